Background: an optimization exercise with open tools, aiming at small area and a short achievable clock period. Do not read the settings as production practice.
Where RTL was checked, it was by simulation tests only, not by an equivalence proof against the original.
Runs are listed by start time; runs that overlapped did not see each other's results, and the first one shown may already differ from the original design.
The series may have gaps, and a smaller design here may also do less where the tests do not look.
Function not checked in runs 3 to 5, 21 and 22: the RTL went through the layout flow alone.
The clock cells of runs 8 to 25 come from the design's own scripts or RTL, not from TritonCTS.
The clock port is modelled as an ideal driver, which makes a skipped or thinned clock tree look cheaper than it is; a real chip needs a root buffer or a tree.
Power is estimated from default activity; no workload was simulated.

===== design.v =====
	module median_filter
	#(
		 parameter WINDOW_SIZE = 3,  
		 parameter IMAGE_WIDTH = 8,  
		 parameter IMAGE_HEIGHT = 8,  
		 parameter PIXEL_WIDTH = 8   
	)
	(
		 input  clk,          
		 input  rst_n,        
		 input  data_valid,   
		 input  [PIXEL_WIDTH-1:0] data_in,  
		 output reg data_valid_out, 
		 output reg [PIXEL_WIDTH-1:0] data_out  
	);
	localparam WINDOW_AREA = WINDOW_SIZE * WINDOW_SIZE;  
	reg [PIXEL_WIDTH-1:0] line_buffers [0:WINDOW_SIZE-1][0:IMAGE_WIDTH-1];
	reg [3:0] col_count;
	reg [3:0] row_count;
	reg [PIXEL_WIDTH-1:0] window_buffer [0:WINDOW_AREA-1];
	reg stage1_valid;
	wire window_valid;
	reg [PIXEL_WIDTH-1:0] stage1_values [0:WINDOW_AREA-1];
	reg [PIXEL_WIDTH-1:0] sorted [0:WINDOW_AREA-1];
	reg [PIXEL_WIDTH-1:0] temp;
	reg [PIXEL_WIDTH-1:0] sort_result;
	reg sort_valid;
	reg [PIXEL_WIDTH-1:0] median_value;
	reg median_valid;
	integer i, j, k;
	always @(posedge clk or negedge rst_n) begin
		if (!rst_n) begin
			for (i = 0; i < WINDOW_SIZE; i = i + 1)
				for (j = 0; j < IMAGE_WIDTH; j = j + 1)
					 line_buffers[i][j] <= 8'b0;
			col_count <= 4'b0;
			row_count <= 4'b0;
		end
		else if (data_valid) begin
			if (col_count == IMAGE_WIDTH) begin
				for (i = WINDOW_SIZE - 1; i > 0; i = i - 1) begin
					 for (j = 0; j < IMAGE_WIDTH; j = j + 1) begin
						  line_buffers[i][j] <= line_buffers[i - 1][j];
					 end
				end
				for (j = 0; j < IMAGE_WIDTH; j = j + 1) begin
					 line_buffers[0][j] <= 8'b0;
				end
				line_buffers[0][0] <= data_in;
				col_count <= 1; 
				if (row_count == IMAGE_HEIGHT - 1)
					 row_count <= 4'b0;
				else
					 row_count <= row_count + 1;
			end
			else begin
				line_buffers[0][col_count] <= data_in;
				col_count <= col_count + 1;
			end
		end
	end
	assign window_valid = (row_count >= WINDOW_SIZE-1) && 
								 (col_count >= WINDOW_SIZE-1) && 
								 (col_count < IMAGE_WIDTH) &&
								 (row_count < IMAGE_HEIGHT);
	always @(posedge clk or negedge rst_n) begin
		if (!rst_n) begin
			for (i = 0; i < WINDOW_AREA; i = i + 1)
				window_buffer[i] <= 8'b0;
				stage1_valid <= 1'b0;
		end
		else if (data_valid && window_valid) begin
			k = 0;
			for (i = 0; i < WINDOW_SIZE; i = i + 1) begin
				for (j = 0; j < WINDOW_SIZE; j = j + 1) begin
					if (col_count >= j && col_count < IMAGE_WIDTH) begin
					  window_buffer[k] <= line_buffers[i][col_count - j];
					end
					k = k + 1; 
				end
			end
		  stage1_valid <= window_valid;
		end
		else begin
		  stage1_valid <= 1'b0;
		end
	end
	always @(posedge clk or negedge rst_n) begin
		if (!rst_n) begin
			for (i = 0; i < WINDOW_AREA; i = i + 1)
				stage1_values[i] <= 8'b0;
		end
		else if (stage1_valid) begin
			for (i = 0; i < WINDOW_AREA; i = i + 1)
				stage1_values[i] <= window_buffer[i];
		end
	end
	always @(*) begin
		for (i = 0; i < WINDOW_AREA; i = i + 1) begin
			 sorted[i] = stage1_values[i]; 
		end
		for (i = 0; i < WINDOW_AREA - 1; i = i + 1) begin
			for (j = 0; j < WINDOW_AREA - 1 - i; j = j + 1) begin
				if (sorted[j] > sorted[j + 1]) begin
					temp = sorted[j];   
					sorted[j] = sorted[j + 1];
					sorted[j + 1] = temp;
				end
			end
		end
		sort_result = sorted[WINDOW_AREA >> 1];
		sort_valid = stage1_valid;
	end
	always @(posedge clk or negedge rst_n) begin
		if (!rst_n) begin
		  median_value <= 8'b0;
		  median_valid <= 1'b0;
		end
		else begin
		  median_value <= sort_result;
		  median_valid <= sort_valid;
		end
	end
	always @(posedge clk or negedge rst_n) begin
		if (!rst_n) begin
			data_out <= 8'b0;
			data_valid_out <= 1'b0;
		end
		else begin
			data_valid_out <= median_valid;
			data_out <= median_value;
		end
	end
	endmodule
module zero_edge_handler
#(
    parameter WINDOW_SIZE = 3,      
    parameter IMAGE_WIDTH = 8,      
    parameter IMAGE_HEIGHT = 8,     
    parameter PIXEL_WIDTH = 8       
)
(
    input wire clk,                 
    input wire rst_n,               
    input wire filtered_valid,      
    input wire [PIXEL_WIDTH-1:0] filtered_data,  
    output reg data_valid_out,      
    output reg [PIXEL_WIDTH-1:0] data_out,       
    output reg frame_complete       
);
    localparam MARGIN = (WINDOW_SIZE - 1) / 2;
    localparam FILTERED_WIDTH = IMAGE_WIDTH - 2*MARGIN;
    localparam FILTERED_HEIGHT = IMAGE_HEIGHT - 2*MARGIN;
    reg [3:0] out_row, out_col;
    reg [7:0] filtered_count;
    reg [PIXEL_WIDTH-1:0] filtered_buffer [0:FILTERED_WIDTH*FILTERED_HEIGHT];
    localparam COLLECTING = 2'b00;
    localparam OUTPUTTING = 2'b01;
    localparam COMPLETED = 2'b10;
    reg [1:0] state;
    always @(posedge clk or negedge rst_n) begin
        if (!rst_n) begin
            filtered_count <= 0;
            out_row <= 0;
            out_col <= 0;
            data_valid_out <= 0;
            data_out <= 0;
            frame_complete <= 0;
            state <= COLLECTING;
        end
        else begin
            case (state)
                COLLECTING: begin
                    if (filtered_valid) begin
                        filtered_buffer[filtered_count] <= filtered_data;
                        filtered_count <= filtered_count + 1;
                        if (filtered_count == FILTERED_WIDTH*FILTERED_HEIGHT) begin
                            filtered_count <= 0;
                            state <= OUTPUTTING;
                        end
                    end
                end
                OUTPUTTING: begin
                    data_valid_out <= 1;
                    if (out_row < MARGIN || out_row >= IMAGE_HEIGHT-MARGIN || 
                        out_col < MARGIN || out_col >= IMAGE_WIDTH-MARGIN) begin
                        data_out <= {PIXEL_WIDTH{1'b0}};  
                    end
                    else begin
                        data_out <= filtered_buffer[(out_row-MARGIN)*FILTERED_WIDTH + (out_col-(MARGIN-1))];
                    end
                    if (out_col == IMAGE_WIDTH-1) begin
                        out_col <= 0;
                        if (out_row == IMAGE_HEIGHT-1) begin
                            out_row <= 0;
                            state <= COMPLETED;
                        end
                        else begin
                            out_row <= out_row + 1;
                        end
                    end
                    else begin
                        out_col <= out_col + 1;
                    end
                end
                COMPLETED: begin
                    data_valid_out <= 0;
                    frame_complete <= 1;
                    state <= COLLECTING;
                end
            endcase
        end
    end
endmodule
module median_filter_system
#(
    parameter WINDOW_SIZE = 3,
    parameter IMAGE_WIDTH = 8,
    parameter IMAGE_HEIGHT = 8,
    parameter PIXEL_WIDTH = 8
)
(
    input wire clk,
    input wire rst_n,
    input wire data_valid,
    input wire [PIXEL_WIDTH-1:0] data_in,
    output wire data_valid_out,
    output wire [PIXEL_WIDTH-1:0] data_out,
    output wire frame_complete
);
    wire filtered_valid;
    wire [PIXEL_WIDTH-1:0] filtered_data;
    median_filter #(
        .WINDOW_SIZE(WINDOW_SIZE),
        .IMAGE_WIDTH(IMAGE_WIDTH),
        .IMAGE_HEIGHT(IMAGE_HEIGHT),
        .PIXEL_WIDTH(PIXEL_WIDTH)
    ) median_filter_inst (
        .clk(clk),
        .rst_n(rst_n),
        .data_valid(data_valid),
        .data_in(data_in),
        .data_valid_out(filtered_valid),
        .data_out(filtered_data)
    );
    zero_edge_handler #(
        .WINDOW_SIZE(WINDOW_SIZE),
        .IMAGE_WIDTH(IMAGE_WIDTH),
        .IMAGE_HEIGHT(IMAGE_HEIGHT),
        .PIXEL_WIDTH(PIXEL_WIDTH)
    ) edge_handler_inst (
        .clk(clk),
        .rst_n(rst_n),
        .filtered_valid(filtered_valid),
        .filtered_data(filtered_data),
        .data_valid_out(data_valid_out),
        .data_out(data_out),
        .frame_complete(frame_complete)
    );
endmodule

===== config.mk =====
export PLATFORM = sky130hd
export DESIGN_NAME = median_filter_system
export DESIGN_NICKNAME = median_filter_system
export VERILOG_FILES = /design/flow/design.v
export SDC_FILE = /design/flow/constraint.sdc
export NUM_CORES = 4
export LEC_CHECK = 0
export CAP_MARGIN = 20
export CORE_MARGIN = 2
export CORE_UTILIZATION = 40
export SLEW_MARGIN = 20

===== run.sh =====
#!/bin/bash
# synth_recipe.tcl (not shown) runs the flow's synth.tcl, then flattens the netlist and writes it again
# the make line also repeats each setting of config.mk as NAME=value (left out here)
make -C /OpenROAD-flow-scripts/flow DESIGN_CONFIG=/design/flow/config.mk WORK_HOME=/design/flow/orfs CLKGATE_MAP_FILE= SYNTH_SCRIPT=/design/flow/synth_recipe.tcl finish

===== constraint.sdc =====
create_clock -name core_clock -period 24.0 [get_ports {clk}]
set_input_delay 4.8000 -clock core_clock [delete_from_list [all_inputs] [get_ports {clk}]]
set_output_delay 4.8000 -clock core_clock [all_outputs]
set_load 0.01 [all_outputs]

==> flow_metrics.py, run 1 <==
metrics = {
    "yosys": {
        "syn-num-nets": 5129,
        "yosys_warnings": 7,
        "yosys.area.top_type_share_pct": 21.2,
        "ys_seq_area_share_pct": 40.5,
        "synth_edf_count": 296,
        "synth_cells": 4881,
        "synth_cell_type_count": 112,
        "synthFlopType": "dfrtp_1",
        "synthArstFlopShare_pct": 56.9,
        "synth_area_leader_cell": "dfrtp_1",
        "ys_ff_latch": 687,
        "synth.area.top_cells": "dfrtp_1, edfxtp_1, ha_1",
        "synthesis.area_sq_mm": 0.0461,
        "syn_avg_cell_area_sq_um": 9.45,
    },
    "detailed_routing": {
        "dr.first_iter.drc_count": 7116,
        "wl_met3_mm": 23.8,
        "via_per_inst": 6.86,
        "detailroute.wirelength.met2_mm": 80.7,
        "routed.top_layer": "met5",
        "wl_met1_mm": 76.4,
        "drc": 0,
        "routed_wirelength_mm": 196,
        "drt_first_pass_iters": 15,
        "postRouteAntennaNets": 0,
        "wl_per_cell_um": 31.1,
        "via_count": 43200,
    },
    "setup_path": {
        "cp_max_fo": 29,
        "cp_common_cell": "ha_1",
        "crit_path_top_delay_cell": "a2111oi_2",
        "critical_path_buf_inv_count": 18,
        "worst_setup_path_start_kind": "flop",
        "worstPathArrival_ns": 23.20,
        "end_kind": "flop",
        "crit_required_ns": 24.60,
        "max_stage_delay_ns": 0.52,
        "crit_type": "reg2reg",
        "crit_family": "compound AO/OA/AOI/OAI gates",
    },
    "sta": {
        "finalClockSkew_ns": 0.0329,
        "hold_viol_final": 0,
        "period_share_pct": 94.2,
        "setup_violations": 0,
        "slew_viol_final": 0,
        "relSlewSlack_pct": 3.41,
        "tns_ns": 0,
        "period_needed_ns": 22.61,
        "tightest_slew_ns": 1.45,
        "timing.fmax_mhz": 44.2,
        "hold_ws_ns": 0.334,
    },
    "global_route": {
        "grt_max_degree": 168,
        "grt_pass1_vias": 41000,
        "grt_first_pass_wirelength_mm": 286,
        "gr-total-overflow": 0,
        "grt.total_usage_pct": 32.6,
        "antenna_found_initial": 14,
    },
    "floorplanning": {
        "fp.dieW_um": 344,
        "boundaryPins": 21,
        "die-area_sq_mm": 0.118,
        "design.core.area_sq_mm": 0.114,
        "die_h_um": 344,
        "floorplan.rows": 124,
        "start_util_pct": 40.3,
    },
    "hold_path": {
        "hold_path.class": "reg2reg",
    },
    "outcome": {
        "outcome": "timing/DRC/antenna clean",
    },
    "clock_network": {
        "cts_tree": "built",
        "cts_inserted_buffers": 77,
        "clockBufferDepth": 3,
        "hold_buffers": 0,
        "clock_latency_ns": 0.69,
        "clock-sinks": 687,
        "root_buffer": "clkbuf_16",
        "h-tree-depth": 3,
        "clk_transition_reported_paths_ns": 0.08,
    },
    "cells_and_area": {
        "finalNonFillerCells": 6290,
        "fin_util_pct": 44.8,
        "fin_nets": 4958,
        "area_growth_pct": 11.0,
        "drive_gt1_share_pct": 13.2,
    },
    "place": {
        "gp_congestion": 1.00,
        "post-place-cells": 6110,
        "portBuffers": 20,
        "dp_hpwl_mm": 123,
    },
    "run": {
        "drv_cap": 0,
    },
}
## routing by layer
metal,GRT usage (%),vias to the layer above
li1,-,18400
met1,41.5,20800
met2,47.1,2930
met3,12.8,1074
met4,17.9,20
met5,0.801,-
## metrics by stage
stage               setup slack (ns)  cell area [sq um]
CTS                           0.0658              50600
floorplan                      0.408              46100
global placement             -0.0338              47800
detailed placement            -0.278              47800
global route                  -0.188              51200
finish                          1.39              51200
## synth_stat cells, types with 5 or more instances
master and instances:
a22oi_1 296, o21ai_1 25, inv_1 236, a21oi_1 234, mux2i_1 146, a222oi_1 50, nor3_1 60, edfxtp_1 296
a2111oi_0 13, o22ai_1 30, or4_1 5, or3_1 7, a211oi_2 6, ha_1 235, a22o_1 249, o31ai_1 8
a31oi_1 20, a21o_1 59, a21oi_2 10, a32o_1 8, buf_1 68, a211oi_1 57, nor2b_1 33, a211o_1 7
xnor2_1 20, clkbuf_1 374, nor2_1 237, nand2_1 431, a221oi_1 203, nand2b_1 28, o21ai_0 332, xor2_1 13
and4_1 11, or2_2 8, mux2_2 160, dfrtp_1 391, and3_1 37, and2_1 65, nand3_1 108, o211ai_1 11
nand4_1 136, o21a_1 24
## final timing paths
path	start	end	slack, ns	cells past startpoint
max	median_filter_inst.stage1_values[1][1]	median_filter_inst.median_value[3]	1.39	119
min	median_filter_inst.median_value[5]	median_filter_inst.data_out[5]	0.33	0
max reg2reg	median_filter_inst.stage1_values[1][1]	median_filter_inst.median_value[3]	1.39	119
min reg2reg	median_filter_inst.median_value[5]	median_filter_inst.data_out[5]	0.33	0
max in group asynchronous	rst_n	median_filter_inst.line_buffers[6][5]	17.90	3
min in group asynchronous	rst_n	edge_handler_inst.data_out[6]	4.00	1
## area by class of cell
type | count | area [sq um]
clock buffer | 107 | 2090
timing repair buffer | 197 | 1600
sequential | 687 | 18700
timing repair inverter | 1 | 7.51
antenna | 3 | 7.51
inverter | 239 | 901
multi-input combinational | 3507 | 25400
clock inverter | 37 | 581
fill | 10800 | 63100
tap | 1512 | 1890
## kinds of logic after synthesis
family	after synthesis	share of synthesized area [%]
multiplexers	312	7.24
flip-flops	687	40.5
AO/OA/AOI/OAI	1715	26.9
adder cells (fa/ha/maj)	243	6.60
XOR/XNOR	33	0.627
buffers and inverters	691	5.72
AND/OR/NAND/NOR	1200	12.4
## flip-flops by register name, indices dropped and copies added (netlist names)
register and flops:
edge_handler_inst.filtered_buffer 296, median_filter_inst.line_buffers 192, median_filter_inst.stage1_values 72, median_filter_inst.window_buffer 72
edge_handler_inst.data_out 8, edge_handler_inst.filtered_count 8, median_filter_inst.data_out 8, median_filter_inst.median_value 8
edge_handler_inst.out_col 4, edge_handler_inst.out_row 4, median_filter_inst.col_count 4, median_filter_inst.row_count 4
edge_handler_inst.state 2, edge_handler_inst.data_valid_out 1, edge_handler_inst.frame_complete 1, median_filter_inst.data_valid_out 1
median_filter_inst.median_valid 1, median_filter_inst.stage1_valid 1
## cells in the final DEF (no fill, tap or decap), drive strengths merged, types with 33 or more instances in the layout
cell    Yosys  routed
a22oi     296     296
a22o      249     249
clkbuf    374     107
nor3       61      61
a21o       59      59
a211oi     63      63
dfrtp     391     391
nand3     108     108
and2       67      67
ha        235     235
nand4     136     136
and3       38      38
o21ai     359     359
nor2      237     237
buf        78     178
a222oi     50      50
edfxtp    296     296
a21oi     244     244
nor2b      33      33
a221oi    205     207
inv       237     239
mux2i     147     147
mux2      165     165
nand2     435     435
## what timing repair did
item,in CTS,in global routing
resized for setup,4,108
setup buffers,3,22
endpoints found under the setup margin,7,8
cloned,1,4
pin swaps,2,10
Power of run 1 is not shown: default switching activity piles up to over one toggle a cycle in this logic, so the estimate is an artifact.
==> run 2, diff against run 1 <==
==> design.v (replaced) <==
module median_filter
(
    input  wire       clk,
    input  wire       rst_n,
    input  wire       data_valid,
    input  wire [7:0] data_in,
    output wire       win,
    output reg  [7:0] win_median
);
    reg       v_r;
    reg [7:0] d_r;
    reg [5:0] pos;
    reg [7:0] lb [1:18];
    integer i, j;
    always @(posedge clk or negedge rst_n) begin
        if (!rst_n) begin
            v_r <= 1'b0;
            pos <= 6'd0;
        end else begin
            v_r <= data_valid;
            if (v_r)
                pos <= pos + 6'd1;
        end
    end
    always @(posedge clk) begin
        d_r <= data_in;
        if (v_r) begin
            lb[1] <= d_r;
            for (i = 2; i <= 18; i = i + 1)
                lb[i] <= lb[i-1];
        end
    end
    assign win = v_r & (pos[2] | pos[1]) & (pos[5] | pos[4]);
    wire [7:0] x [0:7];
    assign x[0] = lb[1];
    assign x[1] = lb[2];
    assign x[2] = lb[8];
    assign x[3] = lb[9];
    assign x[4] = lb[10];
    assign x[5] = lb[16];
    assign x[6] = lb[17];
    assign x[7] = lb[18];
    reg [7:0] bf [0:7];    
    reg [7:0] sel;
    reg [3:0] cnt;
    always @(*) begin
        for (i = 0; i < 8; i = i + 1)
            bf[i] = 8'd0;
        for (i = 0; i < 8; i = i + 1)
            for (j = i + 1; j < 8; j = j + 1) begin
                bf[i][j] = x[j] < x[i];
                bf[j][i] = !(x[j] < x[i]);
            end
        win_median = 8'd0;
        for (i = 0; i < 8; i = i + 1) begin
            cnt = 4'd0;
            for (j = 0; j < 8; j = j + 1)
                cnt = cnt + {3'd0, bf[i][j]};
            sel[i] = (cnt == 4'd3);
            win_median = win_median | ({8{sel[i]}} & x[i]);
        end
    end
endmodule
module zero_edge_handler
(
    input  wire       clk,
    input  wire       rst_n,
    input  wire       win,
    input  wire [7:0] win_median,
    output reg        data_valid_out,
    output reg  [7:0] data_out,
    output reg        frame_complete
);
    reg       play;
    reg [5:0] low;
    reg [7:0] buf_q [0:35];
    integer i;
    wire at_end  = play & (&low) & data_valid_out;
    wire collect = ~play | at_end;
    wire last    = ~play & (low == 6'd36);
    wire push    = win & collect & ~last;
    wire inner   = (low[5:3] != 3'd0) & (low[5:3] != 3'd7) &
                   (low[2:0] != 3'd0) & (low[2:0] != 3'd7);
    wire shift   = push | (play & inner);
    always @(posedge clk or negedge rst_n) begin
        if (!rst_n) begin
            play           <= 1'b0;
            low            <= 6'd0;
            data_valid_out <= 1'b0;
            frame_complete <= 1'b0;
        end else begin
            if (!play) begin
                if (win) begin
                    if (last) begin
                        play <= 1'b1;
                        low  <= 6'd62;
                    end else
                        low <= low + 6'd1;
                end
            end else if (at_end) begin
                play <= 1'b0;
                low  <= {5'd0, win};
            end else
                low <= low + 6'd1;
            data_valid_out <= play & (data_valid_out | (low[5:1] != 5'b11111));
            frame_complete <= frame_complete | (data_valid_out & ~play);
        end
    end
    always @(posedge clk) begin
        if (shift) begin
            buf_q[0] <= win_median;
            for (i = 1; i < 36; i = i + 1)
                buf_q[i] <= buf_q[i-1];
        end
        data_out <= inner ? buf_q[35] : 8'd0;
    end
endmodule
module median_filter_system
#(
    parameter WINDOW_SIZE = 3,
    parameter IMAGE_WIDTH = 8,
    parameter IMAGE_HEIGHT = 8,
    parameter PIXEL_WIDTH = 8
)
(
    input wire clk,
    input wire rst_n,
    input wire data_valid,
    input wire [PIXEL_WIDTH-1:0] data_in,
    output wire data_valid_out,
    output wire [PIXEL_WIDTH-1:0] data_out,
    output wire frame_complete
);
    wire       win;
    wire [7:0] win_median;
    median_filter median_filter_inst (
        .clk(clk),
        .rst_n(rst_n),
        .data_valid(data_valid),
        .data_in(data_in),
        .win(win),
        .win_median(win_median)
    );
    zero_edge_handler edge_handler_inst (
        .clk(clk),
        .rst_n(rst_n),
        .win(win),
        .win_median(win_median),
        .data_valid_out(data_valid_out),
        .data_out(data_out),
        .frame_complete(frame_complete)
    );
endmodule
==> run 2 against run 1 <==
Against the previous run: final area is 55% lower; largest cell class is now sequential cells; register-to-register slack better by 17 ns; flip-flop and latch count is 223 lower; still clean; cell count is 68% lower; first-iteration DRC count is 84% lower; die area is 55% lower; non-clock buffer count is 170 lower; via count is 75% lower; routed wire length is 79% lower; hold slack better by 0.057 ns; setup slack better by 16 ns.
==> flow_metrics.py, run 2 <==
metrics = {
    "yosys": {
        "synth_cell_type_count": 47,
        "yosys.area.top_type_share_pct": 63.7,
        "syn_avg_cell_area_sq_um": 16.3,
        "syn-num-nets": 1518,
        "synthFlopType": "edfxtp_1",
        "ys_seq_area_share_pct": 67.2,
        "yosysMostFrequentCell": "edfxtp_1",
        "synth_top_family_by_area": "adder cells",
        "synthesis.area_sq_mm": 0.0204,
        "synth_xor_xnor_area_share_pct": 0.215,
        "synth_edf_count": 432,
        "yosys_warnings": 5,
        "synth_commonest_cells": "edfxtp_1, ha_1, inv_1, nor2_1, a21oi_1",
        "ys_ff_latch": 464,
        "synth-compound-area-share_pct": 9.83,
        "yosys.area_share.simple_pct": 4.32,
        "synthArstFlopShare_pct": 3.45,
        "synth_area_leader_cell": "edfxtp_1",
        "synthAdderAreaFrac_pct": 16.6,
        "synth.area.mux_share_pct": 0.0553,
        "synth_cells": 1251,
        "synth.area.top_cells": "edfxtp_1, ha_1, fa_1",
    },
    "setup_path": {
        "max_stage_delay_ns": 0.55,
        "worst_setup_path_start_kind": "flop",
        "crit_path_top_delay_cell": "clkdlybuf4s50_1",
        "cp_max_fo": 4,
        "crit_family": "buffers and inverters",
        "critical_path_buf_inv_count": 1,
        "worstPathArrival_ns": 1.50,
        "end_kind": "output port",
        "crit_required_ns": 19.20,
        "crit_chain": "clkdlybuf4s50_1",
        "crit_type": "reg2out",
    },
    "floorplanning": {
        "die_h_um": 230,
        "fp.dieW_um": 230,
        "boundaryPins": 21,
        "design.core.area_sq_mm": 0.0502,
        "floorplan.rows": 82,
        "start_util_pct": 40.6,
        "die-area_sq_mm": 0.0528,
    },
    "sta": {
        "hold_ws_ns": 0.390,
        "period_share_pct": 26.2,
        "rsz0062_at_grt": "no",
        "fin_ws_ns": 17.70,
        "relSlewSlack_pct": 18.9,
        "tightest_slew_ns": 1.20,
        "timing.fmax_mhz": 159,
        "tns_ns": 0,
        "hold_viol_final": 0,
        "setup_violations": 0,
        "slew_viol_final": 0,
        "finalClockSkew_ns": 0.0310,
        "period_needed_ns": 6.30,
    },
    "clock_network": {
        "cts_inserted_buffers": 47,
        "cts_repair_resize_count": 0,
        "postCtsSetupBuffers": 0,
        "clk_transition_reported_paths_ns": 0.06,
        "clock_latency_ns": 0.59,
        "hold_buffers": 0,
        "cts_tree": "built",
        "h-tree-depth": 2,
        "clockBufferDepth": 3,
        "root_buffer": "clkbuf_16",
        "clock-sinks": 464,
    },
    "global_route": {
        "grt_first_pass_wirelength_mm": 64.1,
        "grt_pass1_vias": 10900,
        "grt_max_degree": 94,
        "grt.total_usage_pct": 15.9,
        "antenna_found_initial": 0,
        "gr-total-overflow": 0,
    },
    "cells_and_area": {
        "postLayoutCellArea_sq_mm": 0.0230,
        "regMostFlops": "edge_handler_inst.buf_q",
        "finalNonFillerCells": 2028,
        "fin_nets": 1584,
        "layout_commonest_cell": "edfxtp_1",
        "fin_util_pct": 45.9,
        "antenna_cells": 0,
        "largest_reg_flops": 288,
        "drive_gt1_share_pct": 7.60,
        "final_cell_mix": "edfxtp_1, ha_1, inv_1",
        "area_growth_pct": 13.0,
        "reg_top3": "edge_handler_inst.buf_q: 288 flops, median_filter_inst.lb: 144 flops",
    },
    "power": {
        "pwr_density_cell_mw_per_mm2": 104,
        "leakage_nw": 8.75,
        "total_power_mw": 2.40,
        "vdd_drop_max_uv": 59.6,
    },
    "detailed_routing": {
        "via_count": 10900,
        "drc": 0,
        "dr.first_iter.drc_count": 1159,
        "wl_per_cell_um": 20.3,
        "drt_first_pass_iters": 6,
        "postRouteAntennaNets": 0,
        "routed_wirelength_mm": 41.2,
        "via_per_inst": 5.39,
    },
    "place": {
        "placed_area_sq_mm": 0.0214,
        "dp_hpwl_mm": 26.0,
        "place_ws_ns": 18.16,
        "portBuffers": 20,
        "gp_congestion": 0.879,
        "post-place-cells": 1940,
    },
    "hold_path": {
        "hold_path.class": "reg2reg",
    },
    "run": {
        "drv_cap": 0,
    },
    "outcome": {
        "outcome": "timing/DRC/antenna clean",
    },
}
## run 2: cell types whose count changed after synthesis, moves of 136 or more
cell,previous run,this run
dfrtp_1,391,16
nand2_1,431,24
mux2i_1,146,0
inv_1,236,78
a21oi_1,234,46
edfxtp_1,296,432
o21ai_0,332,33
clkbuf_1,374,1
a221oi_1,203,10
a22o_1,249,14
a22oi_1,296,28
nor2_1,237,59
mux2_2,160,1
## run 2: worst paths after layout
kind | from | end | slack (ns) | cells after the start
max in group asynchronous | rst_n | median_filter_inst.v_r | 18.84 | 1
min | edge_handler_inst.buf_q[6][3] | edge_handler_inst.buf_q[7][3] | 0.39 | 0
min reg2reg | edge_handler_inst.buf_q[6][3] | edge_handler_inst.buf_q[7][3] | 0.39 | 0
min in group asynchronous | rst_n | edge_handler_inst.frame_complete | 4.65 | 1
max reg2reg | median_filter_inst.lb[17][5] | edge_handler_inst.buf_q[0][5] | 18.30 | 15
max | edge_handler_inst.data_valid_out | data_valid_out | 17.70 | 1
## run 2: layout make-up
class,instances,area (sq um)
Clock buffer,65,1310
Multi-Input combinational cell,699,6350
Tap cell,672,841
Timing Repair Buffer,27,256
Inverter,78,293
Fill cell,4255,27200
Clock inverter,23,274
Sequential cell,464,13700
## run 2: cells by family after synthesis
family | Yosys count
DFF | 464
AOI/OAI and AO/OA | 271
adders and majority gates | 256
and+or+nand+nor | 166
buffers and inverters | 88
xor gates and xnor gates | 5
muxes | 1
## run 2: metal layers
layer  vias up  global-route usage [%]  share of wire, %
met5         -                       0                 0
met4         0                    7.24               3.9
met3       120                    3.00               6.0
met2       368                    23.9                43
met1      5362                    22.5                47
li1       5079                       -                 -
## run 2: power breakdown
part	internal [mW]	total (mW)	switching (mW)
combinational	0.181	0.470	0.289
sequential	1.13	1.20	0.0704
clock	0.428	0.729	0.302
total	1.74	2.40	0.661
==> run 3, diff against run 2 <==
--- a/design.v
+++ b/design.v
@@ -33,2 +33,45 @@
     assign win = v_r & (pos[2] | pos[1]) & (pos[5] | pos[4]);
+    function lt8(input [7:0] a, input [7:0] b);
+        reg l;
+        integer t;
+        begin
+            l = 1'b0;
+            for (t = 0; t < 8; t = t + 1)
+                l = (~a[t] & b[t]) | ((~a[t] | b[t]) & l);
+            lt8 = l;
+        end
+    endfunction
+    wire k1_2   = lt8(lb[2],  lb[1]);
+    wire k8_9   = lt8(lb[9],  lb[8]);
+    wire k16_17 = lt8(lb[17], lb[16]);
+    wire k8_10  = lt8(lb[10], lb[8]);
+    wire k16_18 = lt8(lb[18], lb[16]);
+    wire k2_8   = lt8(lb[8],  lb[2]);
+    wire k10_16 = lt8(lb[16], lb[10]);
+    wire k1_8   = lt8(lb[8],  lb[1]);
+    wire k9_16  = lt8(lb[16], lb[9]);
+    wire k1_9   = lt8(lb[9],  lb[1]);
+    wire k8_16  = lt8(lb[16], lb[8]);
+    wire k1_10  = lt8(lb[10], lb[1]);
+    wire k8_17  = lt8(lb[17], lb[8]);
+    wire k8_18  = lt8(lb[18], lb[8]);
+    wire k2_16  = lt8(lb[16], lb[2]);
+    wire k1_16  = lt8(lb[16], lb[1]);
+    wire k1_17  = lt8(lb[17], lb[1]);
+    wire k1_18  = lt8(lb[18], lb[1]);
+    reg k9_10, k17_18, k2_9, k10_17, k2_10, k9_17, k10_18, k9_18, k2_17, k2_18;
+    always @(posedge clk) begin
+        if (v_r) begin
+            k9_10  <= k8_9;
+            k17_18 <= k16_17;
+            k2_9   <= k1_8;
+            k10_17 <= k9_16;
+            k2_10  <= k1_9;
+            k9_17  <= k8_16;
+            k10_18 <= k9_17;
+            k9_18  <= k8_17;
+            k2_17  <= k1_16;
+            k2_18  <= k1_17;
+        end
+    end
     wire [7:0] x [0:7];
@@ -42,19 +85,39 @@
     assign x[7] = lb[18];
+    wire [7:0] g [0:7];
+    assign g[0] = {k1_18,  k1_17,  k1_16,  k1_10,  k1_9,  k1_8,  k1_2,  1'b0};
+    assign g[1] = {k2_18,  k2_17,  k2_16,  k2_10,  k2_9,  k2_8,  2'b0};
+    assign g[2] = {k8_18,  k8_17,  k8_16,  k8_10,  k8_9,  3'b0};
+    assign g[3] = {k9_18,  k9_17,  k9_16,  k9_10,  4'b0};
+    assign g[4] = {k10_18, k10_17, k10_16, 5'b0};
+    assign g[5] = {k16_18, k16_17, 6'b0};
+    assign g[6] = {k17_18, 7'b0};
+    assign g[7] = 8'b0;
     reg [7:0] bf [0:7];    
+    reg [6:0] b;
     reg [7:0] sel;
-    reg [3:0] cnt;
+    reg s1, c1, s2, c2, s3, c3;
     always @(*) begin
         for (i = 0; i < 8; i = i + 1)
-            bf[i] = 8'd0;
-        for (i = 0; i < 8; i = i + 1)
-            for (j = i + 1; j < 8; j = j + 1) begin
-                bf[i][j] = x[j] < x[i];
-                bf[j][i] = !(x[j] < x[i]);
-            end
+            for (j = 0; j < 8; j = j + 1)
+                if (j > i)
+                    bf[i][j] = g[i][j];
+                else if (j < i)
+                    bf[i][j] = !g[j][i];
+                else
+                    bf[i][j] = 1'b0;
         win_median = 8'd0;
         for (i = 0; i < 8; i = i + 1) begin
-            cnt = 4'd0;
+            b = 7'd0;
             for (j = 0; j < 8; j = j + 1)
-                cnt = cnt + {3'd0, bf[i][j]};
-            sel[i] = (cnt == 4'd3);
+                if (j < i)
+                    b[j] = bf[i][j];
+                else if (j > i)
+                    b[j-1] = bf[i][j];
+            s1 = b[0] ^ b[1] ^ b[2];
+            c1 = (b[0] & b[1]) | (b[0] & b[2]) | (b[1] & b[2]);
+            s2 = b[3] ^ b[4] ^ b[5];
+            c2 = (b[3] & b[4]) | (b[3] & b[5]) | (b[4] & b[5]);
+            s3 = s1 ^ s2 ^ b[6];
+            c3 = (s1 & s2) | (s1 & b[6]) | (s2 & b[6]);
+            sel[i] = s3 & (c1 ^ c2 ^ c3) & ~(c1 & c2 & c3);
             win_median = win_median | ({8{sel[i]}} & x[i]);
--- a/config.mk
+++ b/config.mk
@@ -9,3 +9,4 @@
 export CORE_MARGIN = 2
-export CORE_UTILIZATION = 40
+export CORE_UTILIZATION = 70
+export CTS_BUF_LIST = sky130_fd_sc_hd__clkbuf_4 sky130_fd_sc_hd__clkbuf_8
 export SLEW_MARGIN = 20
==> run 3 against run 2 <==
Against the previous run: via count decreased by 20%; still clean; largest cell class unchanged; critical path type unchanged; core utilization grew 33 points; total power fell by 11%; first-iteration DRC count decreased by 16%; largest power group unchanged; clock power shrank 13%.
==> flow_metrics.py, run 3 <==
metrics = {
    "outcome": {
        "outcome": "timing/DRC/antenna clean",
    },
    "sta": {
        "period_share_pct": 26.3,
        "period_needed_ns": 6.32,
        "hold_ws_ns": 0.394,
        "rsz0062_at_grt": "no",
        "tns_ns": 0,
        "finalClockSkew_ns": 0.0283,
        "timing.fmax_mhz": 158,
        "slew_viol_final": 0,
        "hold_viol_final": 0,
        "tightest_slew_ns": 1.04,
        "relSlewSlack_pct": 30.4,
        "setup_violations": 0,
    },
    "cells_and_area": {
        "fin_nets": 1131,
        "final_cell_mix": "edfxtp_1, inv_1, clkbuf_8",
        "postLayoutCellArea_sq_mm": 0.0197,
        "largest_reg_flops": 288,
        "drive_gt1_share_pct": 11.7,
        "antenna_cells": 0,
        "reg_top3": "edge_handler_inst.buf_q: 288 flops, median_filter_inst.lb: 144 flops",
        "fin_util_pct": 78.8,
        "area_growth_pct": 11.6,
        "regMostFlops": "edge_handler_inst.buf_q",
        "layout_commonest_cell": "edfxtp_1",
    },
    "place": {
        "portBuffers": 20,
        "placed_area_sq_mm": 0.0182,
        "dp_hpwl_mm": 17.2,
        "gp_congestion": 0.921,
    },
    "yosys": {
        "yosysMostFrequentCell": "edfxtp_1",
        "synth_cells": 1007,
        "syn_avg_cell_area_sq_um": 17.5,
        "synth_edf_count": 442,
        "ys_ff_latch": 474,
        "synthesis.area_sq_mm": 0.0176,
        "synth_cell_type_count": 58,
        "synth.area.top_cells": "edfxtp_1, fa_1, dfrtp_1",
        "yosys.area.top_type_share_pct": 75.3,
        "synthArstFlopShare_pct": 3.38,
        "synth_commonest_cells": "edfxtp_1, inv_1, nor2_1, nand2_1, maj3_1",
        "synthFlopType": "edfxtp_1",
        "ys_seq_area_share_pct": 79.4,
        "synth_area_leader_cell": "edfxtp_1",
        "syn-num-nets": 1054,
        "yosys_warnings": 5,
    },
    "detailed_routing": {
        "via_per_inst": 5.96,
        "drc": 0,
        "dr.first_iter.drc_count": 972,
        "wl_per_cell_um": 19.9,
        "via_count": 8773,
        "postRouteAntennaNets": 0,
        "drt_first_pass_iters": 6,
        "routed_wirelength_mm": 29.2,
    },
    "setup_path": {
        "worstPathArrival_ns": 1.52,
        "end_kind": "output port",
        "crit_type": "reg2out",
        "worst_setup_path_start_kind": "flop",
        "critical_path_buf_inv_count": 1,
        "cp_max_fo": 4,
        "max_stage_delay_ns": 0.55,
        "crit_path_top_delay_cell": "clkdlybuf4s50_1",
        "crit_family": "buffers and inverters",
        "crit_chain": "clkdlybuf4s50_1",
        "crit_required_ns": 19.20,
    },
    "floorplanning": {
        "die-area_sq_mm": 0.0265,
        "boundaryPins": 21,
        "die_h_um": 163,
        "design.core.area_sq_mm": 0.0250,
        "fp.dieW_um": 163,
        "floorplan.rows": 58,
        "start_util_pct": 70.6,
    },
    "global_route": {
        "grt_first_pass_wirelength_mm": 46.2,
        "grt_pass1_vias": 8816,
        "grt.total_usage_pct": 23.1,
        "grt_max_degree": 212,
        "gr-total-overflow": 0,
        "antenna_found_initial": 0,
    },
    "clock_network": {
        "clock_latency_ns": 0.59,
        "clockBufferDepth": 3,
        "cts_repair_resize_count": 0,
        "clk_transition_reported_paths_ns": 0.06,
        "postCtsSetupBuffers": 0,
        "clock-sinks": 474,
        "cts_inserted_buffers": 71,
        "hold_buffers": 0,
        "root_buffer": "clkbuf_8",
        "h-tree-depth": 3,
        "cts_tree": "built",
    },
    "power": {
        "vdd_drop_max_uv": 73.8,
        "leakage_nw": 6.92,
        "pwr_density_cell_mw_per_mm2": 108,
        "total_power_mw": 2.13,
    },
    "hold_path": {
        "hold_path.class": "reg2reg",
    },
    "run": {
        "drv_cap": 0,
    },
}
==> run 3: cell types whose count changed after synthesis, sizes merged, moves of 12 or more <==
cell     before  now
o22ai         0   17
nand2        24   36
nor3          2   16
ha          232   12
maj3          0   42
a211oi       51    7
a21o         44    5
o2111ai      28    0
a21oi        46   19
o21ai        35   22
nor2         59   39
nor2b         0   28
clkbuf        1   15
==> run 3: cell type report <==
| cell class | count | area, sq um |
|---|---|---|
| fillers | 1315 | 5290 |
| inverters | 83 | 312 |
| clock buffers | 106 | 1290 |
| flip-flops and latches | 474 | 14000 |
| clock inverters | 25 | 130 |
| multi-input cells | 431 | 3270 |
| well taps | 330 | 413 |
| repair buffers | 23 | 255 |
==> run 3: logic make-up (layout without fill, tap and decap cells) <==
kind of cell               Yosys count  after routing  share of synthesized area [%]
muxes                                3              3                          0.177
xor gates and xnor gates             6              6                          0.298
AOI/OAI and AO/OA                  164            164                           6.74
DFF                                474            474                           79.4
and+or+nand+nor                    180            180                           5.15
buffers and inverters              102            237                           2.19
adders and majority gates           78             78                           6.03
==> run 3: where the power goes <==
part | internal [mW] | total, mW | leakage, nW | switching, mW
clock | 0.347 | 0.636 | 0.754 | 0.289
sequential | 1.15 | 1.22 | 4.52 | 0.0714
combinational | 0.0925 | 0.274 | 1.64 | 0.181
total | 1.59 | 2.13 | 6.92 | 0.542
==> run 3: worst paths after layout <==
check	end	cells past startpoint	slack, ns	startpoint
max in group asynchronous	median_filter_inst.v_r	1	18.85	rst_n
hold / removal	median_filter_inst.lb[1][1]	0	0.39	median_filter_inst.d_r[1]
hold reg to reg	median_filter_inst.lb[1][1]	0	0.39	median_filter_inst.d_r[1]
min in group asynchronous	edge_handler_inst.frame_complete	1	4.64	rst_n
setup / recovery	data_valid_out	1	17.68	edge_handler_inst.data_valid_out
setup reg to reg	edge_handler_inst.buf_q[0][4]	14	19.07	median_filter_inst.lb[16][0]
==> run 3: per-layer routing <==
layer  GRT usage (%)  part of all wire [%]  vias up
met5               0                     0        -
met4            10.3                   3.7        0
met3            4.63                   6.3       99
met2            35.6                    47      328
met1            33.1                    43     4317
li1                -                     -     4029
==> run 3: metrics by stage <==
stage / cells / worst slack (ns)
global placement: 1340 / 18.23
finish: 1472 / 17.68
floorplan: 1007 / 12.39
CTS: 1471 / 17.64
detailed placement: 1340 / 18.21
global route: 1472 / 17.62
==> run 4, diff against run 3 <==
==> flow/run.sh (new file) <==
#!/bin/bash
# Standard ORFS layout with two changes to how it is made:
#  - port buffers are buf_4 instead of the default delay buffer, so the
#    output ports are driven quickly;
#  - timing repair is asked to over-fix setup by SETUP_SLACK_MARGIN.
# Constraints (clock period, I/O delays, loads) are the design's.
set -euo pipefail
cd "$(dirname "$0")/.."
export BUFFER_PORTS_ARGS="-buffer_cell sky130_fd_sc_hd__buf_4"
export SETUP_SLACK_MARGIN="${OWN_SETUP_MARGIN:-18.2}"
bash standard.sh > standard_flow.log 2>&1
==> standard.sh (new file) <==
#!/bin/bash
# synth_recipe.tcl (not shown) runs the flow's synth.tcl, then flattens the netlist and writes it again
# the make line also repeats each setting of config.mk as NAME=value (left out here)
make -C /OpenROAD-flow-scripts/flow DESIGN_CONFIG=/design/flow/config.mk WORK_HOME=/design/flow/orfs CLKGATE_MAP_FILE= SYNTH_SCRIPT=/design/flow/synth_recipe.tcl "${@:-finish}"
removed: run.sh
==> run 4 against run 3 <==
Against the previous run: hold slack improved by 0.0048 ns; global-route usage rose by 0.99 points; first-iteration DRC count rose by 17%; critical endpoint is now frame_complete; largest cell class unchanged; largest power group unchanged.
==> flow_metrics.py, run 4 <==
metrics = {
    "yosys": {
        "synth_area_leader_cell": "edfxtp_1",
        "synthFlopType": "edfxtp_1",
        "syn-num-nets": 1054,
        "synthesis.area_sq_mm": 0.0176,
        "ys_ff_latch": 474,
        "yosys.area.top_type_share_pct": 75.3,
        "synth.area.top_cells": "edfxtp_1, fa_1, dfrtp_1",
        "yosysMostFrequentCell": "edfxtp_1",
        "synth_edf_count": 442,
        "synth_commonest_cells": "edfxtp_1, inv_1, nor2_1, nand2_1, maj3_1",
        "synthArstFlopShare_pct": 3.38,
        "synth_cell_type_count": 58,
        "synth_cells": 1007,
        "yosys_warnings": 5,
        "syn_avg_cell_area_sq_um": 17.5,
        "ys_seq_area_share_pct": 79.4,
    },
    "clock_network": {
        "root_buffer": "clkbuf_8",
        "cts_inserted_buffers": 72,
        "h-tree-depth": 3,
        "clock_latency_ns": 0.61,
        "clock-sinks": 474,
        "clk_transition_reported_paths_ns": 0.06,
        "clockBufferDepth": 3,
        "cts_tree": "built",
    },
    "detailed_routing": {
        "via_count": 8869,
        "drc": 0,
        "postRouteAntennaNets": 0,
        "dr.first_iter.drc_count": 1134,
        "via_per_inst": 6.03,
        "wl_per_cell_um": 20.9,
        "drt_first_pass_iters": 5,
        "routed_wirelength_mm": 30.8,
    },
    "sta": {
        "setup_violations": 0,
        "finalClockSkew_ns": 0.0327,
        "period_needed_ns": 5.91,
        "relSlewSlack_pct": 28.4,
        "tns_ns": 0,
        "timing.fmax_mhz": 169,
        "hold_viol_final": 0,
        "fin_ws_ns": 18.09,
        "slew_viol_final": 0,
        "rsz0062_at_grt": "yes",
        "tightest_slew_ns": 1.07,
        "period_share_pct": 24.6,
    },
    "setup_path": {
        "worstPathArrival_ns": 1.11,
        "crit_family": "flip-flops",
        "r2r_end": "edge_handler_inst.buf_q[0][4]",
        "crit_type": "reg2out",
        "reg2reg_slack_ns": 19.18,
        "crit_cells": 1,
        "reg2reg_depth": 14,
        "cp_max_fo": 2,
        "max_stage_delay_ns": 0.39,
        "crit_chain": "buf_6",
        "crit_required_ns": 19.20,
        "end_kind": "output port",
        "critical_path_buf_inv_count": 1,
        "worst_setup_path_start_kind": "flop",
        "crit_path_top_delay_cell": "dfrtp_1",
        "r2r_start": "median_filter_inst.lb[16][0]",
    },
    "power": {
        "vdd_drop_max_uv": 78.2,
        "pwr_density_cell_mw_per_mm2": 109,
        "total_power_mw": 2.15,
        "leakage_nw": 6.97,
    },
    "place": {
        "portBuffers": 20,
        "placed_area_sq_mm": 0.0182,
        "place_ws_ns": 18.67,
        "gp_congestion": 0.923,
        "dp_hpwl_mm": 18.3,
        "post-place-cells": 1343,
    },
    "global_route": {
        "grt_pass1_vias": 8851,
        "gr-total-overflow": 0,
        "grt_max_degree": 97,
        "met1_usage_pct": 34.1,
        "grt_first_pass_wirelength_mm": 47.5,
        "groute.layer.met3.usage_pct": 4.71,
        "grt.total_usage_pct": 24.1,
        "antenna_found_initial": 1,
        "busiest_layer": "met2",
        "use_met2_pct": 37.8,
    },
    "outcome": {
        "outcome": "timing/DRC/antenna clean",
    },
    "floorplanning": {
        "start_util_pct": 70.6,
        "die_h_um": 163,
        "boundaryPins": 21,
        "fp.dieW_um": 163,
        "design.core.area_sq_mm": 0.0250,
        "floorplan.rows": 58,
        "die-area_sq_mm": 0.0265,
    },
    "cells_and_area": {
        "layout_commonest_cell": "edfxtp_1",
        "final_cell_mix": "edfxtp_1, inv_1, clkbuf_8",
        "largest_reg_flops": 288,
        "reg_top3": "edge_handler_inst.buf_q: 288 flops, median_filter_inst.lb: 144 flops",
        "n_fill_cell": 1328,
        "drive_gt1_share_pct": 14.5,
        "regMostFlops": "edge_handler_inst.buf_q",
        "fin_nets": 1136,
        "postLayoutCellArea_sq_mm": 0.0197,
        "finalNonFillerCells": 1470,
        "area_growth_pct": 11.6,
        "antenna_cells": 0,
    },
    "hold_path": {
        "hold_depth": 0,
        "hold_start": "edge_handler_inst.buf_q[23][6]",
        "hold_end": "edge_handler_inst.buf_q[24][6]",
        "hold_path.class": "reg2reg",
    },
    "run": {
        "drv_cap": 0,
    },
}
## run 4: cell counts after synthesis
No cell type changed its count.
## run 4: layer usage
layer / wire length, um / vias up
met5: 0 / -
met4: 1060 / 0
met3: 1660 / 90
met2: 15100 / 356
met1: 13000 / 4398
li1: - / 4025
## run 4: layout make-up
cell class | count | area [sq um] | share of cell area (%)
Inverter | 83 | 312 | 1.58
Clock buffer | 100 | 1230 | 6.27
Timing Repair Buffer | 27 | 248 | 1.26
Tap cell | 330 | 413 | 2.10
Sequential cell | 474 | 14000 | 71.2
Multi-Input combinational cell | 431 | 3260 | 16.6
Clock inverter | 25 | 198 | 1.01
## run 4: worst max path at each step
stage	start	to	slack, ns
6_report	edge_handler_inst.frame_complete	frame_complete	18.09
5_1_grt	edge_handler_inst.frame_complete	frame_complete	18.05
4_1_cts	edge_handler_inst.data_valid_out	data_valid_out	18.06
3_5_place_dp	edge_handler_inst.data_valid_out	data_valid_out	18.67
3_3_place_gp	edge_handler_inst.data_valid_out	data_valid_out	18.68
2_1_floorplan	edge_handler_inst.data_valid_out	data_valid_out	18.80
## run 4: worst register-to-register path, cell delays in order (launching register included)
cell and delay, ns:
edfxtp_1 0.53, nand2b_1 0.21, maj3_2 0.31, maj3_2 0.31, maj3_2 0.31, maj3_2 0.35
o41ai_1 0.40, fa_1 0.52, fa_1 0.45, nor3_1 0.19, a21oi_1 0.07, nor2_1 0.57
a22o_1 0.25, a221oi_1 0.05, nand3_1 0.14
## run 4: metrics by stage
stage                     hold slack, ns  utilization, %
after detailed placement           0.394            72.8
after global placement             0.387            72.8
final                              0.399            78.8
after floorplan                    0.386               -
after CTS                          0.400            78.7
after global routing               0.411            78.8
## run 4: cells by family after synthesis
logic type	count (synthesis)	share of synthesized area, %
flops	474	79.4
simple gates	180	5.15
compound gates	164	6.74
buf+inv	102	2.19
fa+ha+maj	78	6.03
xor+xnor	6	0.298
mux	3	0.177
## run 4: repair_timing
| action | in CTS | in global routing |
|---|---|---|
| setup endpoints to repair | 10 | 10 |
| gates cloned | 0 | 0 |
| buffers inserted | 1 | 1 |
| gates resized for setup | 17 | 0 |
| hold buffers | 0 | 0 |
## run 4: report_power, final
group,leakage [nW],switching (mW),total [mW],internal [mW]
sequential,4.53,0.0716,1.22,1.15
combinational,1.69,0.186,0.275,0.0887
clock,0.754,0.304,0.654,0.350
total,6.97,0.562,2.15,1.59
==> run 5, diff against run 4 <==
--- a/config.mk
+++ b/config.mk
@@ -10,3 +10,5 @@
 export CORE_UTILIZATION = 70
-export CTS_BUF_LIST = sky130_fd_sc_hd__clkbuf_4 sky130_fd_sc_hd__clkbuf_8
+export CTS_BUF_LIST = sky130_fd_sc_hd__clkbuf_8 sky130_fd_sc_hd__clkbuf_16
+export CTS_CLUSTER_DIAMETER = 80
+export CTS_CLUSTER_SIZE = 30
 export SLEW_MARGIN = 20
==> run 5 against run 4 <==
Against the previous run: critical endpoint unchanged; largest power group unchanged; hold slack improved by 0.0071 ns; largest cell class unchanged; setup slack improved by 0.051 ns; clock-buffer cell count fell by 78; die area did not move; sequential share of layout area rose by 3.1 points; combinational power barely moved; synthesized cell count did not move.
==> flow_metrics.py, run 5 <==
metrics = {
    "run": {
        "drv_cap": 0,
    },
    "setup_path": {
        "crit_type": "reg2out",
        "crit_required_ns": 19.20,
        "reg2reg_depth": 14,
        "max_stage_delay_ns": 0.41,
        "end_kind": "output port",
        "crit_family": "flip-flops",
        "worstPathArrival_ns": 1.06,
        "crit_chain": "buf_6",
        "cp_max_fo": 2,
        "r2r_start": "median_filter_inst.lb[16][0]",
        "reg2reg_slack_ns": 19.20,
        "r2r_end": "edge_handler_inst.buf_q[0][4]",
        "worst_setup_path_start_kind": "flop",
        "crit_path_top_delay_cell": "dfrtp_1",
        "critical_path_buf_inv_count": 1,
    },
    "place": {
        "placed_area_sq_mm": 0.0182,
        "place_ws_ns": 18.67,
        "gp_congestion": 0.923,
        "portBuffers": 20,
        "dp_hpwl_mm": 18.3,
        "post-place-cells": 1343,
    },
    "power": {
        "vdd_drop_max_uv": 81.8,
        "combPwrFrac_pct": 14.4,
        "netSwitchingFraction_pct": 25.9,
        "p_int_mw": 1.40,
        "p_switching_mw": 0.490,
        "pwr_density_cell_mw_per_mm2": 100,
        "total_power_mw": 1.89,
        "clock_power_share_pct": 21.2,
        "seq_power_share_pct": 64.4,
        "leakage_nw": 6.56,
    },
    "detailed_routing": {
        "drc": 0,
        "via_count": 8481,
        "routed_wirelength_mm": 29.9,
        "via_per_inst": 6.14,
        "wl_per_cell_um": 21.6,
        "dr.first_iter.drc_count": 995,
        "postRouteAntennaNets": 0,
        "drt_first_pass_iters": 5,
    },
    "yosys": {
        "yosys.area.top_type_share_pct": 75.3,
        "ys_seq_area_share_pct": 79.4,
        "synth_area_leader_cell": "edfxtp_1",
        "synth_cells": 1007,
        "synth_commonest_cells": "edfxtp_1, inv_1, nor2_1, nand2_1, maj3_1",
        "synthFlopType": "edfxtp_1",
        "synthesis.area_sq_mm": 0.0176,
        "ys_ff_latch": 474,
        "synthArstFlopShare_pct": 3.38,
        "syn-num-nets": 1054,
        "syn_avg_cell_area_sq_um": 17.5,
        "synth_cell_type_count": 58,
        "synth_edf_count": 442,
        "yosysMostFrequentCell": "edfxtp_1",
        "yosys_warnings": 5,
        "synth.area.top_cells": "edfxtp_1, fa_1, dfrtp_1",
    },
    "global_route": {
        "grt_first_pass_wirelength_mm": 46.2,
        "grt_pass1_vias": 8279,
        "grt.total_usage_pct": 23.1,
        "gr-total-overflow": 0,
        "antenna_found_initial": 0,
        "grt_max_degree": 97,
    },
    "sta": {
        "period_needed_ns": 5.86,
        "fin_ws_ns": 18.14,
        "hold_viol_final": 0,
        "period_share_pct": 24.4,
        "hold_ws_ns": 0.406,
        "finalClockSkew_ns": 0.0161,
        "setup_violations": 0,
        "tns_ns": 0,
        "tightest_slew_ns": 1.07,
        "rsz0062_at_grt": "yes",
        "timing.fmax_mhz": 171,
        "slew_viol_final": 0,
        "relSlewSlack_pct": 28.7,
    },
    "floorplanning": {
        "die_h_um": 163,
        "floorplan.rows": 58,
        "design.core.area_sq_mm": 0.0250,
        "die-area_sq_mm": 0.0265,
        "boundaryPins": 21,
        "fp.dieW_um": 163,
        "start_util_pct": 70.6,
    },
    "clock_network": {
        "root_buffer": "clkbuf_16",
        "h-tree-depth": 1,
        "clk_transition_reported_paths_ns": 0.11,
        "clock_latency_ns": 0.53,
        "cts_tree": "built",
        "cts_inserted_buffers": 20,
        "clockBufferDepth": 3,
        "clock-sinks": 474,
    },
    "cells_and_area": {
        "largest_reg_flops": 288,
        "regMostFlops": "edge_handler_inst.buf_q",
        "postLayoutCellArea_sq_mm": 0.0189,
        "drive_gt1_share_pct": 7.04,
        "area_growth_pct": 7.02,
        "fin_nets": 1084,
        "layout_commonest_cell": "edfxtp_1",
        "antenna_cells": 0,
        "fin_util_pct": 75.6,
        "finalNonFillerCells": 1381,
        "final_cell_mix": "edfxtp_1, inv_1, nor2_1",
        "reg_top3": "edge_handler_inst.buf_q: 288 flops, median_filter_inst.lb: 144 flops",
    },
    "hold_path": {
        "hold_depth": 0,
        "hold_end": "median_filter_inst.lb[6][2]",
        "hold_path.class": "reg2reg",
        "hold_start": "median_filter_inst.lb[5][2]",
    },
    "outcome": {
        "outcome": "timing/DRC/antenna clean",
    },
}
-- run 5: cell counts after synthesis --
Identical to the previous run, type by type.
-- run 5: worst max path at each step --
stage	slack [ns]	cells past startpoint	from	to
2_1_floorplan	18.80	0	edge_handler_inst.data_valid_out	data_valid_out
3_3_place_gp	18.68	1	edge_handler_inst.data_valid_out	data_valid_out
3_5_place_dp	18.67	1	edge_handler_inst.data_valid_out	data_valid_out
4_1_cts	18.12	1	edge_handler_inst.data_valid_out	data_valid_out
5_1_grt	18.10	1	edge_handler_inst.frame_complete	frame_complete
6_report	18.14	1	edge_handler_inst.frame_complete	frame_complete
-- run 5: layout make-up --
cell class,count,area (sq um)
fill,1436,6100
clock buffer,22,539
clock inverter,14,82.6
sequential,474,14000
inverter,83,312
timing repair buffer,27,248
multi-input combinational,431,3260
tap,330,413
-- run 5: logic make-up after synthesis --
family / after synthesis / share of synthesized area [%]
buf+inv: 102 / 2.19
mux: 3 / 0.177
flops: 474 / 79.4
simple gates: 180 / 5.15
fa+ha+maj: 78 / 6.03
xor+xnor: 6 / 0.298
compound gates: 164 / 6.74
-- run 5: timing repair --
action | in CTS | in global routing
buffers inserted | 1 | 1
setup endpoints to repair | 7 | 10
endpoints found under the hold margin | 0 | 0
pin swaps | 0 | 0
cloned | 0 | 0
hold buffers | 0 | 0
gates resized for setup | 12 | 5
-- run 5: routing by layer --
| metal | global-route usage [%] | share of wire, % | up-vias |
|---|---|---|---|
| met5 | 0 | 0 | - |
| met4 | 7.52 | 3.0 | 0 |
| met3 | 2.37 | 4.9 | 63 |
| met2 | 37.9 | 49 | 287 |
| met1 | 33.7 | 43 | 4249 |
| li1 | - | - | 3882 |
-- run 5: power by group through the flow --
stage          registers (mW)  clock network [mW]  logic [mW]
6_report                 1.22               0.401       0.273
3_5_place_dp             1.23                   0       0.270
5_1_grt                  1.24               0.437       0.305
4_1_cts                  1.22               0.412       0.271
2_1_floorplan            1.21                   0       0.198
3_3_place_gp             1.22                   0       0.260
==> run 6, diff against run 5 <==
--- a/design.v
+++ b/design.v
@@ -9,4 +9,2 @@
 );
-    reg       v_r;
-    reg [7:0] d_r;
     reg [5:0] pos;
@@ -15,15 +13,10 @@
     always @(posedge clk or negedge rst_n) begin
-        if (!rst_n) begin
-            v_r <= 1'b0;
+        if (!rst_n)
             pos <= 6'd0;
-        end else begin
-            v_r <= data_valid;
-            if (v_r)
-                pos <= pos + 6'd1;
-        end
+        else if (data_valid)
+            pos <= pos + 6'd1;
     end
     always @(posedge clk) begin
-        d_r <= data_in;
-        if (v_r) begin
-            lb[1] <= d_r;
+        if (data_valid) begin
+            lb[1] <= data_in;
             for (i = 2; i <= 18; i = i + 1)
@@ -32,3 +25,3 @@
     end
-    assign win = v_r & (pos[2] | pos[1]) & (pos[5] | pos[4]);
+    assign win = data_valid & (pos[2] | pos[1]) & (pos[5] | pos[4]);
     function lt8(input [7:0] a, input [7:0] b);
@@ -63,3 +56,3 @@
     always @(posedge clk) begin
-        if (v_r) begin
+        if (data_valid) begin
             k9_10  <= k8_9;
@@ -137,2 +130,4 @@
     reg       play;
+    reg       on;
+    reg       tail;
     reg [5:0] low;
@@ -140,3 +135,5 @@
     integer i;
-    wire at_end  = play & (&low) & data_valid_out;
+    wire lead    = (&low[5:2]) & (low[1] | low[0]);
+    wire showing = play & (on | ~lead);
+    wire at_end  = play & on & (low == 6'd62);
     wire collect = ~play | at_end;
@@ -150,2 +147,4 @@
             play           <= 1'b0;
+            on             <= 1'b0;
+            tail           <= 1'b0;
             low            <= 6'd0;
@@ -158,3 +157,3 @@
                         play <= 1'b1;
-                        low  <= 6'd62;
+                        low  <= 6'd61;
                     end else
@@ -167,4 +166,6 @@
                 low <= low + 6'd1;
-            data_valid_out <= play & (data_valid_out | (low[5:1] != 5'b11111));
-            frame_complete <= frame_complete | (data_valid_out & ~play);
+            on             <= showing & ~at_end;
+            tail           <= at_end;
+            data_valid_out <= showing | tail;
+            frame_complete <= frame_complete | (data_valid_out & ~play & ~tail);
         end
--- a/config.mk
+++ b/config.mk
@@ -9,3 +9,3 @@
 export CORE_MARGIN = 2
-export CORE_UTILIZATION = 70
+export CORE_UTILIZATION = 85
 export CTS_BUF_LIST = sky130_fd_sc_hd__clkbuf_8 sky130_fd_sc_hd__clkbuf_16
==> run 6 against run 5 <==
Against the previous run: the flow now stops in 3_5_place_dp; synthesized cell count is 1.6% lower; area after synthesis is 0.53% lower.
==> flow_metrics.py, run 6 <==
metrics = {
    "yosys": {
        "synth_commonest_cells": "edfxtp_1, inv_1, maj3_1, nor2_1, a21oi_1",
        "synthesis.area_sq_mm": 0.0175,
        "synth_area_leader_cell": "edfxtp_1",
        "synth_cell_type_count": 56,
        "synthArstFlopShare_pct": 3.64,
        "syn_avg_cell_area_sq_um": 17.7,
        "ys_ff_latch": 467,
        "syn-num-nets": 1039,
        "ys_seq_area_share_pct": 79.1,
        "synth-compound-area-share_pct": 7.53,
        "synthAdderAreaFrac_pct": 6.70,
        "synth.area.mux_share_pct": 0.121,
        "yosysMostFrequentCell": "edfxtp_1",
        "synth_xor_xnor_area_share_pct": 0.250,
        "yosys.area_share.simple_pct": 4.10,
        "synth_edf_count": 442,
        "synth_top_family_by_area": "compound AO/OA/AOI/OAI gates",
        "yosys.area.top_type_share_pct": 75.7,
        "synthFlopType": "edfxtp_1",
        "synth_cells": 991,
        "synth.area.top_cells": "edfxtp_1, fa_1, maj3_1",
        "yosys_warnings": 5,
    },
    "floorplanning": {
        "fp.dieW_um": 148,
        "floorplan.rows": 52,
        "boundaryPins": 21,
        "die_h_um": 148,
        "start_util_pct": 86.6,
    },
    "outcome": {
        "stop_error": "[ERROR DPL-0033] detailed placement checks failed during check placement.",
        "outcome": "aborted with a tool error",
        "haltStage": "3_5_place_dp",
    },
    "place": {
        "gp_congestion": 1.01,
        "portBuffers": 20,
        "dp_hpwl_mm": 22.9,
    },
}
==> run 6: cell count changes after synthesis, moves of 5 or more <==
cell and change:
nand2b_1 -13, dfxtp_1 -8, maj3_1 +11, nor3_1 -5
a31oi_1 +6, nor2b_1 -9, inv_1 -6, a211oi_1 -7
a21oi_1 +12, nand2_1 -13, clkbuf_1 +5
==> run 6: cells by family after synthesis <==
| kind of cell | after synthesis |
|---|---|
| xor+xnor | 5 |
| mux | 2 |
| flops | 467 |
| buf+inv | 103 |
| simple gates | 140 |
| compound gates | 185 |
| fa+ha+maj | 89 |
==> run 6: worst max path at each step <==
stage,startpoint,end,slack [ns],cells past startpoint
floorplan,data_valid,edge_handler_inst.buf_q[0][0],16.38,3
global placement,data_valid,edge_handler_inst.buf_q[25][6],16.49,4
==> run 6: metrics by stage <==
step,cells,hold slack (ns),area (sq um),setup WS (ns)
3_3_place_gp,1259,0.400,18000,16.49
2_1_floorplan,991,0.400,17600,16.38
==> run 7, diff against run 6 <==
==> flow/run.sh (replaced) <==
#!/bin/bash
# Layout flow: the standard ORFS flow (standard.sh) with these changes
# to how the layout is made (constraints are the design's):
#  1. After the standard synthesis, its combinational logic is re-mapped by
#     yosys/ABC with an area-oriented script (flow/remap.*). Flip-flops are
#     kept exactly as the standard synthesis made them.
#  2. Port buffers are buf_4 instead of the default delay buffer.
#  3. Timing repair over-fixes setup by SETUP_SLACK_MARGIN.
# Each tool's output goes to a log file in the work folder.
set -euo pipefail
cd "$(dirname "$0")/.."
W=$PWD
F=$W/flow
RES=$W/orfs/results/${FLOW_PLATFORM:-sky130hd}/median_filter_system/base
export BUFFER_PORTS_ARGS="-buffer_cell sky130_fd_sc_hd__buf_4"
export SETUP_SLACK_MARGIN="${OWN_SETUP_MARGIN:-18.3}"

# 1. standard synthesis netlist
bash standard.sh "$RES/1_2_yosys.v" > flow_synth.log 2>&1
cp "$RES/1_2_yosys.v" "$W/standard_synth.v"

# 2. re-map combinational logic
LIB=$(ls "$FLOW_HOME"/platforms/sky130hd/lib/sky130_fd_sc_hd__tt_025C_1v80.lib)
python3 "$F/gen_models.py" "$LIB" "$W/remap_models.v" > gen_models.log 2>&1
python3 "$F/gen_models.py" "$LIB" "$W/remap_stubs.v" -stubs >> gen_models.log 2>&1
LIB="$LIB" TOP="${FLOW_TOP:-median_filter_system}" \
  REMAP_IN="$W/standard_synth.v" REMAP_OUT="$W/remapped.v" \
  REMAP_MODELS="$W/remap_models.v" REMAP_STUBS="$W/remap_stubs.v" \
  REMAP_ABC="$F/remap.abc" \
  DONT_USE="sky130_fd_sc_hd__probe_p_8 sky130_fd_sc_hd__probec_p_8 sky130_fd_sc_hd__lpflow_* sky130_fd_sc_hd__fa_* sky130_fd_sc_hd__ha_* sky130_fd_sc_hd__fah*" \
  yosys -c "$F/remap.tcl" > remap_yosys.log 2>&1
cp "$W/remapped.v" "$RES/1_2_yosys.v"
touch "$RES/1_2_yosys.v"

# 3. the rest of the standard flow
bash standard.sh > flow_layout.log 2>&1
==> flow/gen_models.py (new file) <==
#!/usr/bin/env python3
"""Write Verilog models of the liberty's combinational cells (name list on argv[2:] or all)."""
import re, sys
lib = open(sys.argv[1]).read()
stub_all = len(sys.argv) > 3 and sys.argv[3] == "-stubs"
want = set()
out = open(sys.argv[2], 'w')
# split into cells by brace matching
pos = 0
for m in re.finditer(r'\n\s*cell\s*\(\s*"?([\w]+)"?\s*\)\s*\{', lib):
    name = m.group(1)
    if want and name not in want:
        continue
    i = m.end(); depth = 1
    while depth:
        c = lib[i]
        if c == '{': depth += 1
        elif c == '}': depth -= 1
        i += 1
    body = lib[m.end():i]
    seq = bool(re.search(r'\n\s*(ff|latch|statetable|ff_bank)\s*\(', body))
    pins = []
    for pm in re.finditer(r'\n\s*pin\s*\(\s*"?(\w+)"?\s*\)\s*\{', body):
        j = pm.end(); d = 1
        while d:
            c = body[j]
            if c == '{': d += 1
            elif c == '}': d -= 1
            j += 1
        pb = body[pm.end():j]
        dm = re.search(r'direction\s*:\s*"?(\w+)"?', pb)
        fm = re.search(r'\n\s*function\s*:\s*"([^"]*)"', pb)
        pins.append((pm.group(1), dm.group(1) if dm else None, fm.group(1) if fm else None))
    seen = set(); up = []
    for p in pins:
        if p[0] not in seen:
            seen.add(p[0]); up.append(p)
    pins = up
    outs = [p for p in pins if p[1] == 'output']
    ins = [p for p in pins if p[1] == 'input']
    ports = [p[0] for p in ins] + [p[0] for p in outs]
    if stub_all or seq or not outs or any(p[2] is None for p in outs):
        out.write("(* blackbox *)\n")
        out.write(f"module {name} ({', '.join(ports)});\n")
        for p in ins:
            out.write(f"  input {p[0]};\n")
        for p in outs:
            out.write(f"  output {p[0]};\n")
        out.write("endmodule\n")
        continue
    out.write(f"module {name} ({', '.join(ports)});\n")
    for p in ins:
        out.write(f"  input {p[0]};\n")
    for p in outs:
        f = p[2].replace('!', '~').replace('+', '|')
        out.write(f"  output {p[0]};\n  assign {p[0]} = {f};\n")
    out.write("endmodule\n")
==> flow/remap.abc (new file) <==
strash
&get -n
&fraig -x
&put
scorr
dc2
strash
&get -n
&dch -f
&nf -R 1000
&put
topo
==> flow/remap.tcl (new file) <==
# Re-map the combinational logic of the standard synthesis netlist with an
# area-oriented ABC script. Flip-flop instances (names, cell types and
# connections to their own nets) are left as the standard synthesis made them.
# env: REMAP_IN REMAP_OUT REMAP_MODELS REMAP_STUBS REMAP_ABC LIB TOP DONT_USE
yosys read_verilog $::env(REMAP_MODELS)
yosys read_verilog $::env(REMAP_IN)
yosys hierarchy -check -top $::env(TOP)
yosys flatten
yosys delete "A:blackbox"
yosys hierarchy -top $::env(TOP)
yosys delete "A:blackbox"
yosys read_verilog $::env(REMAP_STUBS)
yosys hierarchy -check -top $::env(TOP)
yosys opt -purge
yosys techmap
yosys opt -fast -purge
set du {}
foreach c $::env(DONT_USE) { lappend du -dont_use $c }
yosys abc -script $::env(REMAP_ABC) -liberty $::env(LIB) {*}$du
yosys opt_clean -purge
yosys hilomap -singleton -hicell sky130_fd_sc_hd__conb_1 HI -locell sky130_fd_sc_hd__conb_1 LO
yosys insbuf -buf sky130_fd_sc_hd__buf_4 A X
yosys splitnets
yosys opt_clean -purge
yosys check -assert
yosys tee -o $::env(REMAP_OUT).stat stat -liberty $::env(LIB)
yosys select $::env(TOP)
yosys write_verilog -noattr -nohex -nodec -selected $::env(REMAP_OUT)
--- a/config.mk
+++ b/config.mk
@@ -9,6 +9,6 @@
 export CORE_MARGIN = 2
-export CORE_UTILIZATION = 85
+export CORE_UTILIZATION = 70
 export CTS_BUF_LIST = sky130_fd_sc_hd__clkbuf_8 sky130_fd_sc_hd__clkbuf_16
-export CTS_CLUSTER_DIAMETER = 80
-export CTS_CLUSTER_SIZE = 30
+export CTS_CLUSTER_DIAMETER = 70
+export CTS_CLUSTER_SIZE = 25
 export SLEW_MARGIN = 20
==> run 7 against run 6 <==
Against the previous run: now clean on timing, DRC and antenna; area after synthesis shrank 4.2%; synthesized cell count down 4.9%.
==> flow_metrics.py, run 7 <==
metrics = {
    "clock_network": {
        "hold_buffers": 0,
        "cts_tree": "built",
        "cts_inserted_buffers": 23,
        "clk_transition_reported_paths_ns": 0.11,
        "clock-sinks": 467,
        "clockBufferDepth": 3,
        "clock_latency_ns": 0.57,
        "root_buffer": "clkbuf_16",
        "h-tree-depth": 1,
    },
    "global_route": {
        "grt_max_degree": 94,
        "antenna_found_initial": 0,
        "grt_pass1_vias": 8735,
        "grt_first_pass_wirelength_mm": 50.4,
        "grt.total_usage_pct": 26.1,
        "gr-total-overflow": 0,
    },
    "setup_path": {
        "max_stage_delay_ns": 0.42,
        "reg2reg_slack_ns": 19.01,
        "crit_path_top_delay_cell": "dfrtp_1",
        "crit_family": "flip-flops",
        "crit_required_ns": 19.20,
        "reg2reg_depth": 17,
        "crit_chain": "buf_6",
        "critical_path_buf_inv_count": 1,
        "worstPathArrival_ns": 1.11,
        "r2r_start": "median_filter_inst.lb[16][1]",
        "crit_type": "reg2out",
        "end_kind": "output port",
        "cp_max_fo": 2,
        "r2r_end": "edge_handler_inst.buf_q[0][4]",
        "crit_cells": 1,
        "worst_setup_path_start_kind": "flop",
    },
    "yosys": {
        "synthesis.area_sq_mm": 0.0168,
        "synth_cells": 942,
        "syn-num-nets": 953,
        "syn_avg_cell_area_sq_um": 17.8,
        "yosys_warnings": 5,
    },
    "floorplanning": {
        "boundaryPins": 21,
        "die_h_um": 159,
        "die-area_sq_mm": 0.0253,
        "start_util_pct": 71.3,
        "floorplan.rows": 56,
        "design.core.area_sq_mm": 0.0235,
        "fp.dieW_um": 159,
    },
    "detailed_routing": {
        "postRouteAntennaNets": 0,
        "via_count": 8941,
        "wl_per_cell_um": 24.2,
        "via_per_inst": 6.67,
        "drt_first_pass_iters": 7,
        "dr.first_iter.drc_count": 1408,
        "routed_wirelength_mm": 32.5,
        "drc": 0,
    },
    "sta": {
        "slew_viol_final": 0,
        "timing.fmax_mhz": 169,
        "finalClockSkew_ns": 0.0349,
        "fin_ws_ns": 18.09,
        "rsz0062_at_grt": "yes",
        "period_share_pct": 24.6,
        "relSlewSlack_pct": 23.9,
        "hold_viol_final": 0,
        "tns_ns": 0,
        "hold_ws_ns": 0.392,
        "tightest_slew_ns": 1.14,
        "setup_violations": 0,
        "period_needed_ns": 5.91,
    },
    "cells_and_area": {
        "antenna_cells": 0,
        "regMostFlops": "edge_handler_inst.buf_q",
        "drive_gt1_share_pct": 7.84,
        "final_cell_mix": "edfxtp_1, clkinv_1, nand2_1",
        "finalNonFillerCells": 1340,
        "regArea_sq_mm": 0.0139,
        "multiInputGateArea_sq_mm": 0.00278,
        "n_fill_cell": 1269,
        "area_growth_pct": 10.1,
        "reg_top3": "edge_handler_inst.buf_q: 288 flops, median_filter_inst.lb: 144 flops, edge_handler_inst.data_out: 8 flops",
        "layout_commonest_cell": "edfxtp_1",
        "fin_util_pct": 78.6,
        "largest_reg_flops": 288,
        "fin_nets": 1018,
    },
    "place": {
        "portBuffers": 20,
        "post-place-cells": 1287,
        "place_ws_ns": 16.27,
        "gp_congestion": 0.896,
        "dp_hpwl_mm": 16.9,
    },
    "power": {
        "leakage_nw": 6.45,
        "vdd_drop_max_uv": 61.3,
        "pwr_density_cell_mw_per_mm2": 83.7,
    },
    "hold_path": {
        "hold_path.class": "reg2reg",
        "hold_start": "edge_handler_inst.buf_q[3][7]",
        "hold_end": "edge_handler_inst.buf_q[4][7]",
        "hold_depth": 0,
    },
    "outcome": {
        "outcome": "timing/DRC/antenna clean",
    },
    "run": {
        "drv_cap": 0,
    },
}
## run 7: through the flow
| stage | area [sq um] | total power, mW |
|---|---|---|
| after floorplan | 16800 | 1.06 |
| after global placement | 17400 | 1.11 |
| after detailed placement | 17400 | 1.11 |
| after CTS | 18500 | 1.54 |
| after global routing | 18500 | 1.60 |
| final | 18500 | 1.55 |
## run 7: cell type report
| type | instances | area share [%] |
|---|---|---|
| Inverter | 58 | 1.18 |
| Sequential cell | 467 | 75.0 |
| Timing Repair Buffer | 38 | 2.83 |
| Clock buffer | 23 | 3.11 |
| Multi-Input combinational cell | 419 | 15.1 |
| Tap cell | 319 | 2.16 |
| Clock inverter | 16 | 0.690 |
## run 7: repair_timing
item,CTS,global route
buffers inserted,4,1
gates resized for setup,21,4
endpoints found under the setup margin,396,102
pin swaps,1,1
cloned,8,0
## run 7: power breakdown
group / total (mW) / switching, mW / internal (mW) / leakage [nW]
logic: 0.176 / 0.105 / 0.0704 / 1.24
clock network: 0.438 / 0.247 / 0.191 / 0.383
registers: 0.935 / 0.0253 / 0.910 / 4.83
total: 1.55 / 0.378 / 1.17 / 6.45
## run 7: worst max path at each step
stage                                     startpoint                              to
floorplan                                 data_valid   edge_handler_inst.buf_q[0][0]
global placement                          data_valid  edge_handler_inst.buf_q[25][7]
detailed placement                        data_valid  edge_handler_inst.buf_q[31][7]
CTS                 edge_handler_inst.data_valid_out                  data_valid_out
global route        edge_handler_inst.frame_complete                  frame_complete
finish              edge_handler_inst.frame_complete                  frame_complete
## run 7: routing by layer
layer / vias up / share of wire, % / GRT usage [%]
met1: 4417 / 39 / 37.0
met5: - / 0 / 0
met4: 0 / 4.1 / 8.72
met2: 512 / 49 / 43.2
li1: 3889 / - / -
met3: 123 / 7.3 / 3.45
==> run 8, diff against run 7 <==
--- a/design.v
+++ b/design.v
@@ -9,2 +9,4 @@
 );
+    reg       v_r;
+    reg [7:0] d_r;
     reg [5:0] pos;
@@ -13,10 +15,15 @@
     always @(posedge clk or negedge rst_n) begin
-        if (!rst_n)
+        if (!rst_n) begin
+            v_r <= 1'b0;
             pos <= 6'd0;
-        else if (data_valid)
-            pos <= pos + 6'd1;
+        end else begin
+            v_r <= data_valid;
+            if (v_r)
+                pos <= pos + 6'd1;
+        end
     end
     always @(posedge clk) begin
-        if (data_valid) begin
-            lb[1] <= data_in;
+        d_r <= data_in;
+        if (v_r) begin
+            lb[1] <= d_r;
             for (i = 2; i <= 18; i = i + 1)
@@ -25,3 +32,3 @@
     end
-    assign win = data_valid & (pos[2] | pos[1]) & (pos[5] | pos[4]);
+    assign win = v_r & (pos[2] | pos[1]) & (pos[5] | pos[4]);
     function lt8(input [7:0] a, input [7:0] b);
@@ -56,3 +63,3 @@
     always @(posedge clk) begin
-        if (data_valid) begin
+        if (v_r) begin
             k9_10  <= k8_9;
@@ -131,3 +138,2 @@
     reg       on;
-    reg       tail;
     reg [5:0] low;
@@ -135,5 +141,5 @@
     integer i;
-    wire lead    = (&low[5:2]) & (low[1] | low[0]);
+    wire lead    = &low[5:1];
     wire showing = play & (on | ~lead);
-    wire at_end  = play & on & (low == 6'd62);
+    wire at_end  = play & on & (&low);
     wire collect = ~play | at_end;
@@ -148,3 +154,2 @@
             on             <= 1'b0;
-            tail           <= 1'b0;
             low            <= 6'd0;
@@ -157,3 +162,3 @@
                         play <= 1'b1;
-                        low  <= 6'd61;
+                        low  <= 6'd62;
                     end else
@@ -167,5 +172,4 @@
             on             <= showing & ~at_end;
-            tail           <= at_end;
-            data_valid_out <= showing | tail;
-            frame_complete <= frame_complete | (data_valid_out & ~play & ~tail);
+            data_valid_out <= showing;
+            frame_complete <= frame_complete | (data_valid_out & ~play);
         end
--- a/flow/run.sh
+++ b/flow/run.sh
@@ -8,2 +8,5 @@
 #  3. Timing repair over-fixes setup by SETUP_SLACK_MARGIN.
+#  4. The clock tree is a balanced two-level tree (flow/mytree.tcl) in
+#     place of TritonCTS's three-level one: 4 group buffers on the clock
+#     port, 8 leaf buffers on each, 1/32 of the flip-flops on each leaf.
 # Each tool's output goes to a log file in the work folder.
@@ -15,3 +18,4 @@
 export BUFFER_PORTS_ARGS="-buffer_cell sky130_fd_sc_hd__buf_4"
-export SETUP_SLACK_MARGIN="${OWN_SETUP_MARGIN:-18.3}"
+export SETUP_SLACK_MARGIN="${OWN_SETUP_MARGIN:-18.0}"
+export PRE_CTS_TCL="$F/mytree.tcl"
 
==> flow/mytree.tcl (new file) <==
# Two-level clock tree: the clock port drives 4 group buffers (one per
# quadrant of the flip-flops), each drives 4 leaf buffers, each leaf drives
# the flip-flops of its sixteenth. Groups come from recursive median
# bisection of the flip-flop positions, alternating x and y.
proc mytree_split {items axis} {
  set s [lsort -real -index $axis $items]
  set h [expr {[llength $s] / 2}]
  return [list [lrange $s 0 [expr {$h - 1}]] [lrange $s $h end]]
}
proc mytree_centroid {items} {
  set sx 0.0; set sy 0.0
  foreach it $items { set sx [expr {$sx + [lindex $it 1]}]; set sy [expr {$sy + [lindex $it 2]}] }
  set n [llength $items]
  return [list [expr {int($sx / $n)}] [expr {int($sy / $n)}]]
}
proc mytree_build {clk_port_net leaf_master group_master {leaf_depth 2}} {
  set block [ord::get_db_block]
  set db [ord::get_db]
  set net [$block findNet $clk_port_net]
  set sinks {}
  foreach it [$net getITerms] {
    set inst [$it getInst]
    set loc [$inst getLocation]
    lappend sinks [list $it [lindex $loc 0] [lindex $loc 1]]
  }
  # two bisections -> 4 groups; two more -> 4 leaves per group
  set groups {}
  foreach a [mytree_split $sinks 1] { foreach b [mytree_split $a 2] { lappend groups $b } }
  set lm [$db findMaster $leaf_master]
  set gm [$db findMaster $group_master]
  set gi 0; set li 0
  foreach g $groups {
    set leaves [list $g]
    for {set d 0} {$d < $leaf_depth} {incr d} {
      set nl {}
      foreach l $leaves { foreach h [mytree_split $l [expr {1 + ($d % 2)}]] { lappend nl $h } }
      set leaves $nl
    }
    set gbuf [odb::dbInst_create $block $gm "clkbuf_grp_$gi"]
    set gnet [odb::dbNet_create $block "clknet_grp_$gi"]
    $gnet setSigType CLOCK
    [$gbuf findITerm A] connect $net
    [$gbuf findITerm X] connect $gnet
    set lcs {}
    foreach l $leaves {
      set lbuf [odb::dbInst_create $block $lm "clkbuf_leaf_$li"]
      set lnet [odb::dbNet_create $block "clknet_leaf_$li"]
      $lnet setSigType CLOCK
      foreach it $l {
        set iterm [lindex $it 0]
        $iterm disconnect
        $iterm connect $lnet
      }
      [$lbuf findITerm A] connect $gnet
      [$lbuf findITerm X] connect $lnet
      set c [mytree_centroid $l]
      $lbuf setLocation [lindex $c 0] [lindex $c 1]
      $lbuf setPlacementStatus PLACED
      lappend lcs [list x [lindex $c 0] [lindex $c 1]]
      incr li
    }
    set c [mytree_centroid $lcs]
    $gbuf setLocation [lindex $c 0] [lindex $c 1]
    $gbuf setPlacementStatus PLACED
    incr gi
  }
  $net setSigType CLOCK
  global_connect
  puts "mytree: [llength $sinks] sinks, $gi group buffers, $li leaf buffers"
}

# Used as PRE_CTS_TCL: cts.tcl then calls clock_tree_synthesis, which builds
# this tree instead of TritonCTS's; the rest of cts.tcl (placement
# legalization, timing repair) runs as usual.
rename clock_tree_synthesis tritoncts_clock_tree_synthesis
proc clock_tree_synthesis { args } {
  mytree_build clk sky130_fd_sc_hd__clkbuf_8 sky130_fd_sc_hd__clkbuf_16 3
  set_propagated_clock [all_clocks]
}
--- a/config.mk
+++ b/config.mk
@@ -10,5 +10,2 @@
 export CORE_UTILIZATION = 70
-export CTS_BUF_LIST = sky130_fd_sc_hd__clkbuf_8 sky130_fd_sc_hd__clkbuf_16
-export CTS_CLUSTER_DIAMETER = 70
-export CTS_CLUSTER_SIZE = 25
 export SLEW_MARGIN = 20
==> run 8 against run 7 <==
Against the previous run: still clean on timing, DRC and antenna; sequential power up 34%; maximum frequency up 3.7%; sequential share of layout area up 2.1 points; clock power down 16%; setup slack better by 0.21 ns; clock skew down 0.0029 ns; register-to-register slack worse by 0.14 ns; flip-flop and latch count up 8; synthesized cell count up 1.6%; first-iteration DRC count down 16%; total power up 23%; hold slack better by 0.011 ns.
==> flow_metrics.py, run 8 <==
metrics = {
    "place": {
        "dp_hpwl_mm": 19.2,
        "place_ws_ns": 18.67,
        "gp_congestion": 0.849,
        "placed_area_sq_mm": 0.0176,
        "portBuffers": 20,
        "post-place-cells": 1307,
    },
    "setup_path": {
        "crit_chain": "buf_4",
        "crit_type": "reg2out",
        "cp_max_fo": 2,
        "worst_setup_path_start_kind": "flop",
        "crit_path_top_delay_cell": "dfrtp_1",
        "worstPathArrival_ns": 0.90,
        "critical_path_buf_inv_count": 1,
        "crit_cells": 1,
        "reg2reg_depth": 16,
        "end_kind": "output port",
        "max_stage_delay_ns": 0.42,
        "crit_family": "flip-flops",
        "crit_required_ns": 19.20,
    },
    "cells_and_area": {
        "finalNonFillerCells": 1344,
        "regArea_sq_mm": 0.0140,
        "largest_reg_flops": 288,
        "antenna_cells": 0,
        "reg_top3": "edge_handler_inst.buf_q: 288 flops, median_filter_inst.lb: 144 flops",
        "final_cell_mix": "edfxtp_1, clkinv_1, o22ai_1",
        "postLayoutCellArea_sq_mm": 0.0182,
        "fin_util_pct": 75.7,
        "multiInputGateArea_sq_mm": 0.00277,
        "drive_gt1_share_pct": 6.57,
        "area_growth_pct": 7.12,
        "regMostFlops": "edge_handler_inst.buf_q",
        "layout_commonest_cell": "edfxtp_1",
        "fin_nets": 1033,
        "n_fill_cell": 1287,
    },
    "floorplanning": {
        "design.core.area_sq_mm": 0.0240,
        "die-area_sq_mm": 0.0255,
        "boundaryPins": 21,
        "fp.dieW_um": 160,
        "floorplan.rows": 57,
        "start_util_pct": 70.7,
        "die_h_um": 160,
    },
    "sta": {
        "period_share_pct": 23.7,
        "rsz0062_at_grt": "no",
        "finalClockSkew_ns": 0.0320,
        "period_needed_ns": 5.70,
        "fin_ws_ns": 18.30,
        "tightest_slew_ns": 1.06,
        "tns_ns": 0,
        "relSlewSlack_pct": 29.1,
        "timing.fmax_mhz": 175,
        "hold_ws_ns": 0.403,
        "hold_viol_final": 0,
        "setup_violations": 0,
        "slew_viol_final": 0,
    },
    "global_route": {
        "grt_pass1_vias": 8679,
        "antenna_found_initial": 0,
        "grt_max_degree": 244,
        "gr-total-overflow": 0,
        "grt_first_pass_wirelength_mm": 49.5,
        "grt.total_usage_pct": 24.9,
    },
    "hold_path": {
        "hold_path.class": "reg2reg",
        "hold_depth": 0,
    },
    "clock_network": {
        "clk_transition_reported_paths_ns": 0.10,
        "hold_buffers": 0,
        "cts_repair_resize_count": 0,
        "clock_latency_ns": 0.35,
        "postCtsSetupBuffers": 0,
    },
    "detailed_routing": {
        "dr.first_iter.drc_count": 1181,
        "routed_wirelength_mm": 32.0,
        "drt_first_pass_iters": 8,
        "postRouteAntennaNets": 0,
        "via_count": 8799,
        "via_per_inst": 6.55,
        "wl_per_cell_um": 23.8,
        "drc": 0,
    },
    "power": {
        "total_power_mw": 1.91,
        "leakage_nw": 5.92,
        "pwr_density_cell_mw_per_mm2": 105,
        "vdd_drop_max_uv": 90.1,
    },
    "yosys": {
        "yosys_warnings": 5,
        "syn-num-nets": 968,
        "synthesis.area_sq_mm": 0.0170,
        "syn_avg_cell_area_sq_um": 17.7,
        "synth_cells": 957,
    },
    "run": {
        "drv_cap": 0,
    },
    "outcome": {
        "outcome": "timing/DRC/antenna clean",
    },
}
[run 8: worst paths after layout]
| path | end | start | slack (ns) |
|---|---|---|---|
| setup / recovery | frame_complete | edge_handler_inst.frame_complete | 18.30 |
| hold reg to reg | median_filter_inst.lb[13][2] | median_filter_inst.lb[12][2] | 0.40 |
| max in group asynchronous | median_filter_inst.v_r | rst_n | 19.46 |
| min in group asynchronous | edge_handler_inst.low[0] | rst_n | 4.32 |
| setup reg to reg | edge_handler_inst.buf_q[0][4] | median_filter_inst.lb[8][1] | 18.87 |
| hold / removal | median_filter_inst.lb[13][2] | median_filter_inst.lb[12][2] | 0.40 |
[run 8: area by class of cell]
class / instances / area share (%)
Buffer: 36 / 2.97
Timing Repair Buffer: 27 / 1.31
Inverter: 57 / 1.18
Tap cell: 324 / 2.23
Multi-Input combinational cell: 425 / 15.2
Sequential cell: 475 / 77.1
[run 8: routing by layer]
layer	vias to the layer above	routed length [um]	GRT usage (%)	share of wire, %
li1	3888	-	-	-
met1	4368	12900	35.3	40
met2	466	16000	42.6	50
met3	77	2220	2.62	6.9
met4	0	938	6.63	2.9
met5	-	0	0	0
[run 8: worst reg2reg max path: stages (launching register included)]
cell and delay, ns:
edfxtp_1 0.55, clkinv_1 0.33, maj3_1 0.44, maj3_1 0.38, a21oi_1 0.16, nor2_1 0.07
a221oi_1 0.24, a221oi_1 0.10, o22ai_1 0.48, xor2_1 0.15, xnor2_1 0.20, a21boi_0 0.38
o21ai_0 0.18, a21oi_1 0.82, a222oi_1 0.26, nand3_1 0.17, a21o_1 0.13
[run 8: report_power, final]
part | total (mW) | switching [mW] | internal (mW)
clock network | 0.367 | 0.216 | 0.151
registers | 1.25 | 0.0863 | 1.16
logic | 0.297 | 0.203 | 0.0940
==> run 9, diff against run 8 <==
--- a/config.mk
+++ b/config.mk
@@ -7,5 +7,5 @@
 export LEC_CHECK = 0
-export CAP_MARGIN = 20
+export CAP_MARGIN = 5
 export CORE_MARGIN = 2
 export CORE_UTILIZATION = 70
-export SLEW_MARGIN = 20
+export SLEW_MARGIN = 5
==> run 9 against run 8 <==
Against the previous run: critical path type unchanged; critical endpoint is now data_valid_out; combinational power decreased by 2%; still clean on timing, DRC and antenna; area after synthesis unchanged; die area stayed put; critical path depth did not move.
==> flow_metrics.py, run 9 <==
metrics = {
    "detailed_routing": {
        "via_per_inst": 6.55,
        "wl_per_cell_um": 23.6,
        "postRouteAntennaNets": 0,
        "routed_wirelength_mm": 31.6,
        "drt_first_pass_iters": 6,
        "via_count": 8800,
        "dr.first_iter.drc_count": 1187,
        "drc": 0,
    },
    "cells_and_area": {
        "antenna_cells": 0,
        "reg_top3": "edge_handler_inst.buf_q: 288 flops, median_filter_inst.lb: 144 flops",
        "final_cell_mix": "edfxtp_1, clkinv_1, o22ai_1",
        "layout_commonest_cell": "edfxtp_1",
        "largest_reg_flops": 288,
        "fin_nets": 1032,
        "drive_gt1_share_pct": 6.48,
        "area_growth_pct": 6.93,
        "fin_util_pct": 75.6,
        "finalNonFillerCells": 1343,
        "regMostFlops": "edge_handler_inst.buf_q",
    },
    "sta": {
        "timing.fmax_mhz": 176,
        "tns_ns": 0,
        "setup_violations": 0,
        "period_share_pct": 23.7,
        "finalClockSkew_ns": 0.0305,
        "period_needed_ns": 5.70,
        "tightest_slew_ns": 1.22,
        "fin_ws_ns": 18.30,
        "rsz0062_at_grt": "no",
        "slew_viol_final": 0,
        "relSlewSlack_pct": 18.6,
        "hold_viol_final": 0,
    },
    "clock_network": {
        "postCtsSetupBuffers": 0,
        "clk_transition_reported_paths_ns": 0.10,
        "clock_latency_ns": 0.34,
        "cts_repair_resize_count": 0,
        "hold_buffers": 0,
    },
    "global_route": {
        "busiest_layer": "met2",
        "use_met2_pct": 42.6,
        "met1_usage_pct": 35.3,
        "groute.layer.met3.usage_pct": 2.62,
        "grt_pass1_vias": 8679,
        "grt_first_pass_wirelength_mm": 49.5,
        "grt.total_usage_pct": 24.9,
        "gr-total-overflow": 0,
        "grt_max_degree": 244,
        "antenna_found_initial": 0,
    },
    "setup_path": {
        "max_stage_delay_ns": 0.42,
        "worstPathArrival_ns": 0.90,
        "crit_path_top_delay_cell": "dfrtp_1",
        "reg2reg_slack_ns": 18.91,
        "critical_path_buf_inv_count": 1,
        "crit_chain": "buf_4",
        "crit_required_ns": 19.20,
        "crit_family": "flip-flops",
        "worst_setup_path_start_kind": "flop",
        "end_kind": "output port",
        "crit_type": "reg2out",
        "cp_max_fo": 2,
    },
    "floorplanning": {
        "floorplan.rows": 57,
        "fp.dieW_um": 160,
        "design.core.area_sq_mm": 0.0240,
        "die-area_sq_mm": 0.0255,
        "start_util_pct": 70.7,
        "die_h_um": 160,
        "boundaryPins": 21,
    },
    "hold_path": {
        "hold_path.class": "reg2reg",
    },
    "power": {
        "p_switching_mw": 0.500,
        "pwr_density_cell_mw_per_mm2": 105,
        "netSwitchingFraction_pct": 26.2,
        "p_int_mw": 1.41,
        "leakage_nw": 5.91,
        "seq_power_share_pct": 65.6,
        "vdd_drop_max_uv": 108,
        "total_power_mw": 1.91,
        "clock_power_share_pct": 19.1,
        "combPwrFrac_pct": 15.3,
    },
    "yosys": {
        "synth_cells": 957,
        "syn_avg_cell_area_sq_um": 17.7,
        "synthesis.area_sq_mm": 0.0170,
        "yosys_warnings": 5,
        "syn-num-nets": 968,
    },
    "place": {
        "dp_hpwl_mm": 19.2,
        "gp_congestion": 0.849,
        "post-place-cells": 1307,
        "portBuffers": 20,
        "place_ws_ns": 18.67,
    },
    "outcome": {
        "outcome": "timing/DRC/antenna clean",
    },
    "run": {
        "drv_cap": 0,
    },
}
[run 9: final timing paths]
kind,startpoint,to,depth (start not counted)
min in group asynchronous,rst_n,edge_handler_inst.low[1],1
hold / removal,median_filter_inst.lb[12][2],median_filter_inst.lb[13][2],0
setup reg to reg,median_filter_inst.lb[8][1],edge_handler_inst.buf_q[0][5],16
setup / recovery,edge_handler_inst.data_valid_out,data_valid_out,1
max in group asynchronous,rst_n,median_filter_inst.v_r,1
hold reg to reg,median_filter_inst.lb[12][2],median_filter_inst.lb[13][2],0
[run 9: layout make-up]
cell class	instances	area [sq um]
Inverter	57	214
Fill cell	1290	5870
Buffer	36	541
Tap cell	324	405
Sequential cell	475	14000
Timing Repair Buffer	26	208
Multi-Input combinational cell	425	2770
[run 9: stage by stage]
step	hold WS, ns	area [sq um]
floorplan	0.386	17000
global placement	0.386	17600
detailed placement	0.392	17600
CTS	0.411	18200
global route	0.419	18200
finish	0.405	18200
[run 9: power by group through the flow]
stage                     registers [mW]  logic [mW]  clock network (mW)
after detailed placement            1.26       0.287                   0
after global routing                1.27       0.314               0.401
after CTS                           1.25       0.288               0.373
after floorplan                     1.24       0.189                   0
final                               1.25       0.292               0.364
after global placement              1.24       0.268                   0
[run 9: per-layer routing]
layer  up-vias  wire length [um]  part of all wire, %
met1      4375             12800                   41
met3        83              2090                  6.6
met2       461             15800                   50
li1       3881                 -                    -
met4         0               954                  3.0
met5         -                 0                    0
==> run 10, diff against run 9 <==
--- a/config.mk
+++ b/config.mk
@@ -9,3 +9,3 @@
 export CORE_MARGIN = 2
-export CORE_UTILIZATION = 70
+export CORE_UTILIZATION = 80
 export SLEW_MARGIN = 5
==> run 10 against run 9 <==
Against the previous run: critical path type is now reg2reg; cell count shrank 3.6%; final area fell by 0.39%; first-iteration DRC count is 96% higher; maximum frequency is 5.3% lower; synthesized cell count did not move; combinational power rose by 11%; routed wire length increased by 19%; die area decreased by 12%; flip-flop and latch count unchanged; clock power up 4%.
==> flow_metrics.py, run 10 <==
metrics = {
    "cells_and_area": {
        "multiInputGateArea_sq_mm": 0.00277,
        "postLayoutCellArea_sq_mm": 0.0181,
        "layout_commonest_cell": "edfxtp_1",
        "regArea_sq_mm": 0.0140,
        "antenna_cells": 0,
        "regMostFlops": "edge_handler_inst.buf_q",
        "area_growth_pct": 6.52,
        "drive_gt1_share_pct": 6.47,
        "largest_reg_flops": 288,
        "reg_top3": "edge_handler_inst.buf_q: 288 flops, median_filter_inst.lb: 144 flops",
        "n_fill_cell": 773,
        "fin_nets": 1033,
        "final_cell_mix": "edfxtp_1, clkinv_1, o22ai_1",
    },
    "detailed_routing": {
        "dr.first_iter.drc_count": 2325,
        "postRouteAntennaNets": 0,
        "drt_first_pass_iters": 14,
        "wl_per_cell_um": 29.1,
        "via_count": 9635,
        "via_per_inst": 7.44,
        "drc": 0,
        "routed_wirelength_mm": 37.7,
    },
    "floorplanning": {
        "design.core.area_sq_mm": 0.0210,
        "fp.dieW_um": 150,
        "start_util_pct": 81.1,
        "die_h_um": 150,
        "floorplan.rows": 53,
        "die-area_sq_mm": 0.0224,
        "boundaryPins": 21,
    },
    "power": {
        "vdd_drop_max_uv": 87.4,
        "pwr_density_cell_mw_per_mm2": 108,
        "leakage_nw": 5.91,
    },
    "setup_path": {
        "cp_max_fo": 9,
        "worstPathArrival_ns": 6.11,
        "end_kind": "flop",
        "reg2reg_depth": 17,
        "crit_start": "median_filter_inst.lb[8][1]",
        "r2r_end": "edge_handler_inst.buf_q[0][4]",
        "crit_required_ns": 24.09,
        "reg2reg_slack_ns": 17.98,
        "cp-endpoint": "edge_handler_inst.buf_q[0][4]",
        "worst_setup_path_start_kind": "flop",
        "r2r_start": "median_filter_inst.lb[8][1]",
        "crit_type": "reg2reg",
    },
    "sta": {
        "relSlewSlack_pct": 16.5,
        "timing.fmax_mhz": 166,
        "finalClockSkew_ns": 0.0298,
        "tightest_slew_ns": 1.25,
        "rsz0062_at_grt": "no",
        "setup_violations": 0,
        "period_needed_ns": 6.02,
        "hold_viol_final": 0,
        "tns_ns": 0,
        "period_share_pct": 25.1,
        "slew_viol_final": 0,
    },
    "place": {
        "placed_area_sq_mm": 0.0175,
        "gp_congestion": 0.855,
        "dp_hpwl_mm": 22.1,
        "portBuffers": 20,
    },
    "global_route": {
        "grt.total_usage_pct": 34.6,
        "grt_max_degree": 103,
        "grt_first_pass_wirelength_mm": 57.1,
        "antenna_found_initial": 0,
        "gr-total-overflow": 0,
        "grt_pass1_vias": 9480,
    },
    "yosys": {
        "syn-num-nets": 968,
        "syn_avg_cell_area_sq_um": 17.7,
        "synth_cells": 957,
        "yosys_warnings": 5,
        "synthesis.area_sq_mm": 0.0170,
    },
    "clock_network": {
        "clk_transition_reported_paths_ns": 0.10,
        "hold_buffers": 0,
        "clock_latency_ns": 0.35,
    },
    "hold_path": {
        "hold_path.class": "reg2reg",
    },
    "run": {
        "drv_cap": 0,
    },
    "outcome": {
        "outcome": "timing/DRC/antenna clean",
    },
}
[run 10: cell count changes in the layout (fill, tap and decap cells not counted), sizes merged]
| cell | before | now |
|---|---|---|
| buf | 26 | 27 |
[run 10: worst min path at each step]
stage | from | end | slack (ns) | depth (start not counted)
2_1_floorplan | median_filter_inst.d_r[0] | median_filter_inst.lb[1][0] | 0.39 | 0
3_3_place_gp | median_filter_inst.d_r[3] | median_filter_inst.lb[1][3] | 0.39 | 0
3_5_place_dp | median_filter_inst.d_r[5] | median_filter_inst.lb[1][5] | 0.39 | 0
4_1_cts | median_filter_inst.d_r[5] | median_filter_inst.lb[1][5] | 0.41 | 0
5_1_grt | median_filter_inst.lb[13][0] | median_filter_inst.lb[14][0] | 0.42 | 0
6_report | median_filter_inst.d_r[5] | median_filter_inst.lb[1][5] | 0.41 | 0
[run 10: through the flow]
stage,hold WS (ns),utilization [%],power (mW),setup WS (ns),std cells
after floorplan,0.386,-,1.43,18.62,957
after global placement,0.391,83.7,1.50,18.71,1259
after detailed placement,0.389,83.7,1.56,18.50,1259
after CTS,0.410,86.3,1.94,18.09,1295
after global routing,0.415,86.3,2.02,18.03,1295
final,0.411,86.3,1.96,17.98,1295
[run 10: final cells by class]
class                      instances  area share (%)
buffer                            36            2.99
inverter                          57            1.18
multi-input combinational        425            15.3
tap                              275            1.90
sequential                       475            77.5
timing repair buffer              27            1.12
[run 10: metal layers]
| layer | part of all wire (%) | GRT usage [%] |
|---|---|---|
| met1 | 32 | 46.1 |
| met2 | 47 | 55.1 |
| met3 | 14 | 9.51 |
| met4 | 6.7 | 15.3 |
| met5 | 0 | 0 |
[run 10: worst max-delay path, stage by stage (launching register included)]
cell and delay (ns):
edfxtp_1 0.59, clkinv_1 0.44, a211oi_1 0.33, o2bb2ai_1 0.16
maj3_1 0.43, o21ai_0 0.14, o21ai_0 0.24, a21oi_1 0.17
a221oi_1 0.07, o22ai_1 0.58, xor2_1 0.23, xnor2_2 0.41
a21oi_1 0.19, o311ai_0 0.16, o21ai_1 0.45, a222oi_1 0.77
nand3_1 0.17, a21o_1 0.24
[run 10: power by group]
group	switching [mW]	internal, mW
logic	0.233	0.0907
registers	0.0947	1.17
clock network	0.226	0.151
[run 10: repair_timing]
action                                  CTS  global route
endpoints found under the setup margin    0             5
setup buffers                             0             0
gates resized for setup                   0             2
==> run 11, diff against run 10 <==
--- a/design.v
+++ b/design.v
@@ -138,2 +138,3 @@
     reg       on;
+    reg       done;
     reg [5:0] low;
@@ -154,2 +155,3 @@
             on             <= 1'b0;
+            done           <= 1'b0;
             low            <= 6'd0;
@@ -173,3 +175,4 @@
             data_valid_out <= showing;
-            frame_complete <= frame_complete | (data_valid_out & ~play);
+            done           <= done | at_end;
+            frame_complete <= done;
         end
--- a/config.mk
+++ b/config.mk
@@ -9,3 +9,3 @@
 export CORE_MARGIN = 2
-export CORE_UTILIZATION = 80
+export CORE_UTILIZATION = 70
 export SLEW_MARGIN = 5
==> run 11 against run 10 <==
Against the previous run: still clean on timing, DRC and antenna; maximum frequency up 6.3%; total power decreased by 2.4%; final area grew 0.29%; flip-flop and latch count grew 1; synthesized cell count shrank 2.0%; register-to-register slack better by 0.55 ns; hold slack got worse by 0.034 ns; setup slack better by 0.36 ns; global-route usage is 9.6 points lower; die area up 14%; routed wire length fell by 15%; critical path type is now reg2out; largest cell class unchanged; largest power group unchanged.
==> flow_metrics.py, run 11 <==
metrics = {
    "outcome": {
        "outcome": "timing/DRC/antenna clean",
    },
    "power": {
        "leakage_nw": 5.87,
        "pwr_density_cell_mw_per_mm2": 106,
        "vdd_drop_max_uv": 64.4,
    },
    "global_route": {
        "gr-total-overflow": 0,
        "grt_max_degree": 99,
        "grt_pass1_vias": 8546,
        "antenna_found_initial": 0,
        "grt_first_pass_wirelength_mm": 49.4,
        "grt.total_usage_pct": 25.0,
    },
    "sta": {
        "hold_viol_final": 0,
        "setup_violations": 0,
        "period_share_pct": 23.6,
        "tightest_slew_ns": 1.15,
        "finalClockSkew_ns": 0.0486,
        "tns_ns": 0,
        "period_needed_ns": 5.66,
        "timing.fmax_mhz": 177,
        "relSlewSlack_pct": 23.4,
        "fin_ws_ns": 18.34,
        "rsz0062_at_grt": "no",
        "slew_viol_final": 0,
    },
    "setup_path": {
        "cp_max_fo": 1,
        "worst_setup_path_start_kind": "flop",
        "crit_cells": 1,
        "crit_family": "flip-flops",
        "crit_path_top_delay_cell": "dfrtp_1",
        "end_kind": "output port",
        "reg2reg_depth": 8,
        "r2r_end": "edge_handler_inst.buf_q[19][5]",
        "crit_chain": "buf_4",
        "critical_path_buf_inv_count": 1,
        "crit_type": "reg2out",
        "reg2reg_slack_ns": 18.53,
        "crit_required_ns": 19.20,
        "r2r_start": "edge_handler_inst.low[3]",
        "worstPathArrival_ns": 0.86,
        "max_stage_delay_ns": 0.39,
    },
    "clock_network": {
        "cts_repair_resize_count": 0,
        "hold_buffers": 0,
        "clock_latency_ns": 0.35,
        "clk_transition_reported_paths_ns": 0.08,
        "postCtsSetupBuffers": 0,
    },
    "place": {
        "place_ws_ns": 18.53,
        "placed_area_sq_mm": 0.0176,
        "dp_hpwl_mm": 20.0,
        "post-place-cells": 1287,
        "gp_congestion": 0.942,
        "portBuffers": 20,
    },
    "yosys": {
        "syn_avg_cell_area_sq_um": 18.1,
        "yosys_warnings": 5,
        "syn-num-nets": 949,
        "synth_cells": 938,
        "synthesis.area_sq_mm": 0.0170,
    },
    "hold_path": {
        "hold_path.class": "reg2reg",
        "hold_end": "edge_handler_inst.frame_complete",
        "hold_depth": 0,
        "hold_start": "edge_handler_inst.done",
    },
    "cells_and_area": {
        "antenna_cells": 0,
        "reg_top3": "edge_handler_inst.buf_q: 288 flops, median_filter_inst.lb: 144 flops",
        "regMostFlops": "edge_handler_inst.buf_q",
        "postLayoutCellArea_sq_mm": 0.0181,
        "largest_reg_flops": 288,
        "final_cell_mix": "edfxtp_1, clkinv_1, o22ai_1",
        "finalNonFillerCells": 1323,
        "area_growth_pct": 6.99,
        "fin_util_pct": 76.8,
        "layout_commonest_cell": "edfxtp_1",
        "fin_nets": 1017,
        "drive_gt1_share_pct": 6.87,
    },
    "detailed_routing": {
        "dr.first_iter.drc_count": 1576,
        "routed_wirelength_mm": 32.0,
        "via_per_inst": 6.65,
        "postRouteAntennaNets": 0,
        "via_count": 8803,
        "drc": 0,
        "drt_first_pass_iters": 6,
        "wl_per_cell_um": 24.2,
    },
    "floorplanning": {
        "start_util_pct": 71.8,
        "fp.dieW_um": 160,
        "boundaryPins": 21,
        "design.core.area_sq_mm": 0.0236,
        "floorplan.rows": 56,
        "die-area_sq_mm": 0.0255,
        "die_h_um": 160,
    },
    "run": {
        "drv_cap": 0,
    },
}
[run 11: cell count changes in the layout (fill, tap and decap cells not counted), moves of 4 or more]
cell / change
nand2_1: -17
o2bb2ai_1: -5
a221oi_1: +9
o221ai_1: +11
o21ai_0: -18
clkinv_1: +5
a21o_1: -8
nor2_1: +4
a22oi_1: +9
nor3_1: +10
[run 11: worst max-delay path by stage]
stage                                                end                              from  slack (ns)
final                                     data_valid_out  edge_handler_inst.data_valid_out       18.34
after global routing      edge_handler_inst.buf_q[18][5]          edge_handler_inst.low[3]       18.07
after CTS                                 data_valid_out  edge_handler_inst.data_valid_out       18.35
after detailed placement  edge_handler_inst.buf_q[22][6]          edge_handler_inst.low[3]       18.53
after global placement                    frame_complete  edge_handler_inst.frame_complete       18.72
after floorplan                           data_valid_out  edge_handler_inst.data_valid_out       18.82
[run 11: cell type report]
cell class                      count  area [sq um]
Buffer                             36           541
Fill cell                        1259          5470
Tap cell                          319           399
Inverter                           62           233
Multi-Input combinational cell    400          2700
Timing Repair Buffer               30           225
Sequential cell                   476         14000
[run 11: through the flow]
step                power, mW  hold WS (ns)
CTS                      1.92         0.373
floorplan                1.43         0.347
global route             1.99         0.384
global placement         1.51         0.356
finish                   1.91         0.377
detailed placement       1.55         0.357
[run 11: power breakdown]
group / internal [mW] / total, mW / switching, mW / leakage [nW]
sequential: 1.17 / 1.26 / 0.0898 / 4.56
combinational: 0.0919 / 0.292 / 0.201 / 1.03
clock: 0.151 / 0.365 / 0.214 / 0.279
[run 11: metal layers]
metal	track usage [%]	vias to the layer above	wire (um)	part of all wire [%]
met5	0	-	0	0
met3	2.96	76	2510	7.8
met1	37.0	4367	13100	41
met4	5.17	0	832	2.6
met2	41.8	504	15600	49
li1	-	3856	-	-
==> run 12, diff against run 11 <==
--- a/flow/run.sh
+++ b/flow/run.sh
@@ -6,3 +6,3 @@
 #     kept exactly as the standard synthesis made them.
-#  2. Port buffers are buf_4 instead of the default delay buffer.
+#  2. Port buffers are buf_2 instead of the default delay buffer.
 #  3. Timing repair over-fixes setup by SETUP_SLACK_MARGIN.
@@ -17,3 +17,3 @@
 RES=$W/orfs/results/${FLOW_PLATFORM:-sky130hd}/median_filter_system/base
-export BUFFER_PORTS_ARGS="-buffer_cell sky130_fd_sc_hd__buf_4"
+export BUFFER_PORTS_ARGS="-buffer_cell sky130_fd_sc_hd__buf_2"
 export SETUP_SLACK_MARGIN="${OWN_SETUP_MARGIN:-18.0}"
==> run 12 against run 11 <==
Against the previous run: still clean on timing, DRC and antenna; maximum frequency down 0.17%; setup slack worse by 0.0097 ns; via count fell by 1.3%; synthesized cell count unchanged; hold slack improved by 0.017 ns; cell count up 0.15%; die area stayed put; total power fell by 0.51%; first-iteration DRC count shrank 14%; clock power about the same; final area fell by 0.22%; clock skew fell by 0.011 ns; critical endpoint unchanged.
==> flow_metrics.py, run 12 <==
metrics = {
    "setup_path": {
        "r2r_start": "median_filter_inst.lb[8][1]",
        "crit_required_ns": 19.20,
        "worst_setup_path_start_kind": "flop",
        "crit_chain": "buf_2",
        "end_kind": "output port",
        "reg2reg_slack_ns": 18.91,
        "crit_type": "reg2out",
        "crit_family": "flip-flops",
        "r2r_end": "edge_handler_inst.buf_q[0][7]",
        "critical_path_buf_inv_count": 1,
        "reg2reg_depth": 18,
        "crit_path_top_delay_cell": "dfrtp_1",
        "worstPathArrival_ns": 0.87,
        "max_stage_delay_ns": 0.40,
        "cp_max_fo": 1,
    },
    "sta": {
        "period_share_pct": 23.6,
        "relSlewSlack_pct": 26.9,
        "setup_violations": 0,
        "hold_viol_final": 0,
        "rsz0062_at_grt": "no",
        "finalClockSkew_ns": 0.0372,
        "hold_ws_ns": 0.394,
        "tns_ns": 0,
        "period_needed_ns": 5.67,
        "timing.fmax_mhz": 176,
        "tightest_slew_ns": 1.10,
        "slew_viol_final": 0,
    },
    "hold_path": {
        "hold_end": "median_filter_inst.lb[1][4]",
        "hold_depth": 0,
        "hold_start": "median_filter_inst.d_r[4]",
        "hold_path.class": "reg2reg",
    },
    "clock_network": {
        "hold_buffers": 0,
        "cts_repair_resize_count": 0,
        "clock_latency_ns": 0.34,
        "clk_transition_reported_paths_ns": 0.10,
        "postCtsSetupBuffers": 0,
    },
    "outcome": {
        "outcome": "timing/DRC/antenna clean",
    },
    "detailed_routing": {
        "routed_wirelength_mm": 31.6,
        "dr.first_iter.drc_count": 1352,
        "via_per_inst": 6.56,
        "drc": 0,
        "postRouteAntennaNets": 0,
        "via_count": 8689,
        "wl_per_cell_um": 23.8,
        "drt_first_pass_iters": 6,
    },
    "floorplanning": {
        "design.core.area_sq_mm": 0.0236,
        "boundaryPins": 21,
        "start_util_pct": 71.8,
        "die_h_um": 160,
        "floorplan.rows": 56,
        "fp.dieW_um": 160,
        "die-area_sq_mm": 0.0255,
    },
    "cells_and_area": {
        "area_growth_pct": 6.75,
        "fin_nets": 1019,
        "n_fill_cell": 1269,
        "layout_commonest_cell": "edfxtp_1",
        "reg_top3": "edge_handler_inst.buf_q: 288 flops, median_filter_inst.lb: 144 flops",
        "final_cell_mix": "edfxtp_1, clkinv_1, o22ai_1",
        "regMostFlops": "edge_handler_inst.buf_q",
        "antenna_cells": 0,
        "largest_reg_flops": 288,
        "drive_gt1_share_pct": 6.96,
        "postLayoutCellArea_sq_mm": 0.0181,
    },
    "run": {
        "drv_cap": 0,
    },
    "yosys": {
        "syn-num-nets": 949,
        "yosys_warnings": 5,
        "synthesis.area_sq_mm": 0.0170,
        "synth_cells": 938,
        "syn_avg_cell_area_sq_um": 18.1,
    },
    "global_route": {
        "grt_pass1_vias": 8555,
        "gr-total-overflow": 0,
        "antenna_found_initial": 0,
        "grt_first_pass_wirelength_mm": 48.5,
        "grt.total_usage_pct": 24.6,
        "grt_max_degree": 95,
    },
    "place": {
        "dp_hpwl_mm": 19.3,
        "placed_area_sq_mm": 0.0176,
        "portBuffers": 20,
        "gp_congestion": 0.903,
    },
    "power": {
        "leakage_nw": 5.87,
        "vdd_drop_max_uv": 83.4,
        "pwr_density_cell_mw_per_mm2": 105,
    },
}
-- run 12: through the flow --
stage | worst slack (ns) | power, mW | util [%] | std cells
2_1_floorplan | 18.82 | 1.43 | - | 938
3_3_place_gp | 18.74 | 1.51 | 74.4 | 1289
3_5_place_dp | 18.71 | 1.54 | 74.4 | 1289
4_1_cts | 18.33 | 1.91 | 76.7 | 1325
5_1_grt | 18.31 | 1.98 | 76.7 | 1325
6_report | 18.33 | 1.90 | 76.7 | 1325
-- run 12: area by class of cell --
cell class	count	area [sq um]	share of cell area, %
sequential	476	14000	77.6
multi-input combinational	400	2700	14.9
buffer	36	541	2.99
tap	319	399	2.20
inverter	62	233	1.29
timing repair buffer	32	190	1.05
-- run 12: how the worst max path moves through the flow --
| stage | from | end | slack [ns] | cells after the start |
|---|---|---|---|---|
| after global placement | edge_handler_inst.frame_complete | frame_complete | 18.74 | 1 |
| final | edge_handler_inst.data_valid_out | data_valid_out | 18.33 | 1 |
| after detailed placement | edge_handler_inst.data_valid_out | data_valid_out | 18.71 | 1 |
| after floorplan | edge_handler_inst.data_valid_out | data_valid_out | 18.82 | 0 |
| after global routing | edge_handler_inst.data_valid_out | data_valid_out | 18.31 | 1 |
| after CTS | edge_handler_inst.data_valid_out | data_valid_out | 18.33 | 1 |
-- run 12: routing by layer --
layer | share of wire [%] | track usage, % | routed length, um
met1 | 40 | 34.4 | 12500
met2 | 51 | 42.6 | 16000
met3 | 7.0 | 2.62 | 2220
met4 | 2.7 | 6.24 | 850
met5 | 0 | 0 | 0
-- run 12: power by group --
part	total [mW]	internal [mW]	switching, mW	leakage [nW]
sequential	1.25	1.17	0.0865	4.56
clock	0.367	0.151	0.217	0.279
combinational	0.284	0.0890	0.195	1.03
==> run 13, diff against run 12 <==
--- a/flow/run.sh
+++ b/flow/run.sh
@@ -6,3 +6,3 @@
 #     kept exactly as the standard synthesis made them.
-#  2. Port buffers are buf_2 instead of the default delay buffer.
+#  2. Port buffers are buf_1 instead of the default delay buffer.
 #  3. Timing repair over-fixes setup by SETUP_SLACK_MARGIN.
@@ -17,4 +17,4 @@
 RES=$W/orfs/results/${FLOW_PLATFORM:-sky130hd}/median_filter_system/base
-export BUFFER_PORTS_ARGS="-buffer_cell sky130_fd_sc_hd__buf_2"
-export SETUP_SLACK_MARGIN="${OWN_SETUP_MARGIN:-18.0}"
+export BUFFER_PORTS_ARGS="-buffer_cell sky130_fd_sc_hd__buf_1"
+export SETUP_SLACK_MARGIN="${OWN_SETUP_MARGIN:-18.6}"
 export PRE_CTS_TCL="$F/mytree.tcl"
==> run 13 against run 12 <==
Against the previous run: still clean on timing, DRC and antenna; hold slack improved by 0.0025 ns; routed wire length increased by 3.4%; die area did not move; sequential share of layout area fell by 0.20 points; sequential power barely moved; total power increased by 1.2%; largest power group unchanged.
==> flow_metrics.py, run 13 <==
metrics = {
    "power": {
        "pwr_density_cell_mw_per_mm2": 106,
        "p_int_mw": 1.41,
        "vdd_drop_max_uv": 77.2,
        "clock_power_share_pct": 19.3,
        "netSwitchingFraction_pct": 26.7,
        "total_power_mw": 1.93,
        "leakage_nw": 5.86,
        "seq_power_share_pct": 65.4,
        "p_switching_mw": 0.515,
        "combPwrFrac_pct": 15.3,
    },
    "detailed_routing": {
        "drt_first_pass_iters": 9,
        "via_count": 8897,
        "routed_wirelength_mm": 32.7,
        "drc": 0,
        "via_per_inst": 6.71,
        "wl_per_cell_um": 24.7,
        "postRouteAntennaNets": 0,
        "dr.first_iter.drc_count": 1609,
    },
    "sta": {
        "period_needed_ns": 5.64,
        "hold_ws_ns": 0.397,
        "tightest_slew_ns": 1.14,
        "rsz0062_at_grt": "yes",
        "finalClockSkew_ns": 0.0301,
        "hold_viol_final": 0,
        "slew_viol_final": 0,
        "period_share_pct": 23.5,
        "setup_violations": 0,
        "relSlewSlack_pct": 23.1,
        "tns_ns": 0,
        "timing.fmax_mhz": 177,
    },
    "place": {
        "placed_area_sq_mm": 0.0175,
        "dp_hpwl_mm": 19.2,
        "gp_congestion": 0.899,
        "post-place-cells": 1287,
        "portBuffers": 20,
    },
    "floorplanning": {
        "design.core.area_sq_mm": 0.0236,
        "die_h_um": 160,
        "die-area_sq_mm": 0.0255,
        "boundaryPins": 21,
        "start_util_pct": 71.8,
        "floorplan.rows": 56,
        "fp.dieW_um": 160,
    },
    "yosys": {
        "syn-num-nets": 949,
        "syn_avg_cell_area_sq_um": 18.1,
        "synthesis.area_sq_mm": 0.0170,
        "synth_cells": 938,
        "yosys_warnings": 5,
    },
    "cells_and_area": {
        "largest_reg_flops": 288,
        "drive_gt1_share_pct": 6.95,
        "regMostFlops": "edge_handler_inst.buf_q",
        "finalNonFillerCells": 1326,
        "final_cell_mix": "edfxtp_1, clkinv_1, o22ai_1",
        "layout_commonest_cell": "edfxtp_1",
        "reg_top3": "edge_handler_inst.buf_q: 288 flops, median_filter_inst.lb: 144 flops",
        "antenna_cells": 0,
        "postLayoutCellArea_sq_mm": 0.0182,
        "area_growth_pct": 7.09,
        "fin_nets": 1020,
    },
    "setup_path": {
        "end_kind": "output port",
        "critical_path_buf_inv_count": 1,
        "crit_family": "flip-flops",
        "crit_chain": "clkbuf_2",
        "max_stage_delay_ns": 0.39,
        "crit_path_top_delay_cell": "dfrtp_1",
        "cp_max_fo": 1,
        "crit_required_ns": 19.20,
        "crit_type": "reg2out",
        "worst_setup_path_start_kind": "flop",
        "worstPathArrival_ns": 0.84,
    },
    "global_route": {
        "grt_first_pass_wirelength_mm": 50.0,
        "grt.total_usage_pct": 25.2,
        "antenna_found_initial": 1,
        "grt_pass1_vias": 8621,
        "gr-total-overflow": 0,
        "grt_max_degree": 105,
    },
    "clock_network": {
        "clock_latency_ns": 0.34,
        "clk_transition_reported_paths_ns": 0.10,
    },
    "hold_path": {
        "hold_path.class": "reg2reg",
    },
    "outcome": {
        "outcome": "timing/DRC/antenna clean",
    },
    "run": {
        "drv_cap": 0,
    },
}
==> run 13: changes by cell type in the layout (fill, tap and decap cells not counted), moves of 3 or more <==
cell      before  now
dfxtp_2        0    6
buf_6          0    8
buf_1          0    9
buf_2         20    2
clkbuf_2       0    3
dfxtp_1       16   10
==> run 13: worst paths after layout <==
| kind | start | endpoint | slack, ns | depth (start not counted) |
|---|---|---|---|---|
| max in group asynchronous | rst_n | median_filter_inst.v_r | 19.22 | 1 |
| worst min register to register | median_filter_inst.d_r[7] | median_filter_inst.lb[1][7] | 0.40 | 0 |
| worst min-delay path | median_filter_inst.d_r[7] | median_filter_inst.lb[1][7] | 0.40 | 0 |
| worst max-delay path | edge_handler_inst.frame_complete | frame_complete | 18.36 | 1 |
| min in group asynchronous | rst_n | edge_handler_inst.low[4] | 4.42 | 1 |
| worst max register to register | median_filter_inst.lb[8][1] | edge_handler_inst.buf_q[0][1] | 18.92 | 17 |
==> run 13: metrics by stage <==
| stage | utilization (%) | worst slack, ns |
|---|---|---|
| finish | 76.9 | 18.36 |
| floorplan | - | 18.82 |
| global placement | 74.2 | 18.46 |
| global route | 76.9 | 18.34 |
| CTS | 76.7 | 18.35 |
| detailed placement | 74.2 | 18.29 |
==> run 13: power by group through the flow <==
stage          Clock, mW  Combinational, mW  Sequential, mW
2_1_floorplan          0              0.189            1.24
3_3_place_gp           0              0.260            1.25
6_report           0.372              0.296            1.26
3_5_place_dp           0              0.279            1.27
5_1_grt            0.409              0.318            1.28
4_1_cts            0.377              0.286            1.26
==> run 13: cell type report <==
type	count	area, sq um
plain buffers	36	541
fillers	1234	5450
inverters	62	233
multi-input cells	400	2700
flip-flops and latches	476	14100
well taps	319	399
repair buffers	33	231
==> run 13: per-layer routing <==
metal / up-vias / part of all wire, % / GRT usage, %
li1: 3871 / - / -
met1: 4367 / 39 / 36.4
met2: 563 / 49 / 42.2
met3: 96 / 8.4 / 3.04
met4: 0 / 2.9 / 6.65
met5: - / 0 / 0
==> run 13: what timing repair did <==
action | in CTS | in global routing
gates cloned | 0 | 0
setup endpoints to repair | 114 | 140
setup buffers | 0 | 3
hold buffers | 0 | 0
resized for setup | 17 | 10
==> run 14, diff against run 13 <==
--- a/flow/run.sh
+++ b/flow/run.sh
@@ -18,3 +18,3 @@
 export BUFFER_PORTS_ARGS="-buffer_cell sky130_fd_sc_hd__buf_1"
-export SETUP_SLACK_MARGIN="${OWN_SETUP_MARGIN:-18.6}"
+export SETUP_SLACK_MARGIN="${OWN_SETUP_MARGIN:-18.0}"
 export PRE_CTS_TCL="$F/mytree.tcl"
==> run 14 against run 13 <==
Against the previous run: still clean on timing, DRC and antenna; critical path depth is the same; register-to-register slack lost 0.42 ns; hold slack lost 0.0045 ns; cell count shrank 0.23%; final area shrank 0.51%; largest cell class unchanged; highest routed layer unchanged.
==> flow_metrics.py, run 14 <==
metrics = {
    "outcome": {
        "outcome": "timing/DRC/antenna clean",
    },
    "yosys": {
        "synthesis.area_sq_mm": 0.0170,
        "yosys_warnings": 5,
        "syn-num-nets": 949,
        "synth_cells": 938,
        "syn_avg_cell_area_sq_um": 18.1,
    },
    "sta": {
        "relSlewSlack_pct": 20.7,
        "hold_viol_final": 0,
        "setup_violations": 0,
        "finalClockSkew_ns": 0.0301,
        "tns_ns": 0,
        "period_share_pct": 23.5,
        "rsz0062_at_grt": "no",
        "slew_viol_final": 0,
        "period_needed_ns": 5.64,
        "tightest_slew_ns": 1.18,
        "timing.fmax_mhz": 177,
        "hold_ws_ns": 0.392,
        "fin_ws_ns": 18.36,
    },
    "cells_and_area": {
        "fin_util_pct": 76.5,
        "n_fill_cell": 1251,
        "reg_top3": "edge_handler_inst.buf_q: 288 flops, median_filter_inst.lb: 144 flops",
        "drive_gt1_share_pct": 4.88,
        "largest_reg_flops": 288,
        "regArea_sq_mm": 0.0140,
        "final_cell_mix": "edfxtp_1, clkinv_1, o22ai_1",
        "multiInputGateArea_sq_mm": 0.00270,
        "area_growth_pct": 6.54,
        "layout_commonest_cell": "edfxtp_1",
        "fin_nets": 1017,
        "regMostFlops": "edge_handler_inst.buf_q",
        "antenna_cells": 0,
    },
    "place": {
        "place_ws_ns": 18.29,
        "dp_hpwl_mm": 19.2,
        "gp_congestion": 0.899,
        "portBuffers": 20,
    },
    "setup_path": {
        "crit_required_ns": 19.20,
        "crit_start": "edge_handler_inst.frame_complete",
        "crit_cells": 1,
        "reg2reg_depth": 6,
        "crit_family": "flip-flops",
        "r2r_end": "edge_handler_inst.buf_q[10][7]",
        "critical_path_buf_inv_count": 1,
        "cp-endpoint": "frame_complete",
        "crit_type": "reg2out",
        "crit_chain": "buf_1",
        "end_kind": "output port",
        "cp_max_fo": 1,
        "worstPathArrival_ns": 0.84,
        "crit_path_top_delay_cell": "dfrtp_1",
        "worst_setup_path_start_kind": "flop",
        "reg2reg_slack_ns": 18.50,
        "r2r_start": "edge_handler_inst.low[1]",
        "max_stage_delay_ns": 0.39,
    },
    "detailed_routing": {
        "postRouteAntennaNets": 0,
        "dr.first_iter.drc_count": 1638,
        "via_per_inst": 6.66,
        "via_count": 8808,
        "drc": 0,
        "wl_per_cell_um": 24.2,
        "drt_first_pass_iters": 7,
        "routed_wirelength_mm": 32.0,
    },
    "floorplanning": {
        "die-area_sq_mm": 0.0255,
        "die_h_um": 160,
        "floorplan.rows": 56,
        "design.core.area_sq_mm": 0.0236,
        "boundaryPins": 21,
        "fp.dieW_um": 160,
        "start_util_pct": 71.8,
    },
    "power": {
        "seq_power_share_pct": 65.8,
        "clock_power_share_pct": 19.3,
        "netSwitchingFraction_pct": 26.5,
        "leakage_nw": 5.79,
        "p_int_mw": 1.40,
        "p_switching_mw": 0.506,
        "total_power_mw": 1.91,
        "vdd_drop_max_uv": 70.5,
        "combPwrFrac_pct": 14.9,
        "pwr_density_cell_mw_per_mm2": 106,
    },
    "hold_path": {
        "hold_path.class": "reg2reg",
    },
    "clock_network": {
        "clock_latency_ns": 0.35,
        "postCtsSetupBuffers": 0,
        "cts_repair_resize_count": 0,
        "hold_buffers": 0,
        "clk_transition_reported_paths_ns": 0.11,
    },
    "global_route": {
        "grt_pass1_vias": 8596,
        "grt_max_degree": 105,
        "gr-total-overflow": 0,
        "antenna_found_initial": 0,
        "grt.total_usage_pct": 25.2,
        "grt_first_pass_wirelength_mm": 49.9,
    },
    "run": {
        "drv_cap": 0,
    },
}
-- run 14: final cells by class --
type / instances / share of cell area [%]
buffer: 36 / 2.99
inverter: 62 / 1.29
multi-input combinational: 400 / 14.9
sequential: 476 / 77.7
tap: 319 / 2.21
timing repair buffer: 30 / 0.831
-- run 14: worst min path at each step --
stage                                         start                               end  cells past startpoint
final                     median_filter_inst.d_r[7]       median_filter_inst.lb[1][7]                      0
after global routing      median_filter_inst.d_r[7]       median_filter_inst.lb[1][7]                      0
after CTS                 median_filter_inst.d_r[7]       median_filter_inst.lb[1][7]                      0
after detailed placement     edge_handler_inst.done  edge_handler_inst.frame_complete                      0
after global placement       edge_handler_inst.done  edge_handler_inst.frame_complete                      0
after floorplan              edge_handler_inst.done  edge_handler_inst.frame_complete                      0
-- run 14: layer usage --
metal  share of wire [%]  global-route usage, %
met1                  40                   36.5
met3                 7.8                   3.04
met2                  49                   41.9
met4                 3.5                   6.61
met5                   0                      0
-- run 14: power by group through the flow --
stage | clock network [mW] | registers, mW | logic (mW)
2_1_floorplan | 0 | 1.24 | 0.189
3_5_place_dp | 0 | 1.27 | 0.279
3_3_place_gp | 0 | 1.25 | 0.260
4_1_cts | 0.377 | 1.26 | 0.280
5_1_grt | 0.406 | 1.28 | 0.308
6_report | 0.369 | 1.26 | 0.285
-- run 14: metrics by stage --
stage	cell area (sq um)	std cells
2_1_floorplan	17000	938
3_3_place_gp	17500	1287
3_5_place_dp	17500	1287
4_1_cts	18100	1323
5_1_grt	18100	1323
6_report	18100	1323
==> run 15, diff against run 14 <==
--- a/flow/run.sh
+++ b/flow/run.sh
@@ -9,4 +9,4 @@
 #  4. The clock tree is a balanced two-level tree (flow/mytree.tcl) in
-#     place of TritonCTS's three-level one: 4 group buffers on the clock
-#     port, 8 leaf buffers on each, 1/32 of the flip-flops on each leaf.
+#     place of TritonCTS's three-level one: 4 group buffers (buf_12) on the clock
+#     port, 8 leaf buffers (buf_6) on each, 1/32 of the flip-flops on each leaf.
 # Each tool's output goes to a log file in the work folder.
--- a/flow/mytree.tcl
+++ b/flow/mytree.tcl
@@ -1,9 +1,16 @@
 # Two-level clock tree: the clock port drives 4 group buffers (one per
-# quadrant of the flip-flops), each drives 4 leaf buffers, each leaf drives
-# the flip-flops of its sixteenth. Groups come from recursive median
-# bisection of the flip-flop positions, alternating x and y.
-proc mytree_split {items axis} {
+# quadrant of the flip-flops), each drives 8 leaf buffers, each leaf drives
+# the flip-flops of its 1/32. Groups come from recursive median bisection
+# of the flip-flop positions, alternating x and y. Every flip-flop is
+# behind exactly one group and one leaf buffer, so the tree is balanced.
+proc mytree_split {items axis {k 2}} {
   set s [lsort -real -index $axis $items]
-  set h [expr {[llength $s] / 2}]
-  return [list [lrange $s 0 [expr {$h - 1}]] [lrange $s $h end]]
+  set n [llength $s]
+  set out {}
+  for {set i 0} {$i < $k} {incr i} {
+    set a [expr {($n * $i) / $k}]
+    set b [expr {($n * ($i + 1)) / $k - 1}]
+    lappend out [lrange $s $a $b]
+  }
+  return $out
 }
@@ -15,3 +22,3 @@
 }
-proc mytree_build {clk_port_net leaf_master group_master {leaf_depth 2}} {
+proc mytree_build {clk_port_net leaf_master group_master {leaf_depth {2 2}}} {
   set block [ord::get_db_block]
@@ -33,6 +40,8 @@
     set leaves [list $g]
-    for {set d 0} {$d < $leaf_depth} {incr d} {
+    set d 0
+    foreach k $leaf_depth {
       set nl {}
-      foreach l $leaves { foreach h [mytree_split $l [expr {1 + ($d % 2)}]] { lappend nl $h } }
+      foreach l $leaves { foreach h [mytree_split $l [expr {1 + ($d % 2)}] $k] { lappend nl $h } }
       set leaves $nl
+      incr d
     }
@@ -76,3 +85,3 @@
 proc clock_tree_synthesis { args } {
-  mytree_build clk sky130_fd_sc_hd__clkbuf_8 sky130_fd_sc_hd__clkbuf_16 3
+  mytree_build clk sky130_fd_sc_hd__buf_6 sky130_fd_sc_hd__buf_12 {2 2 2}
   set_propagated_clock [all_clocks]
==> run 15 against run 14 <==
Against the previous run: routed wire length decreased by 0.80%; flip-flop and latch count is the same; core utilization is 0.42 points lower; sequential share of layout area grew 0.43 points; combinational power barely moved; synthesized cell count unchanged; setup slack improved by 0.027 ns; clock power shrank 5%; area after synthesis stayed put; clock skew grew 0.0069 ns; via count increased by 0.17%; sequential power about the same.
==> flow_metrics.py, run 15 <==
metrics = {
    "yosys": {
        "synth_cells": 938,
        "syn-num-nets": 949,
        "synthesis.area_sq_mm": 0.0170,
        "syn_avg_cell_area_sq_um": 18.1,
        "yosys_warnings": 5,
    },
    "floorplanning": {
        "start_util_pct": 71.8,
        "die-area_sq_mm": 0.0255,
        "die_h_um": 160,
        "floorplan.rows": 56,
        "fp.dieW_um": 160,
        "boundaryPins": 21,
        "design.core.area_sq_mm": 0.0236,
    },
    "power": {
        "leakage_nw": 5.75,
        "pwr_density_cell_mw_per_mm2": 105,
        "vdd_drop_max_uv": 59.9,
    },
    "setup_path": {
        "crit_start": "edge_handler_inst.frame_complete",
        "r2r_end": "edge_handler_inst.buf_q[25][5]",
        "crit_family": "flip-flops",
        "worst_setup_path_start_kind": "flop",
        "r2r_start": "edge_handler_inst.low[1]",
        "max_stage_delay_ns": 0.40,
        "end_kind": "output port",
        "reg2reg_slack_ns": 18.48,
        "crit_path_top_delay_cell": "dfrtp_1",
        "critical_path_buf_inv_count": 1,
        "cp_max_fo": 1,
        "crit_chain": "buf_1",
        "crit_required_ns": 19.20,
        "reg2reg_depth": 6,
        "crit_cells": 1,
        "worstPathArrival_ns": 0.82,
        "crit_type": "reg2out",
        "cp-endpoint": "frame_complete",
    },
    "place": {
        "post-place-cells": 1287,
        "portBuffers": 20,
        "gp_congestion": 0.899,
        "dp_hpwl_mm": 19.2,
    },
    "sta": {
        "period_needed_ns": 5.62,
        "tns_ns": 0,
        "rsz0062_at_grt": "no",
        "timing.fmax_mhz": 178,
        "hold_viol_final": 0,
        "setup_violations": 0,
        "tightest_slew_ns": 1.23,
        "finalClockSkew_ns": 0.0371,
        "hold_ws_ns": 0.393,
        "period_share_pct": 23.4,
        "relSlewSlack_pct": 18.3,
        "slew_viol_final": 0,
    },
    "cells_and_area": {
        "reg_top3": "edge_handler_inst.buf_q: 288 flops, median_filter_inst.lb: 144 flops",
        "layout_commonest_cell": "edfxtp_1",
        "drive_gt1_share_pct": 4.88,
        "area_growth_pct": 5.95,
        "regMostFlops": "edge_handler_inst.buf_q",
        "final_cell_mix": "edfxtp_1, clkinv_1, o22ai_1",
        "fin_nets": 1017,
        "finalNonFillerCells": 1323,
        "n_fill_cell": 1286,
        "largest_reg_flops": 288,
        "antenna_cells": 0,
    },
    "outcome": {
        "outcome": "timing/DRC/antenna clean",
    },
    "global_route": {
        "grt_pass1_vias": 8600,
        "grt_first_pass_wirelength_mm": 49.7,
        "antenna_found_initial": 0,
        "grt.total_usage_pct": 25.0,
        "grt_max_degree": 105,
        "gr-total-overflow": 0,
    },
    "detailed_routing": {
        "via_per_inst": 6.67,
        "drt_first_pass_iters": 8,
        "routed_wirelength_mm": 31.8,
        "drc": 0,
        "wl_per_cell_um": 24.0,
        "dr.first_iter.drc_count": 1637,
        "postRouteAntennaNets": 0,
        "via_count": 8823,
    },
    "clock_network": {
        "hold_buffers": 0,
        "cts_repair_resize_count": 0,
        "postCtsSetupBuffers": 0,
        "clk_transition_reported_paths_ns": 0.11,
        "clock_latency_ns": 0.30,
    },
    "hold_path": {
        "hold_path.class": "reg2reg",
        "hold_depth": 0,
    },
    "run": {
        "drv_cap": 0,
    },
}
## run 15: cell types whose count changed in the layout (fill, tap and decap cells not counted), sizes merged
cell / previous run / this run
clkbuf: 36 / 0
buf: 30 / 66
## run 15: worst min path at each step
stage                                        to                      start
2_1_floorplan  edge_handler_inst.frame_complete     edge_handler_inst.done
3_3_place_gp   edge_handler_inst.frame_complete     edge_handler_inst.done
3_5_place_dp   edge_handler_inst.frame_complete     edge_handler_inst.done
4_1_cts             median_filter_inst.lb[1][7]  median_filter_inst.d_r[7]
5_1_grt             median_filter_inst.lb[1][7]  median_filter_inst.d_r[7]
6_report            median_filter_inst.lb[1][7]  median_filter_inst.d_r[7]
## run 15: cell type report
| type | instances | area, sq um | area share (%) |
|---|---|---|---|
| inverter | 62 | 233 | 1.30 |
| buffer | 36 | 440 | 2.45 |
| multi-input combinational | 400 | 2700 | 15.0 |
| tap | 319 | 399 | 2.22 |
| timing repair buffer | 30 | 150 | 0.836 |
| sequential | 476 | 14000 | 78.2 |
## run 15: report_power, final
part	internal (mW)	total (mW)	switching (mW)
registers	1.17	1.26	0.0887
clock network	0.131	0.352	0.221
logic	0.0861	0.287	0.201
## run 15: stage by stage
| step | util (%) | power (mW) | setup WS (ns) | area [sq um] |
|---|---|---|---|---|
| 2_1_floorplan | - | 1.43 | 18.82 | 17000 |
| 3_3_place_gp | 74.2 | 1.51 | 18.46 | 17500 |
| 4_1_cts | 76.1 | 1.90 | 18.39 | 18000 |
| 3_5_place_dp | 74.2 | 1.55 | 18.29 | 17500 |
| 5_1_grt | 76.1 | 1.97 | 18.08 | 18000 |
| 6_report | 76.1 | 1.90 | 18.38 | 18000 |
## run 15: metal layers
metal	part of all wire, %	vias to the layer above	GRT usage, %
met5	0	-	0
met2	49	532	41.8
met4	2.8	0	5.83
met3	8.3	93	3.38
met1	40	4326	36.2
li1	-	3872	-
==> run 16, diff against run 15 <==
--- a/config.mk
+++ b/config.mk
@@ -9,3 +9,3 @@
 export CORE_MARGIN = 2
-export CORE_UTILIZATION = 70
+export CORE_UTILIZATION = 75
 export SLEW_MARGIN = 5
==> run 16 against run 15 <==
Against the previous run: routed wire length is 3.5% higher; maximum frequency is 0.23% lower; clock skew is 0.0026 ns higher; first-iteration DRC count is 22% lower; via count is 1.8% higher; core utilization is 3.8 points higher; register-to-register slack better by 0.15 ns; area after synthesis stayed put; synthesized cell count stayed put; sequential share of layout area is 0.15 points higher; sequential power hardly changed; die area is 6.5% lower; largest power group unchanged.
==> flow_metrics.py, run 16 <==
metrics = {
    "setup_path": {
        "r2r_end": "edge_handler_inst.buf_q[0][2]",
        "end_kind": "output port",
        "reg2reg_slack_ns": 18.63,
        "max_stage_delay_ns": 0.36,
        "cp_max_fo": 1,
        "worstPathArrival_ns": 0.83,
        "worst_setup_path_start_kind": "flop",
        "crit_type": "reg2out",
        "r2r_start": "median_filter_inst.lb[8][1]",
        "crit_family": "flip-flops",
        "critical_path_buf_inv_count": 1,
        "reg2reg_depth": 18,
        "crit_chain": "buf_1",
        "crit_path_top_delay_cell": "dfrtp_1",
        "crit_required_ns": 19.20,
    },
    "hold_path": {
        "hold_end": "median_filter_inst.lb[1][7]",
        "hold_path.class": "reg2reg",
        "hold_start": "median_filter_inst.d_r[7]",
        "hold_depth": 0,
    },
    "sta": {
        "setup_violations": 0,
        "finalClockSkew_ns": 0.0397,
        "timing.fmax_mhz": 178,
        "rsz0062_at_grt": "no",
        "slew_viol_final": 0,
        "hold_viol_final": 0,
        "hold_ws_ns": 0.409,
        "period_needed_ns": 5.63,
        "period_share_pct": 23.5,
        "relSlewSlack_pct": 11.7,
        "tns_ns": 0,
        "tightest_slew_ns": 1.31,
    },
    "clock_network": {
        "clk_transition_reported_paths_ns": 0.10,
        "cts_repair_resize_count": 0,
        "clock_latency_ns": 0.31,
        "postCtsSetupBuffers": 0,
        "hold_buffers": 0,
    },
    "power": {
        "combPwrFrac_pct": 15.6,
        "pwr_density_cell_mw_per_mm2": 106,
        "vdd_drop_max_uv": 61.1,
        "leakage_nw": 5.75,
        "p_int_mw": 1.39,
        "p_switching_mw": 0.525,
        "clock_power_share_pct": 18.4,
        "seq_power_share_pct": 65.9,
        "netSwitchingFraction_pct": 27.5,
    },
    "floorplanning": {
        "design.core.area_sq_mm": 0.0224,
        "fp.dieW_um": 154,
        "boundaryPins": 21,
        "start_util_pct": 75.6,
        "floorplan.rows": 55,
        "die_h_um": 154,
        "die-area_sq_mm": 0.0238,
    },
    "global_route": {
        "grt_pass1_vias": 8664,
        "grt_max_degree": 87,
        "grt_first_pass_wirelength_mm": 50.4,
        "antenna_found_initial": 0,
        "gr-total-overflow": 0,
        "grt.total_usage_pct": 27.8,
    },
    "yosys": {
        "synthesis.area_sq_mm": 0.0170,
        "syn_avg_cell_area_sq_um": 18.1,
        "syn-num-nets": 949,
        "synth_cells": 938,
        "yosys_warnings": 5,
    },
    "cells_and_area": {
        "fin_nets": 1018,
        "postLayoutCellArea_sq_mm": 0.0179,
        "final_cell_mix": "edfxtp_1, clkinv_1, o22ai_1",
        "largest_reg_flops": 288,
        "regMostFlops": "edge_handler_inst.buf_q",
        "regArea_sq_mm": 0.0140,
        "reg_top3": "edge_handler_inst.buf_q: 288 flops, median_filter_inst.lb: 144 flops",
        "finalNonFillerCells": 1290,
        "antenna_cells": 0,
        "area_growth_pct": 5.75,
        "drive_gt1_share_pct": 4.98,
        "multiInputGateArea_sq_mm": 0.00270,
        "n_fill_cell": 1115,
        "layout_commonest_cell": "edfxtp_1",
    },
    "place": {
        "placed_area_sq_mm": 0.0175,
        "portBuffers": 20,
        "gp_congestion": 0.880,
        "dp_hpwl_mm": 20.0,
        "post-place-cells": 1254,
    },
    "detailed_routing": {
        "routed_wirelength_mm": 32.9,
        "via_per_inst": 6.96,
        "via_count": 8982,
        "wl_per_cell_um": 25.5,
        "postRouteAntennaNets": 0,
        "drt_first_pass_iters": 8,
        "drc": 0,
        "dr.first_iter.drc_count": 1272,
    },
    "run": {
        "drv_cap": 0,
    },
    "outcome": {
        "outcome": "timing/DRC/antenna clean",
    },
}
[run 16: final cells by class]
type	count	area share [%]
inverter	62	1.30
sequential	476	78.3
multi-input combinational	400	15.1
buffer	36	2.46
timing repair buffer	31	0.879
tap	285	1.99
[run 16: per-stage QoR]
stage | utilization (%) | power [mW] | setup slack, ns
floorplan | - | 1.43 | 18.82
global placement | 78.0 | 1.51 | 18.48
detailed placement | 78.0 | 1.56 | 18.35
CTS | 79.9 | 1.91 | 18.38
global route | 79.9 | 1.97 | 18.36
finish | 79.9 | 1.91 | 18.37
[run 16: layer usage]
metal | share of wire (%) | track usage (%) | vias up
met2 | 48 | 46.0 | 585
li1 | - | - | 3870
met3 | 8.7 | 3.64 | 119
met4 | 4.3 | 9.83 | 0
met1 | 38 | 39.6 | 4408
met5 | 0 | 0 | -
[run 16: power groups by stage]
stage               sequential [mW]  combinational [mW]  clock, mW
finish                         1.26               0.299      0.352
CTS                            1.26               0.294      0.356
global placement               1.25               0.262          0
floorplan                      1.24               0.189          0
detailed placement             1.27               0.290          0
global route                   1.27               0.320      0.381
[run 16: worst max path at each step]
stage / slack [ns] / from / endpoint / cells after the start
floorplan: 18.82 / edge_handler_inst.data_valid_out / data_valid_out / 0
global placement: 18.48 / rst_n / median_filter_inst.v_r / 1
detailed placement: 18.35 / rst_n / median_filter_inst.v_r / 1
CTS: 18.38 / edge_handler_inst.data_out[2] / data_out[2] / 1
global route: 18.36 / edge_handler_inst.data_valid_out / data_valid_out / 1
finish: 18.37 / edge_handler_inst.data_valid_out / data_valid_out / 1
==> run 17, diff against run 16 <==
--- a/config.mk
+++ b/config.mk
@@ -7,5 +7,5 @@
 export LEC_CHECK = 0
-export CAP_MARGIN = 5
+export CAP_MARGIN = 0
 export CORE_MARGIN = 2
-export CORE_UTILIZATION = 75
-export SLEW_MARGIN = 5
+export CORE_UTILIZATION = 70
+export SLEW_MARGIN = 0
==> run 17 against run 16 <==
Against the previous run: still clean on timing, DRC and antenna; clock skew decreased by 0.0026 ns; cell count increased by 2.6%; maximum frequency increased by 0.23%; synthesized cell count unchanged; global-route usage decreased by 2.8 points; combinational power decreased by 4%; die area increased by 7.0%; register-to-register slack got worse by 0.15 ns; hold slack got worse by 0.015 ns; largest cell class unchanged; largest power group unchanged.
==> flow_metrics.py, run 17 <==
metrics = {
    "sta": {
        "fin_ws_ns": 18.38,
        "rsz0062_at_grt": "no",
        "tightest_slew_ns": 1.23,
        "timing.fmax_mhz": 178,
        "period_needed_ns": 5.62,
        "setup_violations": 0,
        "tns_ns": 0,
        "slew_viol_final": 0,
        "relSlewSlack_pct": 18.3,
        "period_share_pct": 23.4,
        "finalClockSkew_ns": 0.0371,
        "hold_viol_final": 0,
    },
    "detailed_routing": {
        "via_per_inst": 6.67,
        "drc": 0,
        "drt_first_pass_iters": 8,
        "routed_wirelength_mm": 31.8,
        "dr.first_iter.drc_count": 1637,
        "wl_per_cell_um": 24.0,
        "postRouteAntennaNets": 0,
        "via_count": 8823,
    },
    "setup_path": {
        "crit_family": "flip-flops",
        "critical_path_buf_inv_count": 1,
        "crit_path_top_delay_cell": "dfrtp_1",
        "max_stage_delay_ns": 0.40,
        "worstPathArrival_ns": 0.82,
        "cp_max_fo": 1,
        "crit_required_ns": 19.20,
        "crit_chain": "buf_1",
        "worst_setup_path_start_kind": "flop",
        "reg2reg_slack_ns": 18.48,
        "end_kind": "output port",
        "crit_type": "reg2out",
    },
    "global_route": {
        "antenna_found_initial": 0,
        "grt_max_degree": 105,
        "gr-total-overflow": 0,
        "grt.total_usage_pct": 25.0,
        "grt_pass1_vias": 8600,
        "grt_first_pass_wirelength_mm": 49.7,
    },
    "floorplanning": {
        "die_h_um": 160,
        "floorplan.rows": 56,
        "die-area_sq_mm": 0.0255,
        "fp.dieW_um": 160,
        "design.core.area_sq_mm": 0.0236,
        "start_util_pct": 71.8,
        "boundaryPins": 21,
    },
    "clock_network": {
        "clock_latency_ns": 0.30,
        "clk_transition_reported_paths_ns": 0.11,
        "hold_buffers": 0,
        "cts_repair_resize_count": 0,
        "postCtsSetupBuffers": 0,
    },
    "place": {
        "post-place-cells": 1287,
        "portBuffers": 20,
        "gp_congestion": 0.899,
        "place_ws_ns": 18.29,
        "dp_hpwl_mm": 19.2,
    },
    "cells_and_area": {
        "regMostFlops": "edge_handler_inst.buf_q",
        "reg_top3": "edge_handler_inst.buf_q: 288 flops, median_filter_inst.lb: 144 flops",
        "final_cell_mix": "edfxtp_1, clkinv_1, o22ai_1",
        "area_growth_pct": 5.95,
        "fin_nets": 1017,
        "finalNonFillerCells": 1323,
        "drive_gt1_share_pct": 4.88,
        "layout_commonest_cell": "edfxtp_1",
        "antenna_cells": 0,
        "largest_reg_flops": 288,
    },
    "power": {
        "leakage_nw": 5.75,
        "total_power_mw": 1.90,
        "vdd_drop_max_uv": 59.9,
        "pwr_density_cell_mw_per_mm2": 105,
    },
    "yosys": {
        "syn-num-nets": 949,
        "yosys_warnings": 5,
        "synth_cells": 938,
        "syn_avg_cell_area_sq_um": 18.1,
        "synthesis.area_sq_mm": 0.0170,
    },
    "hold_path": {
        "hold_path.class": "reg2reg",
    },
    "run": {
        "drv_cap": 0,
    },
    "outcome": {
        "outcome": "timing/DRC/antenna clean",
    },
}
## run 17: path summary, 6_finish.rpt
| path | from | endpoint | cells after the start |
|---|---|---|---|
| setup / recovery | edge_handler_inst.frame_complete | frame_complete | 1 |
| hold / removal | median_filter_inst.d_r[7] | median_filter_inst.lb[1][7] | 0 |
| setup reg to reg | edge_handler_inst.low[1] | edge_handler_inst.buf_q[25][5] | 6 |
| hold reg to reg | median_filter_inst.d_r[7] | median_filter_inst.lb[1][7] | 0 |
| max in group asynchronous | rst_n | median_filter_inst.v_r | 1 |
| min in group asynchronous | rst_n | edge_handler_inst.low[4] | 1 |
## run 17: routing by layer
metal	GRT usage, %	share of wire, %	wire length, um
met3	3.38	8.3	2650
met1	36.2	40	12700
met4	5.83	2.8	884
met2	41.8	49	15600
met5	0	0	0
## run 17: where the power goes
part           internal (mW)  total (mW)  leakage, nW  switching, mW
clock                  0.131       0.352        0.231          0.221
sequential              1.17        1.26         4.56         0.0887
combinational         0.0861       0.287        0.955          0.201
## run 17: worst reg2reg max path, delay by kind of cell (launching register included)
kind                   cells  cell delay [ns]
buffers and inverters      3             2.77
AND/OR/NAND/NOR            2             1.20
AO/OA/AOI/OAI              1             0.61
flip-flops                 1             0.48
## run 17: area by class of cell
type | instances | area (sq um)
Inverter | 62 | 233
Tap cell | 319 | 399
Sequential cell | 476 | 14000
Fill cell | 1286 | 5640
Multi-Input combinational cell | 400 | 2700
Buffer | 36 | 440
Timing Repair Buffer | 30 | 150
## run 17: through the flow
step	hold slack [ns]	utilization [%]	area, sq um
after CTS	0.395	76.1	18000
after floorplan	0.347	-	17000
after detailed placement	0.383	74.2	17500
after global placement	0.356	74.2	17500
after global routing	0.401	76.1	18000
final	0.393	76.1	18000
==> run 18, diff against run 17 <==
--- a/config.mk
+++ b/config.mk
@@ -7,5 +7,6 @@
 export LEC_CHECK = 0
-export CAP_MARGIN = 0
+export CAP_MARGIN = 20
 export CORE_MARGIN = 2
 export CORE_UTILIZATION = 70
-export SLEW_MARGIN = 0
+export GPL_TIMING_DRIVEN = 0
+export SLEW_MARGIN = 20
==> run 18 against run 17 <==
Against the previous run: cell count down 0.15%; total power rose by 0.72%; maximum frequency grew 0.55%; die area unchanged; area after synthesis stayed put; sequential power barely moved; clock power about the same; sequential share of layout area down 0.50 points; highest routed layer unchanged.
==> flow_metrics.py, run 18 <==
metrics = {
    "outcome": {
        "outcome": "timing/DRC/antenna clean",
    },
    "floorplanning": {
        "boundaryPins": 21,
        "die_h_um": 160,
        "fp.dieW_um": 160,
        "die-area_sq_mm": 0.0255,
        "design.core.area_sq_mm": 0.0236,
        "floorplan.rows": 56,
        "start_util_pct": 71.8,
    },
    "global_route": {
        "grt_pass1_vias": 8801,
        "grt_first_pass_wirelength_mm": 49.9,
        "gr-total-overflow": 0,
        "grt_max_degree": 69,
        "grt.total_usage_pct": 25.3,
        "antenna_found_initial": 0,
    },
    "setup_path": {
        "crit_chain": "buf_1",
        "crit_type": "reg2out",
        "worst_setup_path_start_kind": "flop",
        "crit_family": "flip-flops",
        "worstPathArrival_ns": 0.78,
        "critical_path_buf_inv_count": 1,
        "reg2reg_slack_ns": 18.52,
        "cp_max_fo": 1,
        "end_kind": "output port",
        "max_stage_delay_ns": 0.39,
        "crit_required_ns": 19.20,
        "crit_path_top_delay_cell": "dfrtp_1",
    },
    "sta": {
        "hold_viol_final": 0,
        "relSlewSlack_pct": 30.5,
        "setup_violations": 0,
        "hold_ws_ns": 0.394,
        "slew_viol_final": 0,
        "tns_ns": 0,
        "finalClockSkew_ns": 0.0349,
        "timing.fmax_mhz": 179,
        "period_share_pct": 23.3,
        "tightest_slew_ns": 1.03,
        "period_needed_ns": 5.58,
        "rsz0062_at_grt": "no",
    },
    "cells_and_area": {
        "drive_gt1_share_pct": 5.29,
        "n_fill_cell": 1239,
        "largest_reg_flops": 288,
        "layout_commonest_cell": "edfxtp_1",
        "regArea_sq_mm": 0.0140,
        "final_cell_mix": "edfxtp_1, clkinv_1, o22ai_1",
        "antenna_cells": 0,
        "area_growth_pct": 6.64,
        "finalNonFillerCells": 1321,
        "reg_top3": "edge_handler_inst.buf_q: 288 flops, median_filter_inst.lb: 144 flops",
        "fin_nets": 1015,
        "regMostFlops": "edge_handler_inst.buf_q",
        "multiInputGateArea_sq_mm": 0.00273,
    },
    "place": {
        "post-place-cells": 1285,
        "gp_congestion": 0.879,
        "portBuffers": 20,
        "dp_hpwl_mm": 19.9,
    },
    "power": {
        "p_int_mw": 1.39,
        "combPwrFrac_pct": 16.0,
        "leakage_nw": 5.78,
        "seq_power_share_pct": 65.6,
        "clock_power_share_pct": 18.4,
        "pwr_density_cell_mw_per_mm2": 106,
        "vdd_drop_max_uv": 83.2,
        "total_power_mw": 1.91,
        "p_switching_mw": 0.518,
        "netSwitchingFraction_pct": 27.1,
    },
    "detailed_routing": {
        "postRouteAntennaNets": 0,
        "via_per_inst": 6.66,
        "drc": 0,
        "drt_first_pass_iters": 6,
        "routed_wirelength_mm": 32.5,
        "via_count": 8802,
        "wl_per_cell_um": 24.6,
        "dr.first_iter.drc_count": 1502,
    },
    "clock_network": {
        "hold_buffers": 0,
        "postCtsSetupBuffers": 0,
        "clk_transition_reported_paths_ns": 0.11,
        "cts_repair_resize_count": 0,
        "clock_latency_ns": 0.30,
    },
    "yosys": {
        "synthesis.area_sq_mm": 0.0170,
        "syn-num-nets": 949,
        "syn_avg_cell_area_sq_um": 18.1,
        "yosys_warnings": 5,
        "synth_cells": 938,
    },
    "hold_path": {
        "hold_path.class": "reg2reg",
    },
    "run": {
        "drv_cap": 0,
    },
}
==> run 18: path summary, 6_finish.rpt <==
kind | start | cells after the start | end
max | edge_handler_inst.frame_complete | 1 | frame_complete
min | median_filter_inst.d_r[6] | 0 | median_filter_inst.lb[1][6]
max reg2reg | median_filter_inst.lb[8][1] | 18 | edge_handler_inst.buf_q[0][4]
min reg2reg | median_filter_inst.d_r[6] | 0 | median_filter_inst.lb[1][6]
max in group asynchronous | rst_n | 1 | median_filter_inst.v_r
min in group asynchronous | rst_n | 1 | median_filter_inst.pos[2]
==> run 18: per-stage QoR <==
step | area (sq um) | utilization [%] | worst slack, ns
after CTS | 18100 | 76.6 | 18.41
final | 18100 | 76.6 | 18.42
after global placement | 17400 | 73.9 | 17.77
after global routing | 18100 | 76.6 | 18.31
after detailed placement | 17600 | 74.7 | 18.25
after floorplan | 17000 | - | 18.82
==> run 18: area by class of cell <==
| type | instances | area share [%] |
|---|---|---|
| buffer | 36 | 2.44 |
| inverter | 62 | 1.29 |
| multi-input combinational | 400 | 15.1 |
| sequential | 476 | 77.7 |
| tap | 319 | 2.21 |
| timing repair buffer | 28 | 1.34 |
==> run 18: power groups by stage <==
stage,Combinational (mW),Clock [mW],Sequential (mW)
3_5_place_dp,0.297,0,1.26
2_1_floorplan,0.189,0,1.24
6_report,0.305,0.352,1.25
5_1_grt,0.327,0.387,1.27
3_3_place_gp,0.244,0,1.26
4_1_cts,0.299,0.360,1.26
==> run 18: routing by layer <==
metal	up-vias	wire length, um	global-route usage (%)
li1	3867	-	-
met1	4332	12800	35.7
met2	497	16100	43.2
met3	106	2400	2.65
met4	0	1200	7.02
met5	-	0	0
==> run 19, diff against run 18 <==
--- a/config.mk
+++ b/config.mk
@@ -10,2 +10,3 @@
 export CORE_UTILIZATION = 70
+export GPL_ROUTABILITY_DRIVEN = 0
 export GPL_TIMING_DRIVEN = 0
==> run 19 against run 18 <==
Against the previous run: synthesized cell count unchanged; sequential power about the same; first-iteration DRC count increased by 8.5%; core utilization about the same; cell count decreased by 0.15%; flip-flop and latch count unchanged; clock power decreased by 3%; highest routed layer unchanged; hold slack got worse by 0.0088 ns; sequential share of layout area about the same.
==> flow_metrics.py, run 19 <==
metrics = {
    "cells_and_area": {
        "largest_reg_flops": 288,
        "final_cell_mix": "edfxtp_1, clkinv_1, o22ai_1",
        "layout_commonest_cell": "edfxtp_1",
        "drive_gt1_share_pct": 5.00,
        "postLayoutCellArea_sq_mm": 0.0181,
        "antenna_cells": 0,
        "regMostFlops": "edge_handler_inst.buf_q",
        "reg_top3": "edge_handler_inst.buf_q: 288 flops, median_filter_inst.lb: 144 flops",
        "area_growth_pct": 6.59,
        "fin_nets": 1013,
    },
    "yosys": {
        "synthesis.area_sq_mm": 0.0170,
        "synth_cells": 938,
        "yosys_warnings": 5,
        "syn-num-nets": 949,
        "syn_avg_cell_area_sq_um": 18.1,
    },
    "global_route": {
        "grt.total_usage_pct": 20.6,
        "gr-total-overflow": 0,
        "antenna_found_initial": 0,
        "grt_pass1_vias": 8246,
        "grt_max_degree": 62,
        "grt_first_pass_wirelength_mm": 42.5,
    },
    "sta": {
        "period_needed_ns": 5.56,
        "period_share_pct": 23.2,
        "slew_viol_final": 0,
        "relSlewSlack_pct": 26.6,
        "tns_ns": 0,
        "rsz0062_at_grt": "no",
        "tightest_slew_ns": 1.09,
        "setup_violations": 0,
        "timing.fmax_mhz": 180,
        "finalClockSkew_ns": 0.0428,
        "hold_viol_final": 0,
    },
    "floorplanning": {
        "start_util_pct": 71.8,
        "boundaryPins": 21,
        "floorplan.rows": 56,
        "die-area_sq_mm": 0.0255,
        "die_h_um": 160,
        "design.core.area_sq_mm": 0.0236,
        "fp.dieW_um": 160,
    },
    "setup_path": {
        "crit_start": "edge_handler_inst.data_out[3]",
        "crit_family": "flip-flops",
        "max_stage_delay_ns": 0.33,
        "crit_cells": 1,
        "crit_required_ns": 19.20,
        "critical_path_buf_inv_count": 1,
        "crit_chain": "buf_1",
        "worstPathArrival_ns": 0.76,
        "end_kind": "output port",
        "crit_type": "reg2out",
        "r2r_end": "edge_handler_inst.buf_q[0][6]",
        "cp_max_fo": 1,
        "reg2reg_slack_ns": 18.71,
        "cp-endpoint": "data_out[3]",
        "r2r_start": "median_filter_inst.lb[8][1]",
        "reg2reg_depth": 18,
        "worst_setup_path_start_kind": "flop",
        "crit_path_top_delay_cell": "dfxtp_1",
    },
    "hold_path": {
        "hold_path.class": "reg2reg",
    },
    "detailed_routing": {
        "via_count": 8675,
        "via_per_inst": 6.58,
        "drt_first_pass_iters": 13,
        "dr.first_iter.drc_count": 1629,
        "drc": 0,
        "routed_wirelength_mm": 26.4,
        "postRouteAntennaNets": 0,
        "wl_per_cell_um": 20.0,
    },
    "run": {
        "drv_cap": 0,
    },
    "place": {
        "portBuffers": 20,
        "placed_area_sq_mm": 0.0176,
        "dp_hpwl_mm": 15.9,
    },
    "clock_network": {
        "clk_transition_reported_paths_ns": 0.11,
        "postCtsSetupBuffers": 0,
        "cts_repair_resize_count": 0,
        "hold_buffers": 0,
        "clock_latency_ns": 0.30,
    },
    "outcome": {
        "outcome": "timing/DRC/antenna clean",
    },
    "power": {
        "total_power_mw": 1.87,
        "pwr_density_cell_mw_per_mm2": 103,
        "leakage_nw": 5.77,
        "vdd_drop_max_uv": 71.3,
    },
}
[run 19: metal layers]
metal / track usage (%) / vias up / share of wire [%]
li1: - / 3860 / -
met1: 31.5 / 4108 / 42
met2: 31.3 / 540 / 44
met3: 3.25 / 167 / 8.7
met4: 6.98 / 0 / 4.8
met5: 0 / - / 0
[run 19: through the flow]
step                instances  setup WS (ns)  hold slack [ns]  util (%)
detailed placement       1283          18.31            0.389      74.6
CTS                      1319          18.42            0.396      76.5
floorplan                 938          18.82            0.347         -
global placement         1277          17.69            0.358      73.9
finish                   1319          18.44            0.386      76.6
global route             1319          18.38            0.405      76.6
[run 19: final cells by class]
class                   instances  area (sq um)
flip-flops and latches        476         14000
well taps                     319           399
multi-input cells             400          2730
repair buffers                 26           233
fillers                      1365          5540
inverters                      62           233
plain buffers                  36           440
[run 19: power by group]
group	internal [mW]	total (mW)	switching [mW]
logic	0.0944	0.292	0.198
clock network	0.131	0.342	0.212
registers	1.16	1.24	0.0721
total	1.39	1.87	0.482
[run 19: worst min-delay path by stage]
stage	from	to	depth (start not counted)
after CTS	median_filter_inst.d_r[7]	median_filter_inst.lb[1][7]	0
after floorplan	edge_handler_inst.done	edge_handler_inst.frame_complete	0
after global routing	median_filter_inst.d_r[7]	median_filter_inst.lb[1][7]	0
after global placement	edge_handler_inst.done	edge_handler_inst.frame_complete	0
final	median_filter_inst.d_r[5]	median_filter_inst.lb[1][5]	0
after detailed placement	edge_handler_inst.done	edge_handler_inst.frame_complete	0
[run 19: worst reg2reg max path, delay by kind of cell, from the launching register on]
kind            cells  cell delay [ns]
buf+inv             1             0.28
simple gates        3             0.58
fa+ha+maj           4             1.57
xor+xnor            3             0.51
compound gates      7             1.63
flops               1             0.55
==> run 20, diff against run 19 <==
--- a/flow/run.sh
+++ b/flow/run.sh
@@ -11,2 +11,4 @@
 #     port, 8 leaf buffers (buf_6) on each, 1/32 of the flip-flops on each leaf.
+#  5. Before detailed placement, each output port's flip-flop is moved next
+#     to the port's buffer (flow/pull_outputs.tcl).
 # Each tool's output goes to a log file in the work folder.
@@ -20,2 +22,3 @@
 export PRE_CTS_TCL="$F/mytree.tcl"
+export PRE_DETAIL_PLACE_TCL="$F/pull_outputs.tcl"
 
==> flow/pull_outputs.tcl (new file) <==
# Place each output port's driving flip-flop next to the port's buffer, so
# the flip-flop-to-port path has short wires; detailed placement then
# legalizes. Used as PRE_DETAIL_PLACE_TCL.
proc pull_outputs {} {
  set block [ord::get_db_block]
  set n 0
  foreach bterm [$block getBTerms] {
    if {[$bterm getIoType] ne "OUTPUT"} { continue }
    set net [$bterm getNet]
    set buf ""
    foreach it [$net getITerms] { if {[$it isOutputSignal]} { set buf [$it getInst] } }
    if {$buf eq "" || [[$buf getMaster] getType] ne "CORE"} { continue }
    set ff ""
    foreach it [$buf getITerms] {
      if {[$it isInputSignal]} {
        set in [$it getNet]
        if {$in eq "NULL"} { continue }
        foreach d [$in getITerms] { if {[$d isOutputSignal]} { set ff [$d getInst] } }
      }
    }
    if {$ff eq "" || ![[$ff getMaster] isSequential]} { continue }
    set loc [$buf getLocation]
    $ff setLocation [lindex $loc 0] [lindex $loc 1]
    incr n
  }
  puts "pull_outputs: moved $n flip-flops next to their output buffers"
}
pull_outputs
--- a/config.mk
+++ b/config.mk
@@ -7,7 +7,5 @@
 export LEC_CHECK = 0
-export CAP_MARGIN = 20
+export CAP_MARGIN = 5
 export CORE_MARGIN = 2
 export CORE_UTILIZATION = 70
-export GPL_ROUTABILITY_DRIVEN = 0
-export GPL_TIMING_DRIVEN = 0
-export SLEW_MARGIN = 20
+export SLEW_MARGIN = 5
==> run 20 against run 19 <==
Against the previous run: global-route usage up 5.0 points; core utilization down 0.46 points; critical path type unchanged; setup slack worse by 0.032 ns; cell count up 0.30%; critical path depth unchanged; combinational power down 1%; largest cell class unchanged; critical endpoint is now frame_complete; hold slack worse by 0.0079 ns; highest routed layer unchanged.
==> flow_metrics.py, run 20 <==
metrics = {
    "cells_and_area": {
        "largest_reg_flops": 288,
        "drive_gt1_share_pct": 4.88,
        "reg_top3": "edge_handler_inst.buf_q: 288 flops, median_filter_inst.lb: 144 flops",
        "layout_commonest_cell": "edfxtp_1",
        "area_growth_pct": 5.95,
        "regMostFlops": "edge_handler_inst.buf_q",
        "n_fill_cell": 1284,
        "regArea_sq_mm": 0.0140,
        "final_cell_mix": "edfxtp_1, clkinv_1, o22ai_1",
        "antenna_cells": 0,
        "multiInputGateArea_sq_mm": 0.00270,
        "fin_nets": 1017,
        "fin_util_pct": 76.1,
    },
    "place": {
        "gp_congestion": 0.899,
        "place_ws_ns": 18.24,
        "portBuffers": 20,
        "dp_hpwl_mm": 20.1,
    },
    "clock_network": {
        "postCtsSetupBuffers": 0,
        "cts_repair_resize_count": 0,
        "clk_transition_reported_paths_ns": 0.12,
        "clock_latency_ns": 0.31,
        "hold_buffers": 0,
    },
    "sta": {
        "tightest_slew_ns": 1.23,
        "rsz0062_at_grt": "no",
        "setup_violations": 0,
        "hold_viol_final": 0,
        "period_share_pct": 23.3,
        "tns_ns": 0,
        "timing.fmax_mhz": 179,
        "relSlewSlack_pct": 18.3,
        "period_needed_ns": 5.60,
        "hold_ws_ns": 0.378,
        "finalClockSkew_ns": 0.0445,
        "slew_viol_final": 0,
        "fin_ws_ns": 18.40,
    },
    "power": {
        "total_power_mw": 1.90,
        "pwr_density_cell_mw_per_mm2": 106,
        "leakage_nw": 5.75,
        "p_int_mw": 1.39,
        "p_switching_mw": 0.513,
        "combPwrFrac_pct": 15.2,
        "netSwitchingFraction_pct": 27.0,
        "vdd_drop_max_uv": 66.9,
        "seq_power_share_pct": 66.4,
        "clock_power_share_pct": 18.4,
    },
    "outcome": {
        "outcome": "timing/DRC/antenna clean",
    },
    "detailed_routing": {
        "dr.first_iter.drc_count": 1485,
        "via_per_inst": 6.66,
        "postRouteAntennaNets": 0,
        "drc": 0,
        "via_count": 8805,
        "routed_wirelength_mm": 32.5,
        "wl_per_cell_um": 24.6,
        "drt_first_pass_iters": 6,
    },
    "hold_path": {
        "hold_start": "median_filter_inst.d_r[7]",
        "hold_end": "median_filter_inst.lb[1][7]",
        "hold_depth": 0,
        "hold_path.class": "reg2reg",
    },
    "yosys": {
        "synthesis.area_sq_mm": 0.0170,
        "syn_avg_cell_area_sq_um": 18.1,
        "yosys_warnings": 5,
        "syn-num-nets": 949,
        "synth_cells": 938,
    },
    "setup_path": {
        "end_kind": "output port",
        "crit_required_ns": 19.20,
        "r2r_end": "edge_handler_inst.buf_q[24][5]",
        "crit_type": "reg2out",
        "cp_max_fo": 1,
        "max_stage_delay_ns": 0.39,
        "crit_path_top_delay_cell": "dfrtp_1",
        "r2r_start": "edge_handler_inst.low[3]",
        "reg2reg_slack_ns": 18.51,
        "crit_chain": "buf_1",
        "crit_family": "flip-flops",
        "reg2reg_depth": 8,
        "worst_setup_path_start_kind": "flop",
        "critical_path_buf_inv_count": 1,
        "worstPathArrival_ns": 0.80,
    },
    "floorplanning": {
        "fp.dieW_um": 160,
        "floorplan.rows": 56,
        "die_h_um": 160,
        "start_util_pct": 71.8,
        "design.core.area_sq_mm": 0.0236,
        "die-area_sq_mm": 0.0255,
        "boundaryPins": 21,
    },
    "global_route": {
        "grt_pass1_vias": 8808,
        "grt_first_pass_wirelength_mm": 50.6,
        "antenna_found_initial": 0,
        "grt.total_usage_pct": 25.7,
        "gr-total-overflow": 0,
        "grt_max_degree": 105,
    },
    "run": {
        "drv_cap": 0,
    },
}
[run 20: final cells by class]
cell class | instances | area share [%]
inverters | 62 | 1.30
flip-flops and latches | 476 | 78.2
repair buffers | 30 | 0.836
plain buffers | 36 | 2.45
multi-input cells | 400 | 15.0
well taps | 319 | 2.22
[run 20: stage by stage]
stage,area [sq um],instances
6_report,18000,1323
5_1_grt,18000,1323
4_1_cts,18000,1323
3_5_place_dp,17500,1287
3_3_place_gp,17500,1287
2_1_floorplan,17000,938
[run 20: worst max-delay path by stage]
stage | cells past startpoint | to | slack (ns) | from
after floorplan | 0 | data_valid_out | 18.82 | edge_handler_inst.data_valid_out
after global placement | 1 | median_filter_inst.v_r | 18.46 | rst_n
after detailed placement | 1 | median_filter_inst.v_r | 18.24 | rst_n
after CTS | 1 | frame_complete | 18.41 | edge_handler_inst.frame_complete
after global routing | 8 | edge_handler_inst.buf_q[6][7] | 18.04 | edge_handler_inst.low[3]
final | 1 | frame_complete | 18.40 | edge_handler_inst.frame_complete
[run 20: power groups by stage]
stage | clock, mW | combinational, mW | sequential (mW)
5_1_grt | 0.387 | 0.313 | 1.28
6_report | 0.350 | 0.288 | 1.26
3_3_place_gp | 0 | 0.260 | 1.25
4_1_cts | 0.359 | 0.283 | 1.26
2_1_floorplan | 0 | 0.189 | 1.24
3_5_place_dp | 0 | 0.282 | 1.27
[run 20: routing by layer]
layer  wire [um]  GRT usage (%)
met5           0              0
met4        1190           7.77
met3        2250           2.86
met2       16100           43.3
met1       12900           36.2
==> run 21, diff against run 20 <==
--- a/design.v
+++ b/design.v
@@ -12,12 +12,17 @@
     reg [5:0] pos;
+    reg       wpos;      
     reg [7:0] lb [1:18];
     integer i, j;
+    wire [5:0] pos_next = pos + 6'd1;
     always @(posedge clk or negedge rst_n) begin
         if (!rst_n) begin
-            v_r <= 1'b0;
-            pos <= 6'd0;
+            v_r  <= 1'b0;
+            pos  <= 6'd0;
+            wpos <= 1'b0;
         end else begin
             v_r <= data_valid;
-            if (v_r)
-                pos <= pos + 6'd1;
+            if (v_r) begin
+                pos  <= pos_next;
+                wpos <= (pos_next[2] | pos_next[1]) & (pos_next[5] | pos_next[4]);
+            end
         end
@@ -32,3 +37,3 @@
     end
-    assign win = v_r & (pos[2] | pos[1]) & (pos[5] | pos[4]);
+    assign win = v_r & wpos;
     function lt8(input [7:0] a, input [7:0] b);
@@ -140,2 +145,6 @@
     reg [5:0] low;
+    reg       refuse;
+    reg       show_in;
+    reg       play_n;
+    reg [5:0] low_n;
     reg [7:0] buf_q [0:35];
@@ -145,8 +154,26 @@
     wire at_end  = play & on & (&low);
-    wire collect = ~play | at_end;
     wire last    = ~play & (low == 6'd36);
-    wire push    = win & collect & ~last;
-    wire inner   = (low[5:3] != 3'd0) & (low[5:3] != 3'd7) &
-                   (low[2:0] != 3'd0) & (low[2:0] != 3'd7);
-    wire shift   = push | (play & inner);
+    wire shift   = (win & ~refuse) | show_in;
+    wire on_n    = showing & ~at_end;
+    always @(*) begin
+        play_n = play;
+        low_n  = low;
+        if (!play) begin
+            if (win) begin
+                if (last) begin
+                    play_n = 1'b1;
+                    low_n  = 6'd62;
+                end else
+                    low_n = low + 6'd1;
+            end
+        end else if (at_end) begin
+            play_n = 1'b0;
+            low_n  = {5'd0, win};
+        end else
+            low_n = low + 6'd1;
+    end
+    function inner(input [5:0] k);
+        inner = (k[5:3] != 3'd0) & (k[5:3] != 3'd7) &
+                (k[2:0] != 3'd0) & (k[2:0] != 3'd7);
+    endfunction
     always @(posedge clk or negedge rst_n) begin
@@ -157,2 +184,4 @@
             low            <= 6'd0;
+            refuse         <= 1'b0;
+            show_in        <= 1'b0;
             data_valid_out <= 1'b0;
@@ -160,16 +189,8 @@
         end else begin
-            if (!play) begin
-                if (win) begin
-                    if (last) begin
-                        play <= 1'b1;
-                        low  <= 6'd62;
-                    end else
-                        low <= low + 6'd1;
-                end
-            end else if (at_end) begin
-                play <= 1'b0;
-                low  <= {5'd0, win};
-            end else
-                low <= low + 6'd1;
-            on             <= showing & ~at_end;
+            play           <= play_n;
+            low            <= low_n;
+            on             <= on_n;
+            refuse         <= ~(~play_n | (play_n & on_n & (&low_n))) |
+                              (~play_n & (low_n == 6'd36));
+            show_in        <= play_n & inner(low_n);
             data_valid_out <= showing;
@@ -185,3 +206,3 @@
         end
-        data_out <= inner ? buf_q[35] : 8'd0;
+        data_out <= show_in ? buf_q[35] : 8'd0;
     end
==> run 21 against run 20 <==
Against the previous run: critical path depth is the same; final area grew 0.98%; combinational power grew 16%; via count grew 1.6%; first-iteration DRC count grew 0.47%; global-route usage shrank 2.2 points.
==> flow_metrics.py, run 21 <==
metrics = {
    "power": {
        "netSwitchingFraction_pct": 27.2,
        "combPwrFrac_pct": 16.4,
        "p_switching_mw": 0.557,
        "p_int_mw": 1.49,
        "total_power_mw": 2.05,
        "seq_power_share_pct": 66.7,
        "pwr_density_cell_mw_per_mm2": 113,
        "leakage_nw": 5.86,
        "vdd_drop_max_uv": 89.2,
        "clock_power_share_pct": 16.9,
    },
    "setup_path": {
        "reg2reg_slack_ns": 19.03,
        "cp-endpoint": "data_valid_out",
        "max_stage_delay_ns": 0.38,
        "worstPathArrival_ns": 0.78,
        "critical_path_buf_inv_count": 1,
        "crit_cells": 1,
        "end_kind": "output port",
        "crit_start": "edge_handler_inst.data_valid_out",
        "crit_chain": "buf_1",
        "worst_setup_path_start_kind": "flop",
        "crit_path_top_delay_cell": "dfrtp_1",
        "reg2reg_depth": 15,
        "r2r_start": "median_filter_inst.lb[8][2]",
        "crit_type": "reg2out",
        "crit_family": "flip-flops",
        "crit_required_ns": 19.20,
        "cp_max_fo": 1,
        "r2r_end": "edge_handler_inst.buf_q[0][3]",
    },
    "yosys": {
        "synth_cells": 962,
        "syn-num-nets": 973,
        "synthesis.area_sq_mm": 0.0171,
        "yosys_warnings": 5,
        "syn_avg_cell_area_sq_um": 17.8,
    },
    "sta": {
        "hold_viol_final": 0,
        "fin_ws_ns": 18.42,
        "timing.fmax_mhz": 179,
        "finalClockSkew_ns": 0.0374,
        "relSlewSlack_pct": 18.3,
        "period_needed_ns": 5.58,
        "period_share_pct": 23.2,
        "tightest_slew_ns": 1.23,
        "tns_ns": 0,
        "slew_viol_final": 0,
        "rsz0062_at_grt": "no",
        "setup_violations": 0,
    },
    "cells_and_area": {
        "antenna_cells": 0,
        "largest_reg_flops": 288,
        "postLayoutCellArea_sq_mm": 0.0181,
        "final_cell_mix": "edfxtp_1, clkinv_1, nand2_1",
        "fin_util_pct": 75.1,
        "regMostFlops": "edge_handler_inst.buf_q",
        "reg_top3": "edge_handler_inst.buf_q: 288 flops, median_filter_inst.lb: 144 flops",
        "area_growth_pct": 5.89,
        "layout_commonest_cell": "edfxtp_1",
        "drive_gt1_share_pct": 4.67,
        "fin_nets": 1040,
    },
    "global_route": {
        "antenna_found_initial": 0,
        "grt_first_pass_wirelength_mm": 47.4,
        "grt_max_degree": 105,
        "gr-total-overflow": 0,
        "grt.total_usage_pct": 23.5,
        "grt_pass1_vias": 8612,
    },
    "outcome": {
        "outcome": "timing/DRC/antenna clean",
    },
    "floorplanning": {
        "boundaryPins": 21,
        "design.core.area_sq_mm": 0.0242,
        "start_util_pct": 70.9,
        "floorplan.rows": 57,
        "die_h_um": 160,
        "die-area_sq_mm": 0.0257,
        "fp.dieW_um": 160,
    },
    "place": {
        "portBuffers": 20,
        "dp_hpwl_mm": 18.8,
        "placed_area_sq_mm": 0.0177,
        "place_ws_ns": 18.15,
        "gp_congestion": 0.926,
    },
    "clock_network": {
        "hold_buffers": 0,
        "postCtsSetupBuffers": 0,
        "clock_latency_ns": 0.30,
        "clk_transition_reported_paths_ns": 0.09,
        "cts_repair_resize_count": 0,
    },
    "detailed_routing": {
        "drt_first_pass_iters": 7,
        "drc": 0,
        "routed_wirelength_mm": 30.3,
        "wl_per_cell_um": 22.4,
        "via_per_inst": 6.62,
        "via_count": 8947,
        "dr.first_iter.drc_count": 1492,
        "postRouteAntennaNets": 0,
    },
    "hold_path": {
        "hold_path.class": "reg2reg",
    },
    "run": {
        "drv_cap": 0,
    },
}
[run 21: how the worst min path moves through the flow]
stage	startpoint	endpoint	slack, ns	cells past startpoint
floorplan	edge_handler_inst.done	edge_handler_inst.frame_complete	0.35	0
CTS	edge_handler_inst.done	edge_handler_inst.frame_complete	0.41	0
global placement	edge_handler_inst.done	edge_handler_inst.frame_complete	0.37	0
detailed placement	edge_handler_inst.done	edge_handler_inst.frame_complete	0.39	0
finish	edge_handler_inst.done	edge_handler_inst.frame_complete	0.41	0
global route	edge_handler_inst.buf_q[25][4]	edge_handler_inst.buf_q[26][4]	0.41	0
[run 21: layer usage]
layer,vias up,global-route usage [%],share of wire (%)
met5,-,0,0
met4,0,6.88,3.2
met3,113,3.36,7.4
met2,486,39.2,49
met1,4390,33.3,40
li1,3958,-,-
[run 21: layout make-up]
class | count | area [sq um]
flip-flops and latches | 479 | 14100
inverters | 63 | 236
well taps | 324 | 405
repair buffers | 29 | 143
fillers | 1385 | 6030
plain buffers | 36 | 440
multi-input cells | 420 | 2800
[run 21: per-stage QoR]
step	std cells	hold slack (ns)
finish	1351	0.408
global route	1351	0.414
CTS	1351	0.409
detailed placement	1315	0.387
global placement	1315	0.365
floorplan	962	0.346
[run 21: power groups by stage]
| stage | Sequential (mW) | Clock [mW] | Combinational (mW) |
|---|---|---|---|
| finish | 1.36 | 0.345 | 0.335 |
| global route | 1.39 | 0.385 | 0.362 |
| floorplan | 1.36 | 0 | 0.221 |
| CTS | 1.37 | 0.357 | 0.326 |
| global placement | 1.36 | 0 | 0.294 |
| detailed placement | 1.38 | 0 | 0.327 |
==> run 22, diff against run 21 <==
--- a/config.mk
+++ b/config.mk
@@ -7,5 +7,7 @@
 export LEC_CHECK = 0
-export CAP_MARGIN = 5
+export CAP_MARGIN = 20
 export CORE_MARGIN = 2
 export CORE_UTILIZATION = 70
-export SLEW_MARGIN = 5
+export GPL_ROUTABILITY_DRIVEN = 0
+export GPL_TIMING_DRIVEN = 0
+export SLEW_MARGIN = 20
==> run 22 against run 21 <==
Against the previous run: cell count grew 0.30%; critical path depth is the same; combinational power grew 6.6%; largest power group unchanged; still clean on timing, DRC and antenna; setup slack lost 0.017 ns; final area grew 1.2%; routed wire length shrank 9.3%; flip-flop and latch count is the same.
==> flow_metrics.py, run 22 <==
metrics = {
    "global_route": {
        "grt.total_usage_pct": 21.6,
        "gr-total-overflow": 0,
        "antenna_found_initial": 0,
        "grt_pass1_vias": 8711,
        "grt_max_degree": 62,
        "grt_first_pass_wirelength_mm": 44.7,
    },
    "yosys": {
        "syn-num-nets": 973,
        "synth_cells": 962,
        "syn_avg_cell_area_sq_um": 17.8,
        "yosys_warnings": 5,
        "synthesis.area_sq_mm": 0.0171,
    },
    "detailed_routing": {
        "via_per_inst": 6.63,
        "dr.first_iter.drc_count": 1858,
        "wl_per_cell_um": 20.3,
        "drt_first_pass_iters": 12,
        "postRouteAntennaNets": 0,
        "routed_wirelength_mm": 27.5,
        "drc": 0,
        "via_count": 8980,
    },
    "floorplanning": {
        "start_util_pct": 70.9,
        "die_h_um": 160,
        "boundaryPins": 21,
        "design.core.area_sq_mm": 0.0242,
        "die-area_sq_mm": 0.0257,
        "floorplan.rows": 57,
        "fp.dieW_um": 160,
    },
    "place": {
        "post-place-cells": 1319,
        "placed_area_sq_mm": 0.0179,
        "place_ws_ns": 18.11,
        "dp_hpwl_mm": 17.4,
        "portBuffers": 20,
    },
    "sta": {
        "rsz0062_at_grt": "no",
        "period_share_pct": 23.3,
        "tightest_slew_ns": 0.927,
        "hold_viol_final": 0,
        "setup_violations": 0,
        "relSlewSlack_pct": 38.2,
        "period_needed_ns": 5.59,
        "tns_ns": 0,
        "finalClockSkew_ns": 0.0393,
        "slew_viol_final": 0,
        "timing.fmax_mhz": 179,
        "fin_ws_ns": 18.41,
        "hold_ws_ns": 0.393,
    },
    "setup_path": {
        "critical_path_buf_inv_count": 1,
        "crit_family": "flip-flops",
        "crit_chain": "buf_1",
        "max_stage_delay_ns": 0.38,
        "end_kind": "output port",
        "crit_type": "reg2out",
        "crit_required_ns": 19.20,
        "worstPathArrival_ns": 0.79,
        "worst_setup_path_start_kind": "flop",
        "cp_max_fo": 1,
        "crit_path_top_delay_cell": "dfrtp_1",
    },
    "cells_and_area": {
        "postLayoutCellArea_sq_mm": 0.0184,
        "n_fill_cell": 1366,
        "antenna_cells": 0,
        "largest_reg_flops": 288,
        "fin_nets": 1044,
        "area_growth_pct": 7.16,
        "layout_commonest_cell": "edfxtp_1",
        "final_cell_mix": "edfxtp_1, clkinv_1, nand2_1",
        "drive_gt1_share_pct": 5.43,
        "finalNonFillerCells": 1355,
        "reg_top3": "edge_handler_inst.buf_q: 288 flops, median_filter_inst.lb: 144 flops",
        "regMostFlops": "edge_handler_inst.buf_q",
    },
    "clock_network": {
        "hold_buffers": 0,
        "postCtsSetupBuffers": 0,
        "clock_latency_ns": 0.30,
        "clk_transition_reported_paths_ns": 0.10,
        "cts_repair_resize_count": 0,
    },
    "hold_path": {
        "hold_path.class": "reg2reg",
    },
    "power": {
        "vdd_drop_max_uv": 78.9,
        "pwr_density_cell_mw_per_mm2": 112,
        "leakage_nw": 5.94,
    },
    "outcome": {
        "outcome": "timing/DRC/antenna clean",
    },
    "run": {
        "drv_cap": 0,
    },
}
==> run 22: final timing paths <==
path | end | from | cells past startpoint | slack, ns
min in group asynchronous | edge_handler_inst.low[4] | rst_n | 1 | 4.47
max | data_valid_out | edge_handler_inst.data_valid_out | 1 | 18.41
max in group asynchronous | median_filter_inst.v_r | rst_n | 1 | 19.11
min | edge_handler_inst.frame_complete | edge_handler_inst.done | 0 | 0.39
min reg2reg | edge_handler_inst.frame_complete | edge_handler_inst.done | 0 | 0.39
max reg2reg | edge_handler_inst.buf_q[0][3] | median_filter_inst.lb[16][1] | 16 | 19.23
==> run 22: area by class of cell <==
cell class                 count  area (sq um)  share of cell area, %
timing repair buffer          33           344                   1.87
tap                          324           405                   2.21
buffer                        36           440                   2.40
multi-input combinational    420          2810                   15.3
inverter                      63           236                   1.29
sequential                   479         14100                   76.9
==> run 22: routing by layer <==
metal  share of wire, %  wire [um]  GRT usage (%)  up-vias
met5                  0          0              0        -
met2                 47      12800           34.7      569
met4                3.9       1080           6.59        0
met3                9.1       2510           3.23      162
met1                 40      11100           31.6     4290
li1                   -          -              -     3959
==> run 22: per-stage QoR <==
stage          util (%)  power [mW]
6_report           76.0        2.05
5_1_grt            76.0        2.15
3_5_place_dp       74.1        1.72
3_3_place_gp       72.9        1.68
4_1_cts            75.9        2.07
2_1_floorplan         -        1.59
==> run 22: report_power, final <==
group          total (mW)  internal, mW  switching, mW  leakage (nW)
Sequential           1.35          1.26         0.0946          4.61
Clock               0.344         0.131          0.213         0.231
Combinational       0.357         0.123          0.234          1.10
Total                2.05          1.51          0.542          5.94
==> run 23, diff against run 22 <==
==> design.v: back to that of run 11 <==
==> run 23 against run 22 <==
Against the previous run: hold slack got worse by 0.0087 ns; global-route usage decreased by 0.94 points; final area down 1.5%; sequential power is 8% lower; clock skew up 0.0037 ns; sequential share of layout area up 0.79 points; register-to-register slack got worse by 0.54 ns; first-iteration DRC count shrank 19%; total power decreased by 9.0%; area after synthesis is 1.0% lower; critical path type unchanged; critical endpoint is now data_out[3]; largest power group unchanged.
==> flow_metrics.py, run 23 <==
metrics = {
    "sta": {
        "setup_violations": 0,
        "tns_ns": 0,
        "period_share_pct": 23.2,
        "period_needed_ns": 5.57,
        "slew_viol_final": 0,
        "rsz0062_at_grt": "no",
        "fin_ws_ns": 18.43,
        "tightest_slew_ns": 1.25,
        "finalClockSkew_ns": 0.0429,
        "timing.fmax_mhz": 180,
        "relSlewSlack_pct": 15.9,
        "hold_viol_final": 0,
    },
    "setup_path": {
        "worst_setup_path_start_kind": "flop",
        "crit_start": "edge_handler_inst.data_out[3]",
        "reg2reg_slack_ns": 18.69,
        "cp-endpoint": "data_out[3]",
        "crit_required_ns": 19.20,
        "crit_family": "flip-flops",
        "worstPathArrival_ns": 0.77,
        "crit_path_top_delay_cell": "dfxtp_1",
        "crit_chain": "buf_1",
        "cp_max_fo": 1,
        "end_kind": "output port",
        "r2r_end": "edge_handler_inst.buf_q[0][0]",
        "r2r_start": "median_filter_inst.lb[16][1]",
        "critical_path_buf_inv_count": 1,
        "crit_cells": 1,
        "reg2reg_depth": 17,
        "crit_type": "reg2out",
        "max_stage_delay_ns": 0.33,
    },
    "floorplanning": {
        "fp.dieW_um": 160,
        "floorplan.rows": 56,
        "start_util_pct": 71.8,
        "die-area_sq_mm": 0.0255,
        "design.core.area_sq_mm": 0.0236,
        "boundaryPins": 21,
        "die_h_um": 160,
    },
    "yosys": {
        "yosys_warnings": 5,
        "synthesis.area_sq_mm": 0.0170,
        "syn-num-nets": 949,
        "synth_cells": 938,
        "syn_avg_cell_area_sq_um": 18.1,
    },
    "power": {
        "combPwrFrac_pct": 15.6,
        "p_switching_mw": 0.479,
        "pwr_density_cell_mw_per_mm2": 103,
        "leakage_nw": 5.78,
        "seq_power_share_pct": 66.1,
        "p_int_mw": 1.39,
        "vdd_drop_max_uv": 83.7,
        "clock_power_share_pct": 18.3,
        "netSwitchingFraction_pct": 25.6,
    },
    "detailed_routing": {
        "routed_wirelength_mm": 26.3,
        "postRouteAntennaNets": 0,
        "dr.first_iter.drc_count": 1496,
        "wl_per_cell_um": 19.9,
        "drc": 0,
        "via_count": 8651,
        "drt_first_pass_iters": 9,
        "via_per_inst": 6.55,
    },
    "clock_network": {
        "cts_repair_resize_count": 0,
        "postCtsSetupBuffers": 0,
        "hold_buffers": 0,
        "clock_latency_ns": 0.30,
        "clk_transition_reported_paths_ns": 0.11,
    },
    "cells_and_area": {
        "antenna_cells": 0,
        "largest_reg_flops": 288,
        "drive_gt1_share_pct": 5.09,
        "regMostFlops": "edge_handler_inst.buf_q",
        "reg_top3": "edge_handler_inst.buf_q: 288 flops, median_filter_inst.lb: 144 flops",
        "final_cell_mix": "edfxtp_1, clkinv_1, o22ai_1",
        "postLayoutCellArea_sq_mm": 0.0181,
        "finalNonFillerCells": 1320,
        "fin_nets": 1014,
        "area_growth_pct": 6.60,
        "layout_commonest_cell": "edfxtp_1",
        "fin_util_pct": 76.6,
    },
    "place": {
        "post-place-cells": 1283,
        "portBuffers": 20,
        "place_ws_ns": 18.31,
        "dp_hpwl_mm": 15.9,
        "placed_area_sq_mm": 0.0176,
    },
    "hold_path": {
        "hold_path.class": "reg2reg",
    },
    "global_route": {
        "grt_first_pass_wirelength_mm": 42.5,
        "grt_pass1_vias": 8340,
        "gr-total-overflow": 0,
        "grt.total_usage_pct": 20.6,
        "grt_max_degree": 62,
        "antenna_found_initial": 0,
    },
    "outcome": {
        "outcome": "timing/DRC/antenna clean",
    },
    "run": {
        "drv_cap": 0,
    },
}
[run 23: changes by cell type in the layout (fill, tap and decap cells not counted), sizes merged, moves of 4 or more]
cell,previous run,this run
a221o,4,0
nor3,4,13
maj3,18,23
nor2,19,28
o22ai,47,52
o221ai,24,16
buf,68,62
o21ai,29,20
nand2,53,29
[run 23: how the worst min path moves through the flow]
stage	slack (ns)	endpoint	depth (start not counted)	start
2_1_floorplan	0.35	edge_handler_inst.frame_complete	0	edge_handler_inst.done
3_3_place_gp	0.36	edge_handler_inst.frame_complete	0	edge_handler_inst.done
3_5_place_dp	0.37	edge_handler_inst.frame_complete	0	edge_handler_inst.done
4_1_cts	0.39	median_filter_inst.lb[1][7]	0	median_filter_inst.d_r[7]
5_1_grt	0.41	median_filter_inst.lb[1][5]	0	median_filter_inst.d_r[5]
6_report	0.38	median_filter_inst.lb[1][5]	0	median_filter_inst.d_r[5]
[run 23: layer usage]
layer  up-vias  wire (um)  GRT usage [%]
li1       3872          -              -
met1      4123      11200           31.3
met2       502      11700           31.5
met3       154       2210           3.25
met4         0       1170           7.19
met5         -          0              0
[run 23: layout make-up]
class	instances	area, sq um
Sequential cell	476	14000
Fill cell	1367	5530
Multi-Input combinational cell	400	2720
Buffer	36	440
Tap cell	319	399
Timing Repair Buffer	27	239
Inverter	62	233
[run 23: stage by stage]
step	total power [mW]	hold slack, ns
after floorplan	1.43	0.347
after global placement	1.50	0.358
after detailed placement	1.53	0.366
after CTS	1.88	0.392
after global routing	1.95	0.409
final	1.87	0.384
[run 23: worst register-to-register path, stage by stage (launching register included)]
cell and delay (ns):
edfxtp_1 0.59, clkinv_1 0.35, a221oi_1 0.35, a21oi_1 0.08
maj3_1 0.37, a21oi_1 0.20, a21oi_1 0.07, a21oi_1 0.14
a221oi_1 0.09, a221oi_1 0.34, a21oi_1 0.22, xor2_1 0.24
xnor2_1 0.25, a21oi_1 0.14, maj3_1 0.36, nor3_1 0.95
a22oi_1 0.21, nand3_1 0.21
[run 23: power groups by stage]
stage / Sequential, mW / Combinational [mW] / Clock (mW)
global placement: 1.26 / 0.242 / 0
finish: 1.24 / 0.291 / 0.341
global route: 1.25 / 0.315 / 0.385
detailed placement: 1.25 / 0.285 / 0
floorplan: 1.24 / 0.189 / 0
CTS: 1.24 / 0.284 / 0.356
==> run 24, diff against run 23 <==
--- a/flow/run.sh
+++ b/flow/run.sh
@@ -6,3 +6,4 @@
 #     kept exactly as the standard synthesis made them.
-#  2. Port buffers are buf_1 instead of the default delay buffer.
+#  2. Port buffers are buf_1 (inputs, flow/inbuf.tcl) and buf_2 (outputs)
+#     instead of the default delay buffer.
 #  3. Timing repair over-fixes setup by SETUP_SLACK_MARGIN.
@@ -11,4 +12,2 @@
 #     port, 8 leaf buffers (buf_6) on each, 1/32 of the flip-flops on each leaf.
-#  5. Before detailed placement, each output port's flip-flop is moved next
-#     to the port's buffer (flow/pull_outputs.tcl).
 # Each tool's output goes to a log file in the work folder.
@@ -19,6 +18,6 @@
 RES=$W/orfs/results/${FLOW_PLATFORM:-sky130hd}/median_filter_system/base
-export BUFFER_PORTS_ARGS="-buffer_cell sky130_fd_sc_hd__buf_1"
+export BUFFER_PORTS_ARGS="-outputs -buffer_cell sky130_fd_sc_hd__buf_2"
+export PRE_GLOBAL_PLACE_TCL="$F/inbuf.tcl"
 export SETUP_SLACK_MARGIN="${OWN_SETUP_MARGIN:-18.0}"
 export PRE_CTS_TCL="$F/mytree.tcl"
-export PRE_DETAIL_PLACE_TCL="$F/pull_outputs.tcl"
 
==> flow/inbuf.tcl (new file) <==
# Used as PRE_GLOBAL_PLACE_TCL: buffer the input ports with buf_1 here; the
# standard global_place.tcl then buffers the output ports (BUFFER_PORTS_ARGS
# has -outputs).
buffer_ports -inputs -buffer_cell sky130_fd_sc_hd__buf_1
removed: flow/pull_outputs.tcl
==> run 24 against run 23 <==
Against the previous run: maximum frequency fell by 0.81%; final area about the same; still clean on timing, DRC and antenna; critical endpoint is now data_valid_out; register-to-register slack gained 0.03 ns; largest cell class unchanged; highest routed layer unchanged.
==> flow_metrics.py, run 24 <==
metrics = {
    "detailed_routing": {
        "drt_first_pass_iters": 9,
        "wl_per_cell_um": 19.7,
        "drc": 0,
        "postRouteAntennaNets": 0,
        "via_count": 8642,
        "via_per_inst": 6.55,
        "dr.first_iter.drc_count": 1730,
        "routed_wirelength_mm": 26.0,
    },
    "global_route": {
        "grt_first_pass_wirelength_mm": 41.7,
        "antenna_found_initial": 0,
        "grt_pass1_vias": 8256,
        "grt.total_usage_pct": 20.1,
        "gr-total-overflow": 0,
        "grt_max_degree": 63,
    },
    "yosys": {
        "synth_cells": 938,
        "syn-num-nets": 949,
        "yosys_warnings": 5,
        "syn_avg_cell_area_sq_um": 18.1,
        "synthesis.area_sq_mm": 0.0170,
    },
    "floorplanning": {
        "boundaryPins": 21,
        "fp.dieW_um": 160,
        "floorplan.rows": 56,
        "die_h_um": 160,
        "die-area_sq_mm": 0.0255,
        "start_util_pct": 71.8,
        "design.core.area_sq_mm": 0.0236,
    },
    "power": {
        "leakage_nw": 5.82,
        "total_power_mw": 1.87,
        "pwr_density_cell_mw_per_mm2": 103,
        "vdd_drop_max_uv": 76.7,
    },
    "setup_path": {
        "crit_family": "flip-flops",
        "end_kind": "output port",
        "crit_required_ns": 19.20,
        "crit_chain": "buf_2",
        "worst_setup_path_start_kind": "flop",
        "worstPathArrival_ns": 0.81,
        "max_stage_delay_ns": 0.39,
        "crit_type": "reg2out",
        "cp_max_fo": 1,
        "crit_path_top_delay_cell": "dfrtp_1",
        "critical_path_buf_inv_count": 1,
    },
    "clock_network": {
        "postCtsSetupBuffers": 0,
        "clk_transition_reported_paths_ns": 0.10,
        "clock_latency_ns": 0.31,
        "cts_repair_resize_count": 0,
        "hold_buffers": 0,
    },
    "place": {
        "post-place-cells": 1283,
        "dp_hpwl_mm": 15.7,
        "portBuffers": 20,
        "place_ws_ns": 18.24,
    },
    "cells_and_area": {
        "layout_commonest_cell": "edfxtp_1",
        "final_cell_mix": "edfxtp_1, clkinv_1, o22ai_1",
        "antenna_cells": 0,
        "reg_top3": "edge_handler_inst.buf_q: 288 flops, median_filter_inst.lb: 144 flops",
        "regMostFlops": "edge_handler_inst.buf_q",
        "drive_gt1_share_pct": 6.00,
        "largest_reg_flops": 288,
        "fin_nets": 1013,
        "area_growth_pct": 6.64,
        "finalNonFillerCells": 1319,
    },
    "sta": {
        "timing.fmax_mhz": 178,
        "tightest_slew_ns": 1.27,
        "tns_ns": 0,
        "fin_ws_ns": 18.39,
        "hold_viol_final": 0,
        "period_share_pct": 23.4,
        "finalClockSkew_ns": 0.0432,
        "rsz0062_at_grt": "no",
        "period_needed_ns": 5.61,
        "slew_viol_final": 0,
        "hold_ws_ns": 0.388,
        "setup_violations": 0,
        "relSlewSlack_pct": 14.8,
    },
    "hold_path": {
        "hold_path.class": "reg2reg",
    },
    "run": {
        "drv_cap": 0,
    },
    "outcome": {
        "outcome": "timing/DRC/antenna clean",
    },
}
[run 24: changes by cell type in the layout (fill, tap and decap cells not counted)]
cell and change:
buf_1 -10, buf_2 +9
[run 24: path summary, 6_finish.rpt]
kind / start / endpoint / slack [ns] / depth (start not counted)
hold reg to reg: median_filter_inst.d_r[5] / median_filter_inst.lb[1][5] / 0.39 / 0
min in group asynchronous: rst_n / median_filter_inst.v_r / 4.46 / 1
setup reg to reg: median_filter_inst.lb[8][1] / edge_handler_inst.buf_q[0][6] / 18.72 / 18
hold / removal: median_filter_inst.d_r[5] / median_filter_inst.lb[1][5] / 0.39 / 0
setup / recovery: edge_handler_inst.data_valid_out / data_valid_out / 18.39 / 1
max in group asynchronous: rst_n / median_filter_inst.v_r / 19.19 / 1
[run 24: metrics by stage]
| stage | util [%] | instance area (sq um) |
|---|---|---|
| 6_report | 76.6 | 18100 |
| 4_1_cts | 76.5 | 18100 |
| 3_3_place_gp | 73.9 | 17500 |
| 3_5_place_dp | 74.7 | 17600 |
| 2_1_floorplan | - | 17000 |
| 5_1_grt | 76.6 | 18100 |
[run 24: layout make-up]
cell class                      instances  area [sq um]
Buffer                                 36           440
Inverter                               62           233
Tap cell                              319           399
Sequential cell                       476         14000
Fill cell                            1332          5530
Multi-Input combinational cell        400          2720
Timing Repair Buffer                   26           246
[run 24: layer usage]
| layer | vias up | global-route usage, % | share of wire [%] |
|---|---|---|---|
| li1 | 3859 | - | - |
| met1 | 4131 | 30.6 | 43 |
| met2 | 506 | 30.3 | 44 |
| met3 | 146 | 3.40 | 8.4 |
| met4 | 0 | 6.98 | 4.1 |
| met5 | - | 0 | 0 |
[run 24: where the power goes]
group          internal, mW  switching (mW)
clock network         0.131           0.210
registers              1.16          0.0716
logic                0.0948           0.195
total                  1.39           0.476
==> run 25, diff against run 24 <==
--- a/flow/run.sh
+++ b/flow/run.sh
@@ -6,3 +6,3 @@
 #     kept exactly as the standard synthesis made them.
-#  2. Port buffers are buf_1 (inputs, flow/inbuf.tcl) and buf_2 (outputs)
+#  2. Port buffers are buf_1 (inputs, flow/inbuf.tcl) and buf_4 (outputs)
 #     instead of the default delay buffer.
@@ -18,3 +18,3 @@
 RES=$W/orfs/results/${FLOW_PLATFORM:-sky130hd}/median_filter_system/base
-export BUFFER_PORTS_ARGS="-outputs -buffer_cell sky130_fd_sc_hd__buf_2"
+export BUFFER_PORTS_ARGS="-outputs -buffer_cell sky130_fd_sc_hd__buf_4"
 export PRE_GLOBAL_PLACE_TCL="$F/inbuf.tcl"
==> run 25 against run 24 <==
Against the previous run: synthesized cell count unchanged; via count barely moved; cell count stayed put; combinational power up 2%; die area stayed put; register-to-register slack got worse by 0.08 ns; sequential power hardly changed; sequential share of layout area shrank 0.097 points; flip-flop and latch count did not move; area after synthesis is the same; critical endpoint unchanged; highest routed layer unchanged.
==> flow_metrics.py, run 25 <==
metrics = {
    "outcome": {
        "outcome": "timing/DRC/antenna clean",
    },
    "detailed_routing": {
        "via_count": 8636,
        "wl_per_cell_um": 20.4,
        "drc": 0,
        "via_per_inst": 6.55,
        "postRouteAntennaNets": 0,
        "routed_wirelength_mm": 26.9,
        "drt_first_pass_iters": 9,
        "dr.first_iter.drc_count": 1683,
    },
    "clock_network": {
        "clk_transition_reported_paths_ns": 0.11,
        "cts_repair_resize_count": 0,
        "hold_buffers": 0,
        "postCtsSetupBuffers": 0,
        "clock_latency_ns": 0.30,
    },
    "floorplanning": {
        "start_util_pct": 71.8,
        "die_h_um": 160,
        "die-area_sq_mm": 0.0255,
        "fp.dieW_um": 160,
        "design.core.area_sq_mm": 0.0236,
        "boundaryPins": 21,
        "floorplan.rows": 56,
    },
    "sta": {
        "tns_ns": 0,
        "period_needed_ns": 5.57,
        "tightest_slew_ns": 1.35,
        "timing.fmax_mhz": 179,
        "fin_ws_ns": 18.43,
        "hold_ws_ns": 0.380,
        "period_share_pct": 23.2,
        "relSlewSlack_pct": 9.05,
        "slew_viol_final": 0,
        "setup_violations": 0,
        "hold_viol_final": 0,
        "rsz0062_at_grt": "no",
        "finalClockSkew_ns": 0.0418,
    },
    "cells_and_area": {
        "final_cell_mix": "edfxtp_1, clkinv_1, o22ai_1",
        "area_growth_pct": 6.77,
        "drive_gt1_share_pct": 6.10,
        "reg_top3": "edge_handler_inst.buf_q: 288 flops, median_filter_inst.lb: 144 flops",
        "layout_commonest_cell": "edfxtp_1",
        "regMostFlops": "edge_handler_inst.buf_q",
        "fin_util_pct": 76.7,
        "largest_reg_flops": 288,
        "antenna_cells": 0,
        "fin_nets": 1013,
    },
    "setup_path": {
        "r2r_end": "edge_handler_inst.buf_q[0][6]",
        "worstPathArrival_ns": 0.77,
        "worst_setup_path_start_kind": "flop",
        "crit_cells": 1,
        "crit_required_ns": 19.20,
        "cp_max_fo": 1,
        "critical_path_buf_inv_count": 1,
        "r2r_start": "median_filter_inst.lb[8][1]",
        "reg2reg_slack_ns": 18.64,
        "crit_type": "reg2out",
        "end_kind": "output port",
        "crit_family": "flip-flops",
        "crit_chain": "buf_4",
        "max_stage_delay_ns": 0.37,
        "reg2reg_depth": 18,
        "crit_path_top_delay_cell": "dfrtp_1",
    },
    "power": {
        "vdd_drop_max_uv": 73.6,
        "pwr_density_cell_mw_per_mm2": 104,
        "leakage_nw": 5.81,
        "total_power_mw": 1.88,
    },
    "yosys": {
        "yosys_warnings": 5,
        "synth_cells": 938,
        "synthesis.area_sq_mm": 0.0170,
        "syn_avg_cell_area_sq_um": 18.1,
        "syn-num-nets": 949,
    },
    "global_route": {
        "grt_pass1_vias": 8320,
        "grt_first_pass_wirelength_mm": 42.5,
        "antenna_found_initial": 0,
        "grt_max_degree": 63,
        "grt.total_usage_pct": 20.6,
        "gr-total-overflow": 0,
    },
    "hold_path": {
        "hold_depth": 0,
        "hold_end": "median_filter_inst.lb[1][6]",
        "hold_start": "median_filter_inst.d_r[6]",
        "hold_path.class": "reg2reg",
    },
    "place": {
        "dp_hpwl_mm": 16.2,
        "place_ws_ns": 18.29,
        "portBuffers": 20,
    },
    "run": {
        "drv_cap": 0,
    },
}
run 25: cell type report:
class	instances	area (sq um)
Sequential cell	476	14000
Fill cell	1338	5500
Multi-Input combinational cell	400	2730
Buffer	36	440
Tap cell	319	399
Timing Repair Buffer	26	264
Inverter	62	233
run 25: power by group:
part / switching, mW / internal [mW]
registers: 0.0745 / 1.16
logic: 0.198 / 0.0981
clock network: 0.212 / 0.131
run 25: stage by stage:
step	instance area, sq um	std cells
6_report	18100	1319
5_1_grt	18100	1319
4_1_cts	18100	1319
3_5_place_dp	17700	1283
3_3_place_gp	17500	1277
2_1_floorplan	17000	938
run 25: metal layers:
layer / wire [um] / global-route usage, %
met4: 1120 / 7.02
met5: 0 / 0
met3: 2350 / 3.61
met1: 11300 / 31.1
met2: 12100 / 31.5
run 25: worst max path at each step:
stage                                           from                       endpoint
floorplan           edge_handler_inst.data_valid_out                 data_valid_out
global placement              median_filter_inst.v_r  edge_handler_inst.buf_q[0][6]
detailed placement                             rst_n         median_filter_inst.v_r
CTS                 edge_handler_inst.data_valid_out                 data_valid_out
global route        edge_handler_inst.frame_complete                 frame_complete
finish              edge_handler_inst.data_valid_out                 data_valid_out

-- static timing again, ports no longer ideal --
The results above use ideal ports. As a check the final layouts listed here were re-extracted and re-timed, cells and wires unchanged.
Step 1 assumes that a clkbuf_16 drives the clock port and a buf_2 every other input.
Step 2 times the ports against the registers' clock, not the clock port: input delays grow and output delays shrink by t, the midpoint of the rising clock arrivals with the driver on.
Slacks: ideal / step 1 / step 2; pairs: ideal / step 1.
run	t (ns)	slack for setup (ns)	worst data-port slew with drivers (ns)
run 1	0.752	1.394 / 1.394 / 1.394	0.06
run 2	0.636	17.702 / 17.644 / 18.240	0.03
run 3	0.615	17.676 / 17.634 / 18.249	0.03
run 4	0.637	18.086 / 18.043 / 18.680	0.03
run 5	0.572	18.137 / 18.087 / 18.659	0.03
run 7	0.599	18.089 / 18.042 / 17.625	0.16
run 8	0.438	18.302 / 18.193 / 18.631	0.04
run 9	0.432	18.302 / 18.195 / 18.627	0.04
run 10	0.451	17.981 / 17.981 / 17.981	0.03
run 11	0.441	18.338 / 18.225 / 18.527	0.04
run 12	0.431	18.328 / 18.221 / 18.653	0.03
run 13	0.430	18.360 / 18.256 / 18.686	0.04
run 14	0.432	18.358 / 18.254 / 18.238	0.04
run 15	0.390	18.385 / 18.277 / 18.313	0.03
run 16	0.394	18.372 / 18.263 / 18.360	0.04
run 17	0.390	18.385 / 18.277 / 18.313	0.03
run 18	0.394	18.415 / 18.304 / 18.519	0.04
run 19	0.390	18.437 / 18.330 / 18.374	0.03
run 20	0.394	18.405 / 18.299 / 18.368	0.04
run 21	0.393	18.422 / 18.314 / 18.166	0.03
run 22	0.388	18.405 / 18.300 / 18.688	0.04
run 23	0.387	18.435 / 18.331 / 18.690	0.03
run 24	0.394	18.389 / 18.280 / 18.674	0.03
run 25	0.389	18.425 / 18.316 / 18.641	0.03
After both steps every run listed still meets setup and hold. The setup slack of run 7, which loses most, moves by -0.047 ns with the drivers and by -0.464 ns with both steps. Setup slack includes reset recovery checks.
